Source: an optimization exercise on an open RTL-to-GDS flow (aim: small area). Production flows keep margins and buffers that such runs may drop.
Where RTL was checked, it was by simulation tests only, not by an equivalence proof against the original.
Runs are listed by start time; runs that overlapped did not see each other's results, and the first one shown may already differ from the original design.
Some runs may be left out. An edit can pass the tests and still lose a function that they never use.
The RTL of runs 1, 2, 4 to 7, 10, 11, 16 and 17 was laid out without a check of its function.
The clock cells of runs 7 to 17 come from the design's own scripts or RTL, not from TritonCTS.
The clock input has no modelled driver; a real chip could not lean on it and would need a root buffer or a full tree.
Power and IR drop assume default switching activity.

==> design.v <==
module axis_sm(
    input clk,
    input rstn,
    input start_en,
    input [31:0] phase_start_value,
    input [31:0] phase_stop_value,
    input [31:0] phase_step_value,
    output reg s_axis_phase_tvalid,
    input s_axis_phase_tready,
    output [63:0] s_axis_phase_tdata,
    output m_axis_phase_tready,
    output m_axis_data_tready,
    output [4:0] state_reg
    );
    localparam LO = 17;
    reg [2:0]  st;
    reg [31:0] td;
    reg [31:0] fp;
    reg [6:0]  cnt;
    reg        rdy;
    reg        cmp;
    reg        cy;
    assign s_axis_phase_tdata = {32'h0, td};
    assign state_reg = {2'b00, st};
    assign m_axis_phase_tready = rdy;
    assign m_axis_data_tready = rdy;
    wire s0 = (st == 3'd0);
    wire s1 = (st == 3'd1);
    wire s2 = (st == 3'd2);
    wire s3 = (st == 3'd3);
    wire s4 = (st == 3'd4);
    wire s5 = (st == 3'd5);
    wire s6 = (st == 3'd6);
    wire s7 = (st == 3'd7);
    wire [LO:0] clo;
    wire [LO-1:0] sum_lo;
    assign clo[0] = 1'b0;
    wire [32-LO:0] chi;
    wire [31-LO:0] sum_hi;
    assign chi[0] = cy;
    wire [32:0] ge;
    assign ge[0] = 1'b1;
    genvar i;
    generate
        for (i = 0; i < LO; i = i + 1) begin : g_lo
            assign sum_lo[i] = td[i] ^ phase_step_value[i] ^ clo[i];
            assign clo[i+1] = (td[i] & phase_step_value[i]) | (clo[i] & (td[i] ^ phase_step_value[i]));
        end
        for (i = 0; i < 32 - LO; i = i + 1) begin : g_hi
            assign sum_hi[i] = td[LO+i] ^ fp[LO+i] ^ chi[i];
            assign chi[i+1] = (td[LO+i] & fp[LO+i]) | (chi[i] & (td[LO+i] ^ fp[LO+i]));
        end
        for (i = 0; i < 32; i = i + 1) begin : g_ge
            assign ge[i+1] = (td[i] ^ phase_stop_value[i]) ? td[i] : ge[i];
        end
    endgenerate
    wire done = (cnt[3:0] == 4'b0000) && cnt[6];
    wire [6:0] cnt_nx = {cnt[5:0], ~(cnt[6] ^ cnt[3])};
    wire ld = s0 | (s6 & cmp);
    always @(posedge clk) begin
        cmp <= ge[32];
        cy  <= clo[LO];
        cnt <= (s5 && !done) ? cnt_nx : 7'd0;
        if (s0) s_axis_phase_tvalid <= 1'b0;
        else if (s2) s_axis_phase_tvalid <= 1'b1;
        if (ld) fp <= phase_start_value;
        else if (s7) fp <= {phase_step_value[31:LO], sum_lo};
        else if (s6) fp[31:LO] <= sum_hi;
        if (!rstn) begin
            st  <= 3'd0;
            td  <= 32'd0;
            rdy <= 1'b0;
        end else begin
            if (s1) rdy <= 1'b1;
            if (s3) td <= fp;
            case (st)
                3'd0: st <= start_en ? 3'd1 : 3'd0;
                3'd1: st <= 3'd2;
                3'd2: st <= 3'd3;
                3'd3: st <= 3'd4;
                3'd4: st <= s_axis_phase_tready ? 3'd5 : 3'd4;
                3'd5: st <= done ? 3'd7 : 3'd5;
                3'd7: st <= 3'd6;
                3'd6: st <= (cmp && !start_en) ? 3'd0 : 3'd1;
            endcase
        end
    end
endmodule
==> run.sh <==
#!/bin/bash
# synth_recipe.tcl (not shown) runs the flow's synth.tcl, then flattens the netlist and writes it again
# the make line also repeats each setting of config.mk as NAME=value (left out here)
make -C /OpenROAD-flow-scripts/flow DESIGN_CONFIG=/design/flow/config.mk WORK_HOME=/design/flow/orfs CLKGATE_MAP_FILE= SYNTH_SCRIPT=/design/flow/synth_recipe.tcl finish
==> config.mk <==
export PLATFORM = sky130hd
export DESIGN_NAME = axis_sm
export DESIGN_NICKNAME = axis_sm
export VERILOG_FILES = /design/flow/design.v
export SDC_FILE = /design/flow/constraint.sdc
export NUM_CORES = 4
export LEC_CHECK = 0
export CAP_MARGIN = 20
export CORE_MARGIN = 2
export CORE_UTILIZATION = 40
export SLEW_MARGIN = 20
==> constraint.sdc <==
create_clock -name core_clock -period 10.0 [get_ports {clk}]
set_input_delay 2.0000 -clock core_clock [delete_from_list [all_inputs] [get_ports {clk}]]
set_output_delay 2.0000 -clock core_clock [all_outputs]
set_load 0.01 [all_outputs]
==> qor.yml, run 1 <==
timing:
  post-route-min-period_ps: 8930
  min_period_over_period: 0.893
  maxSlewViolCount: 0
  max_freq_mhz: 112
  worst_clock_skew_ps: 7.17
  hold_violations: 0
  rsz0062_at_grt: "false"
  worst_max_slew_margin_expressed_relative_to_the_limit: 0.425
  worst-slew-pin-transition_ps: 862
  final.setup.tns_ps: 0
  setup_viol: 0
outcome:
  run_status: "finished clean"
job:
  maxCapViolCount: 0
cells_and_area:
  sequential_cell_area_sq_um: 1880
  diodes: 0
  multi_input_area_sq_um: 2440
  final_net_count: 759
  area_added_between_synthesis_and_finish_pct: 35.9
  utilization: 0.555
  final.fill_count: 1045
  post_route_cells_drive_above_1_share: 0.0442
setup_path:
  reg2reg_from: "td[0]"
  timing.critical_path.from: "phase_step_value[0]"
  timing.critical_path.slowest_stage_cell: "fa_1"
  cp_data_required_time_ps: 10160
  timing.rr.end: "fp[16]"
  start_kind: "primary input"
  cp_cell_sequence: "clkdlybuf4s50_1 -> ha_1 -> fa_1 -> fa_1 -> fa_1 -> fa_1 -> fa_1 -> fa_1 -> fa_1 -> fa_1 -> fa_1 -> fa_1 -> fa_1 -> fa_1 -> inv_1 -> fa_1 -> inv_1 -> fa_1 -> fa_1 -> inv_1 -> fa_1 -> a21oi_1"
  cp_num_buf_inv: 4
  crit_arrival_ps: 9090
  crit_path_max_incr_delay_ps: 430
  path_common_cell: "fa_1"
  crit_path_end_kind: "flip-flop"
  worst_r2r_setup_slack_ps: 2820
  cell_count_along_the_critical_path: 22
  endpoint: "fp[16]"
  cp_top_family: "adder cells"
  worst-r2r-cell-count: 21
  worstPathMaxFanout: 1
  crit_type: "in2reg"
synth:
  ys_seq_elements: 78
  synth_top_cell_by_area: "edfxtp_1"
  synth_ff_type: "dfxtp_1"
  synthArstFlopShare: 0
  synth_cells: 498
  synth.yosys.warnings: 1
  synth_sequential_area_ratio: 0.403
  synth.lib_cells_used.distinct: 52
  number_of_enable_flip_flop_cells_after_synthesis: 32
  synthesis.area_per_instance_sq_um: 9.37
  netlist_top_cells_area: "edfxtp_1 (21%), dfxtp_1 (20%), fa_1 (13%), nand2_1 (11%), buf_4 (5.8%)"
  synth_top_area_frac: 0.206
  post_synth_instance_area_sq_um: 4670
place:
  hpwlAfterDp_microns: 8740
  place_congestion: 0.855
  portBuffers: 137
floorplan:
  ioPinCount: 172
  design.die.area_sq_um: 12500
  rows: 39
  initial_core_util: 0.409
  floorplan.core_area_sq_um: 11400
  chipHeight_microns: 112
  die-width_microns: 112
power_and_ir_drop:
  vdd.ir_drop.worst_mv: 0.105
  power-per-cell-area_nw_per_um2: 153
  p_leak_nw: 2.57
global_route:
  grt_antenna_before_repair: 0
  first_global_vias: 3919
  grt_pass1_wl_microns: 19600
  grt_usage: 0.196
  grt_start_max_net_pins: 37
  grt_remaining_overflow: 0
clocking:
  post_cts_resize_count: 0
  post-cts-setup-buffers: 0
  h_tree_lvl_count: 3
  cts_made_buffers: 9
  ctsRootBufferMaster: "clkbuf_16"
  clkSinkCount: 78
  cts_tree: "yes"
  ctsLongestPathBuffers: 2
  clock_network_latency_to_the_later_pin_of_the_worst_skew_pair_ps: 330
  clkTransAtPathRegs_ps: 60
  cts_hold_buf: 0
routing:
  wl_microns: 11900
  routed_via_density: 4.86
  mean_routed_wirelength_per_cell_microns: 15.3
  detail_route.first_pass.iterations: 4
  postRouteAntennaNets: 0
  dr.first_iter.drc_count: 198
  dr_total_vias: 3768
  post_detailed_route_drc_marker_count: 0
min_path:
  worst_hold_path_type: "reg2reg"
==> placed cells by master, fill, tap and decap left out, drive strengths merged, types with 3 or more instances in the layout <==
cell / n
and2: 7
inv: 34
o22ai: 3
nor3b: 3
mux2i: 14
a22oi: 3
a21oi: 8
nand2: 132
edfxtp: 32
nand3: 7
o2111ai: 3
fa: 30
clkdlybuf4s50: 137
nor2: 10
o21ai: 18
a21boi: 34
clkbuf: 12
nor2b: 11
dfxtp: 46
conb: 34
nand2b: 12
buf: 4
nand4: 3
o221ai: 3
==> metrics by stage <==
stage | power [mW] | hold slack, ps | cells | instance area (sq um) | setup WS, ps
after global routing | 1.02 | 492 | 776 | 6340 | 846
after CTS | 0.980 | 440 | 776 | 6340 | 1120
after detailed placement | 0.637 | 413 | 760 | 6020 | 831
after global placement | 0.631 | 418 | 760 | 6020 | 888
final | 0.968 | 437 | 776 | 6340 | 1070
after floorplan | 0.549 | 406 | 531 | 4790 | 1590
==> registers in the layout, indices dropped and copies added, names as in the netlist, named ones only <==
register	flops
rdy	1
td	32
st	2
cy	1
cnt	7
fp	32
cmp	1
s_axis_phase_tvalid	1
==> worst min-delay path by stage <==
stage	to	slack, ps	depth (start not counted)	start
after floorplan	cnt[5]	410	1	cnt[4]
after CTS	cnt[5]	440	1	cnt[4]
after global routing	cnt[6]	490	1	cnt[5]
final	cnt[5]	440	1	cnt[4]
after detailed placement	cnt[5]	410	1	cnt[4]
after global placement	cnt[5]	420	1	cnt[4]
==> cell families (layout without fill, tap and decap cells) <==
logic type / count (synthesis) / in the layout / synth area share
AOI/OAI and AO/OA: 88 / 88 / 0.136
xor gates and xnor gates: 3 / 3 / 0.00563
adders and majority gates: 33 / 33 / 0.136
buffers and inverters: 87 / 189 / 0.103
DFF: 78 / 78 / 0.403
muxes: 15 / 15 / 0.0324
other: 1 / 34 / 0.000804
and+or+nand+nor: 193 / 193 / 0.183
==> worst reg2reg max path: stages, from the launching register on <==
cell and delay [ps]:
dfxtp_1 340, ha_1 200, fa_1 380, fa_1 390
fa_1 400, fa_1 390, fa_1 420, fa_1 410
fa_1 430, fa_1 410, fa_1 410, fa_1 410
fa_1 410, fa_1 370, inv_1 80, fa_1 160
inv_1 50, fa_1 380, fa_1 360, inv_1 70
fa_1 400, a21oi_1 150
==> where the power goes <==
group / switching [mW] / total [mW] / internal (mW)
logic: 0.105 / 0.205 / 0.0997
registers: 0.0310 / 0.423 / 0.392
clock network: 0.133 / 0.340 / 0.207
total: 0.269 / 0.968 / 0.699
==> cell type report <==
type,instances,share of cell area
multi-input combinational,366,0.384
clock inverter,4,0.00513
clock buffer,12,0.0456
inverter,32,0.0189
sequential,78,0.297
timing repair buffer,141,0.221
tap,143,0.0282
==> synthesized netlist by cell type, types with 4 or more instances <==
cell type / instances
a21boi_1: 5
buf_4: 36
dfxtp_1: 46
inv_1: 32
buf_2: 15
nor2_1: 10
a21oi_1: 8
nor2b_1: 11
fa_1: 30
o21ai_0: 16
edfxtp_1: 32
a21boi_0: 29
mux2i_1: 14
and2_1: 7
nand3_1: 6
nand2_1: 132
nand2b_1: 12
clkbuf_1: 4
==> routing by layer <==
metal / part of all wire / GRT usage / vias to the layer above
li1: - / - / 1845
met1: 0.46 / 0.260 / 1799
met2: 0.49 / 0.335 / 112
met3: 0.044 / 0.0324 / 12
met4: 0.013 / 0.0569 / 0
met5: 0 / 0 / -
==> inputs of run 2 (changes only) <==
--- a/design.v
+++ b/design.v
@@ -17,5 +17,4 @@
     reg [31:0] td;
     reg [31:0] fp;
-    reg [6:0]  cnt;
     reg        rdy;
     reg        cmp;
@@ -55,23 +54,27 @@
         end
     endgenerate
-    wire done = (cnt[3:0] == 4'b0000) && cnt[6];
-    wire [6:0] cnt_nx = {cnt[5:0], ~(cnt[6] ^ cnt[3])};
+    wire done = (fp[3:0] == 4'b0000) && fp[6];
+    wire [6:0] cnt_nx = {fp[5:0], ~(fp[6] ^ fp[3])};
     wire ld = s0 | (s6 & cmp);
+    wire hold_lo = s1 | s2 | (s6 & ~cmp);
+    wire hold_cn = s1 | s2 | s3 | s4 | s5 | (s6 & ~cmp);
+    wire hold_hi = ~(ld | s7 | s6);
     always @(posedge clk) begin
         cmp <= ge[32];
         cy  <= clo[LO];
-        cnt <= (s5 && !done) ? cnt_nx : 7'd0;
         if (s0) s_axis_phase_tvalid <= 1'b0;
         else if (s2) s_axis_phase_tvalid <= 1'b1;
-        if (ld) fp <= phase_start_value;
-        else if (s7) fp <= {phase_step_value[31:LO], sum_lo};
-        else if (s6) fp[31:LO] <= sum_hi;
+        fp <= ({32{ld}} & phase_start_value)
+            | ({32{s7}} & {phase_step_value[31:LO], sum_lo})
+            | ({{(32-LO){s6 & ~cmp}}, {LO{1'b0}}} & {sum_hi, {LO{1'b0}}})
+            | ({{(32-LO){hold_hi}}, {(LO-7){hold_cn}}, 7'd0} & fp)
+            | ({25'd0, {7{hold_lo}}} & fp[6:0])
+            | ({25'd0, {7{s5}}} & cnt_nx);
+        td <= ({32{s3 & rstn}} & fp) | ({32{~s3 & rstn}} & td);
         if (!rstn) begin
             st  <= 3'd0;
-            td  <= 32'd0;
             rdy <= 1'b0;
         end else begin
             if (s1) rdy <= 1'b1;
-            if (s3) td <= fp;
             case (st)
                 3'd0: st <= start_en ? 3'd1 : 3'd0;
@@ -80,5 +83,5 @@
                 3'd3: st <= 3'd4;
                 3'd4: st <= s_axis_phase_tready ? 3'd5 : 3'd4;
-                3'd5: st <= done ? 3'd7 : 3'd5;
+                3'd5: st <= (s5 & done) ? 3'd7 : 3'd5;
                 3'd7: st <= 3'd6;
                 3'd6: st <= (cmp && !start_en) ? 3'd0 : 3'd1;
==> flow/run.sh (new file) <==
#!/bin/bash
# Standard ORFS layout; ports buffered with the smallest buffer.
bash standard.sh "BUFFER_PORTS_ARGS=-buffer_cell sky130_fd_sc_hd__buf_1" finish > standard.log 2>&1
==> standard.sh (new file) <==
#!/bin/bash
# synth_recipe.tcl (not shown) runs the flow's synth.tcl, then flattens the netlist and writes it again
# the make line also repeats each setting of config.mk as NAME=value (left out here)
make -C /OpenROAD-flow-scripts/flow DESIGN_CONFIG=/design/flow/config.mk WORK_HOME=/design/flow/orfs CLKGATE_MAP_FILE= SYNTH_SCRIPT=/design/flow/synth_recipe.tcl "${@:-finish}"
removed: run.sh
==> qor.yml, run 2 <==
outcome:
  run_status: "finished clean"  # unchanged
power_and_ir_drop:
  power-per-cell-area_nw_per_um2: 155  # was 153 nW/um^2
  p_int_mw: 0.513  # was 0.699 mW
  comb_power_share: 0.220  # was 0.212
  sequentialPowerShare: 0.481  # was 0.437
  p_switching_mw: 0.241  # was 0.269 mW
  power.clock.fraction: 0.299  # was 0.351
  power_switching_share: 0.320  # was 0.278
  p_leak_nw: 1.88  # was 2.57 nW
  vdd.ir_drop.worst_mv: 0.0679  # was 0.105 mV
routing:
  dr.first_iter.drc_count: 155  # was 198
  wl_microns: 10800  # was 11900 microns
  routed_via_density: 4.97  # was 4.86
  detail_route.first_pass.iterations: 4  # unchanged
  post_detailed_route_drc_marker_count: 0  # unchanged
  postRouteAntennaNets: 0  # unchanged
  dr_total_vias: 3599  # was 3768
  mean_routed_wirelength_per_cell_microns: 14.9  # was 15.3 microns
global_route:
  grt_pass1_wl_microns: 17200  # was 19600 microns
  grt_usage: 0.192  # was 0.196
  grt_remaining_overflow: 0  # unchanged
  grt_antenna_before_repair: 0  # unchanged
  first_global_vias: 3520  # was 3919
  grt_start_max_net_pins: 31  # was 37
place:
  dp_slack_ps: 1520  # was 831 ps
  portBuffers: 137  # unchanged
  hpwlAfterDp_microns: 8090  # was 8740 microns
  place_congestion: 0.798  # was 0.855
  post_dp_cell_area_sq_um: 4690  # was 6020 sq um
synth:
  synth.lib_cells_used.distinct: 52  # unchanged
  ys_seq_elements: 71  # was 78
  synthArstFlopShare: 0  # unchanged
  post-synth-top-count-cell: "dfxtp_1"  # was nand2_1
  synth_top_cell_by_area: "dfxtp_1"  # was edfxtp_1
  synth_top_area_frac: 0.339  # was 0.206
  synthesis.area_per_instance_sq_um: 9.24  # was 9.37 sq um
  synth.yosys.warnings: 1  # unchanged
  synth_ff_type: "dfxtp_1"  # unchanged
  synth.cells.most_frequent: "dfxtp_1 (71), inv_1 (64), nand2_1 (37)"  # was nand2_1 (132), dfxtp_1 (46), buf_4 (36)
  synth_cells: 454  # was 498
  number_of_enable_flip_flop_cells_after_synthesis: 0  # was 32
  netlist_top_cells_area: "dfxtp_1 (34%), fa_1 (14%), a22o_1 (6.7%), buf_4 (6.3%), inv_1 (5.7%)"  # was edfxtp_1 (21%), dfxtp_1 (20%), fa_1 (13%), nand2_1 (11%), buf_4 (5.8%)
  synth_sequential_area_ratio: 0.339  # was 0.403
  post_synth_instance_area_sq_um: 4200  # was 4670 sq um
setup_path:
  worst_r2r_setup_slack_ps: 3330  # was 2820 ps
  cp_data_required_time_ps: 10230  # was 10160 ps
  start_kind: "primary input"  # unchanged
  worstPathMaxFanout: 1  # unchanged
  crit_arrival_ps: 8270  # was 9090 ps
  crit_type: "in2reg"  # unchanged
  crit_path_end_kind: "flip-flop"  # unchanged
clocking:
  cts_tree: "yes"  # unchanged
  post_cts_resize_count: 0  # unchanged
  clkSinkCount: 71  # was 78
  clock_network_latency_to_the_later_pin_of_the_worst_skew_pair_ps: 340  # was 330 ps
  clkTransAtPathRegs_ps: 70  # was 60 ps
  h_tree_lvl_count: 3  # unchanged
  cts_hold_buf: 0  # unchanged
  post-cts-setup-buffers: 0  # unchanged
  ctsRootBufferMaster: "clkbuf_8"  # was clkbuf_16
  cts_made_buffers: 9  # unchanged
  ctsLongestPathBuffers: 2  # unchanged
cells_and_area:
  post_route_cells_drive_above_1_share: 0.0510  # was 0.0442
  final.fill_count: 1034  # was 1045
  area_added_between_synthesis_and_finish_pct: 16.2  # was 35.9%
  mostFrequentLayoutCell: "buf_1"  # was clkdlybuf4s50_1
  most-common-layout-cells: "buf_1 (137), dfxtp_1 (71), inv_1 (64)"  # was clkdlybuf4s50_1 (137), nand2_1 (132), dfxtp_1 (46)
  utilization: 0.477  # was 0.555
  layout.cell_area.non_filler_sq_um: 4880  # was 6340 sq um
  final_net_count: 714  # was 759
  diodes: 0  # unchanged
  reg.largest.list: "fp x32, td x32, st x2"  # was fp x32, td x32, cnt x7
timing:
  worst_slack_ps: 1960  # was 1070 ps
  setup_viol: 0  # unchanged
  min_period_over_period: 0.804  # was 0.893
  final.setup.tns_ps: 0  # unchanged
  post-route-min-period_ps: 8040  # was 8930 ps
  max_freq_mhz: 124  # was 112 MHz
  worst-slew-pin-transition_ps: 942  # was 862 ps
  fin_worst_hold_slack_ps: 452  # was 437 ps
  maxSlewViolCount: 0  # unchanged
  rsz0062_at_grt: "false"  # unchanged
  hold_violations: 0  # unchanged
  worst_clock_skew_ps: 10.7  # was 7.17 ps
  worst_max_slew_margin_expressed_relative_to_the_limit: 0.371  # was 0.425
floorplan:
  rows: 37  # was 39
  die-width_microns: 106  # was 112 microns
  design.die.area_sq_um: 11300  # was 12500 sq um
  floorplan.core_area_sq_um: 10200  # was 11400 sq um
  chipHeight_microns: 106  # was 112 microns
  ioPinCount: 172  # unchanged
  initial_core_util: 0.410  # was 0.409
min_path:
  worst_hold_path_type: "reg2reg"  # unchanged
job:
  maxCapViolCount: 0  # unchanged
[run 2: cell types whose count changed after synthesis, sizes merged, moves of 8 or more]
cell	before	now
nand2	132	37
inv	32	66
a21boi	34	1
a22o	0	33
edfxtp	32	0
dfxtp	46	71
a221o	0	21
mux2i	14	2
o21ai	18	30
a22oi	3	14
nor2	10	21
nand2b	12	4
[run 2: critical path: stages]
cell     delay, ps
buf_1           90
ha_1           150
inv_1           50
fa_1           370
fa_1           390
fa_1           360
inv_1           80
fa_1           180
fa_1           160
inv_1           50
fa_1           390
fa_1           400
fa_1           390
fa_1           390
fa_1           380
fa_1           380
fa_1           390
fa_1           390
fa_1           370
inv_1           80
fa_1           190
fa_1           410
a22oi_1        160
nand2_1         70
[run 2: power by group through the flow]
| stage | Clock (mW) | Sequential [mW] | Combinational [mW] |
|---|---|---|---|
| floorplan | 0 | 0.358 | 0.128 |
| global placement | 0 | 0.368 | 0.161 |
| detailed placement | 0 | 0.369 | 0.165 |
| CTS | 0.233 | 0.363 | 0.167 |
| global route | 0.243 | 0.369 | 0.187 |
| finish | 0.226 | 0.363 | 0.166 |
[run 2: cells by family after synthesis]
| family | Yosys count | synth area share |
|---|---|---|
| xor gates and xnor gates | 3 | 0.00626 |
| other | 1 | 0.000894 |
| DFF | 71 | 0.339 |
| and+or+nand+nor | 88 | 0.0990 |
| AOI/OAI and AO/OA | 127 | 0.239 |
| adders and majority gates | 38 | 0.163 |
| muxes | 3 | 0.00746 |
| buffers and inverters | 123 | 0.146 |
[run 2: path summary, 6_finish.rpt]
path | start | endpoint | cells past startpoint
min reg2reg | fp[16] | fp[16] | 2
min | fp[16] | fp[16] | 2
max reg2reg | td[0] | fp[16] | 23
max | phase_step_value[0] | fp[16] | 24
[run 2: layout make-up]
type / count / area, sq um / area share
clock inverters: 5 / 58.8 / 0.0121
repair buffers: 141 / 544 / 0.112
multi-input cells: 293 / 2300 / 0.471
flip-flops and latches: 71 / 1420 / 0.292
inverters: 67 / 253 / 0.0518
clock buffers: 11 / 131 / 0.0269
well taps: 136 / 170 / 0.0349
[run 2: per-layer routing]
| metal | wire [microns] | global-route usage | vias up |
|---|---|---|---|
| met5 | 0 | 0 | - |
| met4 | 97 | 0.0482 | 0 |
| met3 | 807 | 0.0429 | 10 |
| met2 | 5020 | 0.318 | 147 |
| met1 | 4880 | 0.255 | 1688 |
| li1 | - | - | 1754 |
[run 2: stage by stage]
stage,power [mW],cells
floorplan,0.486,487
global placement,0.529,708
detailed placement,0.533,708
CTS,0.763,724
global route,0.799,724
finish,0.754,724
==> inputs of run 3 (changes only) <==
--- a/design.v
+++ b/design.v
@@ -34,5 +34,5 @@
     wire [LO:0] clo;
     wire [LO-1:0] sum_lo;
-    assign clo[0] = 1'b0;
+    hadd u_ha0 (.a(td[0]), .b(phase_step_value[0]), .s(sum_lo[0]), .co(clo[1]));
     wire [32-LO:0] chi;
     wire [31-LO:0] sum_hi;
@@ -42,11 +42,9 @@
     genvar i;
     generate
-        for (i = 0; i < LO; i = i + 1) begin : g_lo
-            assign sum_lo[i] = td[i] ^ phase_step_value[i] ^ clo[i];
-            assign clo[i+1] = (td[i] & phase_step_value[i]) | (clo[i] & (td[i] ^ phase_step_value[i]));
+        for (i = 1; i < LO; i = i + 1) begin : g_lo
+            fadd u_fa (.a(td[i]), .b(phase_step_value[i]), .ci(clo[i]), .s(sum_lo[i]), .co(clo[i+1]));
         end
         for (i = 0; i < 32 - LO; i = i + 1) begin : g_hi
-            assign sum_hi[i] = td[LO+i] ^ fp[LO+i] ^ chi[i];
-            assign chi[i+1] = (td[LO+i] & fp[LO+i]) | (chi[i] & (td[LO+i] ^ fp[LO+i]));
+            fadd u_fa (.a(td[LO+i]), .b(fp[LO+i]), .ci(chi[i]), .s(sum_hi[i]), .co(chi[i+1]));
         end
         for (i = 0; i < 32; i = i + 1) begin : g_ge
@@ -90,2 +88,21 @@
     end
 endmodule
+module fadd (
+    input a,
+    input b,
+    input ci,
+    output s,
+    output co
+    );
+    assign s = a ^ b ^ ci;
+    assign co = (a & b) | (ci & (a ^ b));
+endmodule
+module hadd (
+    input a,
+    input b,
+    output s,
+    output co
+    );
+    assign s = a ^ b;
+    assign co = a & b;
+endmodule
==> flow/run.sh (replaced) <==
#!/bin/bash
# Standard ORFS layout; ports buffered with the smallest buffer, and the
# constant outputs share the tie cell that synthesis made.
bash standard.sh "BUFFER_PORTS_ARGS=-buffer_cell sky130_fd_sc_hd__buf_1" SKIP_REPAIR_TIE_FANOUT=1 finish > standard.log 2>&1
--- a/config.mk
+++ b/config.mk
@@ -10,2 +10,3 @@
 export CORE_UTILIZATION = 40
 export SLEW_MARGIN = 20
+export SYNTH_HIERARCHICAL = 1
==> qor.yml, run 3 <==
outcome:
  run_status: "finished clean"  # unchanged
clocking:
  clkSinkCount: 71  # unchanged
  cts_made_buffers: 9  # unchanged
  cts_tree: "yes"  # unchanged
  cts_hold_buf: 0  # unchanged
  clkTransAtPathRegs_ps: 80  # was 70 ps
  h_tree_lvl_count: 3  # unchanged
  ctsRootBufferMaster: "clkbuf_8"  # unchanged
  post_cts_resize_count: 0  # unchanged
  post-cts-setup-buffers: 0  # unchanged
  clock_network_latency_to_the_later_pin_of_the_worst_skew_pair_ps: 340  # about the same
  ctsLongestPathBuffers: 2  # unchanged
setup_path:
  timing.critical_path.from: "phase_step_value[0]"  # unchanged
  start_kind: "primary input"  # unchanged
  timing.rr.end: "fp[16]"  # unchanged
  crit_type: "in2reg"  # unchanged
  crit_path_max_incr_delay_ps: 430  # was 410 ps
  endpoint: "fp[16]"  # unchanged
  cp_num_buf_inv: 1  # was 5
  cp_data_required_time_ps: 10230  # about the same
  crit_path_end_kind: "flip-flop"  # unchanged
  cp_top_family: "adder cells"  # unchanged
  crit_arrival_ps: 8830  # was 8270 ps
  worstPathMaxFanout: 1  # unchanged
  cp_cell_sequence: "buf_1 -> ha_1 -> fa_1 -> fa_1 -> fa_1 -> fa_1 -> fa_1 -> fa_1 -> fa_1 -> fa_1 -> fa_1 -> fa_1 -> fa_1 -> fa_1 -> fa_1 -> fa_1 -> fa_1 -> fa_1 -> a22oi_1 -> nand2_1"  # was buf_1 -> ha_1 -> inv_1 -> fa_1 -> fa_1 -> fa_1 -> inv_1 -> fa_1 -> fa_1 -> inv_1 -> fa_1 -> fa_1 -> fa_1 -> fa_1 -> fa_1 -> fa_1 -> fa_1 -> fa_1 -> fa_1 -> inv_1 -> fa_1 -> fa_1 -> a22oi_1 -> nand2_1
  path_common_cell: "fa_1"  # unchanged
  timing.critical_path.slowest_stage_cell: "fa_1"  # unchanged
  worst-r2r-cell-count: 19  # was 23
  reg2reg_from: "td[0]"  # unchanged
  worst_r2r_setup_slack_ps: 2780  # was 3330 ps
  cell_count_along_the_critical_path: 20  # was 24
power_and_ir_drop:
  sequentialPowerShare: 0.470  # was 0.481
  p_switching_mw: 0.247  # was 0.241 mW
  comb_power_share: 0.200  # was 0.220
  power-per-cell-area_nw_per_um2: 168  # was 155 nW/um^2
  p_int_mw: 0.534  # was 0.513 mW
  p_leak_nw: 1.87  # was 1.88 nW
  power_switching_share: 0.316  # was 0.320
  power.clock.fraction: 0.329  # was 0.299
  total_design_power_mw: 0.781  # was 0.754 mW
  vdd.ir_drop.worst_mv: 0.0719  # was 0.0679 mV
timing:
  worst-slew-pin-transition_ps: 925  # was 942 ps
  setup_viol: 0  # unchanged
  min_period_over_period: 0.860  # was 0.804
  worst_clock_skew_ps: 15.0  # was 10.7 ps
  max_freq_mhz: 116  # was 124 MHz
  hold_violations: 0  # unchanged
  maxSlewViolCount: 0  # unchanged
  post-route-min-period_ps: 8600  # was 8040 ps
  final.setup.tns_ps: 0  # unchanged
  fin_worst_hold_slack_ps: 443  # was 452 ps
  rsz0062_at_grt: "false"  # unchanged
  worst_max_slew_margin_expressed_relative_to_the_limit: 0.383  # was 0.371
global_route:
  grt_usage: 0.192  # about the same
  grt_pass1_wl_microns: 16800  # was 17200 microns
  grt_remaining_overflow: 0  # unchanged
  first_global_vias: 3407  # was 3520
  grt_start_max_net_pins: 35  # was 31
  grt_antenna_before_repair: 0  # unchanged
synth:
  number_of_enable_flip_flop_cells_after_synthesis: 0  # unchanged
  synthesis.area_per_instance_sq_um: 9.81  # was 9.24 sq um
  synth_ff_type: "dfxtp_1"  # unchanged
  ys_seq_elements: 71  # unchanged
  netlist_top_cells_area: "dfxtp_1 (35%), fa_1 (15%), a22o_1 (6.9%), buf_4 (6.5%), nand2_1 (5.2%)"  # was dfxtp_1 (34%), fa_1 (14%), a22o_1 (6.7%), buf_4 (6.3%), inv_1 (5.7%)
  synth_top_cell_by_area: "dfxtp_1"  # unchanged
  main_combinational_cell_family_by_area_after_synthesis: "compound AO/OA/AOI/OAI gates"  # unchanged
  synth.cells.most_frequent: "dfxtp_1 (71), nand2_1 (56), buf_4 (35)"  # was dfxtp_1 (71), inv_1 (64), nand2_1 (37)
  post_synth_fa_ha_maj_area_fraction: 0.172  # was 0.163
  synth-compound-area-share: 0.231  # was 0.239
  synth.yosys.warnings: 7  # was 1
  synthSimpleGateAreaFrac: 0.111  # was 0.0990
  post_synth_instance_area_sq_um: 4050  # was 4200 sq um
  synth_cells: 413  # was 454
  post-synth-top-count-cell: "dfxtp_1"  # unchanged
  synth_xor_area_frac: 0.00432  # was 0.00626
  synth_mux_area_frac: 0.0176  # was 0.00746
  synthArstFlopShare: 0  # unchanged
  synth.lib_cells_used.distinct: 50  # was 52
  synth_sequential_area_ratio: 0.351  # was 0.339
  synth_top_area_frac: 0.351  # was 0.339
routing:
  routed_via_density: 5.23  # was 4.97
  wl_microns: 10300  # was 10800 microns
  detail_route.first_pass.iterations: 7  # was 4
  dr.first_iter.drc_count: 201  # was 155
  mean_routed_wirelength_per_cell_microns: 15.9  # was 14.9 microns
  postRouteAntennaNets: 0  # unchanged
  post_detailed_route_drc_marker_count: 0  # unchanged
  dr_total_vias: 3396  # was 3599
cells_and_area:
  mostFrequentLayoutCell: "buf_1"  # unchanged
  layout.cell_area.non_filler_sq_um: 4660  # was 4880 sq um
  diodes: 0  # unchanged
  multi_input_area_sq_um: 2200  # was 2300 sq um
  sequential_cell_area_sq_um: 1420  # unchanged
  reg.largest.list: "fp x32, td x32, st x2"  # unchanged
  final.fill_count: 1012  # was 1034
  area_added_between_synthesis_and_finish_pct: 15.1  # was 16.2%
  most-common-layout-cells: "buf_1 (137), dfxtp_1 (71), nand2_1 (56)"  # was buf_1 (137), dfxtp_1 (71), inv_1 (64)
  final_net_count: 643  # was 714
  post_route_cells_drive_above_1_share: 0.0620  # was 0.0510
place:
  hpwlAfterDp_microns: 7710  # was 8090 microns
  portBuffers: 137  # unchanged
  place_congestion: 0.798  # about the same
  post_dp_cell_area_sq_um: 4430  # was 4690 sq um
floorplan:
  initial_core_util: 0.413  # was 0.410
  ioPinCount: 172  # unchanged
  design.die.area_sq_um: 10900  # was 11300 sq um
  chipHeight_microns: 105  # was 106 microns
  rows: 36  # was 37
  floorplan.core_area_sq_um: 9820  # was 10200 sq um
  die-width_microns: 105  # was 106 microns
min_path:
  worst_hold_path_type: "reg2reg"  # unchanged
job:
  maxCapViolCount: 0  # unchanged
run 3: routing by layer:
| metal | routed length, microns | vias to the layer above | GRT usage |
|---|---|---|---|
| li1 | - | 1635 | - |
| met1 | 4610 | 1625 | 0.248 |
| met2 | 5130 | 125 | 0.326 |
| met3 | 459 | 11 | 0.0368 |
| met4 | 136 | 0 | 0.0581 |
| met5 | 0 | - | 0 |
run 3: how the worst min path moves through the flow:
stage / to / cells past startpoint / startpoint
final: fp[14] / 2 / fp[14]
after global routing: fp[14] / 2 / fp[14]
after CTS: fp[14] / 2 / fp[14]
after detailed placement: fp[14] / 2 / fp[14]
after global placement: fp[10] / 2 / fp[10]
after floorplan: fp[10] / 2 / fp[10]
run 3: area by class of cell:
| type | count | share of cell area |
|---|---|---|
| Clock buffer | 9 | 0.0266 |
| Clock inverter | 7 | 0.0204 |
| Inverter | 30 | 0.0241 |
| Multi-Input combinational cell | 258 | 0.472 |
| Sequential cell | 71 | 0.305 |
| Tap cell | 133 | 0.0357 |
| Timing Repair Buffer | 141 | 0.117 |
run 3: metrics by stage:
step	instances	worst slack (ps)	utilization
final	649	1400	0.475
after global routing	649	1160	0.475
after CTS	649	1350	0.473
after detailed placement	633	978	0.451
after global placement	633	1110	0.451
after floorplan	413	1400	-
run 3: power by group through the flow:
stage / clock network (mW) / logic, mW / registers [mW]
2_1_floorplan: 0 / 0.119 / 0.364
3_3_place_gp: 0 / 0.154 / 0.373
3_5_place_dp: 0 / 0.157 / 0.374
4_1_cts: 0.262 / 0.157 / 0.368
5_1_grt: 0.275 / 0.179 / 0.376
6_report: 0.257 / 0.157 / 0.368
run 3: kinds of logic after synthesis:
kind of cell,after synthesis
AO/OA/AOI/OAI,116
other,1
flip-flops,71
AND/OR/NAND/NOR,94
buffers and inverters,84
XOR/XNOR,2
adder cells (fa/ha/maj),38
multiplexers,7
run 3: worst min-delay path, cell delays in order (launching register included):
cell and delay (ps):
dfxtp_1 310, nand2_1 50, nand2_1 40
run 3: Yosys stat by module (local to each module, per instance):
| module | cells | flip-flops and latches | times used |
|---|---|---|---|
| axis_sm | 381 | 71 | 1 |
| fadd | 1 | 0 | 31 |
| hadd | 1 | 0 | 1 |
==> inputs of run 4 (changes only) <==
--- a/design.v
+++ b/design.v
@@ -16,5 +16,5 @@
     reg [2:0]  st;
     reg [31:0] td;
-    reg [31:0] fp;
+    reg [31:0] fp;       
     reg        rdy;
     reg        cmp;
@@ -38,6 +38,6 @@
     wire [31-LO:0] sum_hi;
     assign chi[0] = cy;
-    wire [32:0] ge;
-    assign ge[0] = 1'b1;
+    wire [32:0] lt;
+    assign lt[0] = 1'b0;
     genvar i;
     generate
@@ -49,5 +49,6 @@
         end
         for (i = 0; i < 32; i = i + 1) begin : g_ge
-            assign ge[i+1] = (td[i] ^ phase_stop_value[i]) ? td[i] : ge[i];
+            wire an = (i < 7) ? ~td[i] : fp[i];
+            assign lt[i+1] = (an & phase_stop_value[i]) | (lt[i] & (an | phase_stop_value[i]));
         end
     endgenerate
@@ -59,15 +60,15 @@
     wire hold_hi = ~(ld | s7 | s6);
     always @(posedge clk) begin
-        cmp <= ge[32];
+        cmp <= ~lt[32];
         cy  <= clo[LO];
         if (s0) s_axis_phase_tvalid <= 1'b0;
         else if (s2) s_axis_phase_tvalid <= 1'b1;
-        fp <= ({32{ld}} & phase_start_value)
-            | ({32{s7}} & {phase_step_value[31:LO], sum_lo})
-            | ({{(32-LO){s6 & ~cmp}}, {LO{1'b0}}} & {sum_hi, {LO{1'b0}}})
+        fp <= ({32{ld}} & ~phase_start_value)
+            | ({32{s7}} & {phase_step_value[31:LO], ~sum_lo})
+            | ({{(32-LO){s6 & ~cmp}}, {LO{1'b0}}} & {~sum_hi, {LO{1'b0}}})
             | ({{(32-LO){hold_hi}}, {(LO-7){hold_cn}}, 7'd0} & fp)
             | ({25'd0, {7{hold_lo}}} & fp[6:0])
             | ({25'd0, {7{s5}}} & cnt_nx);
-        td <= ({32{s3 & rstn}} & fp) | ({32{~s3 & rstn}} & td);
+        td <= ({32{s3 & rstn}} & ~fp) | ({32{~s3 & rstn}} & td);
         if (!rstn) begin
             st  <= 3'd0;
==> qor.yml, run 4 <==
synth:
  ys_seq_elements: 71  # unchanged
  netlist_top_cells_area: "dfxtp_1 (36%), fa_1 (16%), o21ai_0 (7.7%), buf_4 (6.7%), nand2_1 (5.3%)"  # was dfxtp_1 (35%), fa_1 (15%), a22o_1 (6.9%), buf_4 (6.5%), nand2_1 (5.2%)
  synth.lib_cells_used.distinct: 48  # was 50
  synth.cells.most_frequent: "dfxtp_1 (71), o21ai_0 (61), nand2_1 (56)"  # was dfxtp_1 (71), nand2_1 (56), buf_4 (35)
  number_of_enable_flip_flop_cells_after_synthesis: 0  # unchanged
  synthArstFlopShare: 0  # unchanged
  synth.yosys.warnings: 7  # unchanged
  synth_sequential_area_ratio: 0.360  # was 0.351
  post-synth-top-count-cell: "dfxtp_1"  # unchanged
  synthesis.area_per_instance_sq_um: 9.10  # was 9.81 sq um
  synth_cells: 434  # was 413
  synth_ff_type: "dfxtp_1"  # unchanged
  synth_top_cell_by_area: "dfxtp_1"  # unchanged
  synth_top_area_frac: 0.360  # was 0.351
  post_synth_instance_area_sq_um: 3950  # was 4050 sq um
cells_and_area:
  final_net_count: 659  # was 643
  diodes: 0  # unchanged
  area_added_between_synthesis_and_finish_pct: 14.7  # was 15.1%
  reg.largest.list: "fp x32, td x32, st x2"  # unchanged
  mostFrequentLayoutCell: "buf_1"  # unchanged
  post_route_cells_drive_above_1_share: 0.0583  # was 0.0620
  utilization: 0.468  # was 0.475
  layout.cell_area.non_filler_sq_um: 4530  # was 4660 sq um
  most-common-layout-cells: "buf_1 (137), dfxtp_1 (71), o21ai_0 (61)"  # was buf_1 (137), dfxtp_1 (71), nand2_1 (56)
routing:
  route.top_layer_used: "met4"  # unchanged
  postRouteAntennaNets: 0  # unchanged
  detailroute.wirelength.met2_microns: 4930  # was 5130 microns
  post_detailed_route_drc_marker_count: 0  # unchanged
  met1Wirelength_microns: 4630  # was 4610 microns
  wl_microns: 10300  # about the same
  routed_via_density: 5.27  # was 5.23
  dr_total_vias: 3505  # was 3396
  dr.first_iter.drc_count: 82  # was 201
  mean_routed_wirelength_per_cell_microns: 15.5  # was 15.9 microns
  route.met3.wl_microns: 595  # was 459 microns
  detail_route.first_pass.iterations: 4  # was 7
clocking:
  cts_hold_buf: 0  # unchanged
  post-cts-setup-buffers: 0  # unchanged
  post_cts_resize_count: 0  # unchanged
  cts_made_buffers: 9  # unchanged
  ctsRootBufferMaster: "clkbuf_8"  # unchanged
  clock_network_latency_to_the_later_pin_of_the_worst_skew_pair_ps: 340  # about the same
  h_tree_lvl_count: 3  # unchanged
  clkTransAtPathRegs_ps: 70  # was 80 ps
  clkSinkCount: 71  # unchanged
  ctsLongestPathBuffers: 2  # unchanged
  cts_tree: "yes"  # unchanged
power_and_ir_drop:
  p_int_mw: 0.557  # was 0.534 mW
  p_leak_nw: 1.68  # was 1.87 nW
  power.clock.fraction: 0.310  # was 0.329
  power_switching_share: 0.325  # was 0.316
  p_switching_mw: 0.268  # was 0.247 mW
  power-per-cell-area_nw_per_um2: 182  # was 168 nW/um^2
  vdd.ir_drop.worst_mv: 0.0681  # was 0.0719 mV
  comb_power_share: 0.220  # was 0.200
  sequentialPowerShare: 0.470  # about the same
global_route:
  first_global_vias: 3288  # was 3407
  grt_usage: 0.195  # was 0.192
  grt_remaining_overflow: 0  # unchanged
  grt_antenna_before_repair: 0  # unchanged
  grt_start_max_net_pins: 35  # unchanged
  grt_pass1_wl_microns: 16100  # was 16800 microns
setup_path:
  timing.critical_path.from: "phase_step_value[0]"  # unchanged
  reg2reg_from: "td[0]"  # unchanged
  cp_data_required_time_ps: 10190  # was 10230 ps
  worst_r2r_setup_slack_ps: 2870  # was 2780 ps
  crit_type: "in2reg"  # unchanged
  worstPathMaxFanout: 1  # unchanged
  crit_path_end_kind: "flip-flop"  # unchanged
  start_kind: "primary input"  # unchanged
  crit_arrival_ps: 8680  # was 8830 ps
timing:
  min_period_over_period: 0.849  # was 0.860
  maxSlewViolCount: 0  # unchanged
  worst_clock_skew_ps: 11.9  # was 15.0 ps
  hold_violations: 0  # unchanged
  final.setup.tns_ps: 0  # unchanged
  setup_viol: 0  # unchanged
  post-route-min-period_ps: 8490  # was 8600 ps
  worst-slew-pin-transition_ps: 959  # was 925 ps
  rsz0062_at_grt: "false"  # unchanged
  worst_max_slew_margin_expressed_relative_to_the_limit: 0.360  # was 0.383
  max_freq_mhz: 118  # was 116 MHz
outcome:
  run_status: "finished clean"  # unchanged
floorplan:
  die-width_microns: 103  # was 105 microns
  ioPinCount: 172  # unchanged
  design.die.area_sq_um: 10700  # was 10900 sq um
  floorplan.core_area_sq_um: 9680  # was 9820 sq um
  rows: 36  # unchanged
  chipHeight_microns: 103  # was 105 microns
  initial_core_util: 0.408  # was 0.413
place:
  hpwlAfterDp_microns: 7560  # was 7710 microns
  portBuffers: 137  # unchanged
  place_congestion: 0.801  # was 0.798
  post_dp_cell_area_sq_um: 4310  # was 4430 sq um
min_path:
  worst_hold_path_type: "reg2reg"  # unchanged
  min_from: "s_axis_phase_tvalid"  # was fp[14]
job:
  maxCapViolCount: 0  # unchanged
[run 4: cell count changes in the layout (fill, tap and decap cells not counted), moves of 13 or more]
cell      previous run  this run
nor2_1               7        34
o21ai_0             12        61
a22o_1              32         0
a222oi_1            15         2
inv_1               30         6
[run 4: critical path, stage by stage]
cell and delay, ps:
buf_1 70, ha_1 180, fa_1 390, fa_1 400
fa_1 390, fa_1 390, fa_1 380, fa_1 380
fa_1 380, fa_1 380, fa_1 380, fa_1 380
fa_1 390, fa_1 380, fa_1 410, fa_1 390
fa_1 400, fa_1 500, o221ai_1 90
[run 4: per-layer routing]
metal / vias to the layer above / GRT usage
li1: 1701 / -
met1: 1695 / 0.266
met2: 95 / 0.311
met3: 14 / 0.0403
met4: 0 / 0.0668
met5: - / 0
[run 4: power by group through the flow]
stage | logic [mW] | registers, mW | clock network (mW)
after global placement | 0.179 | 0.392 | 0
after detailed placement | 0.182 | 0.394 | 0
after CTS | 0.183 | 0.388 | 0.262
final | 0.181 | 0.387 | 0.256
after global routing | 0.211 | 0.398 | 0.276
after floorplan | 0.139 | 0.377 | 0
[run 4: layout make-up]
type | count | area [sq um]
inverter | 6 | 22.5
clock inverter | 5 | 81.3
multi-input combinational | 299 | 2160
clock buffer | 11 | 141
timing repair buffer | 140 | 537
sequential | 71 | 1420
tap | 133 | 166
fill | 961 | 5150
[run 4: logic make-up (layout without fill, tap and decap cells)]
group | count (synthesis) | in the layout | synth area share
fa+ha+maj | 35 | 35 | 0.169
mux | 2 | 2 | 0.00539
xor+xnor | 2 | 2 | 0.00444
buf+inv | 64 | 162 | 0.0941
simple gates | 116 | 116 | 0.130
flops | 71 | 71 | 0.360
compound gates | 143 | 143 | 0.236
other cells | 1 | 1 | 0.000950
[run 4: path summary, 6_finish.rpt]
check,endpoint,cells after the start
worst min register to register,s_axis_phase_tvalid,1
worst min-delay path,s_axis_phase_tvalid,1
worst max register to register,fp[16],18
worst max-delay path,fp[16],19
[run 4: metrics by stage]
step                      instances  setup slack, ps  hold WS, ps  power (mW)
after floorplan                 434             1440          450       0.517
final                           665             1510          489       0.825
after global routing            665             1320          510       0.885
after global placement          649             1170          464       0.571
after detailed placement        649             1060          475       0.576
after CTS                       665             1440          493       0.833
[run 4: modules after synthesis, one instance, submodules excluded]
module   flip-flops and latches  cell area [sq um]
hadd                          0               12.5
fadd                          0               20.0
axis_sm                      71               3320
==> inputs of run 5 (changes only) <==
--- a/config.mk
+++ b/config.mk
@@ -9,4 +9,6 @@
 export CORE_MARGIN = 2
 export CORE_UTILIZATION = 40
+export CTS_CLUSTER_DIAMETER = 200
+export CTS_CLUSTER_SIZE = 40
 export SLEW_MARGIN = 20
 export SYNTH_HIERARCHICAL = 1
==> qor.yml, run 5 <==
outcome:
  run_status: "finished clean"  # unchanged
cells_and_area:
  reg.largest.list: "fp x32, td x32, st x2"  # unchanged
  diodes: 0  # unchanged
  sequential_cell_area_sq_um: 1420  # unchanged
  final.fill_count: 961  # unchanged
  mostFrequentLayoutCell: "buf_1"  # unchanged
  post_route_cells_drive_above_1_share: 0.0583  # unchanged
  multi_input_area_sq_um: 2160  # unchanged
  area_added_between_synthesis_and_finish_pct: 14.7  # unchanged
  final_net_count: 659  # unchanged
  most-common-layout-cells: "buf_1 (137), dfxtp_1 (71), o21ai_0 (61)"  # unchanged
synth:
  synth.cells.most_frequent: "dfxtp_1 (71), o21ai_0 (61), nand2_1 (56)"  # unchanged
  synth_cells: 434  # unchanged
  netlist_top_cells_area: "dfxtp_1 (36%), fa_1 (16%), o21ai_0 (7.7%), buf_4 (6.7%), nand2_1 (5.3%)"  # unchanged
  synth_sequential_area_ratio: 0.360  # unchanged
  synth_top_area_frac: 0.360  # unchanged
  number_of_enable_flip_flop_cells_after_synthesis: 0  # unchanged
  post_synth_instance_area_sq_um: 3950  # unchanged
  post-synth-top-count-cell: "dfxtp_1"  # unchanged
  synth_top_cell_by_area: "dfxtp_1"  # unchanged
  ys_seq_elements: 71  # unchanged
  synth_ff_type: "dfxtp_1"  # unchanged
  synthesis.area_per_instance_sq_um: 9.10  # unchanged
  synthArstFlopShare: 0  # unchanged
  synth.lib_cells_used.distinct: 48  # unchanged
  synth.yosys.warnings: 7  # unchanged
clocking:
  cts_tree: "yes"  # unchanged
  post_cts_resize_count: 0  # unchanged
  cts_hold_buf: 0  # unchanged
  ctsLongestPathBuffers: 2  # unchanged
  clkTransAtPathRegs_ps: 70  # about the same
  clock_network_latency_to_the_later_pin_of_the_worst_skew_pair_ps: 340  # about the same
  ctsRootBufferMaster: "clkbuf_8"  # unchanged
  cts_made_buffers: 9  # unchanged
  post-cts-setup-buffers: 0  # unchanged
  clkSinkCount: 71  # unchanged
  h_tree_lvl_count: 3  # unchanged
global_route:
  grt_remaining_overflow: 0  # unchanged
  grt_antenna_before_repair: 0  # unchanged
  first_global_vias: 3288  # unchanged
  grt_usage: 0.195  # unchanged
  grt_pass1_wl_microns: 16100  # unchanged
  grt_start_max_net_pins: 35  # unchanged
setup_path:
  worstPathMaxFanout: 1  # unchanged
  path_common_cell: "fa_1"  # unchanged
  cp_num_buf_inv: 1  # unchanged
  timing.critical_path.slowest_stage_cell: "fa_1"  # unchanged
  cp_data_required_time_ps: 10190  # about the same
  crit_path_end_kind: "flip-flop"  # unchanged
  crit_type: "in2reg"  # unchanged
  crit_path_max_incr_delay_ps: 500  # about the same
  timing.rr.end: "fp[16]"  # unchanged
  worst-r2r-cell-count: 18  # unchanged
  cp_top_family: "adder cells"  # unchanged
  worst_r2r_setup_slack_ps: 2870  # about the same
  cp_cell_sequence: "buf_1 -> ha_1 -> fa_1 -> fa_1 -> fa_1 -> fa_1 -> fa_1 -> fa_1 -> fa_1 -> fa_1 -> fa_1 -> fa_1 -> fa_1 -> fa_1 -> fa_1 -> fa_1 -> fa_1 -> fa_1 -> o221ai_1"  # unchanged
  start_kind: "primary input"  # unchanged
  reg2reg_from: "td[0]"  # unchanged
  crit_arrival_ps: 8680  # about the same
timing:
  rsz0062_at_grt: "false"  # unchanged
  worst_max_slew_margin_expressed_relative_to_the_limit: 0.360  # unchanged
  hold_violations: 0  # unchanged
  maxSlewViolCount: 0  # unchanged
  final.setup.tns_ps: 0  # unchanged
  setup_viol: 0  # unchanged
  worst-slew-pin-transition_ps: 959  # unchanged
  worst_clock_skew_ps: 11.9  # unchanged
  max_freq_mhz: 118  # unchanged
  min_period_over_period: 0.849  # unchanged
  worst_slack_ps: 1510  # unchanged
  fin_worst_hold_slack_ps: 489  # unchanged
  post-route-min-period_ps: 8490  # unchanged
routing:
  post_detailed_route_drc_marker_count: 0  # unchanged
  routed_via_density: 5.27  # unchanged
  mean_routed_wirelength_per_cell_microns: 15.5  # unchanged
  detail_route.first_pass.iterations: 4  # unchanged
  dr_total_vias: 3505  # unchanged
  postRouteAntennaNets: 0  # unchanged
  wl_microns: 10300  # unchanged
  dr.first_iter.drc_count: 82  # unchanged
power_and_ir_drop:
  p_int_mw: 0.557  # unchanged
  sequentialPowerShare: 0.470  # about the same
  power.clock.fraction: 0.310  # about the same
  p_leak_nw: 1.68  # unchanged
  power-per-cell-area_nw_per_um2: 182  # unchanged
  power_switching_share: 0.325  # unchanged
  p_switching_mw: 0.268  # unchanged
  vdd.ir_drop.worst_mv: 0.0681  # unchanged
  comb_power_share: 0.220  # about the same
floorplan:
  design.die.area_sq_um: 10700  # unchanged
  ioPinCount: 172  # unchanged
  die-width_microns: 103  # unchanged
  floorplan.core_area_sq_um: 9680  # unchanged
  initial_core_util: 0.408  # unchanged
  rows: 36  # unchanged
  chipHeight_microns: 103  # unchanged
min_path:
  timing.hold.worst_path_depth: 1  # unchanged
  min_from: "s_axis_phase_tvalid"  # unchanged
  worst_hold_path_type: "reg2reg"  # unchanged
  hold-path-endpoint: "s_axis_phase_tvalid"  # unchanged
place:
  place_congestion: 0.801  # unchanged
  hpwlAfterDp_microns: 7560  # unchanged
  dp_slack_ps: 1060  # unchanged
  portBuffers: 137  # unchanged
job:
  maxCapViolCount: 0  # unchanged
-- run 5: worst max-delay path by stage --
stage / startpoint / end / depth (start not counted)
4_1_cts: phase_step_value[0] / fp[16] / 19
3_5_place_dp: phase_step_value[0] / fp[16] / 19
5_1_grt: phase_step_value[0] / fp[16] / 19
6_report: phase_step_value[0] / fp[16] / 19
3_3_place_gp: phase_step_value[0] / fp[16] / 19
2_1_floorplan: phase_step_value[0] / fp[16] / 18
-- run 5: cells by family after synthesis --
family,share of synthesized area
buffers and inverters,0.0941
AND/OR/NAND/NOR,0.130
AO/OA/AOI/OAI,0.236
adder cells (fa/ha/maj),0.169
other,0.000950
multiplexers,0.00539
XOR/XNOR,0.00444
flip-flops,0.360
-- run 5: metal layers --
| layer | track usage | vias to the layer above | wire length (microns) |
|---|---|---|---|
| li1 | - | 1701 | - |
| met1 | 0.266 | 1695 | 4630 |
| met2 | 0.311 | 95 | 4930 |
| met3 | 0.0403 | 14 | 595 |
| met4 | 0.0668 | 0 | 136 |
| met5 | 0 | - | 0 |
-- run 5: per-module statistics from Yosys, one instance, submodules excluded --
module | cells | times used | area (sq um) | flip-flops and latches
fadd | 1 | 31 | 20.0 | 0
axis_sm | 402 | 1 | 3320 | 71
hadd | 1 | 1 | 12.5 | 0
-- run 5: final cells by class --
type,count,share of cell area
multi-input combinational,299,0.477
sequential,71,0.314
timing repair buffer,140,0.118
tap,133,0.0367
clock buffer,11,0.0312
clock inverter,5,0.0180
inverter,6,0.00497
-- run 5: power groups by stage --
stage	clock network, mW	logic (mW)	registers (mW)
3_3_place_gp	0	0.179	0.392
4_1_cts	0.262	0.183	0.388
5_1_grt	0.276	0.211	0.398
3_5_place_dp	0	0.182	0.394
2_1_floorplan	0	0.139	0.377
6_report	0.256	0.181	0.387
-- run 5: through the flow --
step | cells | power (mW) | utilization | instance area, sq um
3_5_place_dp | 649 | 0.576 | 0.445 | 4310
6_report | 665 | 0.825 | 0.468 | 4530
5_1_grt | 665 | 0.885 | 0.468 | 4530
3_3_place_gp | 649 | 0.571 | 0.445 | 4310
4_1_cts | 665 | 0.833 | 0.468 | 4530
2_1_floorplan | 434 | 0.517 | - | 3950
==> inputs of run 6 (changes only) <==
==> flow/run.sh (replaced) <==
#!/bin/bash
# Standard ORFS layout; ports buffered with the smallest buffer, the
# constant outputs share the tie cell that synthesis made, and the clock
# tree is built without dummy loads.
bash standard.sh "BUFFER_PORTS_ARGS=-buffer_cell sky130_fd_sc_hd__buf_1" SKIP_REPAIR_TIE_FANOUT=1 \
  "CTS_ARGS=-sink_clustering_enable -repair_clock_nets -dont_use_dummy_load -sink_clustering_size 40 -sink_clustering_max_diameter 200" \
  finish > standard.log 2>&1
--- a/config.mk
+++ b/config.mk
@@ -9,6 +9,4 @@
 export CORE_MARGIN = 2
 export CORE_UTILIZATION = 40
-export CTS_CLUSTER_DIAMETER = 200
-export CTS_CLUSTER_SIZE = 40
 export SLEW_MARGIN = 20
 export SYNTH_HIERARCHICAL = 1
==> qor.yml, run 6 <==
setup_path:
  reg2reg_from: "td[0]"  # unchanged
  crit_path_end_kind: "flip-flop"  # unchanged
  cp_data_required_time_ps: 10180  # was 10190 ps
  worst-r2r-cell-count: 18  # unchanged
  worst_r2r_setup_slack_ps: 2860  # was 2870 ps
  timing.rr.end: "fp[16]"  # unchanged
  timing.critical_path.from: "phase_step_value[0]"  # unchanged
  crit_arrival_ps: 8690  # was 8680 ps
  crit_type: "in2reg"  # unchanged
  start_kind: "primary input"  # unchanged
  endpoint: "fp[16]"  # unchanged
  worstPathMaxFanout: 1  # unchanged
global_route:
  met3_global_route_usage: 0.0403  # unchanged
  first_global_vias: 3274  # was 3288
  grtUsageMet2: 0.309  # was 0.311
  grt_remaining_overflow: 0  # unchanged
  grt_antenna_before_repair: 0  # unchanged
  grt_start_max_net_pins: 35  # unchanged
  use_met1: 0.266  # about the same
  grt_usage: 0.195  # about the same
  grt_pass1_wl_microns: 16000  # was 16100 microns
  layer_with_the_highest_usage: "met2"  # unchanged
timing:
  worst_clock_skew_ps: 22.9  # was 11.9 ps
  worst_max_slew_margin_expressed_relative_to_the_limit: 0.346  # was 0.360
  rsz0062_at_grt: "false"  # unchanged
  max_freq_mhz: 118  # about the same
  final.setup.tns_ps: 0  # unchanged
  setup_viol: 0  # unchanged
  worst-slew-pin-transition_ps: 979  # was 959 ps
  fin_worst_hold_slack_ps: 484  # was 489 ps
  maxSlewViolCount: 0  # unchanged
  min_period_over_period: 0.851  # was 0.849
  hold_violations: 0  # unchanged
  post-route-min-period_ps: 8510  # was 8490 ps
floorplan:
  initial_core_util: 0.408  # unchanged
  design.die.area_sq_um: 10700  # unchanged
  floorplan.core_area_sq_um: 9680  # unchanged
  die-width_microns: 103  # unchanged
  ioPinCount: 172  # unchanged
  chipHeight_microns: 103  # unchanged
  rows: 36  # unchanged
routing:
  dr.first_iter.drc_count: 72  # was 82
  mean_routed_wirelength_per_cell_microns: 15.7  # was 15.5 microns
  wl_microns: 10300  # about the same
  postRouteAntennaNets: 0  # unchanged
  dr_total_vias: 3483  # was 3505
  detail_route.first_pass.iterations: 4  # unchanged
  post_detailed_route_drc_marker_count: 0  # unchanged
  routed_via_density: 5.29  # was 5.27
cells_and_area:
  final_cell_count_no_fill: 658  # was 665
  final_net_count: 659  # unchanged
  final.fill_count: 965  # was 961
  most-common-layout-cells: "buf_1 (137), dfxtp_1 (71), o21ai_0 (61)"  # unchanged
  post_route_cells_drive_above_1_share: 0.0476  # was 0.0583
  utilization: 0.458  # was 0.468
  reg.largest.list: "fp x32, td x32, st x2"  # unchanged
  area_added_between_synthesis_and_finish_pct: 12.2  # was 14.7%
  mostFrequentLayoutCell: "buf_1"  # unchanged
  diodes: 0  # unchanged
synth:
  synthesis.area_per_instance_sq_um: 9.10  # unchanged
  netlist_top_cells_area: "dfxtp_1 (36%), fa_1 (16%), o21ai_0 (7.7%), buf_4 (6.7%), nand2_1 (5.3%)"  # unchanged
  synth.yosys.warnings: 7  # unchanged
  synth_ff_type: "dfxtp_1"  # unchanged
  synth.lib_cells_used.distinct: 48  # unchanged
  synthArstFlopShare: 0  # unchanged
  synth_cells: 434  # unchanged
  synth_top_area_frac: 0.360  # unchanged
  number_of_enable_flip_flop_cells_after_synthesis: 0  # unchanged
  ys_seq_elements: 71  # unchanged
  post-synth-top-count-cell: "dfxtp_1"  # unchanged
  synth.cells.most_frequent: "dfxtp_1 (71), o21ai_0 (61), nand2_1 (56)"  # unchanged
  synth_sequential_area_ratio: 0.360  # unchanged
  post_synth_instance_area_sq_um: 3950  # unchanged
  synth_top_cell_by_area: "dfxtp_1"  # unchanged
clocking:
  ctsLongestPathBuffers: 2  # unchanged
  clkTransAtPathRegs_ps: 80  # was 70 ps
  clkSinkCount: 71  # unchanged
  h_tree_lvl_count: 3  # unchanged
  post-cts-setup-buffers: 0  # unchanged
  ctsRootBufferMaster: "clkbuf_8"  # unchanged
  cts_tree: "yes"  # unchanged
  cts_made_buffers: 9  # unchanged
  post_cts_resize_count: 0  # unchanged
  cts_hold_buf: 0  # unchanged
  clock_network_latency_to_the_later_pin_of_the_worst_skew_pair_ps: 340  # about the same
place:
  portBuffers: 137  # unchanged
  hpwlAfterDp_microns: 7560  # unchanged
  placed_cells_incl_taps: 649  # unchanged
  place_congestion: 0.801  # unchanged
power_and_ir_drop:
  total_design_power_mw: 0.744  # was 0.825 mW
  power-per-cell-area_nw_per_um2: 168  # was 182 nW/um^2
  vdd.ir_drop.worst_mv: 0.0568  # was 0.0681 mV
  p_leak_nw: 1.63  # was 1.68 nW
outcome:
  run_status: "finished clean"  # unchanged
job:
  maxCapViolCount: 0  # unchanged
min_path:
  worst_hold_path_type: "reg2reg"  # unchanged
[run 6: cell counts after synthesis]
Identical to the previous run, type by type.
[run 6: cell type report]
cell class	instances	area [sq um]	share of cell area
Timing Repair Buffer	140	537	0.121
Clock buffer	9	124	0.0280
Tap cell	133	166	0.0375
Multi-Input combinational cell	299	2160	0.488
Sequential cell	71	1420	0.321
Inverter	6	22.5	0.00508
[run 6: metrics by stage]
stage	setup slack (ps)	cell area, sq um
floorplan	1440	3950
global placement	1170	4310
detailed placement	1060	4310
CTS	1430	4430
global route	1300	4430
finish	1490	4430
[run 6: metal layers]
metal	part of all wire	vias up
li1	-	1691
met1	0.44	1676
met2	0.48	103
met3	0.064	13
met4	0.013	0
met5	0	-
[run 6: worst min path at each step]
stage,from,endpoint,depth (start not counted)
floorplan,fp[4],td[4],1
global placement,s_axis_phase_tvalid,s_axis_phase_tvalid,1
detailed placement,s_axis_phase_tvalid,s_axis_phase_tvalid,1
CTS,s_axis_phase_tvalid,s_axis_phase_tvalid,1
global route,s_axis_phase_tvalid,s_axis_phase_tvalid,1
finish,fp[5],td[5],1
[run 6: critical path, cell delays in order]
cell and delay [ps]:
buf_1 70, ha_1 180, fa_1 390, fa_1 400, fa_1 390, fa_1 390
fa_1 380, fa_1 380, fa_1 380, fa_1 380, fa_1 380, fa_1 380
fa_1 390, fa_1 380, fa_1 410, fa_1 390, fa_1 400, fa_1 500
o221ai_1 90
[run 6: logic make-up (layout without fill, tap and decap cells)]
kind of cell | after synthesis | in the layout | synth area share
buffers and inverters | 64 | 155 | 0.0941
AOI/OAI and AO/OA | 143 | 143 | 0.236
other | 1 | 1 | 0.000950
DFF | 71 | 71 | 0.360
muxes | 2 | 2 | 0.00539
xor gates and xnor gates | 2 | 2 | 0.00444
adders and majority gates | 35 | 35 | 0.169
and+or+nand+nor | 116 | 116 | 0.130
[run 6: power by group]
group          leakage (nW)  switching, mW  internal, mW
clock                0.0647         0.0947        0.0804
combinational         0.984         0.0986        0.0826
sequential            0.586         0.0609         0.327
[run 6: modules after synthesis (local to each module, per instance)]
module | times used | cells
axis_sm | 1 | 402
fadd | 31 | 1
hadd | 1 | 1
==> inputs of run 7 (changes only) <==
==> flow/run.sh (replaced) <==
#!/bin/bash
# Standard ORFS layout; ports buffered with the smallest buffer, the
# constant outputs share the tie cell that synthesis made, and the clock
# tree is replaced after CTS by one level of four buffers (flow/post_cts.tcl).
bash standard.sh "BUFFER_PORTS_ARGS=-buffer_cell sky130_fd_sc_hd__buf_1" SKIP_REPAIR_TIE_FANOUT=1 \
  "CTS_ARGS=-sink_clustering_enable -repair_clock_nets -dont_use_dummy_load" \
  "POST_CTS_TCL=$PWD/flow/post_cts.tcl" \
  finish > standard.log 2>&1
==> flow/post_cts.tcl (new file) <==
# Replace the clock tree that CTS built with a single level: the clock port
# drives four clock buffers, each driving the flip-flops of one quadrant.
set block [ord::get_db_block]
set db [ord::get_db]
set clknet [$block findNet clk]

# undo CTS: move every clock sink back onto the clock port's net and delete
# the CTS buffers and their nets
set cts_insts {}
foreach net [$block getNets] {
  if {[$net getSigType] != "CLOCK" || [$net getName] == "clk"} { continue }
  foreach it [$net getITerms] {
    set inst [$it getInst]
    if {[string match "*clkbuf*" [[$inst getMaster] getName]]} {
      if {[$it isOutputSignal]} { lappend cts_insts $inst }
      continue
    }
    $it disconnect
    $it connect $clknet
  }
}
foreach inst [lsort -unique $cts_insts] {
  foreach it [$inst getITerms] {
    set n [$it getNet]
    if {$n != "NULL"} { $it disconnect }
  }
  odb::dbInst_destroy $inst
}
foreach net [$block getNets] {
  if {[$net getSigType] == "CLOCK" && [$net getName] != "clk" && [llength [$net getITerms]] == 0} {
    odb::dbNet_destroy $net
  }
}

set master [$db findMaster sky130_fd_sc_hd__clkbuf_16]
set sinks {}
foreach it [$clknet getITerms] {
  set inst [$it getInst]
  lappend sinks [list [lindex [$inst getLocation] 0] [lindex [$inst getLocation] 1] $it]
}
set sinks [lsort -integer -index 0 $sinks]
set n [llength $sinks]
set half [expr {($n + 1) / 2}]
set groups {}
foreach col [list [lrange $sinks 0 [expr {$half - 1}]] [lrange $sinks $half end]] {
  set col [lsort -integer -index 1 $col]
  set h [expr {([llength $col] + 1) / 2}]
  lappend groups [lrange $col 0 [expr {$h - 1}]] [lrange $col $h end]
}
set k 0
foreach grp $groups {
  if {[llength $grp] == 0} { continue }
  set net [odb::dbNet_create $block "clknet_q$k"]
  $net setSigType CLOCK
  set sx 0
  set sy 0
  foreach s $grp {
    set it [lindex $s 2]
    $it disconnect
    $it connect $net
    set sx [expr {$sx + [lindex $s 0]}]
    set sy [expr {$sy + [lindex $s 1]}]
  }
  set inst [odb::dbInst_create $block $master "clkbuf_q$k"]
  [$inst findITerm A] connect $clknet
  [$inst findITerm X] connect $net
  $inst setLocation [expr {$sx / [llength $grp]}] [expr {$sy / [llength $grp]}]
  $inst setPlacementStatus PLACED
  incr k
}
puts "post_cts: [llength [lsort -unique $cts_insts]] CTS buffers replaced by $k clkbuf_16"
detailed_placement
estimate_parasitics -placement
==> qor.yml, run 7 <==
global_route:
  grt_pass1_wl_microns: 15900  # was 16000 microns
  grt_usage: 0.192  # was 0.195
  grt_start_max_net_pins: 35  # unchanged
  grt_remaining_overflow: 0  # unchanged
  grt_antenna_before_repair: 0  # unchanged
  first_global_vias: 3241  # was 3274
min_path:
  hold-path-endpoint: "s_axis_phase_tvalid"  # was td[5]
  min_from: "s_axis_phase_tvalid"  # was fp[5]
  timing.hold.worst_path_depth: 1  # unchanged
  worst_hold_path_type: "reg2reg"  # unchanged
cells_and_area:
  post_route_cells_drive_above_1_share: 0.0385  # was 0.0476
  layout.cell_area.non_filler_sq_um: 4410  # was 4430 sq um
  reg.largest.list: "fp x32, td x32, st x2"  # unchanged
  most-common-layout-cells: "buf_1 (137), dfxtp_1 (71), o21ai_0 (61)"  # unchanged
  mostFrequentLayoutCell: "buf_1"  # unchanged
  area_added_between_synthesis_and_finish_pct: 11.6  # was 12.2%
  diodes: 0  # unchanged
  final_net_count: 654  # was 659
routing:
  dr_total_vias: 3464  # was 3483
  dr.first_iter.drc_count: 91  # was 72
  routed_via_density: 5.30  # was 5.29
  post_detailed_route_drc_marker_count: 0  # unchanged
  detail_route.first_pass.iterations: 4  # unchanged
  wl_microns: 10300  # about the same
  mean_routed_wirelength_per_cell_microns: 15.7  # about the same
  postRouteAntennaNets: 0  # unchanged
clocking:
  clkTransAtPathRegs_ps: 80  # about the same
  clkSinkCount: 71  # unchanged
  clock_network_latency_to_the_later_pin_of_the_worst_skew_pair_ps: 140  # was 340 ps
synth:
  synth.cells.most_frequent: "dfxtp_1 (71), o21ai_0 (61), nand2_1 (56)"  # unchanged
  synthesis.area_per_instance_sq_um: 9.10  # unchanged
  main_combinational_cell_family_by_area_after_synthesis: "compound AO/OA/AOI/OAI gates"  # unchanged
  synth_ff_type: "dfxtp_1"  # unchanged
  post_synth_instance_area_sq_um: 3950  # unchanged
  synth_xor_area_frac: 0.00444  # unchanged
  ys_seq_elements: 71  # unchanged
  post-synth-top-count-cell: "dfxtp_1"  # unchanged
  synth.lib_cells_used.distinct: 48  # unchanged
  synth_top_area_frac: 0.360  # unchanged
  synthArstFlopShare: 0  # unchanged
  number_of_enable_flip_flop_cells_after_synthesis: 0  # unchanged
  synth_mux_area_frac: 0.00539  # unchanged
  synth_top_cell_by_area: "dfxtp_1"  # unchanged
  post_synth_fa_ha_maj_area_fraction: 0.169  # unchanged
  netlist_top_cells_area: "dfxtp_1 (36%), fa_1 (16%), o21ai_0 (7.7%), buf_4 (6.7%), nand2_1 (5.3%)"  # unchanged
  synth-compound-area-share: 0.236  # unchanged
  synth_cells: 434  # unchanged
  synth.yosys.warnings: 7  # unchanged
  synthSimpleGateAreaFrac: 0.130  # unchanged
  synth_sequential_area_ratio: 0.360  # unchanged
setup_path:
  crit_type: "in2reg"  # unchanged
  path_common_cell: "fa_1"  # unchanged
  start_kind: "primary input"  # unchanged
  worst-r2r-cell-count: 18  # unchanged
  reg2reg_from: "td[0]"  # unchanged
  crit_path_end_kind: "flip-flop"  # unchanged
  timing.rr.end: "fp[16]"  # unchanged
  worstPathMaxFanout: 1  # unchanged
  cp_cell_sequence: "buf_1 -> ha_1 -> fa_1 -> fa_1 -> fa_1 -> fa_1 -> fa_1 -> fa_1 -> fa_1 -> fa_1 -> fa_1 -> fa_1 -> fa_1 -> fa_1 -> fa_1 -> fa_1 -> fa_1 -> fa_1 -> o221ai_1"  # unchanged
  cp_data_required_time_ps: 10010  # was 10180 ps
  crit_arrival_ps: 8690  # about the same
  timing.critical_path.slowest_stage_cell: "fa_1"  # unchanged
  worst_r2r_setup_slack_ps: 2870  # was 2860 ps
  crit_path_max_incr_delay_ps: 500  # about the same
power_and_ir_drop:
  power_switching_share: 0.327  # was 0.342
  p_switching_mw: 0.234  # was 0.254 mW
  power.clock.fraction: 0.205  # was 0.235
  sequentialPowerShare: 0.542  # was 0.521
  p_leak_nw: 1.62  # was 1.63 nW
  comb_power_share: 0.253  # was 0.244
  vdd.ir_drop.worst_mv: 0.0915  # was 0.0568 mV
  p_int_mw: 0.481  # was 0.490 mW
  power-per-cell-area_nw_per_um2: 162  # was 168 nW/um^2
floorplan:
  rows: 36  # unchanged
  initial_core_util: 0.408  # unchanged
  die-width_microns: 103  # unchanged
  chipHeight_microns: 103  # unchanged
  design.die.area_sq_um: 10700  # unchanged
  floorplan.core_area_sq_um: 9680  # unchanged
  ioPinCount: 172  # unchanged
job:
  maxCapViolCount: 0  # unchanged
timing:
  maxSlewViolCount: 0  # unchanged
  setup_viol: 0  # unchanged
  rsz0062_at_grt: "false"  # unchanged
  max_freq_mhz: 115  # was 118 MHz
  hold_violations: 0  # unchanged
  worst-slew-pin-transition_ps: 978  # was 979 ps
  post-route-min-period_ps: 8680  # was 8510 ps
  min_period_over_period: 0.868  # was 0.851
  worst_clock_skew_ps: 4.40  # was 22.9 ps
  final.setup.tns_ps: 0  # unchanged
  fin_worst_hold_slack_ps: 490  # was 484 ps
  worst_max_slew_margin_expressed_relative_to_the_limit: 0.347  # was 0.346
outcome:
  run_status: "finished clean"  # unchanged
place:
  place_congestion: 0.801  # unchanged
  post_dp_cell_area_sq_um: 4310  # unchanged
  portBuffers: 137  # unchanged
  hpwlAfterDp_microns: 7560  # unchanged
-- run 7: cell types whose count changed in the layout (fill, tap and decap cells not counted) --
cell	change
clkbuf_16	+4
clkbuf_8	-9
-- run 7: cell families after synthesis --
group	after synthesis
flops	71
fa+ha+maj	35
other cells	1
mux	2
buf+inv	64
xor+xnor	2
compound gates	143
simple gates	116
-- run 7: worst max path at each step --
stage	depth (start not counted)	startpoint	end
after detailed placement	19	phase_step_value[0]	fp[16]
after global placement	19	phase_step_value[0]	fp[16]
final	19	phase_step_value[0]	fp[16]
after global routing	19	phase_step_value[0]	fp[16]
after floorplan	18	phase_step_value[0]	fp[16]
-- run 7: layout make-up --
type / count / area (sq um)
fillers: 961 / 5280
multi-input cells: 299 / 2160
flip-flops and latches: 71 / 1420
repair buffers: 140 / 537
well taps: 133 / 166
plain buffers: 4 / 100
inverters: 6 / 22.5
-- run 7: power by group through the flow --
stage | Combinational [mW] | Clock (mW) | Sequential (mW)
floorplan | 0.139 | 0 | 0.377
finish | 0.181 | 0.147 | 0.387
global placement | 0.179 | 0 | 0.392
global route | 0.211 | 0.161 | 0.398
detailed placement | 0.182 | 0 | 0.394
-- run 7: layer usage --
layer / vias up / GRT usage / wire length [microns]
met3: 8 / 0.0504 / 612
met2: 91 / 0.310 / 4900
li1: 1681 / - / -
met1: 1684 / 0.260 / 4630
met5: - / 0 / 0
met4: 0 / 0.0445 / 112
-- run 7: critical path: cells and delay by family --
| family | cells | cell delay (ps) |
|---|---|---|
| AOI/OAI and AO/OA | 1 | 90 |
| adders and majority gates | 17 | 6500 |
| buffers and inverters | 1 | 70 |
-- run 7: stage by stage --
stage | setup slack [ps] | utilization | instances | power (mW)
after global routing | 1120 | 0.455 | 653 | 0.769
after detailed placement | 1060 | 0.445 | 649 | 0.576
after global placement | 1170 | 0.445 | 649 | 0.571
after floorplan | 1440 | - | 434 | 0.517
final | 1320 | 0.455 | 653 | 0.715
-- run 7: Yosys stat by module (local to each module, per instance) --
| module | cell area (sq um) | cells |
|---|---|---|
| hadd | 12.5 | 1 |
| axis_sm | 3320 | 402 |
| fadd | 20.0 | 1 |
==> inputs of run 8 (changes only) <==
==> design.v (replaced) <==
module axis_sm(
    input clk,
    input rstn,
    input start_en,
    input [31:0] phase_start_value,
    input [31:0] phase_stop_value,
    input [31:0] phase_step_value,
    output reg s_axis_phase_tvalid,
    input s_axis_phase_tready,
    output [63:0] s_axis_phase_tdata,
    output m_axis_phase_tready,
    output m_axis_data_tready,
    output [4:0] state_reg
    );
    localparam LO = 19;
    localparam CN = 7;
    reg        st0, st1, st2;
    wire [2:0] st = {st2, st1, st0};
    reg  [2:0] st_nx;
    reg [31:0] td;
    reg [31:0] fp;
    reg        rdy;
    reg        cmp;
    reg        cy;
    assign s_axis_phase_tdata = {32'h0, td};
    assign state_reg = {2'b00, st};
    assign m_axis_phase_tready = rdy;
    assign m_axis_data_tready = rdy;
    wire s0 = (st == 3'd0);
    wire s1 = (st == 3'd1);
    wire s2 = (st == 3'd2);
    wire s3 = (st == 3'd3);
    wire s5 = (st == 3'd5);
    wire s6 = (st == 3'd6);
    wire s7 = (st == 3'd7);
    wire ld   = s0 | (s6 & cmp);     
    wire s6n  = s6 & ~cmp;           
    wire h_lo = ~(ld | s7);          
    wire hhin = ld | s7 | s6;        
    wire s7n  = ~s7;
    wire hcnn = ~(s1 | s2 | s6n);    
    wire s5n  = ~s5;
    wire s3rn = ~(s3 & rstn);
    wire hr   = ~s3 & rstn;
    wire [LO:0] clo;
    wire [LO-1:0] sum_lo;
    hadd u_ha0 (.a(td[0]), .b(phase_step_value[0]), .s(sum_lo[0]), .co(clo[1]));
    wire [32-LO:0] chi;
    wire [31-LO:0] sum_hi;
    assign chi[0] = cy;
    wire [31:0] an = {fp[31:CN], ~td[CN-1:0]};
    wire [32:0] lt;
    assign lt[0] = 1'b0;
    wire done = (fp[3:0] == 4'b1111) && !fp[6];
    wire [CN-1:0] cnt_nx = {fp[5:0], fp[6] ^ fp[3]};
    wire [31:0] fp_d, td_d;
    genvar i;
    generate
        for (i = 1; i < LO; i = i + 1) begin : g_lo
            fadd u_fa (.a(td[i]), .b(phase_step_value[i]), .ci(clo[i]), .s(sum_lo[i]), .co(clo[i+1]));
        end
        for (i = 0; i < 32 - LO; i = i + 1) begin : g_hi
            fadd u_fa (.a(td[LO+i]), .b(fp[LO+i]), .ci(chi[i]), .s(sum_hi[i]), .co(chi[i+1]));
        end
        for (i = 0; i < 32; i = i + 1) begin : g_lt
            assign lt[i+1] = (an[i] & phase_stop_value[i]) | (lt[i] & (an[i] | phase_stop_value[i]));
        end
        for (i = 0; i < 32; i = i + 1) begin : g_td
            assign td_d[i] = (~s3rn & ~fp[i]) | (hr & td[i]);
        end
        for (i = 0; i < CN; i = i + 1) begin : g_cn
            assign fp_d[i] = ~((ld & phase_start_value[i]) | (s7 & sum_lo[i])) & (fp[i] | hcnn) & (cnt_nx[i] | s5n);
        end
        for (i = CN; i < LO; i = i + 1) begin : g_flo
            assign fp_d[i] = ~((ld & phase_start_value[i]) | (s7 & sum_lo[i]) | (h_lo & ~fp[i]));
        end
        for (i = LO; i < 32; i = i + 1) begin : g_fhi
            assign fp_d[i] = ~((ld & phase_start_value[i]) | (s6n & sum_hi[i-LO])) & (fp[i] | hhin) & (phase_step_value[i] | s7n);
        end
    endgenerate
    always @(*) begin
        case (st)
            3'd0: st_nx = start_en ? 3'd1 : 3'd0;
            3'd1: st_nx = 3'd2;
            3'd2: st_nx = 3'd3;
            3'd3: st_nx = 3'd4;
            3'd4: st_nx = s_axis_phase_tready ? 3'd5 : 3'd4;
            3'd5: st_nx = done ? 3'd7 : 3'd5;
            3'd7: st_nx = 3'd6;
            default: st_nx = (cmp && !start_en) ? 3'd0 : 3'd1;
        endcase
    end
    always @(posedge clk) begin
        cmp <= ~lt[32];
        cy  <= clo[LO];
        fp  <= fp_d;
        td  <= td_d;
        if (s0) s_axis_phase_tvalid <= 1'b0;
        else if (s2) s_axis_phase_tvalid <= 1'b1;
        if (!rstn) begin
            st0 <= 1'b0;
            st1 <= 1'b0;
            st2 <= 1'b0;
            rdy <= 1'b0;
        end else begin
            if (s1) rdy <= 1'b1;
            st0 <= st_nx[0];
            st1 <= st_nx[1];
            st2 <= st_nx[2];
        end
    end
endmodule
module fadd (
    input a,
    input b,
    input ci,
    output s,
    output co
    );
    assign s = a ^ b ^ ci;
    assign co = (a & b) | (ci & (a ^ b));
endmodule
module hadd (
    input a,
    input b,
    output s,
    output co
    );
    assign s = a ^ b;
    assign co = a & b;
endmodule
==> flow/run.sh (replaced) <==
#!/bin/bash
# ORFS layout through standard.sh, with these changes:
# - synthesis maps with an area-oriented ABC script (flow/synth.tcl);
# - ports are buffered with the smallest buffer;
# - the constant outputs share the tie cell that synthesis made;
# - after CTS the clock tree is replaced by one level of four buffers
#   (flow/post_cts.tcl).
bash standard.sh "SYNTH_SCRIPT=$PWD/flow/synth.tcl" \
  "BUFFER_PORTS_ARGS=-buffer_cell sky130_fd_sc_hd__buf_1" SKIP_REPAIR_TIE_FANOUT=1 \
  "CTS_ARGS=-sink_clustering_enable -repair_clock_nets -dont_use_dummy_load" \
  "POST_CTS_TCL=$PWD/flow/post_cts.tcl" \
  finish > standard.log 2>&1
==> flow/abc_area.script (new file) <==
strash
dch
map -a
mfs
strash
dch
map -a
topo
stime -c
--- a/flow/post_cts.tcl
+++ b/flow/post_cts.tcl
@@ -33,5 +33,5 @@
 }
 
-set master [$db findMaster sky130_fd_sc_hd__clkbuf_16]
+set master [$db findMaster sky130_fd_sc_hd__clkbuf_8]
 set sinks {}
 foreach it [$clknet getITerms] {
@@ -69,5 +69,5 @@
   incr k
 }
-puts "post_cts: [llength [lsort -unique $cts_insts]] CTS buffers replaced by $k clkbuf_16"
+puts "post_cts: [llength [lsort -unique $cts_insts]] CTS buffers replaced by $k clkbuf_8"
 detailed_placement
 estimate_parasitics -placement
==> flow/synth.tcl (new file) <==
# The standard flow's synthesis script (synth_recipe.tcl), with ABC run on an
# area-oriented script (flow/abc_area.script) instead of ORFS's speed script.
set my_abc_script [file join [file dirname [file normalize [info script]]] abc_area.script]
proc synth {args} { yosys synth -nofsm -noshare {*}$args }
proc abc {args} {
  global my_abc_script
  set i [lsearch $args -script]
  if {$i >= 0} { set args [lreplace $args [expr {$i + 1}] [expr {$i + 1}] $my_abc_script] }
  yosys abc {*}$args
}
source $::env(SCRIPTS_DIR)/synth.tcl
# left out here: clear keep_hierarchy, flatten, clean up, hide names made inside functions, write 1_2_yosys.v
==> qor.yml, run 8 <==
outcome:
  run_status: "finished clean"  # unchanged
synth:
  synth_ff_type: "dfxtp_1"  # unchanged
  synth_top_cell_by_area: "dfxtp_1"  # unchanged
  synth.cells.most_frequent: "dfxtp_1 (71), o22ai_1 (62), clkinv_1 (45)"  # was dfxtp_1 (71), o21ai_0 (61), nand2_1 (56)
  post-synth-top-count-cell: "dfxtp_1"  # unchanged
  synth.yosys.warnings: 7  # unchanged
  post_synth_instance_area_sq_um: 3640  # was 3950 sq um
  synthesis.area_per_instance_sq_um: 9.88  # was 9.10 sq um
  number_of_enable_flip_flop_cells_after_synthesis: 0  # unchanged
  synthArstFlopShare: 0  # unchanged
  synth.lib_cells_used.distinct: 23  # was 48
  netlist_top_cells_area: "dfxtp_1 (39%), fa_1 (17%), o22ai_1 (11%), a221oi_1 (9.9%), buf_4 (7.8%)"  # was dfxtp_1 (36%), fa_1 (16%), o21ai_0 (7.7%), buf_4 (6.7%), nand2_1 (5.3%)
  synth_sequential_area_ratio: 0.391  # was 0.360
  synth_cells: 368  # was 434
  ys_seq_elements: 71  # unchanged
  synth_top_area_frac: 0.391  # was 0.360
timing:
  setup_viol: 0  # unchanged
  maxSlewViolCount: 0  # unchanged
  worst_clock_skew_ps: 8.37  # was 4.40 ps
  post-route-min-period_ps: 9540  # was 8680 ps
  final.setup.tns_ps: 0  # unchanged
  min_period_over_period: 0.954  # was 0.868
  rsz0062_at_grt: "false"  # unchanged
  worst_max_slew_margin_expressed_relative_to_the_limit: 0.497  # was 0.347
  hold_violations: 0  # unchanged
  worst-slew-pin-transition_ps: 755  # was 978 ps
  max_freq_mhz: 105  # was 115 MHz
setup_path:
  reg2reg_from: "td[0]"  # unchanged
  timing.critical_path.from: "phase_step_value[0]"  # unchanged
  cp_data_required_time_ps: 10090  # was 10010 ps
  crit_type: "in2reg"  # unchanged
  crit_path_end_kind: "flip-flop"  # unchanged
  crit_arrival_ps: 9630  # was 8690 ps
  worstPathMaxFanout: 1  # unchanged
  start_kind: "primary input"  # unchanged
place:
  placed_cells_incl_taps: 580  # was 649
  hpwlAfterDp_microns: 6960  # was 7560 microns
  place_congestion: 0.768  # was 0.801
  portBuffers: 137  # unchanged
global_route:
  grt_start_max_net_pins: 45  # was 35
  grt_antenna_before_repair: 0  # unchanged
  grt_remaining_overflow: 0  # unchanged
  grt_pass1_wl_microns: 15200  # was 15900 microns
  grt_usage: 0.189  # was 0.192
  first_global_vias: 3217  # was 3241
cells_and_area:
  reg.largest.list: "fp x32, td x32"  # was fp x32, td x32, st x2
  post_route_cells_drive_above_1_share: 0.0252  # was 0.0385
  most-common-layout-cells: "buf_1 (137), dfxtp_1 (71), o22ai_1 (62)"  # was buf_1 (137), dfxtp_1 (71), o21ai_0 (61)
  final_net_count: 610  # was 654
  area_added_between_synthesis_and_finish_pct: 13.0  # was 11.6%
  diodes: 0  # unchanged
  mostFrequentLayoutCell: "buf_1"  # unchanged
  final.fill_count: 869  # was 961
  final_cell_count_no_fill: 584  # was 653
floorplan:
  design.die.area_sq_um: 9870  # was 10700 sq um
  chipHeight_microns: 99.4  # was 103 microns
  ioPinCount: 172  # unchanged
  floorplan.core_area_sq_um: 8760  # was 9680 sq um
  initial_core_util: 0.415  # was 0.408
  die-width_microns: 99.4  # was 103 microns
  rows: 34  # was 36
power_and_ir_drop:
  power-per-cell-area_nw_per_um2: 218  # was 162 nW/um^2
  vdd.ir_drop.worst_mv: 0.122  # was 0.0915 mV
  p_leak_nw: 1.42  # was 1.62 nW
routing:
  mean_routed_wirelength_per_cell_microns: 15.7  # about the same
  wl_microns: 9190  # was 10300 microns
  post_detailed_route_drc_marker_count: 0  # unchanged
  dr.first_iter.drc_count: 95  # was 91
  postRouteAntennaNets: 0  # unchanged
  dr_total_vias: 3131  # was 3464
  routed_via_density: 5.36  # was 5.30
  detail_route.first_pass.iterations: 4  # unchanged
min_path:
  worst_hold_path_type: "reg2reg"  # unchanged
  min_from: "s_axis_phase_tvalid"  # unchanged
clocking:
  clock_network_latency_to_the_later_pin_of_the_worst_skew_pair_ps: 170  # was 140 ps
  clkTransAtPathRegs_ps: 110  # was 80 ps
  clkSinkCount: 71  # unchanged
job:
  maxCapViolCount: 0  # unchanged
## run 8: modules after synthesis (local to each module, per instance)
module | times used | flip-flops and latches
fadd | 31 | 0
hadd | 1 | 0
axis_sm | 1 | 71
## run 8: kinds of logic after synthesis
group	after synthesis	share of synthesized area
AO/OA/AOI/OAI	127	0.246
flip-flops	71	0.391
AND/OR/NAND/NOR	54	0.0633
other	1	0.00103
adder cells (fa/ha/maj)	32	0.174
buffers and inverters	83	0.125
## run 8: area by class of cell
| class | instances | area, sq um | share of cell area |
|---|---|---|---|
| Multi-Input combinational cell | 214 | 1780 | 0.433 |
| Sequential cell | 71 | 1420 | 0.346 |
| Timing Repair Buffer | 142 | 552 | 0.134 |
| Inverter | 45 | 169 | 0.0411 |
| Tap cell | 108 | 135 | 0.0329 |
| Buffer | 4 | 55.1 | 0.0134 |
## run 8: through the flow
stage	util	setup slack [ps]	cell area (sq um)	total power, mW	hold WS (ps)
finish	0.469	458	4110	0.897	450
global route	0.469	155	4110	0.970	473
detailed placement	0.463	190	4060	0.793	435
global placement	0.463	321	4060	0.783	431
floorplan	-	646	3640	0.696	458
## run 8: path summary, 6_finish.rpt
check	end	slack [ps]	cells after the start
setup reg to reg	fp[18]	2010	20
setup / recovery	fp[18]	460	21
hold reg to reg	s_axis_phase_tvalid	450	2
hold / removal	s_axis_phase_tvalid	450	2
## run 8: per-layer routing
layer  track usage  wire length, microns  up-vias
li1              -                     -     1559
met1         0.250                  4030     1458
met2         0.311                  4310      108
met3        0.0562                   760        6
met4        0.0369                    95        0
met5             0                     0        -
## run 8: power by group
part | leakage [nW] | internal, mW | switching [mW]
sequential | 0.585 | 0.366 | 0.100
clock | 0.0288 | 0.0375 | 0.0759
combinational | 0.803 | 0.146 | 0.172
total | 1.42 | 0.549 | 0.348
## run 8: critical path, stage by stage
cell and delay [ps]:
buf_1 70, ha_1 180, fa_1 390, fa_1 420
fa_1 400, fa_1 390, fa_1 390, fa_1 400
fa_1 390, fa_1 390, fa_1 400, fa_1 390
fa_1 380, fa_1 390, fa_1 410, fa_1 400
fa_1 390, fa_1 390, fa_1 390, fa_1 430
a221oi_1 230
==> inputs of run 9 (changes only) <==
--- a/design.v
+++ b/design.v
@@ -67,5 +67,5 @@
         end
         for (i = 0; i < 32; i = i + 1) begin : g_td
-            assign td_d[i] = (~s3rn & ~fp[i]) | (hr & td[i]);
+            sel_td u_td (.sn(s3rn), .vn(fp[i]), .h(hr), .q(td[i]), .d(td_d[i]));
         end
         for (i = 0; i < CN; i = i + 1) begin : g_cn
@@ -111,4 +111,7 @@
     end
 endmodule
+module sel_td (input sn, input vn, input h, input q, output d);
+    assign d = ~((~h | ~q) & (sn | vn));
+endmodule
 module fadd (
     input a,
==> qor.yml, run 9 <==
timing:
  setup_viol: 0  # unchanged
  min_period_over_period: 0.957  # was 0.954
  worst_slack_ps: 431  # was 458 ps
  maxSlewViolCount: 0  # unchanged
  fin_worst_hold_slack_ps: 468  # was 450 ps
  final.setup.tns_ps: 0  # unchanged
  worst-slew-pin-transition_ps: 1000  # was 755 ps
  rsz0062_at_grt: "false"  # unchanged
  max_freq_mhz: 105  # about the same
  worst_max_slew_margin_expressed_relative_to_the_limit: 0.333  # was 0.497
  worst_clock_skew_ps: 11.7  # was 8.37 ps
  post-route-min-period_ps: 9570  # was 9540 ps
  hold_violations: 0  # unchanged
global_route:
  grt_remaining_overflow: 0  # unchanged
  grt_start_max_net_pins: 35  # was 45
  first_global_vias: 3239  # was 3217
  grt_pass1_wl_microns: 16000  # was 15200 microns
  grt_usage: 0.204  # was 0.189
  grt_antenna_before_repair: 0  # unchanged
power_and_ir_drop:
  comb_power_share: 0.361  # was 0.354
  vdd.ir_drop.worst_mv: 0.0926  # was 0.122 mV
  power-per-cell-area_nw_per_um2: 221  # was 218 nW/um^2
  power.clock.fraction: 0.125  # was 0.126
  p_int_mw: 0.549  # about the same
  p_switching_mw: 0.355  # was 0.348 mW
  p_leak_nw: 1.45  # was 1.42 nW
  power_switching_share: 0.393  # was 0.388
  total_design_power_mw: 0.904  # was 0.897 mW
  sequentialPowerShare: 0.514  # was 0.519
clocking:
  clkSinkCount: 71  # unchanged
  clkTransAtPathRegs_ps: 120  # was 110 ps
  clock_network_latency_to_the_later_pin_of_the_worst_skew_pair_ps: 170  # about the same
floorplan:
  die-width_microns: 99.1  # was 99.4 microns
  rows: 34  # unchanged
  ioPinCount: 172  # unchanged
  design.die.area_sq_um: 9820  # was 9870 sq um
  floorplan.core_area_sq_um: 8760  # unchanged
  initial_core_util: 0.413  # was 0.415
  chipHeight_microns: 99.1  # was 99.4 microns
synth:
  synthesis.area_per_instance_sq_um: 9.78  # was 9.88 sq um
  synth_top_cell_by_area: "dfxtp_1"  # unchanged
  synth_sequential_area_ratio: 0.393  # was 0.391
  synth.cells.most_frequent: "dfxtp_1 (71), nand2_1 (40), buf_4 (38), o21ai_0 (38), a221oi_1 (32)"  # was dfxtp_1 (71), o22ai_1 (62), clkinv_1 (45)
  number_of_enable_flip_flop_cells_after_synthesis: 0  # unchanged
  synth.lib_cells_used.distinct: 25  # was 23
  synth.yosys.warnings: 7  # unchanged
  post-synth-top-count-cell: "dfxtp_1"  # unchanged
  synthArstFlopShare: 0  # unchanged
  post_synth_instance_area_sq_um: 3620  # was 3640 sq um
  synth_top_area_frac: 0.393  # was 0.391
  ys_seq_elements: 71  # unchanged
  synth_cells: 370  # was 368
  synth_ff_type: "dfxtp_1"  # unchanged
  netlist_top_cells_area: "dfxtp_1 (39%), fa_1 (17%), buf_4 (7.9%), a221oi_1 (7.7%), o21ai_0 (5.3%)"  # was dfxtp_1 (39%), fa_1 (17%), o22ai_1 (11%), a221oi_1 (9.9%), buf_4 (7.8%)
setup_path:
  crit_type: "in2reg"  # unchanged
  crit_arrival_ps: 9660  # was 9630 ps
  cell_count_along_the_critical_path: 21  # unchanged
  crit_path_end_kind: "flip-flop"  # unchanged
  cp_data_required_time_ps: 10090  # about the same
  cp_top_family: "adder cells"  # unchanged
  cp_cell_sequence: "buf_1 -> ha_1 -> fa_1 -> fa_1 -> fa_1 -> fa_1 -> fa_1 -> fa_1 -> fa_1 -> fa_1 -> fa_1 -> fa_1 -> fa_1 -> fa_1 -> fa_1 -> fa_1 -> fa_1 -> fa_1 -> fa_1 -> fa_1 -> a221oi_1"  # unchanged
  crit_path_max_incr_delay_ps: 440  # was 430 ps
  path_common_cell: "fa_1"  # unchanged
  worstPathMaxFanout: 1  # unchanged
  start_kind: "primary input"  # unchanged
  worst-r2r-cell-count: 20  # unchanged
  cp_num_buf_inv: 1  # unchanged
  timing.critical_path.slowest_stage_cell: "fa_1"  # unchanged
place:
  dp_slack_ps: 154  # was 190 ps
  hpwlAfterDp_microns: 7560  # was 6960 microns
  place_congestion: 0.832  # was 0.768
  portBuffers: 137  # unchanged
routing:
  dr_total_vias: 3211  # was 3131
  postRouteAntennaNets: 0  # unchanged
  mean_routed_wirelength_per_cell_microns: 17.1  # was 15.7 microns
  dr.first_iter.drc_count: 120  # was 95
  post_detailed_route_drc_marker_count: 0  # unchanged
  routed_via_density: 5.50  # was 5.36
  wl_microns: 9980  # was 9190 microns
  detail_route.first_pass.iterations: 4  # unchanged
outcome:
  run_status: "finished clean"  # unchanged
cells_and_area:
  mostFrequentLayoutCell: "buf_1"  # unchanged
  area_added_between_synthesis_and_finish_pct: 12.9  # was 13.0%
  most-common-layout-cells: "buf_1 (137), dfxtp_1 (71), nand2_1 (40)"  # was buf_1 (137), dfxtp_1 (71), o22ai_1 (62)
  post_route_cells_drive_above_1_share: 0.0441  # was 0.0252
  reg.largest.list: "fp x32, td x32"  # unchanged
  final_net_count: 610  # unchanged
  diodes: 0  # unchanged
min_path:
  worst_hold_path_type: "reg2reg"  # unchanged
  timing.hold.worst_path_depth: 2  # unchanged
job:
  maxCapViolCount: 0  # unchanged
run 9: cell count changes after synthesis, moves of 3 or more:
cell	change
a21oi_1	+3
a221oi_1	-9
a22o_2	+5
a22oi_1	+4
clkinv_1	-28
nand2_1	+31
nor2_1	+3
nor3_1	-12
o21ai_0	+32
o221ai_1	+4
o22ai_1	-32
run 9: power by group through the flow:
stage | clock, mW | combinational [mW] | sequential, mW
2_1_floorplan | 0 | 0.242 | 0.448
3_3_place_gp | 0 | 0.316 | 0.469
3_5_place_dp | 0 | 0.327 | 0.471
5_1_grt | 0.128 | 0.368 | 0.482
6_report | 0.113 | 0.326 | 0.465
run 9: per-layer routing:
layer / track usage / part of all wire
met3: 0.0394 / 0.068
met2: 0.354 / 0.48
met4: 0.0590 / 0.018
met5: 0 / 0
met1: 0.257 / 0.43
run 9: path summary, 6_finish.rpt:
kind,slack [ps],endpoint,start
min,470,s_axis_phase_tvalid,s_axis_phase_tvalid
max,430,fp[18],phase_step_value[0]
min reg2reg,470,s_axis_phase_tvalid,s_axis_phase_tvalid
max reg2reg,1960,fp[18],td[0]
run 9: stage by stage:
step	util	instances	area, sq um
2_1_floorplan	-	370	3620
3_3_place_gp	0.460	580	4030
3_5_place_dp	0.460	580	4030
5_1_grt	0.466	584	4090
6_report	0.466	584	4090
run 9: cell type report:
class	count	area, sq um
sequential	71	1420
tap	108	135
buffer	4	55.1
fill	900	4680
multi-input combinational	244	1870
timing repair buffer	140	537
inverter	17	63.8
run 9: kinds of logic (layout without fill, tap and decap cells):
logic type,Yosys count,in the layout,share of synthesized area
and+or+nand+nor,79,79,0.0879
AOI/OAI and AO/OA,132,132,0.247
DFF,71,71,0.393
buffers and inverters,55,161,0.0965
other,1,1,0.00104
adders and majority gates,32,32,0.175
run 9: modules after synthesis (local to each module, per instance):
| module | area, sq um | copies in the design |
|---|---|---|
| sel_td | 8.76 | 32 |
| fadd | 20.0 | 31 |
| axis_sm | 2700 | 1 |
| hadd | 12.5 | 1 |
run 9: worst reg2reg max path: cells and delay by family (launching register included):
kind            cells  cell delay, ps
fa+ha+maj          19            7390
compound gates      1             230
flops               1             350
==> inputs of run 10 (changes only) <==
--- a/design.v
+++ b/design.v
@@ -13,5 +13,5 @@
     output [4:0] state_reg
     );
-    localparam LO = 19;
+    localparam LO = 17;
     localparam CN = 7;
     reg        st0, st1, st2;
==> qor.yml, run 10 <==
cells_and_area:
  area_added_between_synthesis_and_finish_pct: 13.1  # was 12.9%
  utilization: 0.468  # was 0.466
  layout.cell_area.non_filler_sq_um: 4080  # was 4090 sq um
  mostFrequentLayoutCell: "buf_1"  # unchanged
  sequential_cell_area_sq_um: 1420  # unchanged
  most-common-layout-cells: "buf_1 (137), dfxtp_1 (71), nand2_1 (42)"  # was buf_1 (137), dfxtp_1 (71), nand2_1 (40)
  diodes: 0  # unchanged
  multi_input_area_sq_um: 1860  # was 1870 sq um
  post_route_cells_drive_above_1_share: 0.0249  # was 0.0441
  reg.largest.list: "fp x32, td x32"  # unchanged
  final_net_count: 616  # was 610
  final.fill_count: 879  # was 900
min_path:
  timing.hold.worst_path_depth: 2  # unchanged
  min_from: "s_axis_phase_tvalid"  # unchanged
  hold-path-endpoint: "s_axis_phase_tvalid"  # unchanged
  worst_hold_path_type: "reg2reg"  # unchanged
clocking:
  clkTransAtPathRegs_ps: 110  # was 120 ps
  clkSinkCount: 71  # unchanged
  clock_network_latency_to_the_later_pin_of_the_worst_skew_pair_ps: 170  # about the same
timing:
  final.setup.tns_ps: 0  # unchanged
  worst_max_slew_margin_expressed_relative_to_the_limit: 0.316  # was 0.333
  rsz0062_at_grt: "false"  # unchanged
  worst-slew-pin-transition_ps: 1030  # was 1000 ps
  maxSlewViolCount: 0  # unchanged
  hold_violations: 0  # unchanged
  post-route-min-period_ps: 8830  # was 9570 ps
  min_period_over_period: 0.883  # was 0.957
  worst_clock_skew_ps: 8.41  # was 11.7 ps
  setup_viol: 0  # unchanged
  max_freq_mhz: 113  # was 105 MHz
power_and_ir_drop:
  p_leak_nw: 1.44  # was 1.45 nW
  power-per-cell-area_nw_per_um2: 219  # was 221 nW/um^2
  vdd.ir_drop.worst_mv: 0.0975  # was 0.0926 mV
synth:
  synth_sequential_area_ratio: 0.394  # was 0.393
  post-synth-top-count-cell: "dfxtp_1"  # unchanged
  netlist_top_cells_area: "dfxtp_1 (39%), fa_1 (17%), a221oi_1 (9.2%), buf_4 (7.9%), o21ai_0 (5.8%)"  # was dfxtp_1 (39%), fa_1 (17%), buf_4 (7.9%), a221oi_1 (7.7%), o21ai_0 (5.3%)
  synth.yosys.warnings: 7  # unchanged
  post_synth_instance_area_sq_um: 3610  # was 3620 sq um
  synthesis.area_per_instance_sq_um: 9.62  # was 9.78 sq um
  synth_top_cell_by_area: "dfxtp_1"  # unchanged
  synth.lib_cells_used.distinct: 22  # was 25
  synth_cells: 375  # was 370
  synth_ff_type: "dfxtp_1"  # unchanged
  ys_seq_elements: 71  # unchanged
  synth.cells.most_frequent: "dfxtp_1 (71), nand2_1 (42), o21ai_0 (42)"  # was dfxtp_1 (71), nand2_1 (40), buf_4 (38), o21ai_0 (38), a221oi_1 (32)
  number_of_enable_flip_flop_cells_after_synthesis: 0  # unchanged
  synthArstFlopShare: 0  # unchanged
  synth_top_area_frac: 0.394  # was 0.393
setup_path:
  path_common_cell: "fa_1"  # unchanged
  worstPathMaxFanout: 1  # unchanged
  timing.critical_path.slowest_stage_cell: "fa_1"  # unchanged
  cp_cell_sequence: "buf_1 -> ha_1 -> fa_1 -> fa_1 -> fa_1 -> fa_1 -> fa_1 -> fa_1 -> fa_1 -> fa_1 -> fa_1 -> fa_1 -> fa_1 -> fa_1 -> fa_1 -> fa_1 -> fa_1 -> fa_1 -> a221oi_1"  # was buf_1 -> ha_1 -> fa_1 -> fa_1 -> fa_1 -> fa_1 -> fa_1 -> fa_1 -> fa_1 -> fa_1 -> fa_1 -> fa_1 -> fa_1 -> fa_1 -> fa_1 -> fa_1 -> fa_1 -> fa_1 -> fa_1 -> fa_1 -> a221oi_1
  crit_path_max_incr_delay_ps: 430  # was 440 ps
  reg2reg_from: "td[0]"  # unchanged
  crit_path_end_kind: "flip-flop"  # unchanged
  crit_arrival_ps: 8890  # was 9660 ps
  cp_top_family: "adder cells"  # unchanged
  cp_num_buf_inv: 1  # unchanged
  timing.rr.end: "fp[16]"  # was fp[18]
  cp_data_required_time_ps: 10060  # was 10090 ps
  worst-r2r-cell-count: 18  # was 20
  crit_type: "in2reg"  # unchanged
  start_kind: "primary input"  # unchanged
  cell_count_along_the_critical_path: 19  # was 21
  worst_r2r_setup_slack_ps: 2700  # was 1960 ps
routing:
  detail_route.first_pass.iterations: 4  # unchanged
  post_detailed_route_drc_marker_count: 0  # unchanged
  wl_microns: 9340  # was 9980 microns
  routed_via_density: 5.38  # was 5.50
  postRouteAntennaNets: 0  # unchanged
  dr_total_vias: 3175  # was 3211
  mean_routed_wirelength_per_cell_microns: 15.8  # was 17.1 microns
  dr.first_iter.drc_count: 92  # was 120
job:
  maxCapViolCount: 0  # unchanged
floorplan:
  die-width_microns: 98.9  # was 99.1 microns
  floorplan.core_area_sq_um: 8720  # was 8760 sq um
  initial_core_util: 0.413  # about the same
  ioPinCount: 172  # unchanged
  chipHeight_microns: 98.9  # was 99.1 microns
  design.die.area_sq_um: 9790  # was 9820 sq um
  rows: 34  # unchanged
outcome:
  run_status: "finished clean"  # unchanged
global_route:
  grt_pass1_wl_microns: 15200  # was 16000 microns
  grt_remaining_overflow: 0  # unchanged
  first_global_vias: 3133  # was 3239
  grt_usage: 0.193  # was 0.204
  grt_start_max_net_pins: 35  # unchanged
  grt_antenna_before_repair: 0  # unchanged
place:
  post_dp_cell_area_sq_um: 4020  # was 4030 sq um
  place_congestion: 0.831  # was 0.832
  hpwlAfterDp_microns: 6860  # was 7560 microns
  portBuffers: 137  # unchanged
run 10: cell count changes after synthesis, sizes merged, moves of 3 or more:
cell    delta
o221ai     -3
o22ai      +3
o21ai      +4
nor2       +7
a221oi     +6
a22oi      -4
a22o       -4
run 10: cell type report:
class | count | area share
Tap cell | 108 | 0.0331
Buffer | 4 | 0.0135
Sequential cell | 71 | 0.348
Multi-Input combinational cell | 249 | 0.456
Inverter | 17 | 0.0156
Timing Repair Buffer | 141 | 0.133
run 10: power breakdown:
group          internal (mW)  switching (mW)  leakage, nW
clock                 0.0374          0.0746       0.0288
combinational          0.140           0.177        0.830
sequential             0.366           0.101        0.585
run 10: how the worst max path moves through the flow:
stage | from | to | slack (ps)
finish | phase_step_value[0] | fp[16] | 1170
global route | phase_step_value[0] | fp[16] | 980
detailed placement | phase_step_value[0] | fp[16] | 970
global placement | phase_step_value[0] | fp[16] | 1190
floorplan | phase_step_value[0] | fp[16] | 1390
run 10: per-layer routing:
layer,vias up,GRT usage,part of all wire
li1,1560,-,-
met1,1499,0.260,0.46
met2,106,0.317,0.46
met3,10,0.0433,0.064
met4,0,0.0485,0.021
met5,-,0,0
run 10: metrics by stage:
| stage | power, mW | setup WS (ps) | instances | hold WS (ps) |
|---|---|---|---|---|
| floorplan | 0.688 | 1390 | 375 | 450 |
| global placement | 0.782 | 1190 | 586 | 440 |
| detailed placement | 0.791 | 966 | 586 | 444 |
| global route | 0.972 | 984 | 590 | 480 |
| finish | 0.895 | 1170 | 590 | 457 |
run 10: Yosys stat by module, one instance, submodules excluded:
module,flip-flops and latches,copies in the design
axis_sm,71,1
fadd,0,31
hadd,0,1
sel_td,0,32
run 10: cells by family (layout without fill, tap and decap cells):
logic type / count (synthesis) / count (layout) / share of synthesized area
other: 1 / 1 / 0.00104
DFF: 71 / 71 / 0.394
and+or+nand+nor: 84 / 84 / 0.0902
adders and majority gates: 32 / 32 / 0.176
AOI/OAI and AO/OA: 132 / 132 / 0.242
buffers and inverters: 55 / 162 / 0.0968
run 10: tightest hold or removal path: cells and delay by family (launching register included):
kind | cells | cell delay (ps)
flip-flops | 1 | 330
AO/OA/AOI/OAI | 1 | 50
buffers and inverters | 1 | 40
==> inputs of run 11 (changes only) <==
--- a/design.v
+++ b/design.v
@@ -13,5 +13,5 @@
     output [4:0] state_reg
     );
-    localparam LO = 17;
+    localparam LO = 16;
     localparam CN = 7;
     reg        st0, st1, st2;
==> qor.yml, run 11 <==
clocking:
  clock_network_latency_to_the_later_pin_of_the_worst_skew_pair_ps: 170  # about the same
  clkTransAtPathRegs_ps: 110  # about the same
  clkSinkCount: 71  # unchanged
power_and_ir_drop:
  p_leak_nw: 1.47  # was 1.44 nW
  power-per-cell-area_nw_per_um2: 223  # was 219 nW/um^2
  total_design_power_mw: 0.914  # was 0.895 mW
  vdd.ir_drop.worst_mv: 0.0908  # was 0.0975 mV
setup_path:
  cp_data_required_time_ps: 10090  # was 10060 ps
  crit_arrival_ps: 8410  # was 8890 ps
  timing.critical_path.slowest_stage_cell: "fa_1"  # unchanged
  cp_cell_sequence: "buf_1 -> ha_1 -> fa_1 -> fa_1 -> fa_1 -> fa_1 -> fa_1 -> fa_1 -> fa_1 -> fa_1 -> fa_1 -> fa_1 -> fa_1 -> fa_1 -> fa_1 -> fa_1 -> fa_1 -> a221oi_1"  # was buf_1 -> ha_1 -> fa_1 -> fa_1 -> fa_1 -> fa_1 -> fa_1 -> fa_1 -> fa_1 -> fa_1 -> fa_1 -> fa_1 -> fa_1 -> fa_1 -> fa_1 -> fa_1 -> fa_1 -> fa_1 -> a221oi_1
  worstPathMaxFanout: 1  # unchanged
  cell_count_along_the_critical_path: 18  # was 19
  crit_path_max_incr_delay_ps: 440  # was 430 ps
  path_common_cell: "fa_1"  # unchanged
  crit_path_end_kind: "flip-flop"  # unchanged
  worst-r2r-cell-count: 17  # was 18
  crit_type: "in2reg"  # unchanged
  cp_num_buf_inv: 1  # unchanged
  cp_top_family: "adder cells"  # unchanged
  start_kind: "primary input"  # unchanged
routing:
  mean_routed_wirelength_per_cell_microns: 16.4  # was 15.8 microns
  postRouteAntennaNets: 0  # unchanged
  routed_via_density: 5.48  # was 5.38
  post_detailed_route_drc_marker_count: 0  # unchanged
  wl_microns: 9610  # was 9340 microns
  dr_total_vias: 3209  # was 3175
  detail_route.first_pass.iterations: 4  # unchanged
  dr.first_iter.drc_count: 105  # was 92
synth:
  synth_sequential_area_ratio: 0.391  # was 0.394
  synth.yosys.warnings: 7  # unchanged
  synth_top_area_frac: 0.391  # was 0.394
  netlist_top_cells_area: "dfxtp_1 (39%), fa_1 (17%), buf_4 (7.9%), a221oi_1 (7.7%), o22ai_1 (5.5%)"  # was dfxtp_1 (39%), fa_1 (17%), a221oi_1 (9.2%), buf_4 (7.9%), o21ai_0 (5.8%)
  number_of_enable_flip_flop_cells_after_synthesis: 0  # unchanged
  ys_seq_elements: 71  # unchanged
  post-synth-top-count-cell: "dfxtp_1"  # unchanged
  synth_cells: 372  # was 375
  synth.cells.most_frequent: "dfxtp_1 (71), nand2_1 (44), o21ai_0 (39)"  # was dfxtp_1 (71), nand2_1 (42), o21ai_0 (42)
  post_synth_instance_area_sq_um: 3630  # was 3610 sq um
  synth_ff_type: "dfxtp_1"  # unchanged
  synthesis.area_per_instance_sq_um: 9.77  # was 9.62 sq um
  synth_top_cell_by_area: "dfxtp_1"  # unchanged
  synthArstFlopShare: 0  # unchanged
  synth.lib_cells_used.distinct: 23  # was 22
timing:
  min_period_over_period: 0.833  # was 0.883
  setup_viol: 0  # unchanged
  max_freq_mhz: 120  # was 113 MHz
  worst-slew-pin-transition_ps: 1050  # was 1030 ps
  rsz0062_at_grt: "false"  # unchanged
  hold_violations: 0  # unchanged
  post-route-min-period_ps: 8330  # was 8830 ps
  worst_clock_skew_ps: 10.5  # was 8.41 ps
  maxSlewViolCount: 0  # unchanged
  worst_max_slew_margin_expressed_relative_to_the_limit: 0.298  # was 0.316
  final.setup.tns_ps: 0  # unchanged
  fin_worst_hold_slack_ps: 464  # was 457 ps
floorplan:
  chipHeight_microns: 99.3  # was 98.9 microns
  die-width_microns: 99.3  # was 98.9 microns
  design.die.area_sq_um: 9860  # was 9790 sq um
  floorplan.core_area_sq_um: 8760  # was 8720 sq um
  initial_core_util: 0.415  # was 0.413
  rows: 34  # unchanged
  ioPinCount: 172  # unchanged
min_path:
  timing.hold.worst_path_depth: 2  # unchanged
  worst_hold_path_type: "reg2reg"  # unchanged
global_route:
  first_global_vias: 3258  # was 3133
  grt_pass1_wl_microns: 15700  # was 15200 microns
  grt_remaining_overflow: 0  # unchanged
  grt_antenna_before_repair: 0  # unchanged
  grt_start_max_net_pins: 35  # unchanged
  grt_usage: 0.197  # was 0.193
place:
  hpwlAfterDp_microns: 7020  # was 6860 microns
  portBuffers: 137  # unchanged
  place_congestion: 0.775  # was 0.831
cells_and_area:
  post_route_cells_drive_above_1_share: 0.0460  # was 0.0249
  area_added_between_synthesis_and_finish_pct: 13.0  # was 13.1%
  diodes: 0  # unchanged
  mostFrequentLayoutCell: "buf_1"  # unchanged
  most-common-layout-cells: "buf_1 (137), dfxtp_1 (71), nand2_1 (44)"  # was buf_1 (137), dfxtp_1 (71), nand2_1 (42)
  reg.largest.list: "fp x32, td x32"  # unchanged
  final.fill_count: 899  # was 879
  final_net_count: 612  # was 616
outcome:
  run_status: "finished clean"  # unchanged
job:
  maxCapViolCount: 0  # unchanged
==> run 11: cell count changes after synthesis, moves of 4 or more <==
cell | previous run | this run
nor2_1 | 36 | 24
a221oi_1 | 38 | 32
a22o_2 | 1 | 6
o221ai_1 | 1 | 5
or2_2 | 0 | 4
==> run 11: kinds of logic (layout without fill, tap and decap cells) <==
logic type,after synthesis,after routing,share of synthesized area
flops,71,71,0.391
fa+ha+maj,32,32,0.174
buf+inv,55,161,0.0961
simple gates,79,79,0.0878
other cells,1,1,0.00103
compound gates,134,134,0.250
==> run 11: worst reg2reg max path, cell delays in order, from the launching register on <==
cell,delay (ps)
dfxtp_1,380
fa_1,440
fa_1,400
fa_1,400
fa_1,400
fa_1,390
fa_1,380
fa_1,410
fa_1,400
fa_1,410
fa_1,420
fa_1,400
fa_1,410
fa_1,410
fa_1,390
fa_1,400
fa_1,440
a221oi_1,230
==> run 11: cell type report <==
cell class,instances,area [sq um],share of cell area
tap,108,135,0.0329
timing repair buffer,140,537,0.131
buffer,4,55.1,0.0134
sequential,71,1420,0.346
inverter,17,63.8,0.0155
multi-input combinational,246,1890,0.461
==> run 11: modules after synthesis (local to each module, per instance) <==
module   cells inside  copies in the design  flops+latches
hadd                1                     1              0
fadd                1                    31              0
sel_td              2                    32              0
axis_sm           276                     1             71
==> run 11: metal layers <==
metal	GRT usage	vias to the layer above	routed length (microns)
li1	-	1553	-
met1	0.253	1537	4230
met2	0.334	108	4540
met3	0.0436	11	679
met4	0.0569	0	161
met5	0	-	0
==> run 11: where the power goes <==
group / internal [mW] / total [mW] / switching (mW)
clock: 0.0374 / 0.112 / 0.0744
sequential: 0.366 / 0.467 / 0.101
combinational: 0.151 / 0.335 / 0.184
==> run 11: per-stage QoR <==
step | area, sq um | std cells | setup slack (ps) | utilization
after floorplan | 3630 | 372 | 1770 | -
after global placement | 4040 | 582 | 1580 | 0.461
after detailed placement | 4050 | 582 | 1430 | 0.462
after global routing | 4110 | 586 | 1450 | 0.468
final | 4110 | 586 | 1670 | 0.468
==> run 11: path summary, 6_finish.rpt <==
path	slack (ps)	from	end
max	1670	phase_step_value[0]	fp[15]
min	460	s_axis_phase_tvalid	s_axis_phase_tvalid
max reg2reg	2820	fp[16]	fp[31]
min reg2reg	460	s_axis_phase_tvalid	s_axis_phase_tvalid
==> inputs of run 12 (changes only) <==
--- a/design.v
+++ b/design.v
@@ -13,5 +13,5 @@
     output [4:0] state_reg
     );
-    localparam LO = 16;
+    localparam LO = 18;
     localparam CN = 7;
     reg        st0, st1, st2;
==> qor.yml, run 12 <==
place:
  hpwlAfterDp_microns: 7010  # was 7020 microns
  place_congestion: 0.806  # was 0.775
  post_dp_cell_area_sq_um: 4010  # was 4050 sq um
  placed_cells_incl_taps: 584  # was 582
  dp_slack_ps: 624  # was 1430 ps
  portBuffers: 137  # unchanged
cells_and_area:
  layout.cell_area.non_filler_sq_um: 4070  # was 4110 sq um
  mostFrequentLayoutCell: "buf_1"  # unchanged
  utilization: 0.466  # was 0.468
  final_net_count: 614  # was 612
  final.fill_count: 910  # was 899
  post_route_cells_drive_above_1_share: 0.0229  # was 0.0460
  final_cell_count_no_fill: 588  # was 586
  reg.largest.list: "fp x32, td x32"  # unchanged
  diodes: 0  # unchanged
  area_added_between_synthesis_and_finish_pct: 13.2  # was 13.0%
  most-common-layout-cells: "buf_1 (137), dfxtp_1 (71), nor2_1 (42), a221oi_1 (42)"  # was buf_1 (137), dfxtp_1 (71), nand2_1 (44)
power_and_ir_drop:
  vdd.ir_drop.worst_mv: 0.135  # was 0.0908 mV
  total_design_power_mw: 0.897  # was 0.914 mW
  p_leak_nw: 1.43  # was 1.47 nW
  power-per-cell-area_nw_per_um2: 221  # was 223 nW/um^2
synth:
  number_of_enable_flip_flop_cells_after_synthesis: 0  # unchanged
  post_synth_instance_area_sq_um: 3590  # was 3630 sq um
  synth_top_cell_by_area: "dfxtp_1"  # unchanged
  synth_ff_type: "dfxtp_1"  # unchanged
  synth.cells.most_frequent: "dfxtp_1 (71), a221oi_1 (42), nor2_1 (42)"  # was dfxtp_1 (71), nand2_1 (44), o21ai_0 (39)
  netlist_top_cells_area: "dfxtp_1 (40%), fa_1 (17%), a221oi_1 (10%), buf_4 (7.9%), o22ai_1 (5.6%)"  # was dfxtp_1 (39%), fa_1 (17%), buf_4 (7.9%), a221oi_1 (7.7%), o22ai_1 (5.5%)
  synthArstFlopShare: 0  # unchanged
  synth_sequential_area_ratio: 0.396  # was 0.391
  synth_cells: 373  # was 372
  post-synth-top-count-cell: "dfxtp_1"  # unchanged
  synth.lib_cells_used.distinct: 19  # was 23
  synthesis.area_per_instance_sq_um: 9.63  # was 9.77 sq um
  synth_top_area_frac: 0.396  # was 0.391
  ys_seq_elements: 71  # unchanged
  synth.yosys.warnings: 7  # unchanged
timing:
  fin_worst_hold_slack_ps: 455  # was 464 ps
  worst_clock_skew_ps: 11.2  # was 10.5 ps
  worst_slack_ps: 886  # was 1670 ps
  setup_viol: 0  # unchanged
  max_freq_mhz: 110  # was 120 MHz
  worst-slew-pin-transition_ps: 1020  # was 1050 ps
  min_period_over_period: 0.911  # was 0.833
  rsz0062_at_grt: "false"  # unchanged
  worst_max_slew_margin_expressed_relative_to_the_limit: 0.319  # was 0.298
  post-route-min-period_ps: 9110  # was 8330 ps
  final.setup.tns_ps: 0  # unchanged
  maxSlewViolCount: 0  # unchanged
  hold_violations: 0  # unchanged
setup_path:
  crit_arrival_ps: 9190  # was 8410 ps
  start_kind: "primary input"  # unchanged
  crit_type: "in2reg"  # unchanged
  crit_path_end_kind: "flip-flop"  # unchanged
  cp_data_required_time_ps: 10080  # was 10090 ps
  worstPathMaxFanout: 1  # unchanged
routing:
  wl_microns: 9510  # was 9610 microns
  route.met3.wl_microns: 753  # was 679 microns
  detail_route.first_pass.iterations: 4  # unchanged
  postRouteAntennaNets: 0  # unchanged
  detailroute.wirelength.met2_microns: 4410  # was 4540 microns
  met1Wirelength_microns: 4220  # was 4230 microns
  post_detailed_route_drc_marker_count: 0  # unchanged
  routed_via_density: 5.43  # was 5.48
  dr_total_vias: 3190  # was 3209
  route.top_layer_used: "met4"  # unchanged
  dr.first_iter.drc_count: 117  # was 105
  mean_routed_wirelength_per_cell_microns: 16.2  # was 16.4 microns
floorplan:
  rows: 34  # unchanged
  design.die.area_sq_um: 9760  # was 9860 sq um
  floorplan.core_area_sq_um: 8720  # was 8760 sq um
  ioPinCount: 172  # unchanged
  die-width_microns: 98.8  # was 99.3 microns
  initial_core_util: 0.412  # was 0.415
  chipHeight_microns: 98.8  # was 99.3 microns
global_route:
  grt_usage: 0.195  # was 0.197
  grt_antenna_before_repair: 0  # unchanged
  grt_pass1_wl_microns: 15500  # was 15700 microns
  grt_remaining_overflow: 0  # unchanged
  grt_start_max_net_pins: 35  # unchanged
  first_global_vias: 3158  # was 3258
clocking:
  clkTransAtPathRegs_ps: 110  # about the same
  clkSinkCount: 71  # unchanged
  clock_network_latency_to_the_later_pin_of_the_worst_skew_pair_ps: 170  # about the same
outcome:
  run_status: "finished clean"  # unchanged
job:
  maxCapViolCount: 0  # unchanged
min_path:
  worst_hold_path_type: "reg2reg"  # unchanged
run 12: metal layers:
metal | GRT usage | up-vias
met5 | 0 | -
li1 | - | 1549
met4 | 0.0474 | 0
met2 | 0.319 | 117
met1 | 0.258 | 1514
met3 | 0.0539 | 10
run 12: worst paths after layout:
path / startpoint / to / slack, ps / cells past startpoint
worst max register to register: td[0] / fp[17] / 2410 / 19
worst min register to register: s_axis_phase_tvalid / s_axis_phase_tvalid / 460 / 2
worst max-delay path: phase_step_value[0] / fp[17] / 890 / 20
worst min-delay path: s_axis_phase_tvalid / s_axis_phase_tvalid / 460 / 2
run 12: area by class of cell:
cell class	count	area, sq um	area share
multi-input cells	247	1850	0.454
inverters	17	63.8	0.0157
plain buffers	4	55.1	0.0135
repair buffers	141	544	0.134
well taps	108	135	0.0332
flip-flops and latches	71	1420	0.350
run 12: critical path, cell delays in order:
cell and delay (ps):
buf_1 80, ha_1 180, fa_1 380, fa_1 390, fa_1 390, fa_1 390
fa_1 390, fa_1 390, fa_1 390, fa_1 390, fa_1 400, fa_1 400
fa_1 390, fa_1 390, fa_1 390, fa_1 390, fa_1 390, fa_1 380
fa_1 440, a221oi_1 240
run 12: Yosys stat by module (local to each module, per instance):
module	flip-flops and latches	cell area [sq um]	cells inside
axis_sm	71	2680	277
fadd	0	20.0	1
hadd	0	12.5	1
sel_td	0	8.76	2
run 12: cell families (layout without fill, tap and decap cells):
group / count (synthesis) / after routing / share of synthesized area
and+or+nand+nor: 86 / 86 / 0.0926
AOI/OAI and AO/OA: 128 / 128 / 0.237
DFF: 71 / 71 / 0.396
other: 1 / 1 / 0.00104
adders and majority gates: 32 / 32 / 0.176
buffers and inverters: 55 / 162 / 0.0971
run 12: power breakdown:
part / internal (mW) / switching [mW]
Clock: 0.0374 / 0.0743
Sequential: 0.366 / 0.102
Combinational: 0.140 / 0.178
==> inputs of run 13 (changes only) <==
--- a/config.mk
+++ b/config.mk
@@ -8,5 +8,6 @@
 export CAP_MARGIN = 20
 export CORE_MARGIN = 2
-export CORE_UTILIZATION = 40
+export CORE_UTILIZATION = 65
+export PLACE_DENSITY = 0.85
 export SLEW_MARGIN = 20
 export SYNTH_HIERARCHICAL = 1
==> qor.yml, run 13 <==
timing:
  setup_viol: 0  # unchanged
  final.setup.tns_ps: 0  # unchanged
  fin_worst_hold_slack_ps: 454  # was 455 ps
  post-route-min-period_ps: 9310  # was 9110 ps
  rsz0062_at_grt: "false"  # unchanged
  worst-slew-pin-transition_ps: 752  # was 1020 ps
  worst_clock_skew_ps: 6.82  # was 11.2 ps
  max_freq_mhz: 107  # was 110 MHz
  worst_max_slew_margin_expressed_relative_to_the_limit: 0.497  # was 0.319
  maxSlewViolCount: 0  # unchanged
  hold_violations: 0  # unchanged
  min_period_over_period: 0.931  # was 0.911
clocking:
  clkTransAtPathRegs_ps: 110  # about the same
  clock_network_latency_to_the_later_pin_of_the_worst_skew_pair_ps: 160  # was 170 ps
  clkSinkCount: 71  # unchanged
power_and_ir_drop:
  power.clock.fraction: 0.121  # was 0.125
  sequentialPowerShare: 0.520  # was 0.521
  p_leak_nw: 1.43  # about the same
  p_int_mw: 0.542  # was 0.543 mW
  vdd.ir_drop.worst_mv: 0.163  # was 0.135 mV
  p_switching_mw: 0.356  # was 0.354 mW
  power-per-cell-area_nw_per_um2: 224  # was 221 nW/um^2
  power_switching_share: 0.396  # was 0.395
  comb_power_share: 0.359  # was 0.354
cells_and_area:
  post_route_cells_drive_above_1_share: 0.0250  # was 0.0229
  mostFrequentLayoutCell: "buf_1"  # unchanged
  diodes: 0  # unchanged
  final_net_count: 614  # unchanged
  most-common-layout-cells: "buf_1 (137), dfxtp_1 (71), a221oi_1 (42)"  # was buf_1 (137), dfxtp_1 (71), nor2_1 (42), a221oi_1 (42)
  reg.largest.list: "fp x32, td x32"  # unchanged
  final.fill_count: 414  # was 910
  area_added_between_synthesis_and_finish_pct: 11.7  # was 13.2%
place:
  portBuffers: 137  # unchanged
  place_congestion: 0.878  # was 0.806
  hpwlAfterDp_microns: 6750  # was 7010 microns
synth:
  number_of_enable_flip_flop_cells_after_synthesis: 0  # unchanged
  ys_seq_elements: 71  # unchanged
  synth_sequential_area_ratio: 0.396  # unchanged
  netlist_top_cells_area: "dfxtp_1 (40%), fa_1 (17%), a221oi_1 (10%), buf_4 (7.9%), o22ai_1 (5.6%)"  # unchanged
  synth_cells: 373  # unchanged
  synth.lib_cells_used.distinct: 19  # unchanged
  synth_ff_type: "dfxtp_1"  # unchanged
  post_synth_instance_area_sq_um: 3590  # unchanged
  synth_top_area_frac: 0.396  # unchanged
  post-synth-top-count-cell: "dfxtp_1"  # unchanged
  synthArstFlopShare: 0  # unchanged
  synth.cells.most_frequent: "dfxtp_1 (71), a221oi_1 (42), nor2_1 (42)"  # unchanged
  synth.yosys.warnings: 7  # unchanged
  synthesis.area_per_instance_sq_um: 9.63  # unchanged
  synth_top_cell_by_area: "dfxtp_1"  # unchanged
min_path:
  hold-path-endpoint: "s_axis_phase_tvalid"  # unchanged
  min_from: "s_axis_phase_tvalid"  # unchanged
  worst_hold_path_type: "reg2reg"  # unchanged
  timing.hold.worst_path_depth: 2  # unchanged
global_route:
  use_met1: 0.391  # was 0.258
  layer_with_the_highest_usage: "met2"  # unchanged
  grt_pass1_wl_microns: 15300  # was 15500 microns
  met3_global_route_usage: 0.0690  # was 0.0539
  grt_usage: 0.314  # was 0.195
  grt_antenna_before_repair: 0  # unchanged
  grt_start_max_net_pins: 35  # unchanged
  first_global_vias: 3337  # was 3158
  grt_remaining_overflow: 0  # unchanged
  grtUsageMet2: 0.566  # was 0.319
setup_path:
  worst_r2r_setup_slack_ps: 2220  # was 2410 ps
  timing.rr.end: "fp[17]"  # unchanged
  reg2reg_from: "td[0]"  # unchanged
  worstPathMaxFanout: 1  # unchanged
  crit_path_end_kind: "flip-flop"  # unchanged
  start_kind: "primary input"  # unchanged
  crit_type: "in2reg"  # unchanged
  cp_data_required_time_ps: 10070  # was 10080 ps
  crit_arrival_ps: 9380  # was 9190 ps
  worst-r2r-cell-count: 19  # unchanged
routing:
  wl_microns: 9360  # was 9510 microns
  postRouteAntennaNets: 0  # unchanged
  dr.first_iter.drc_count: 203  # was 117
  detail_route.first_pass.iterations: 5  # was 4
  dr_total_vias: 3325  # was 3190
  mean_routed_wirelength_per_cell_microns: 17.0  # was 16.2 microns
  routed_via_density: 6.02  # was 5.43
  post_detailed_route_drc_marker_count: 0  # unchanged
floorplan:
  rows: 27  # was 34
  design.die.area_sq_um: 6140  # was 9760 sq um
  chipHeight_microns: 78.4  # was 98.8 microns
  initial_core_util: 0.665  # was 0.412
  floorplan.core_area_sq_um: 5410  # was 8720 sq um
  die-width_microns: 78.4  # was 98.8 microns
  ioPinCount: 172  # unchanged
job:
  maxCapViolCount: 0  # unchanged
outcome:
  run_status: "finished clean"  # unchanged
[run 13: changes by cell type in the layout (fill, tap and decap cells not counted)]
cell / before / now
nor2_2: 0 / 1
a31oi_4: 1 / 0
a31oi_2: 0 / 1
nor2_1: 42 / 41
[run 13: per-layer routing]
metal	vias up	routed length, microns
met4	0	91
li1	1548	-
met1	1593	3700
met3	12	777
met2	172	4800
met5	-	0
[run 13: final cells by class]
type / instances / area (sq um) / area share
buffer: 4 / 55.1 / 0.0137
inverter: 17 / 63.8 / 0.0159
multi-input combinational: 247 / 1840 / 0.458
sequential: 71 / 1420 / 0.354
tap: 72 / 90.1 / 0.0224
timing repair buffer: 141 / 544 / 0.136
[run 13: stage by stage]
step / std cells / cell area [sq um] / util / setup WS [ps] / power [mW]
3_5_place_dp: 548 / 3960 / 0.732 / 579 / 0.786
5_1_grt: 552 / 4020 / 0.743 / 574 / 0.962
2_1_floorplan: 373 / 3590 / - / 1010 / 0.686
3_3_place_gp: 548 / 3960 / 0.732 / 832 / 0.767
6_report: 552 / 4020 / 0.743 / 691 / 0.898
[run 13: how the worst max path moves through the flow]
| stage | depth (start not counted) | from | slack, ps | endpoint |
|---|---|---|---|---|
| 5_1_grt | 20 | phase_step_value[0] | 570 | fp[17] |
| 3_3_place_gp | 20 | phase_step_value[0] | 830 | fp[17] |
| 3_5_place_dp | 20 | phase_step_value[0] | 580 | fp[17] |
| 6_report | 20 | phase_step_value[0] | 690 | fp[17] |
| 2_1_floorplan | 19 | phase_step_value[0] | 1010 | fp[17] |
[run 13: kinds of logic (layout without fill, tap and decap cells)]
family	after synthesis	count (layout)	synth area share
flops	71	71	0.396
other cells	1	1	0.00104
buf+inv	55	162	0.0971
simple gates	86	86	0.0926
compound gates	128	128	0.237
fa+ha+maj	32	32	0.176
[run 13: worst max-delay path, stage by stage]
cell	delay (ps)
buf_1	80
ha_1	190
fa_1	390
fa_1	390
fa_1	400
fa_1	390
fa_1	390
fa_1	400
fa_1	410
fa_1	430
fa_1	400
fa_1	400
fa_1	390
fa_1	390
fa_1	390
fa_1	400
fa_1	390
fa_1	420
fa_1	460
a221oi_1	270
[run 13: power groups by stage]
stage               combinational (mW)  sequential, mW  clock [mW]
finish                           0.322           0.467       0.109
global route                     0.359           0.485       0.118
floorplan                        0.236           0.450           0
global placement                 0.299           0.468           0
detailed placement               0.315           0.471           0
[run 13: modules after synthesis, one instance, submodules excluded]
module   flops+latches  copies in the design  area (sq um)  cells inside
axis_sm             71                     1          2680           277
fadd                 0                    31          20.0             1
sel_td               0                    32          8.76             2
hadd                 0                     1          12.5             1
==> inputs of run 14 (changes only) <==
--- a/design.v
+++ b/design.v
@@ -36,5 +36,5 @@
     wire ld   = s0 | (s6 & cmp);     
     wire s6n  = s6 & ~cmp;           
-    wire h_lo = ~(ld | s7);          
+    wire h_lon = ld | s7;            
     wire hhin = ld | s7 | s6;        
     wire s7n  = ~s7;
@@ -70,11 +70,14 @@
         end
         for (i = 0; i < CN; i = i + 1) begin : g_cn
-            assign fp_d[i] = ~((ld & phase_start_value[i]) | (s7 & sum_lo[i])) & (fp[i] | hcnn) & (cnt_nx[i] | s5n);
+            sel_x u_fp (.p1(ld), .a(phase_start_value[i]), .p2(s7), .b(sum_lo[i]),
+                        .q(fp[i]), .hn(hcnn), .c(cnt_nx[i]), .cn(s5n), .d(fp_d[i]));
         end
         for (i = CN; i < LO; i = i + 1) begin : g_flo
-            assign fp_d[i] = ~((ld & phase_start_value[i]) | (s7 & sum_lo[i]) | (h_lo & ~fp[i]));
+            sel_lo u_fp (.p1(ld), .a(phase_start_value[i]), .p2(s7), .b(sum_lo[i]),
+                         .hn(h_lon), .q(fp[i]), .d(fp_d[i]));
         end
         for (i = LO; i < 32; i = i + 1) begin : g_fhi
-            assign fp_d[i] = ~((ld & phase_start_value[i]) | (s6n & sum_hi[i-LO])) & (fp[i] | hhin) & (phase_step_value[i] | s7n);
+            sel_x u_fp (.p1(ld), .a(phase_start_value[i]), .p2(s6n), .b(sum_hi[i-LO]),
+                        .q(fp[i]), .hn(hhin), .c(phase_step_value[i]), .cn(s7n), .d(fp_d[i]));
         end
     endgenerate
@@ -111,4 +114,10 @@
     end
 endmodule
+module sel_lo (input p1, input a, input p2, input b, input hn, input q, output d);
+    assign d = ~((p1 & a) | (p2 & b) | ~(hn | q));
+endmodule
+module sel_x (input p1, input a, input p2, input b, input q, input hn, input c, input cn, output d);
+    assign d = ~((p1 & a) | (p2 & b) | ~((q | hn) & (c | cn)));
+endmodule
 module sel_td (input sn, input vn, input h, input q, output d);
     assign d = ~((~h | ~q) & (sn | vn));
==> qor.yml, run 14 <==
floorplan:
  initial_core_util: 0.661  # was 0.665
  floorplan.core_area_sq_um: 5410  # unchanged
  chipHeight_microns: 78.2  # was 78.4 microns
  die-width_microns: 78.2  # was 78.4 microns
  rows: 27  # unchanged
  design.die.area_sq_um: 6110  # was 6140 sq um
  ioPinCount: 172  # unchanged
timing:
  final.setup.tns_ps: 0  # unchanged
  fin_worst_hold_slack_ps: 479  # was 454 ps
  max_freq_mhz: 109  # was 107 MHz
  rsz0062_at_grt: "false"  # unchanged
  hold_violations: 0  # unchanged
  maxSlewViolCount: 0  # unchanged
  worst-slew-pin-transition_ps: 1090  # was 752 ps
  min_period_over_period: 0.918  # was 0.931
  worst_max_slew_margin_expressed_relative_to_the_limit: 0.269  # was 0.497
  post-route-min-period_ps: 9180  # was 9310 ps
  worst_clock_skew_ps: 8.96  # was 6.82 ps
  setup_viol: 0  # unchanged
synth:
  synthesis.area_per_instance_sq_um: 9.82  # was 9.63 sq um
  netlist_top_cells_area: "dfxtp_1 (40%), fa_1 (17%), a221oi_1 (11%), buf_4 (8.0%), o22ai_1 (5.8%)"  # was dfxtp_1 (40%), fa_1 (17%), a221oi_1 (10%), buf_4 (7.9%), o22ai_1 (5.6%)
  synth.lib_cells_used.distinct: 20  # was 19
  post-synth-top-count-cell: "dfxtp_1"  # unchanged
  synth_sequential_area_ratio: 0.398  # was 0.396
  synthArstFlopShare: 0  # unchanged
  synth_ff_type: "dfxtp_1"  # unchanged
  synth_cells: 364  # was 373
  synth_top_cell_by_area: "dfxtp_1"  # unchanged
  post_synth_instance_area_sq_um: 3570  # was 3590 sq um
  synth.cells.most_frequent: "dfxtp_1 (71), a221oi_1 (43), o21ai_0 (40)"  # was dfxtp_1 (71), a221oi_1 (42), nor2_1 (42)
  ys_seq_elements: 71  # unchanged
  synth_top_area_frac: 0.398  # was 0.396
  synth.yosys.warnings: 7  # unchanged
  number_of_enable_flip_flop_cells_after_synthesis: 0  # unchanged
setup_path:
  worst_r2r_setup_slack_ps: 2340  # was 2220 ps
  worstPathMaxFanout: 1  # unchanged
  crit_path_max_incr_delay_ps: 440  # was 460 ps
  path_common_cell: "fa_1"  # unchanged
  cp_cell_sequence: "buf_1 -> ha_1 -> fa_1 -> fa_1 -> fa_1 -> fa_1 -> fa_1 -> fa_1 -> fa_1 -> fa_1 -> fa_1 -> fa_1 -> fa_1 -> fa_1 -> fa_1 -> fa_1 -> fa_1 -> fa_1 -> fa_1 -> a221oi_1"  # unchanged
  start_kind: "primary input"  # unchanged
  crit_type: "in2reg"  # unchanged
  crit_path_end_kind: "flip-flop"  # unchanged
  cp_data_required_time_ps: 10070  # about the same
  crit_arrival_ps: 9260  # was 9380 ps
  timing.critical_path.slowest_stage_cell: "fa_1"  # unchanged
power_and_ir_drop:
  p_int_mw: 0.542  # about the same
  vdd.ir_drop.worst_mv: 0.149  # was 0.163 mV
  p_switching_mw: 0.353  # was 0.356 mW
  p_leak_nw: 1.43  # about the same
  power-per-cell-area_nw_per_um2: 224  # about the same
  power.clock.fraction: 0.124  # was 0.121
  power_switching_share: 0.395  # was 0.396
  sequentialPowerShare: 0.523  # was 0.520
  comb_power_share: 0.354  # was 0.359
routing:
  routed_via_density: 6.15  # was 6.02
  postRouteAntennaNets: 0  # unchanged
  dr.first_iter.drc_count: 224  # was 203
  wl_microns: 9150  # was 9360 microns
  dr_total_vias: 3334  # was 3325
  detail_route.first_pass.iterations: 5  # unchanged
  post_detailed_route_drc_marker_count: 0  # unchanged
  mean_routed_wirelength_per_cell_microns: 16.9  # was 17.0 microns
cells_and_area:
  most-common-layout-cells: "buf_1 (137), dfxtp_1 (71), a221oi_1 (43)"  # was buf_1 (137), dfxtp_1 (71), a221oi_1 (42)
  final_net_count: 604  # was 614
  post_route_cells_drive_above_1_share: 0.0234  # was 0.0250
  final.fill_count: 413  # was 414
  mostFrequentLayoutCell: "buf_1"  # unchanged
  area_added_between_synthesis_and_finish_pct: 11.8  # was 11.7%
  reg.largest.list: "fp x32, td x32"  # unchanged
  diodes: 0  # unchanged
global_route:
  grt_usage: 0.315  # was 0.314
  grt_remaining_overflow: 0  # unchanged
  grt_start_max_net_pins: 35  # unchanged
  grt_pass1_wl_microns: 15200  # was 15300 microns
  first_global_vias: 3271  # was 3337
  grt_antenna_before_repair: 0  # unchanged
outcome:
  run_status: "finished clean"  # unchanged
clocking:
  clkSinkCount: 71  # unchanged
  clkTransAtPathRegs_ps: 110  # about the same
  clock_network_latency_to_the_later_pin_of_the_worst_skew_pair_ps: 170  # was 160 ps
min_path:
  worst_hold_path_type: "reg2reg"  # unchanged
place:
  portBuffers: 137  # unchanged
  hpwlAfterDp_microns: 6710  # was 6750 microns
  place_congestion: 0.905  # was 0.878
job:
  maxCapViolCount: 0  # unchanged
## run 14: critical path: cells and delay by family
kind / cells / cell delay, ps
compound gates: 1 / 240
fa+ha+maj: 18 / 6930
buf+inv: 1 / 80
## run 14: modules after synthesis (local to each module, per instance)
module	area [sq um]	copies in the design	cells
sel_lo	12.5	11	2
fadd	20.0	31	1
hadd	12.5	1	1
sel_x	15.0	21	2
sel_td	8.76	32	2
axis_sm	2210	1	204
## run 14: kinds of logic after synthesis
family | after synthesis | share of synthesized area
compound gates | 130 | 0.243
xor+xnor | 1 | 0.00245
fa+ha+maj | 32 | 0.177
buf+inv | 52 | 0.0945
flops | 71 | 0.398
other cells | 1 | 0.00105
simple gates | 77 | 0.0844
## run 14: path summary, 6_finish.rpt
path	end	from	depth (start not counted)
setup / recovery	fp[17]	phase_step_value[0]	20
hold / removal	rdy	rdy	2
setup reg to reg	fp[17]	td[0]	19
hold reg to reg	rdy	rdy	2
## run 14: per-layer routing
metal  GRT usage  part of all wire  vias up
li1            -                 -     1531
met4       0.100             0.023        0
met3      0.0563             0.078       20
met1       0.428              0.41     1609
met5           0                 0        -
met2       0.517              0.49      174
## run 14: per-stage QoR
stage | power [mW] | cell area (sq um) | worst slack [ps] | cells | utilization
global placement | 0.765 | 3930 | 782 | 538 | 0.728
global route | 0.959 | 4000 | 587 | 542 | 0.739
floorplan | 0.683 | 3570 | 1030 | 364 | -
finish | 0.895 | 4000 | 816 | 542 | 0.739
detailed placement | 0.784 | 3940 | 623 | 538 | 0.729
## run 14: area by class of cell
cell class | instances | area [sq um] | area share
plain buffers | 4 | 55.1 | 0.0138
multi-input cells | 241 | 1840 | 0.461
repair buffers | 140 | 537 | 0.134
well taps | 72 | 90.1 | 0.0225
inverters | 14 | 52.6 | 0.0131
flip-flops and latches | 71 | 1420 | 0.356
## run 14: power by group through the flow
stage | clock, mW | combinational, mW | sequential [mW]
after floorplan | 0 | 0.233 | 0.450
after global placement | 0 | 0.297 | 0.468
after detailed placement | 0 | 0.312 | 0.472
after global routing | 0.120 | 0.354 | 0.485
final | 0.111 | 0.317 | 0.468
==> inputs of run 15 (changes only) <==
--- a/design.v
+++ b/design.v
@@ -6,5 +6,5 @@
     input [31:0] phase_stop_value,
     input [31:0] phase_step_value,
-    output reg s_axis_phase_tvalid,
+    output s_axis_phase_tvalid,
     input s_axis_phase_tready,
     output [63:0] s_axis_phase_tdata,
@@ -20,11 +20,8 @@
     reg [31:0] td;
     reg [31:0] fp;
-    reg        rdy;
     reg        cmp;
     reg        cy;
     assign s_axis_phase_tdata = {32'h0, td};
     assign state_reg = {2'b00, st};
-    assign m_axis_phase_tready = rdy;
-    assign m_axis_data_tready = rdy;
     wire s0 = (st == 3'd0);
     wire s1 = (st == 3'd1);
@@ -34,4 +31,8 @@
     wire s6 = (st == 3'd6);
     wire s7 = (st == 3'd7);
+    assign s_axis_phase_tvalid = st2 | (st1 & st0) | cy;
+    wire rdy = st2 | st1 | cmp;
+    assign m_axis_phase_tready = rdy;
+    assign m_axis_data_tready = rdy;
     wire ld   = s0 | (s6 & cmp);     
     wire s6n  = s6 & ~cmp;           
@@ -95,17 +96,13 @@
     end
     always @(posedge clk) begin
-        cmp <= ~lt[32];
-        cy  <= clo[LO];
+        cmp <= rstn & (s7 ? ~lt[32] : (s1 | s6 | cmp));
+        cy  <= s7 ? clo[LO] : (s6 | (cy & ~s0));
         fp  <= fp_d;
         td  <= td_d;
-        if (s0) s_axis_phase_tvalid <= 1'b0;
-        else if (s2) s_axis_phase_tvalid <= 1'b1;
         if (!rstn) begin
             st0 <= 1'b0;
             st1 <= 1'b0;
             st2 <= 1'b0;
-            rdy <= 1'b0;
         end else begin
-            if (s1) rdy <= 1'b1;
             st0 <= st_nx[0];
             st1 <= st_nx[1];
==> qor.yml, run 15 <==
outcome:
  run_status: "finished clean"  # unchanged
setup_path:
  crit_type: "in2reg"  # unchanged
  crit_path_max_incr_delay_ps: 430  # was 440 ps
  worst_r2r_setup_slack_ps: 2330  # was 2340 ps
  timing.critical_path.from: "phase_step_value[0]"  # unchanged
  cp_cell_sequence: "buf_1 -> ha_1 -> fa_1 -> fa_1 -> fa_1 -> fa_1 -> fa_1 -> fa_1 -> fa_1 -> fa_1 -> fa_1 -> fa_1 -> fa_1 -> fa_1 -> fa_1 -> fa_1 -> fa_1 -> fa_1 -> fa_1 -> a221oi_1"  # unchanged
  crit_path_end_kind: "flip-flop"  # unchanged
  timing.rr.end: "fp[17]"  # unchanged
  timing.critical_path.slowest_stage_cell: "fa_1"  # unchanged
  reg2reg_from: "td[0]"  # unchanged
  worstPathMaxFanout: 1  # unchanged
  start_kind: "primary input"  # unchanged
  cp_data_required_time_ps: 10060  # was 10070 ps
  worst-r2r-cell-count: 19  # unchanged
  crit_arrival_ps: 9270  # was 9260 ps
  path_common_cell: "fa_1"  # unchanged
routing:
  routed_via_density: 6.03  # was 6.15
  dr.first_iter.drc_count: 167  # was 224
  postRouteAntennaNets: 0  # unchanged
  post_detailed_route_drc_marker_count: 0  # unchanged
  detail_route.first_pass.iterations: 4  # was 5
  wl_microns: 9010  # was 9150 microns
  dr_total_vias: 3340  # was 3334
  mean_routed_wirelength_per_cell_microns: 16.3  # was 16.9 microns
timing:
  post-route-min-period_ps: 9210  # was 9180 ps
  hold_violations: 0  # unchanged
  final.setup.tns_ps: 0  # unchanged
  worst_clock_skew_ps: 8.31  # was 8.96 ps
  setup_viol: 0  # unchanged
  worst-slew-pin-transition_ps: 1040  # was 1090 ps
  rsz0062_at_grt: "false"  # unchanged
  max_freq_mhz: 109  # about the same
  maxSlewViolCount: 0  # unchanged
  worst_max_slew_margin_expressed_relative_to_the_limit: 0.302  # was 0.269
  worst_slack_ps: 793  # was 816 ps
  min_period_over_period: 0.921  # was 0.918
power_and_ir_drop:
  vdd.ir_drop.worst_mv: 0.163  # was 0.149 mV
  power-per-cell-area_nw_per_um2: 221  # was 224 nW/um^2
  total_design_power_mw: 0.886  # was 0.895 mW
  p_leak_nw: 1.46  # was 1.43 nW
synth:
  synth.yosys.warnings: 7  # unchanged
  synth.cells.most_frequent: "dfxtp_1 (69), nand2_1 (44), o21ai_0 (43)"  # was dfxtp_1 (71), a221oi_1 (43), o21ai_0 (40)
  netlist_top_cells_area: "dfxtp_1 (38%), fa_1 (17%), a221oi_1 (9.5%), buf_4 (7.9%), o21ai_0 (6.0%)"  # was dfxtp_1 (40%), fa_1 (17%), a221oi_1 (11%), buf_4 (8.0%), o22ai_1 (5.8%)
  synth_ff_type: "dfxtp_1"  # unchanged
  post_synth_instance_area_sq_um: 3590  # was 3570 sq um
  synthArstFlopShare: 0  # unchanged
  post-synth-top-count-cell: "dfxtp_1"  # unchanged
  synth_cells: 376  # was 364
  synthesis.area_per_instance_sq_um: 9.55  # was 9.82 sq um
  synth_top_area_frac: 0.385  # was 0.398
  synth_sequential_area_ratio: 0.385  # was 0.398
  synth_top_cell_by_area: "dfxtp_1"  # unchanged
  number_of_enable_flip_flop_cells_after_synthesis: 0  # unchanged
  synth.lib_cells_used.distinct: 24  # was 20
  ys_seq_elements: 69  # was 71
cells_and_area:
  most-common-layout-cells: "buf_1 (137), dfxtp_1 (69), nand2_1 (43), o21ai_0 (43), a221oi_1 (39)"  # was buf_1 (137), dfxtp_1 (71), a221oi_1 (43)
  mostFrequentLayoutCell: "buf_1"  # unchanged
  final_net_count: 616  # was 604
  reg.largest.list: "fp x32, td x32"  # unchanged
  diodes: 0  # unchanged
  area_added_between_synthesis_and_finish_pct: 11.4  # was 11.8%
  post_route_cells_drive_above_1_share: 0.0270  # was 0.0234
clocking:
  clock_network_latency_to_the_later_pin_of_the_worst_skew_pair_ps: 160  # was 170 ps
  clkSinkCount: 69  # was 71
  clkTransAtPathRegs_ps: 100  # was 110 ps
place:
  place_congestion: 0.868  # was 0.905
  dp_slack_ps: 571  # was 623 ps
  hpwlAfterDp_microns: 6830  # was 6710 microns
  portBuffers: 137  # unchanged
global_route:
  grt_antenna_before_repair: 0  # unchanged
  grt_start_max_net_pins: 35  # unchanged
  first_global_vias: 3210  # was 3271
  grt_pass1_wl_microns: 14900  # was 15200 microns
  grt_usage: 0.307  # was 0.315
  grt_remaining_overflow: 0  # unchanged
floorplan:
  rows: 27  # unchanged
  initial_core_util: 0.665  # was 0.661
  chipHeight_microns: 78.3  # was 78.2 microns
  floorplan.core_area_sq_um: 5410  # unchanged
  ioPinCount: 172  # unchanged
  design.die.area_sq_um: 6140  # was 6110 sq um
  die-width_microns: 78.3  # was 78.2 microns
min_path:
  hold-path-endpoint: "td[4]"  # was rdy
  min_from: "fp[4]"  # was rdy
  timing.hold.worst_path_depth: 1  # was 2
  worst_hold_path_type: "reg2reg"  # unchanged
job:
  maxCapViolCount: 0  # unchanged
## run 15: cell count changes in the layout (fill, tap and decap cells not counted), moves of 2 or more
cell,change
a221oi_1,-4
o21ai_0,+3
nand2_1,+5
o22ai_1,-2
dfxtp_1,-2
or2_2,+2
nor2_1,+5
clkinv_1,+2
## run 15: kinds of logic (layout without fill, tap and decap cells)
group,count (synthesis),after routing,synth area share
buffers and inverters,54,160,0.0961
AO/OA/AOI/OAI,130,130,0.242
flip-flops,69,69,0.385
other,1,1,0.00104
XOR/XNOR,1,1,0.00244
adder cells (fa/ha/maj),32,32,0.176
AND/OR/NAND/NOR,89,89,0.0979
## run 15: per-layer routing
layer / up-vias / part of all wire / track usage
li1: 1570 / - / -
met1: 1571 / 0.40 / 0.401
met2: 183 / 0.49 / 0.526
met3: 16 / 0.085 / 0.0621
met4: 0 / 0.018 / 0.0789
met5: - / 0 / 0
## run 15: per-stage QoR
stage	utilization	cell area (sq um)	cells	hold WS [ps]
final	0.741	4000	554	504
after global routing	0.741	4000	554	526
after detailed placement	0.730	3950	550	470
after global placement	0.730	3950	550	465
after floorplan	-	3590	376	450
## run 15: cell type report
cell class              instances  area [sq um]
multi-input cells             253          1880
fillers                       448          1400
flip-flops and latches         69          1380
repair buffers                140           537
well taps                      72          90.1
inverters                      16          60.1
plain buffers                   4          55.1
## run 15: worst max-delay path by stage
stage	end	cells after the start
detailed placement	fp[17]	20
global placement	fp[17]	20
finish	fp[17]	20
floorplan	fp[17]	19
global route	fp[17]	20
## run 15: critical path: cells and delay by family
family	cells	cell delay, ps
AO/OA/AOI/OAI	1	240
adder cells (fa/ha/maj)	18	6950
buffers and inverters	1	70
## run 15: power breakdown
part           leakage (nW)  total (mW)  switching [mW]  internal [mW]
registers             0.569       0.457           0.102          0.355
clock network        0.0288       0.106          0.0686         0.0372
logic                 0.861       0.323           0.181          0.142
## run 15: modules after synthesis (local to each module, per instance)
module	times used	flops+latches
hadd	1	0
fadd	31	0
sel_td	32	0
sel_lo	11	0
axis_sm	1	69
sel_x	21	0
==> inputs of run 16 (changes only) <==
--- a/design.v
+++ b/design.v
@@ -13,5 +13,5 @@
     output [4:0] state_reg
     );
-    localparam LO = 18;
+    localparam LO = 17;
     localparam CN = 7;
     reg        st0, st1, st2;
==> qor.yml, run 16 <==
global_route:
  grt_antenna_before_repair: 0  # unchanged
  grt_pass1_wl_microns: 14700  # was 14900 microns
  grt_remaining_overflow: 0  # unchanged
  grt_usage: 0.304  # was 0.307
  grt_start_max_net_pins: 35  # unchanged
  first_global_vias: 3201  # was 3210
routing:
  dr_total_vias: 3339  # was 3340
  wl_microns: 9160  # was 9010 microns
  postRouteAntennaNets: 0  # unchanged
  dr.first_iter.drc_count: 172  # was 167
  post_detailed_route_drc_marker_count: 0  # unchanged
  routed_via_density: 6.04  # was 6.03
  detail_route.first_pass.iterations: 4  # unchanged
  mean_routed_wirelength_per_cell_microns: 16.6  # was 16.3 microns
timing:
  worst_max_slew_margin_expressed_relative_to_the_limit: 0.366  # was 0.302
  worst-slew-pin-transition_ps: 950  # was 1040 ps
  max_freq_mhz: 114  # was 109 MHz
  min_period_over_period: 0.877  # was 0.921
  setup_viol: 0  # unchanged
  worst_slack_ps: 1230  # was 793 ps
  worst_clock_skew_ps: 11.0  # was 8.31 ps
  maxSlewViolCount: 0  # unchanged
  final.setup.tns_ps: 0  # unchanged
  post-route-min-period_ps: 8770  # was 9210 ps
  rsz0062_at_grt: "false"  # unchanged
  hold_violations: 0  # unchanged
power_and_ir_drop:
  vdd.ir_drop.worst_mv: 0.162  # was 0.163 mV
  power-per-cell-area_nw_per_um2: 223  # was 221 nW/um^2
  total_design_power_mw: 0.894  # was 0.886 mW
  p_leak_nw: 1.46  # about the same
synth:
  ys_seq_elements: 69  # unchanged
  number_of_enable_flip_flop_cells_after_synthesis: 0  # unchanged
  synth_top_cell_by_area: "dfxtp_1"  # unchanged
  synth.cells.most_frequent: "dfxtp_1 (69), nand2_1 (44), o21ai_0 (43)"  # unchanged
  post-synth-top-count-cell: "dfxtp_1"  # unchanged
  synth.yosys.warnings: 7  # unchanged
  synth_cells: 376  # unchanged
  synthArstFlopShare: 0  # unchanged
  synthesis.area_per_instance_sq_um: 9.56  # was 9.55 sq um
  synth.lib_cells_used.distinct: 24  # unchanged
  synth_top_area_frac: 0.384  # was 0.385
  post_synth_instance_area_sq_um: 3590  # about the same
  synth_sequential_area_ratio: 0.384  # was 0.385
  synth_ff_type: "dfxtp_1"  # unchanged
  netlist_top_cells_area: "dfxtp_1 (38%), fa_1 (17%), a221oi_1 (9.5%), buf_4 (7.9%), o21ai_0 (6.0%)"  # unchanged
clocking:
  clock_network_latency_to_the_later_pin_of_the_worst_skew_pair_ps: 160  # about the same
  clkSinkCount: 69  # unchanged
  clkTransAtPathRegs_ps: 110  # was 100 ps
cells_and_area:
  layout.cell_area.non_filler_sq_um: 4010  # was 4000 sq um
  final_net_count: 615  # was 616
  final.fill_count: 435  # was 448
  area_added_between_synthesis_and_finish_pct: 11.6  # was 11.4%
  diodes: 0  # unchanged
  most-common-layout-cells: "buf_1 (137), dfxtp_1 (69), nand2_1 (43), o21ai_0 (43), a221oi_1 (39)"  # unchanged
  reg.largest.list: "fp x32, td x32"  # unchanged
  final_cell_count_no_fill: 553  # was 554
  post_route_cells_drive_above_1_share: 0.0249  # was 0.0270
  mostFrequentLayoutCell: "buf_1"  # unchanged
floorplan:
  design.die.area_sq_um: 6140  # about the same
  chipHeight_microns: 78.4  # was 78.3 microns
  ioPinCount: 172  # unchanged
  floorplan.core_area_sq_um: 5440  # was 5410 sq um
  rows: 27  # unchanged
  die-width_microns: 78.4  # was 78.3 microns
  initial_core_util: 0.661  # was 0.665
min_path:
  worst_hold_path_type: "reg2reg"  # unchanged
job:
  maxCapViolCount: 0  # unchanged
place:
  dp_slack_ps: 1000  # was 571 ps
  hpwlAfterDp_microns: 6780  # was 6830 microns
  place_congestion: 0.869  # was 0.868
  placed_cells_incl_taps: 549  # was 550
  post_dp_cell_area_sq_um: 3950  # about the same
  portBuffers: 137  # unchanged
setup_path:
  start_kind: "primary input"  # unchanged
  cp_data_required_time_ps: 10070  # was 10060 ps
  crit_arrival_ps: 8850  # was 9270 ps
  crit_path_end_kind: "flip-flop"  # unchanged
  crit_type: "in2reg"  # unchanged
  worstPathMaxFanout: 1  # unchanged
outcome:
  run_status: "finished clean"  # unchanged
## run 16: stage by stage
step / hold WS (ps) / utilization
after floorplan: 450 / -
after global placement: 465 / 0.726
after detailed placement: 467 / 0.726
after global routing: 509 / 0.738
final: 483 / 0.738
## run 16: cell type report
class	instances	area [sq um]	area share
plain buffers	4	55.1	0.0137
inverters	16	60.1	0.0150
multi-input cells	253	1900	0.473
flip-flops and latches	69	1380	0.344
well taps	72	90.1	0.0225
repair buffers	139	529	0.132
## run 16: report_power, final
group | internal [mW] | switching (mW)
Combinational | 0.144 | 0.184
Clock | 0.0373 | 0.0698
Sequential | 0.355 | 0.104
Total | 0.536 | 0.358
## run 16: kinds of logic after synthesis
logic type | after synthesis | share of synthesized area
adder cells (fa/ha/maj) | 32 | 0.176
XOR/XNOR | 1 | 0.00244
buffers and inverters | 54 | 0.0961
AO/OA/AOI/OAI | 131 | 0.243
other | 1 | 0.00104
flip-flops | 69 | 0.384
AND/OR/NAND/NOR | 88 | 0.0968
## run 16: per-layer routing
layer	global-route usage	vias to the layer above	wire (microns)
li1	-	1559	-
met1	0.379	1577	3680
met2	0.535	180	4450
met3	0.0506	23	791
met4	0.111	0	234
met5	0	-	0
## run 16: path summary, 6_finish.rpt
check | start | endpoint | slack [ps] | cells after the start
setup / recovery | phase_step_value[0] | fp[16] | 1230 | 19
hold / removal | fp[4] | td[4] | 480 | 1
setup reg to reg | td[0] | fp[16] | 2770 | 18
hold reg to reg | fp[4] | td[4] | 480 | 1
## run 16: modules after synthesis, one instance, submodules excluded
module | flip-flops and latches | cell area (sq um) | cells
sel_x | 0 | 15.0 | 2
sel_td | 0 | 8.76 | 2
hadd | 0 | 12.5 | 1
axis_sm | 69 | 2230 | 216
sel_lo | 0 | 12.5 | 2
fadd | 0 | 20.0 | 1
## run 16: worst max-delay path, cell delays in order
cell,delay [ps]
buf_1,80
ha_1,190
fa_1,400
fa_1,410
fa_1,390
fa_1,390
fa_1,390
fa_1,400
fa_1,400
fa_1,390
fa_1,390
fa_1,390
fa_1,390
fa_1,390
fa_1,390
fa_1,410
fa_1,400
fa_1,430
a221oi_1,230
==> inputs of run 17 (changes only) <==
--- a/design.v
+++ b/design.v
@@ -13,5 +13,5 @@
     output [4:0] state_reg
     );
-    localparam LO = 17;
+    localparam LO = 19;
     localparam CN = 7;
     reg        st0, st1, st2;
==> qor.yml, run 17 <==
place:
  placed_cells_incl_taps: 550  # was 549
  hpwlAfterDp_microns: 6730  # was 6780 microns
  place_congestion: 0.868  # was 0.869
  post_dp_cell_area_sq_um: 3940  # was 3950 sq um
  portBuffers: 137  # unchanged
setup_path:
  timing.critical_path.slowest_stage_cell: "fa_1"  # unchanged
  crit_path_end_kind: "flip-flop"  # unchanged
  cp_top_family: "adder cells"  # unchanged
  cp_cell_sequence: "buf_1 -> ha_1 -> fa_1 -> fa_1 -> fa_1 -> fa_1 -> fa_1 -> fa_1 -> fa_1 -> fa_1 -> fa_1 -> fa_1 -> fa_1 -> fa_1 -> fa_1 -> fa_1 -> fa_1 -> fa_1 -> fa_1 -> fa_1 -> a221oi_1"  # was buf_1 -> ha_1 -> fa_1 -> fa_1 -> fa_1 -> fa_1 -> fa_1 -> fa_1 -> fa_1 -> fa_1 -> fa_1 -> fa_1 -> fa_1 -> fa_1 -> fa_1 -> fa_1 -> fa_1 -> fa_1 -> a221oi_1
  cp_data_required_time_ps: 10070  # about the same
  worstPathMaxFanout: 1  # unchanged
  start_kind: "primary input"  # unchanged
  crit_type: "in2reg"  # unchanged
  cp_num_buf_inv: 1  # unchanged
  crit_arrival_ps: 9680  # was 8850 ps
  path_common_cell: "fa_1"  # unchanged
  crit_path_max_incr_delay_ps: 440  # was 430 ps
global_route:
  grt_start_max_net_pins: 35  # unchanged
  grt_usage: 0.299  # was 0.304
  grt_antenna_before_repair: 0  # unchanged
  grt_pass1_wl_microns: 14500  # was 14700 microns
  first_global_vias: 3184  # was 3201
  grt_remaining_overflow: 0  # unchanged
job:
  maxCapViolCount: 0  # unchanged
timing:
  worst-slew-pin-transition_ps: 1060  # was 950 ps
  worst_max_slew_margin_expressed_relative_to_the_limit: 0.287  # was 0.366
  setup_viol: 0  # unchanged
  hold_violations: 0  # unchanged
  worst_clock_skew_ps: 7.93  # was 11.0 ps
  max_freq_mhz: 104  # was 114 MHz
  final.setup.tns_ps: 0  # unchanged
  post-route-min-period_ps: 9610  # was 8770 ps
  rsz0062_at_grt: "false"  # unchanged
  maxSlewViolCount: 0  # unchanged
  min_period_over_period: 0.961  # was 0.877
clocking:
  clock_network_latency_to_the_later_pin_of_the_worst_skew_pair_ps: 160  # about the same
  clkSinkCount: 69  # unchanged
  clkTransAtPathRegs_ps: 100  # was 110 ps
floorplan:
  rows: 27  # unchanged
  design.die.area_sq_um: 6130  # was 6140 sq um
  ioPinCount: 172  # unchanged
  die-width_microns: 78.3  # was 78.4 microns
  chipHeight_microns: 78.3  # was 78.4 microns
  initial_core_util: 0.664  # was 0.661
  floorplan.core_area_sq_um: 5410  # was 5440 sq um
synth:
  synthArstFlopShare: 0  # unchanged
  synth.lib_cells_used.distinct: 24  # unchanged
  synth.cells.most_frequent: "dfxtp_1 (69), nand2_1 (44), o21ai_0 (43)"  # unchanged
  synth_ff_type: "dfxtp_1"  # unchanged
  ys_seq_elements: 69  # unchanged
  synth.yosys.warnings: 7  # unchanged
  synth_cells: 376  # unchanged
  post_synth_instance_area_sq_um: 3590  # about the same
  post-synth-top-count-cell: "dfxtp_1"  # unchanged
  synth_top_area_frac: 0.385  # was 0.384
  synth_sequential_area_ratio: 0.385  # was 0.384
  netlist_top_cells_area: "dfxtp_1 (38%), fa_1 (17%), a221oi_1 (9.5%), buf_4 (7.9%), o21ai_0 (6.0%)"  # unchanged
  synth_top_cell_by_area: "dfxtp_1"  # unchanged
  number_of_enable_flip_flop_cells_after_synthesis: 0  # unchanged
  synthesis.area_per_instance_sq_um: 9.55  # was 9.56 sq um
routing:
  wl_microns: 8950  # was 9160 microns
  dr.first_iter.drc_count: 182  # was 172
  detail_route.first_pass.iterations: 5  # was 4
  post_detailed_route_drc_marker_count: 0  # unchanged
  postRouteAntennaNets: 0  # unchanged
  mean_routed_wirelength_per_cell_microns: 16.2  # was 16.6 microns
  routed_via_density: 6.00  # was 6.04
  dr_total_vias: 3325  # was 3339
power_and_ir_drop:
  vdd.ir_drop.worst_mv: 0.117  # was 0.162 mV
  power-per-cell-area_nw_per_um2: 220  # was 223 nW/um^2
  total_design_power_mw: 0.882  # was 0.894 mW
  p_leak_nw: 1.46  # about the same
cells_and_area:
  layout.cell_area.non_filler_sq_um: 4000  # was 4010 sq um
  mostFrequentLayoutCell: "buf_1"  # unchanged
  reg.largest.list: "fp x32, td x32"  # unchanged
  utilization: 0.740  # was 0.738
  area_added_between_synthesis_and_finish_pct: 11.4  # was 11.6%
  post_route_cells_drive_above_1_share: 0.0270  # was 0.0249
  most-common-layout-cells: "buf_1 (137), dfxtp_1 (69), nand2_1 (43), o21ai_0 (43), a221oi_1 (39)"  # unchanged
  final.fill_count: 432  # was 435
  diodes: 0  # unchanged
  final_net_count: 616  # was 615
  final_cell_count_no_fill: 554  # was 553
outcome:
  run_status: "finished clean"  # unchanged
min_path:
  worst_hold_path_type: "reg2reg"  # unchanged
run 17: path summary, 6_finish.rpt:
| path | startpoint | end | slack [ps] | cells after the start |
|---|---|---|---|---|
| max | phase_step_value[0] | fp[18] | 390 | 21 |
| min | fp[5] | td[5] | 500 | 1 |
| max reg2reg | td[0] | fp[18] | 1920 | 20 |
| min reg2reg | fp[5] | td[5] | 500 | 1 |
run 17: metal layers:
layer,GRT usage,part of all wire,wire [microns],vias to the layer above
met5,0,0,0,-
met4,0.0825,0.022,195,0
met3,0.0598,0.082,730,22
met2,0.520,0.50,4450,169
met1,0.381,0.40,3580,1571
li1,-,-,-,1563
run 17: worst register-to-register path, cell delays in order, from the launching register on:
cell and delay (ps):
dfxtp_1 350, ha_1 220, fa_1 390, fa_1 400
fa_1 390, fa_1 400, fa_1 390, fa_1 400
fa_1 390, fa_1 400, fa_1 410, fa_1 400
fa_1 390, fa_1 380, fa_1 390, fa_1 390
fa_1 400, fa_1 430, fa_1 400, fa_1 440
a221oi_1 230
run 17: kinds of logic (layout without fill, tap and decap cells):
| logic type | Yosys count | after routing | share of synthesized area |
|---|---|---|---|
| AO/OA/AOI/OAI | 129 | 129 | 0.240 |
| AND/OR/NAND/NOR | 90 | 90 | 0.0990 |
| flip-flops | 69 | 69 | 0.385 |
| buffers and inverters | 54 | 160 | 0.0962 |
| adder cells (fa/ha/maj) | 32 | 32 | 0.176 |
| other | 1 | 1 | 0.00104 |
| XOR/XNOR | 1 | 1 | 0.00244 |
run 17: modules after synthesis (local to each module, per instance):
module	area, sq um	copies in the design	cells inside	flops+latches
axis_sm	2230	1	216	69
fadd	20.0	31	1	0
hadd	12.5	1	1	0
sel_lo	12.5	12	2	0
sel_td	8.76	32	2	0
sel_x	15.0	20	2	0
run 17: report_power, final:
part / switching (mW) / internal, mW
sequential: 0.100 / 0.355
clock: 0.0682 / 0.0372
combinational: 0.181 / 0.141
total: 0.349 / 0.533
run 17: area by class of cell:
cell class | instances | area (sq um) | area share
well taps | 72 | 90.1 | 0.0225
plain buffers | 4 | 55.1 | 0.0138
multi-input cells | 253 | 1880 | 0.469
repair buffers | 140 | 537 | 0.134
flip-flops and latches | 69 | 1380 | 0.345
inverters | 16 | 60.1 | 0.0150
run 17: through the flow:
stage          hold slack [ps]  setup WS, ps
2_1_floorplan              450           649
3_3_place_gp               464           370
6_report                   503           388
5_1_grt                    523           165
3_5_place_dp               468           190

## port drivers added, routing unchanged
In the flow no input, the clock included, has a driving cell. The finished layouts below were timed again as built, in two steps. Step 1: set_driving_cell puts a clkbuf_16 on clk and a buf_2 on each other input, an assumption about the parent block. Step 2 adds t to the input delays and takes it off the output delays; t is the mean of the earliest and latest rising clock arrival at the registers after step 1. Input paths then give back, and output paths get back, about the clock's delay inside the block. Three values: ideal, step 1, step 2; two values: the first two.
run | shift t [ns] | setup slack, ns | latest minus earliest clock arrival (ns)
run 1 | 0.361 | 1.075 / 1.090 / 0.729 | 0.008 / 0.007
run 2 | 0.369 | 1.956 / 1.959 / 1.590 | 0.011 / 0.011
run 3 | 0.363 | 1.401 / 1.410 / 1.046 | 0.017 / 0.017
run 4 | 0.363 | 1.509 / 1.519 / 1.156 | 0.012 / 0.012
run 5 | 0.363 | 1.509 / 1.519 / 1.156 | 0.012 / 0.012
run 6 | 0.356 | 1.494 / 1.505 / 1.148 | 0.023 / 0.023
run 7 | 0.221 | 1.321 / 1.380 / 1.159 | 0.005 / 0.004
run 8 | 0.229 | 0.458 / 0.501 / 0.272 | 0.009 / 0.009
run 9 | 0.224 | 0.431 / 0.465 / 0.241 | 0.013 / 0.013
run 10 | 0.227 | 1.173 / 1.215 / 0.988 | 0.008 / 0.008
run 11 | 0.226 | 1.674 / 1.710 / 1.485 | 0.011 / 0.011
run 12 | 0.226 | 0.886 / 0.924 / 0.699 | 0.011 / 0.011
run 13 | 0.220 | 0.691 / 0.723 / 0.504 | 0.007 / 0.007
run 14 | 0.223 | 0.816 / 0.856 / 0.634 | 0.009 / 0.009
run 15 | 0.216 | 0.793 / 0.829 / 0.613 | 0.009 / 0.009
run 16 | 0.216 | 1.230 / 1.267 / 1.051 | 0.011 / 0.011
run 17 | 0.215 | 0.388 / 0.426 / 0.211 | 0.008 / 0.008
After both steps every run listed still meets setup and hold. The setup slack of run 2, which loses most, moves by +0.003 ns with the drivers and by -0.366 ns with both steps.
